Background: an optimization exercise with open tools, aiming at small area. Do not read the settings as production practice.
The RTL was checked by simulation tests, not by an equivalence proof against the original design.
The runs stand in the order in which they began. Some may have run side by side, so a run need not build on the results above it, and the first need not be the original design.
Some runs may be left out. An edit can pass the tests and still lose a function that they never use.
The clock cells of runs 9 to 15 and 17 to 25 come from the design's own scripts or RTL, not from TritonCTS.
The flow treats the clock pin as an ideal source. Dropping or thinning the clock tree relies on that and would not hold on a real chip.

==> flow/design.v <==
module rom_256x8 (
    input wire [7:0] address,
    input wire clock,
    output wire [7:0] q
);
    reg [7:0] mem [0:255];
    reg [7:0] address_reg;
    initial $readmemh("rom_256x8.hex", mem);
    always @(posedge clock) address_reg <= address;
    assign q = mem[address_reg];
endmodule
module key_filter #(
    parameter CNT_MAX=7'd99
) (
    input wire sys_clk,
    input wire sys_rst_n,
    input wire key_in,
    output reg key_flag
);
    reg[6:0] cnt_20ms;
    always @(posedge sys_clk or negedge sys_rst_n) begin
        if(sys_rst_n==1'b0)
            cnt_20ms<=7'b0;
        else if(key_in==1'b1)
            cnt_20ms<=7'b0;
        else if(cnt_20ms==CNT_MAX&&key_in==1'b0)
            cnt_20ms<=cnt_20ms;
        else
            cnt_20ms<=cnt_20ms+1'b1;
    end
    always @(posedge sys_clk or negedge sys_rst_n) begin
        if(sys_rst_n==1'b0)
            key_flag<=1'b0;
        else if(cnt_20ms==CNT_MAX-1'b1)
            key_flag<=1'b1;
        else
            key_flag<=1'b0;
    end
endmodule
module rom_ctrl (
    input wire sys_clk,
    input wire sys_rst_n,
    input wire key1_flag,    
    input wire key2_flag,    
    output reg [7:0] addr    
);
    parameter CNT_MAX = 1999;     
    reg addr_flag1;
    reg addr_flag2;
    reg [10:0] cnt_200ms;
    always @(posedge sys_clk or negedge sys_rst_n) begin
        if(sys_rst_n == 1'b0) addr_flag1 <= 1'b0;
        else if(key2_flag) addr_flag1 <= 1'b0;
        else if(key1_flag) addr_flag1 <= ~addr_flag1;
    end
    always @(posedge sys_clk or negedge sys_rst_n) begin
        if(sys_rst_n == 1'b0) addr_flag2 <= 1'b0;
        else if(key1_flag) addr_flag2 <= 1'b0;
        else if(key2_flag) addr_flag2 <= ~addr_flag2;
    end
    always @(posedge sys_clk or negedge sys_rst_n) begin
        if(sys_rst_n == 1'b0) cnt_200ms <= 11'd0;
        else if((cnt_200ms == CNT_MAX) || addr_flag1 || addr_flag2) cnt_200ms <= 11'd0;
        else cnt_200ms <= cnt_200ms + 1'b1;
    end
    always @(posedge sys_clk or negedge sys_rst_n) begin
        if(sys_rst_n == 1'b0) addr <= 8'd0;
        else if(addr == 8'd255 && cnt_200ms == CNT_MAX) addr <= 8'd0;
        else if(addr_flag1) addr <= 8'd99;
        else if(addr_flag2) addr <= 8'd199;
        else if(cnt_200ms == CNT_MAX) addr <= addr + 1'b1;
    end
endmodule
module bcd_8421 (
    input wire sys_clk,
    input wire sys_rst_n,
    input wire [19:0] data,
    output reg [3:0] unit,
    output reg [3:0] ten,
    output reg [3:0] hun,
    output reg [3:0] tho,
    output reg [3:0] t_tho,
    output reg [3:0] h_hun
);
    reg [4:0] cnt_shift;
    reg [43:0] data_shift;
    reg shift_flag;
    always @(posedge sys_clk or negedge sys_rst_n) begin
        if(sys_rst_n == 1'b0) cnt_shift <= 5'd0;
        else if((cnt_shift == 5'd21)&&(shift_flag == 1'b1)) cnt_shift <= 5'd0;
        else if(shift_flag == 1'b1) cnt_shift <= cnt_shift + 1'b1;
        else cnt_shift <= cnt_shift;
    end
    always @(posedge sys_clk or negedge sys_rst_n) begin
        if(sys_rst_n == 1'b0) data_shift <= 44'b0;
        else if(cnt_shift == 5'd0) data_shift <= {24'b0, data};
        else if((cnt_shift <= 20)&&(shift_flag == 1'b0)) begin
            data_shift[23:20] <= (data_shift[23:20]>4) ? (data_shift[23:20] + 2'd3) : (data_shift[23:20]);
            data_shift[27:24] <= (data_shift[27:24]>4) ? (data_shift[27:24] + 2'd3) : (data_shift[27:24]);
            data_shift[31:28] <= (data_shift[31:28]>4) ? (data_shift[31:28] + 2'd3) : (data_shift[31:28]);
            data_shift[35:32] <= (data_shift[35:32]>4) ? (data_shift[35:32] + 2'd3) : (data_shift[35:32]);
            data_shift[39:36] <= (data_shift[39:36]>4) ? (data_shift[39:36] + 2'd3) : (data_shift[39:36]);
            data_shift[43:40] <= (data_shift[43:40]>4) ? (data_shift[43:40] + 2'd3) : (data_shift[43:40]);
        end
        else if((cnt_shift <= 20)&&(shift_flag == 1'b1)) data_shift <= data_shift << 1;
        else data_shift <= data_shift;
    end
    always @(posedge sys_clk or negedge sys_rst_n) begin
        if(sys_rst_n == 1'b0) begin
            shift_flag <= 1'b0;
        end
        else begin
            shift_flag <= ~shift_flag;
        end
    end
    always @(posedge sys_clk or negedge sys_rst_n) begin
        if(sys_rst_n == 1'b0) begin
            unit <= 4'b0;
            ten <= 4'b0;
            hun <= 4'b0;
            tho <= 4'b0;
            t_tho <= 4'b0;
            h_hun <= 4'b0;
        end
        else if(cnt_shift == 5'd21) begin
            unit <= data_shift[23:20];
            ten <= data_shift[27:24];
            hun <= data_shift[31:28];
            tho <= data_shift[35:32];
            t_tho <= data_shift[39:36];
            h_hun <= data_shift[43:40];
        end
    end
endmodule
module seg_dynamic (
    input wire sys_clk,          
    input wire sys_rst_n,        
    input wire [19:0] data,      
    input wire [5:0] point,      
    input wire seg_en,           
    input wire sign,             
    output reg [5:0] sel,        
    output reg [7:0] seg         
);
    parameter CNT_MAX = 8'd199;   
    wire [3:0] unit;
    wire [3:0] ten;
    wire [3:0] hun;
    wire [3:0] tho;
    wire [3:0] t_tho;
    wire [3:0] h_hun;
    reg [23:0] data_reg;     
    reg [7:0] cnt_1ms;      
    reg flag_1ms;            
    reg [2:0] cnt_sel;       
    reg [5:0] sel_reg;       
    reg [3:0] data_disp;     
    reg dot_disp;            
    always @(posedge sys_clk or negedge sys_rst_n) begin
        if(sys_rst_n == 1'b0) data_reg <= 24'b0;
        else if(h_hun||point[5]) data_reg <= {h_hun,t_tho,tho,hun,ten,unit};
        else if((t_tho || point[4]) && sign) data_reg <= {4'd10,t_tho,tho,hun,ten,unit};
        else if((t_tho || point[4]) && !sign) data_reg <= {4'd11,t_tho,tho,hun,ten,unit};
        else if((tho || point[3]) && sign) data_reg <= {4'd11,4'd10,tho,hun,ten,unit};
        else if((tho || point[3]) && !sign) data_reg <= {4'd11,4'd11,tho,hun,ten,unit};
        else if((hun || point[2]) && sign) data_reg <= {4'd11,4'd11,4'd10,hun,ten,unit};
        else if((hun || point[2]) && !sign) data_reg <= {4'd11,4'd11,4'd11,hun,ten,unit};
        else if((ten || point[1]) && sign) data_reg <= {4'd11,4'd11,4'd11,4'd10,ten,unit};
        else if((ten || point[1]) && !sign) data_reg <= {4'd11,4'd11,4'd11,4'd11,ten,unit};
        else if((unit || point[0]) && sign) data_reg <= {4'd11,4'd11,4'd11,4'd11,4'd10,unit};
        else data_reg <= {4'd11,4'd11,4'd11,4'd11,4'd11,unit};
    end
    always @(posedge sys_clk or negedge sys_rst_n) begin
        if(sys_rst_n == 1'b0) cnt_1ms <= 8'd0;
        else if(cnt_1ms == CNT_MAX) cnt_1ms <= 8'd0;
        else cnt_1ms <= cnt_1ms + 1'b1;
    end
    always @(posedge sys_clk or negedge sys_rst_n) begin
        if(sys_rst_n == 1'b0) flag_1ms <= 1'b0;
        else if(cnt_1ms == CNT_MAX - 1'b1) flag_1ms <= 1'b1;
        else flag_1ms <= 1'b0;
    end
    always @(posedge sys_clk or negedge sys_rst_n) begin
        if(sys_rst_n == 1'b0) cnt_sel <= 3'd0;
        else if((cnt_sel == 3'd5)&&(flag_1ms)) cnt_sel <= 3'd0;
        else if(flag_1ms) cnt_sel <= cnt_sel + 1'b1;
        else cnt_sel <= cnt_sel;
    end
    always @(posedge sys_clk or negedge sys_rst_n) begin
        if(sys_rst_n == 1'b0) sel_reg <= 6'b0;
        else if((cnt_sel == 3'd0)&&(flag_1ms)) sel_reg <= 6'b000001;
        else if(flag_1ms) sel_reg <= sel_reg << 1;
        else sel_reg <= sel_reg;
    end
    always @(posedge sys_clk or negedge sys_rst_n) begin
        if(sys_rst_n == 1'b0) data_disp <= 4'b0;
        else if((seg_en)&&(flag_1ms)) begin
            case (cnt_sel)
                3'd0: data_disp <= data_reg[3:0];
                3'd1: data_disp <= data_reg[7:4];
                3'd2: data_disp <= data_reg[11:8];
                3'd3: data_disp <= data_reg[15:12];
                3'd4: data_disp <= data_reg[19:16];
                3'd5: data_disp <= data_reg[23:20];
                default: data_disp <= 4'b0;
            endcase
        end
        else data_disp <= data_disp;
    end
    always @(posedge sys_clk or negedge sys_rst_n) begin
        if(sys_rst_n == 1'b0) dot_disp <= 1'b1;
        else if(flag_1ms) dot_disp <= ~point[cnt_sel];
        else dot_disp <= dot_disp;
    end
    always @(posedge sys_clk or negedge sys_rst_n) begin
        if(sys_rst_n == 1'b0) seg <= 8'b11111111;
        else begin
            case (data_disp)
                4'd0: seg <= {dot_disp,7'b1000000};
                4'd1: seg <= {dot_disp,7'b1111001};
                4'd2: seg <= {dot_disp,7'b0100100};
                4'd3: seg <= {dot_disp,7'b0110000};
                4'd4: seg <= {dot_disp,7'b0011001};
                4'd5: seg <= {dot_disp,7'b0010010};
                4'd6: seg <= {dot_disp,7'b0000010};
                4'd7: seg <= {dot_disp,7'b1111000};
                4'd8: seg <= {dot_disp,7'b0000000};
                4'd9: seg <= {dot_disp,7'b0010000};
                4'd10: seg <= {dot_disp,8'b10111111};
                4'd11: seg <= {dot_disp,8'b11111111};
                default: seg <= 8'b11000000;
            endcase
        end
    end
    always @(posedge sys_clk or negedge sys_rst_n) begin
        if(sys_rst_n == 1'b0) sel <= 6'b000000;
        else sel <= sel_reg;
    end
    bcd_8421 bcd_inst(
        .sys_clk(sys_clk),
        .sys_rst_n(sys_rst_n),
        .data(data),
        .unit(unit),
        .ten(ten),
        .hun(hun),
        .tho(tho),
        .t_tho(t_tho),
        .h_hun(h_hun)
    );
endmodule
module hc595_ctrl (
    input wire sys_clk,
    input wire sys_rst_n,
    input wire [5:0] sel,
    input wire [7:0] seg,
    output reg stcp,
    output reg shcp,
    output reg ds,
    output wire oe
);
    reg [1:0] cnt_4;         
    reg [3:0] cnt_bit;       
    wire [13:0] data;
    assign data = {seg[0],seg[1],seg[2],seg[3],seg[4],seg[5],seg[6],seg[7],sel};
    assign oe = ~sys_rst_n;
    always @(posedge sys_clk or negedge sys_rst_n) begin
        if(sys_rst_n == 1'b0) cnt_4 <= 2'd0;
        else if(cnt_4 == 2'd3) cnt_4 <= 2'd0;
        else cnt_4 <= cnt_4 + 1'b1;
    end
    always @(posedge sys_clk or negedge sys_rst_n) begin
        if(sys_rst_n == 1'b0) cnt_bit <= 4'd0;
        else if(cnt_4 == 2'd3 && cnt_bit == 4'd13) cnt_bit <= 4'd0;
        else if(cnt_4 == 2'd3) cnt_bit <= cnt_bit + 1'b1;
        else cnt_bit <= cnt_bit;
    end
    always @(posedge sys_clk or negedge sys_rst_n) begin
        if(sys_rst_n == 1'b0) stcp <= 1'b0;
        else if(cnt_bit == 4'd13 && cnt_4 == 2'd3) stcp <= 1'b1;
        else stcp <= 1'b0;
    end
    always @(posedge sys_clk or negedge sys_rst_n) begin
        if(sys_rst_n == 1'b0) shcp <= 1'b0;
        else if(cnt_4 >= 4'd2) shcp <= 1'b1;
        else shcp <= 1'b0;
    end
    always @(posedge sys_clk or negedge sys_rst_n) begin
        if(sys_rst_n == 1'b0) ds <= 1'b0;
        else if(cnt_4 == 2'd0) ds <= data[cnt_bit];
        else ds <= ds;
    end
endmodule
module seg_595_dynamic (
    input wire sys_clk,
    input wire sys_rst_n,
    input wire [19:0] data,
    input wire [5:0] point,
    input wire seg_en,
    input wire sign,
    output wire stcp,
    output wire shcp,
    output wire ds,
    output wire oe
);
    wire [5:0] sel;
    wire [7:0] seg;
    seg_dynamic seg_dynamic_inst(
        .sys_clk(sys_clk),
        .sys_rst_n(sys_rst_n),
        .data(data),
        .point(point),
        .seg_en(seg_en),
        .sign(sign),
        .sel(sel),
        .seg(seg)
    );
    hc595_ctrl hc595_ctrl_inst(
        .sys_clk(sys_clk),
        .sys_rst_n(sys_rst_n),
        .sel(sel),
        .seg(seg),
        .stcp(stcp),
        .shcp(shcp),
        .ds(ds),
        .oe(oe)
    );
endmodule
module ROM (
    input wire sys_clk,
    input wire sys_rst_n,
    input wire [1:0] key,
    output wire stcp,
    output wire shcp,
    output wire ds,
    output wire oe
);
    wire [7:0] addr;
    wire [7:0] rom_data;     
    wire key1_flag;          
    wire key2_flag;          
    rom_ctrl rom_ctrl_inst(
        .sys_clk(sys_clk),
        .sys_rst_n(sys_rst_n),
        .key1_flag(key1_flag),
        .key2_flag(key2_flag),
        .addr(addr)
    );
    key_filter key1_filter_inst(
        .sys_clk(sys_clk),
        .sys_rst_n(sys_rst_n),
        .key_in(key[0]),         
        .key_flag(key1_flag)     
    );
    key_filter key2_filter_inst(
        .sys_clk(sys_clk),
        .sys_rst_n(sys_rst_n),
        .key_in(key[1]),
        .key_flag(key2_flag)
    );
    seg_595_dynamic seg_595_dynamic_inst(
        .sys_clk(sys_clk),
        .sys_rst_n(sys_rst_n),
        .data({12'd0,rom_data}),
        .point(6'd0),
        .seg_en(1'b1),
        .sign(1'b0),
        .stcp(stcp),
        .shcp(shcp),
        .ds(ds),
        .oe(oe)
    );
    rom_256x8 rom_256x8_inst(
        .address(addr),
        .clock(sys_clk),
        .q(rom_data)
    );
endmodule
==> flow/rom_256x8.hex <==
00
01
02
03
04
05
06
07
08
09
0a
0b
0c
0d
0e
0f
10
11
12
13
14
15
16
17
18
19
1a
1b
1c
1d
1e
1f
20
21
22
23
24
25
26
27
28
29
2a
2b
2c
2d
2e
2f
30
31
32
33
34
35
36
37
38
39
3a
3b
3c
3d
3e
3f
40
41
42
43
44
45
46
47
48
49
4a
4b
4c
4d
4e
4f
50
51
52
53
54
55
56
57
58
59
5a
5b
5c
5d
5e
5f
60
61
62
63
64
65
66
67
68
69
6a
6b
6c
6d
6e
6f
70
71
72
73
74
75
76
77
78
79
7a
7b
7c
7d
7e
7f
80
81
82
83
84
85
86
87
88
89
8a
8b
8c
8d
8e
8f
90
91
92
93
94
95
96
97
98
99
9a
9b
9c
9d
9e
9f
a0
a1
a2
a3
a4
a5
a6
a7
a8
a9
aa
ab
ac
ad
ae
af
b0
b1
b2
b3
b4
b5
b6
b7
b8
b9
ba
bb
bc
bd
be
bf
c0
c1
c2
c3
c4
c5
c6
c7
c8
c9
ca
cb
cc
cd
ce
cf
d0
d1
d2
d3
d4
d5
d6
d7
d8
d9
da
db
dc
dd
de
df
e0
e1
e2
e3
e4
e5
e6
e7
e8
e9
ea
eb
ec
ed
ee
ef
f0
f1
f2
f3
f4
f5
f6
f7
f8
f9
fa
fb
fc
fd
fe
ff
==> flow/run.sh <==
#!/bin/bash
# synth_recipe.tcl (not shown) runs the flow's synth.tcl, then flattens the netlist and writes it again
# the make line also repeats each setting of config.mk as NAME=value (left out here)
make -C /OpenROAD-flow-scripts/flow DESIGN_CONFIG=/design/flow/config.mk WORK_HOME=/design/flow/orfs CLKGATE_MAP_FILE= SYNTH_SCRIPT=/design/flow/synth_recipe.tcl finish
==> flow/config.mk <==
export PLATFORM = sky130hd
export DESIGN_NAME = ROM
export DESIGN_NICKNAME = ROM
export VERILOG_FILES = /design/flow/design.v
export SDC_FILE = /design/flow/constraint.sdc
export NUM_CORES = 4
export LEC_CHECK = 0
export CAP_MARGIN = 20
export CORE_MARGIN = 2
export CORE_UTILIZATION = 40
export SLEW_MARGIN = 20
==> flow/constraint.sdc <==
create_clock -name core_clock -period 5.0 [get_ports {sys_clk}]
set_input_delay 1.0000 -clock core_clock [delete_from_list [all_inputs] [get_ports {sys_clk}]]
set_output_delay 1.0000 -clock core_clock [all_outputs]
set_load 0.01 [all_outputs]
==> impl_metrics.env, run 1 <==
export IMPL_dr_first_iter_drc_count=356
export IMPL_grt_pass1_vias=5547
export IMPL_outcome="timing/DRC/antenna clean"
export IMPL_first_pass_iters=5
export IMPL_synth_area_top_cells="dfrtp_1, ha_1, nand2_1"
export IMPL_syn_area_um2=8620
export IMPL_drv_slew=0
export IMPL_yosys_area_top_type="dfrtp_1"
export IMPL_maxCapViolCount=0
export IMPL_syn_num_nets=881
export IMPL_criticalPathCategory="in2out"
export IMPL_wl_per_cell_um=13.7
export IMPL_htreeDepth=4
export IMPL_cp_slowest_cell="clkdlybuf4s50_1"
export IMPL_synth_top_area_share=0.499
export IMPL_layout_min_cycle_time_ns=2.89
export IMPL_finalCritPeriodShare=0.577
export IMPL_grtUsageTotal=0.146
export IMPL_synth_area_per_cell_um2=10.2
export IMPL_die_area_um2=22700
export IMPL_wl_um=15300
export IMPL_hold_path_class="reg2reg"
export IMPL_die_w_um=151
export IMPL_placed_area_um2=8890
export IMPL_nFillCells=1979
export IMPL_fin_skew_ns=0.0103
export IMPL_globalRouteOverflowTotal=0
export IMPL_cp_end_kind="output port"
export IMPL_io_pins=8
export IMPL_via_per_inst=5.12
export IMPL_rows=53
export IMPL_path_clk_slew_ns=0.07
export IMPL_synth_edf_count=0
export IMPL_timing_fmax_mhz=346
export IMPL_cp_start_kind="primary input"
export IMPL_cts_root_buf="clkbuf_16"
export IMPL_tns_ns=0
export IMPL_core_um2=21100
export IMPL_arrival_ns=1.89
export IMPL_worstPathMaxFanout=43
export IMPL_cts_sinks=188
export IMPL_cp_slowest_stage_delay_ns=0.53
export IMPL_hold_slack_ns=0.374
export IMPL_drc=0
export IMPL_rsz0062_at_grt="false"
export IMPL_gp_congestion=0.811
export IMPL_route_vias_total=5738
export IMPL_ys_ff_latch=188
export IMPL_hpwl_um=10200
export IMPL_yosysSeqAreaShare=0.542
export IMPL_setup_viol=0
export IMPL_die_h_um=151
export IMPL_final_area_um2=9480
export IMPL_clk_latency_ns=0.43
export IMPL_syn2layout_area_growth_pct=9.96
export IMPL_antenna_found_initial=0
export IMPL_initial_utilization=0.409
export IMPL_nets=869
export IMPL_final_instance_count_excl_fill=1120
export IMPL_grt_pass1_wl_um=26800
export IMPL_port_buffers=7
export IMPL_largest_reg_flops=44
export IMPL_layout_drive_gt1_share=0.101
export IMPL_synth_async_reset_ratio=0.957
export IMPL_tightest_slew_ns=0.932
export IMPL_cts_tree="built"
export IMPL_worstPathRequired_ns=4.00
export IMPL_diodes=0
export IMPL_synth_warnings=6
export IMPL_synth_ff_type="dfrtp_1"
export IMPL_path_buf_inv=3
export IMPL_cp_top_family="buffers and inverters"
export IMPL_cts_buffers=17
export IMPL_synthesis_instances=844
export IMPL_place_inst=1088
export IMPL_yosysUniqueCellTypes=62
export IMPL_relSlewSlack=0.376
export IMPL_clockBufferDepth=2
export IMPL_cts_resized_gates=0
export IMPL_hold_violations=0
export IMPL_post_cts_buffers=0
export IMPL_crit_chain="clkbuf_8, inv_1, clkdlybuf4s50_1"
export IMPL_drtAntennaViolNets=0
export IMPL_cts_hold_buffers=0
export IMPL_grt_max_degree=74
==> kinds of logic (layout without fill, tap and decap cells) <==
group           after synthesis  count (layout)  synth area share
simple gates                292             292             0.159
flops                       188             188             0.542
compound gates              196             196             0.152
fa+ha+maj                    33              33            0.0479
buf+inv                      87              88            0.0417
xor+xnor                     28              28            0.0285
mux                          19              19            0.0280
other cells                   1               1          0.000435
==> layer usage <==
| layer | wire [um] | GRT usage | vias up |
|---|---|---|---|
| li1 | - | - | 2905 |
| met1 | 7470 | 0.197 | 2756 |
| met4 | 212 | 0.0430 | 0 |
| met2 | 7240 | 0.240 | 57 |
| met3 | 366 | 0.0301 | 20 |
| met5 | 0 | 0 | - |
==> path summary, 6_finish.rpt <==
path	depth (start not counted)	endpoint	from	slack, ns
max in group asynchronous	2	async pin	sys_rst_n	3.28
min	0	seg_595_dynamic_inst.seg_dynamic_inst.data_reg[2]	flop	0.37
max	3	oe	sys_rst_n	2.11
max reg2reg	7	flop	flop	2.54
min reg2reg	0	seg_595_dynamic_inst.seg_dynamic_inst.data_reg[2]	flop	0.37
min in group asynchronous	1	seg_595_dynamic_inst.seg_dynamic_inst.cnt_1ms[4]	sys_rst_n	0.47
==> cells in the final DEF (no fill, tap or decap), types with 9 or more instances in the layout <==
cell and instances:
nor2_1 76, o21ai_0 59, dfrtp_1 171, mux2_2 11
nand2b_1 13, nand2_1 110, clkbuf_16 17, inv_1 44
a21oi_1 43, a31oi_1 17, xor2_1 11, and3_1 9
xnor2_1 17, nor4_1 12, nor3_1 19, nand3_1 18
ha_1 33, o22ai_1 11
==> final cells by class <==
cell class | instances | area, um2 | area share
multi-input combinational | 569 | 3590 | 0.379
tap | 275 | 344 | 0.0363
clock buffer | 18 | 429 | 0.0453
timing repair buffer | 12 | 111 | 0.0118
inverter | 44 | 165 | 0.0174
sequential | 188 | 4680 | 0.493
clock inverter | 14 | 158 | 0.0166
==> worst register-to-register path, stage by stage, from the launching register on <==
cell and delay [ns]:
dfrtp_1 0.41, inv_1 0.10, ha_1 0.20, nor2b_1 0.09, o21a_1 0.40, nor2_1 0.81, a31oi_1 0.19, o32ai_1 0.15
==> cell usage after synthesis, drive strengths merged (9+ instances only) <==
cell type,count
dfrtp,172
nand2,111
nor2,76
o21ai,67
inv,44
a21oi,43
ha,33
clkbuf,31
nand3,19
nor3,19
a31oi,17
xnor2,17
nand2b,13
buf,12
nor4,12
mux2,11
o22ai,11
xor2,11
and3,9
==> metrics by stage <==
stage / setup slack [ns] / utilization
finish: 2.11 / 0.449
floorplan: 2.93 / -
detailed placement: 2.09 / 0.422
CTS: 2.09 / 0.449
global route: 2.05 / 0.449
global placement: 2.08 / 0.422
Power of run 1 is not shown: the default activity estimate is doubtful for this run.
==> run 2: changes to the inputs <==
==> flow/design.v (replaced) <==
module key_filter (
    input wire sys_clk,
    input wire sys_rst_n,
    input wire key_in,
    output wire key_hit
);
    localparam [6:0] S98 = 7'd101, S99 = 7'd75;
    reg [6:0] cnt;
    always @(posedge sys_clk or negedge sys_rst_n) begin
        if (sys_rst_n == 1'b0) cnt <= 7'd0;
        else if (key_in == 1'b1) cnt <= 7'd0;
        else if (cnt != S99) cnt <= {cnt[5:0], ~(cnt[6] ^ cnt[5])};
    end
    assign key_hit = (cnt == S98);
endmodule
module rom_ctrl (
    input wire sys_clk,
    input wire sys_rst_n,
    input wire key1_hit,
    input wire key2_hit,
    output reg [1:0] hun,
    output reg [3:0] ten,
    output reg [3:0] unit
);
    localparam [10:0] S1 = 11'd1, S1999 = 11'd1491;
    reg addr_flag1, addr_flag2;
    reg [10:0] cnt;
    wire wrap = (cnt == S1999);
    always @(posedge sys_clk or negedge sys_rst_n) begin
        if (sys_rst_n == 1'b0) addr_flag1 <= 1'b0;
        else if (key2_hit) addr_flag1 <= 1'b0;
        else if (key1_hit) addr_flag1 <= ~addr_flag1;
    end
    always @(posedge sys_clk or negedge sys_rst_n) begin
        if (sys_rst_n == 1'b0) addr_flag2 <= 1'b0;
        else if (key1_hit) addr_flag2 <= 1'b0;
        else if (key2_hit) addr_flag2 <= ~addr_flag2;
    end
    always @(posedge sys_clk or negedge sys_rst_n) begin
        if (sys_rst_n == 1'b0) cnt <= S1;
        else if (wrap || addr_flag1 || addr_flag2) cnt <= 11'd0;
        else cnt <= {cnt[9:0], ~(cnt[10] ^ cnt[8])};
    end
    always @(posedge sys_clk or negedge sys_rst_n) begin
        if (sys_rst_n == 1'b0) begin
            hun <= 2'd0; ten <= 4'd0; unit <= 4'd0;
        end else if (wrap && hun == 2'd2 && ten == 4'd5 && unit == 4'd5) begin
            hun <= 2'd0; ten <= 4'd0; unit <= 4'd0;
        end else if (addr_flag1) begin
            hun <= 2'd0; ten <= 4'd9; unit <= 4'd9;
        end else if (addr_flag2) begin
            hun <= 2'd1; ten <= 4'd9; unit <= 4'd9;
        end else if (wrap) begin
            if (unit != 4'd9) unit <= unit + 1'b1;
            else begin
                unit <= 4'd0;
                if (ten != 4'd9) ten <= ten + 1'b1;
                else begin
                    ten <= 4'd0;
                    hun <= hun + 1'b1;
                end
            end
        end
    end
endmodule
module seg_595_dynamic (
    input wire sys_clk,
    input wire sys_rst_n,
    input wire [1:0] hun,
    input wire [3:0] ten,
    input wire [3:0] unit,
    output wire stcp,
    output wire shcp,
    output reg ds,
    output wire oe
);
    reg [1:0] cnt_4;
    reg [3:0] c14;
    reg [3:0] c11;
    reg [5:0] c50;
    reg [2:0] jsel;
    reg [3:0] nxt;
    reg [3:0] cur;
    wire tick = (cnt_4 == 2'd3);
    wire slot = (cnt_4 == 2'd0) && (c50 == 6'd0);
    wire [2:0] jnext = (jsel == 3'd7) ? 3'd6 :
                       ((jsel == 3'd6) || (jsel == 3'd5)) ? 3'd0 : jsel + 1'b1;
    wire first = (jsel == 3'd7);
    assign oe = ~sys_rst_n;
    assign shcp = tick || ((cnt_4 == 2'd0) && !first);
    assign stcp = (cnt_4 == 2'd0) && (c14 == 4'd0) && !first;
    always @(posedge sys_clk or negedge sys_rst_n) begin
        if (sys_rst_n == 1'b0) cnt_4 <= 2'd0;
        else cnt_4 <= cnt_4 + 1'b1;
    end
    always @(posedge sys_clk or negedge sys_rst_n) begin
        if (sys_rst_n == 1'b0) c14 <= 4'd0;
        else if (tick) c14 <= (c14 == 4'd4) ? 4'd0 : {c14[2:0], ~(c14[3] ^ c14[2])};
    end
    always @(posedge sys_clk or negedge sys_rst_n) begin
        if (sys_rst_n == 1'b0) c11 <= 4'd0;
        else if (tick) c11 <= (c11 == 4'd2) ? 4'd0 : {c11[2:0], ~(c11[3] ^ c11[2])};
    end
    always @(posedge sys_clk or negedge sys_rst_n) begin
        if (sys_rst_n == 1'b0) c50 <= 6'd0;
        else if (tick) c50 <= (c50 == 6'd49) ? 6'd0 : c50 + 1'b1;
    end
    always @(posedge sys_clk or negedge sys_rst_n) begin
        if (sys_rst_n == 1'b0) jsel <= 3'd7;
        else if (slot) jsel <= jnext;
    end
    reg [3:0] dig;
    always @(*) begin
        case (jnext)
            3'd0: dig = unit;
            3'd1: dig = (hun != 2'd0 || ten != 4'd0) ? ten : 4'd11;
            3'd2: dig = (hun != 2'd0) ? {2'b00, hun} : 4'd11;
            default: dig = 4'd11;
        endcase
    end
    always @(posedge sys_clk) begin
        if (tick && c11 == 4'd2 && c50 <= 6'd37) nxt <= dig;
    end
    always @(posedge sys_clk) begin
        if (slot) cur <= first ? 4'd0 : nxt;
    end
    reg [6:0] seg;
    always @(*) begin
        case (cur)
            4'd0: seg = 7'b1000000;
            4'd1: seg = 7'b1111001;
            4'd2: seg = 7'b0100100;
            4'd3: seg = 7'b0110000;
            4'd4: seg = 7'b0011001;
            4'd5: seg = 7'b0010010;
            4'd6: seg = 7'b0000010;
            4'd7: seg = 7'b1111000;
            4'd8: seg = 7'b0000000;
            4'd9: seg = 7'b0010000;
            default: seg = 7'b1111111;
        endcase
    end
    wire [5:0] sel = {jsel == 3'd5, jsel == 3'd4, jsel == 3'd3,
                      jsel == 3'd2, jsel == 3'd1, jsel == 3'd0};
    wire [13:0] data = {seg[0], seg[1], seg[2], seg[3], seg[4], seg[5], seg[6],
                        1'b1, sel};
    reg bit_out;
    always @(*) begin
        case (c14)    
            4'd0:  bit_out = data[0];
            4'd1:  bit_out = data[1];
            4'd3:  bit_out = data[2];
            4'd7:  bit_out = data[3];
            4'd14: bit_out = data[4];
            4'd13: bit_out = data[5];
            4'd11: bit_out = data[6];
            4'd6:  bit_out = data[7];
            4'd12: bit_out = data[8];
            4'd9:  bit_out = data[9];
            4'd2:  bit_out = data[10];
            4'd5:  bit_out = data[11];
            4'd10: bit_out = data[12];
            4'd4:  bit_out = data[13];
            default: bit_out = 1'b0;
        endcase
    end
    always @(posedge sys_clk or negedge sys_rst_n) begin
        if (sys_rst_n == 1'b0) ds <= 1'b0;
        else if (cnt_4 == 2'd0) ds <= bit_out;
    end
endmodule
module ROM (
    input wire sys_clk,
    input wire sys_rst_n,
    input wire [1:0] key,
    output wire stcp,
    output wire shcp,
    output wire ds,
    output wire oe
);
    wire key1_hit, key2_hit;    
    wire [1:0] a_hun;
    wire [3:0] a_ten, a_unit;   
    key_filter key1_filter_inst(.sys_clk(sys_clk), .sys_rst_n(sys_rst_n),
        .key_in(key[0]), .key_hit(key1_hit));
    key_filter key2_filter_inst(.sys_clk(sys_clk), .sys_rst_n(sys_rst_n),
        .key_in(key[1]), .key_hit(key2_hit));
    rom_ctrl rom_ctrl_inst(.sys_clk(sys_clk), .sys_rst_n(sys_rst_n),
        .key1_hit(key1_hit), .key2_hit(key2_hit),
        .hun(a_hun), .ten(a_ten), .unit(a_unit));
    seg_595_dynamic seg_595_dynamic_inst(.sys_clk(sys_clk), .sys_rst_n(sys_rst_n),
        .hun(a_hun), .ten(a_ten), .unit(a_unit),
        .stcp(stcp), .shcp(shcp), .ds(ds), .oe(oe));
endmodule
removed: flow/rom_256x8.hex
==> run 2 against run 1 <==
Effect of this change: still clean; global-route usage rose by 0.10 points; critical path depth up 2; synthesized area decreased by 56%.
==> impl_metrics.env, run 2 <==
export IMPL_crit_cells=5
export IMPL_cts_resized_gates=0
export IMPL_dr_first_iter_drc_count=86
export IMPL_r2r_start="seg_595_dynamic_inst.jsel[1]"
export IMPL_cp_end_kind="output port"
export IMPL_largest_reg_flops=11
export IMPL_hold_slack_ns=0.454
export IMPL_htreeDepth=3
export IMPL_worstPathMaxFanout=6
export IMPL_crit_top_cell="ha_1"
export IMPL_cts_root_buf="clkbuf_8"
export IMPL_path_buf_inv=2
export IMPL_crit_chain="ha_1, ha_1, inv_1, and4_1, clkdlybuf4s50_1"
export IMPL_globalRouteOverflowTotal=0
export IMPL_die_area_um2=10200
export IMPL_synth_area_top_cells="dfrtp_1, ha_1, edfxtp_1"
export IMPL_post_cts_buffers=0
export IMPL_wl_per_cell_um=13.6
export IMPL_synth_warnings=3
export IMPL_grtUsageTotal=0.148
export IMPL_r2r_cells=7
export IMPL_yosysUniqueCellTypes=60
export IMPL_relSlewSlack=0.460
export IMPL_drv_slew=0
export IMPL_cp_slowest_stage_delay_ns=0.57
export IMPL_synth_ff_type="dfrtp_1"
export IMPL_tns_ns=0
export IMPL_yosysMostFrequentCell="dfrtp_1"
export IMPL_setup_viol=0
export IMPL_die_w_um=101
export IMPL_ys_ff_latch=72
export IMPL_gp_congestion=0.784
export IMPL_tightest_slew_ns=0.807
export IMPL_rows=35
export IMPL_diodes=0
export IMPL_cp_start_kind="flop"
export IMPL_via_per_inst=5.22
export IMPL_layout_min_cycle_time_ns=3.12
export IMPL_core_um2=9200
export IMPL_reg2reg_setup_slack_ns=2.66
export IMPL_final_common_cell="dfrtp_1"
export IMPL_route_vias_total=2561
export IMPL_cts_sinks=72
export IMPL_reg2reg_to="seg_595_dynamic_inst.nxt[3]"
export IMPL_mostFrequentLayoutCells="dfrtp_1, inv_1, o21ai_0"
export IMPL_finalCritPeriodShare=0.625
export IMPL_grt_max_degree=58
export IMPL_crit_path_end="stcp"
export IMPL_drc=0
export IMPL_drtAntennaViolNets=0
export IMPL_yosys_area_top_type="dfrtp_1"
export IMPL_rsz0062_at_grt="false"
export IMPL_synthesis_instances=363
export IMPL_cts_tree="built"
export IMPL_layout_drive_gt1_share=0.0921
export IMPL_grt_pass1_vias=2565
export IMPL_synth_common_cells="dfrtp_1, inv_1, o21ai_0"
export IMPL_path_clk_slew_ns=0.07
export IMPL_syn_area_um2=3780
export IMPL_synth_async_reset_ratio=0.792
export IMPL_io_pins=8
export IMPL_criticalPathCategory="reg2out"
export IMPL_cts_hold_buffers=0
export IMPL_cts_buffers=9
export IMPL_wl_um=6670
export IMPL_cp_top_family="buffers and inverters"
export IMPL_outcome="timing/DRC/antenna clean"
export IMPL_first_pass_iters=4
export IMPL_port_buffers=7
export IMPL_antenna_found_initial=0
export IMPL_hpwl_um=4760
export IMPL_syn2layout_area_growth_pct=9.26
export IMPL_synth_edf_count=8
export IMPL_top_register="rom_ctrl_inst.cnt"
export IMPL_initial_utilization=0.411
export IMPL_startpoint="seg_595_dynamic_inst.jsel[1]"
export IMPL_worstPathRequired_ns=4.00
export IMPL_synth_top_area_share=0.351
export IMPL_syn_num_nets=396
export IMPL_maxCapViolCount=0
export IMPL_hold_violations=0
export IMPL_timing_fmax_mhz=320
export IMPL_cp_slowest_cell="dfstp_2"
export IMPL_grt_pass1_wl_um=11900
export IMPL_clk_latency_ns=0.34
export IMPL_hold_path_class="reg2reg"
export IMPL_die_h_um=101
export IMPL_nets=408
export IMPL_arrival_ns=2.12
export IMPL_yosysSeqAreaShare=0.479
export IMPL_synth_area_per_cell_um2=10.4
export IMPL_fin_skew_ns=0.00997
export IMPL_clockBufferDepth=2
-- run 2: worst min path at each step --
stage,depth (start not counted),endpoint,slack [ns],startpoint
after floorplan,1,seg_595_dynamic_inst.cnt_4[0],0.42,seg_595_dynamic_inst.cnt_4[0]
after global placement,1,seg_595_dynamic_inst.cnt_4[0],0.43,seg_595_dynamic_inst.cnt_4[0]
after detailed placement,1,seg_595_dynamic_inst.cnt_4[0],0.46,seg_595_dynamic_inst.cnt_4[0]
after CTS,1,seg_595_dynamic_inst.cnt_4[0],0.47,seg_595_dynamic_inst.cnt_4[0]
after global routing,1,seg_595_dynamic_inst.cnt_4[0],0.49,seg_595_dynamic_inst.cnt_4[0]
final,1,seg_595_dynamic_inst.cnt_4[0],0.45,seg_595_dynamic_inst.cnt_4[0]
-- run 2: stage by stage --
step | setup WS (ns) | util | instance area [um2] | instances
CTS | 1.84 | 0.449 | 4130 | 491
global route | 1.72 | 0.449 | 4130 | 491
floorplan | 2.79 | - | 3780 | 363
finish | 1.88 | 0.449 | 4130 | 491
global placement | 2.26 | 0.432 | 3970 | 475
detailed placement | 2.22 | 0.432 | 3970 | 475
-- run 2: cell type report --
cell class	instances	area (um2)
inverters	31	116
clock inverters	1	5.00
well taps	111	139
flip-flops and latches	72	1810
clock buffers	15	156
multi-input cells	251	1820
repair buffers	10	87.6
fillers	863	5060
-- run 2: metal layers --
layer  GRT usage  routed length [um]  up-vias
met5           0                   0        -
met4      0.0374                  42        0
met3      0.0455                 186        4
met2       0.245                3230       28
met1       0.188                3210     1232
li1            -                   -     1297
-- run 2: cell families (layout without fill, tap and decap cells) --
family | Yosys count | after routing | synth area share
XOR/XNOR | 10 | 10 | 0.0232
adder cells (fa/ha/maj) | 29 | 29 | 0.0959
buffers and inverters | 40 | 57 | 0.0407
flip-flops | 72 | 72 | 0.479
AO/OA/AOI/OAI | 82 | 82 | 0.142
multiplexers | 12 | 12 | 0.0413
AND/OR/NAND/NOR | 118 | 118 | 0.178
Power of run 2 is not shown: the default activity estimate is doubtful for this run.
==> run 3: changes to the inputs <==
==> flow/design.v (replaced) <==
module key_filter (
    input wire sys_clk,
    input wire sys_rst_n,
    input wire key_in,
    output wire key_hit
);
    localparam [6:0] POL = 7'b1010101;
    localparam [15:0] FB = 16'd12241;
    reg [6:0] t;
    wire [6:0] s = t ^ POL;
    wire clr = key_in | ~sys_rst_n;
    wire fb = FB[{s[6], s[4], s[2], s[0]}];
    wire [6:0] sn = clr ? 7'd0 : {s[5:0], fb};
    always @(posedge sys_clk) t <= sn ^ POL;
    assign key_hit = ((s[6] & s[5] & s[4] & ~s[3] & s[2] & s[1] & s[0]));
endmodule
module rom_ctrl (
    input wire sys_clk,
    input wire sys_rst_n,
    input wire key1_hit,
    input wire key2_hit,
    output reg [1:0] hun,
    output reg [3:0] ten,
    output reg [3:0] unit
);
    localparam [10:0] POL = 11'b01010101010;
    reg addr_flag1, addr_flag2;
    reg [10:0] t;
    wire [10:0] s = t ^ POL;
    wire rst = ~sys_rst_n;
    wire wrap = ((~s[10] & s[9] & ~s[8] & s[7] & s[6] & s[5] & ~s[4] & s[3] & ~s[2] & ~s[1] & s[0]));
    wire [9:0] a = {hun, ten, unit};
    wire at255 = ((a[9] & a[7] & ~a[5] & a[3] & ~a[1]));
    wire u9 = ((unit[3] & ~unit[2] & ~unit[1]));
    wire t9 = ((ten[3] & ~ten[2] & ~ten[1]));
    wire hold = wrap || addr_flag1 || addr_flag2;
    wire [10:0] sn = rst ? 11'd0 : hold ? 11'h400 : {s[9:0], ~(s[10] ^ s[8])};
    always @(posedge sys_clk) t <= sn ^ POL;
    always @(posedge sys_clk) begin
        if (rst) addr_flag1 <= 1'b0;
        else if (key2_hit) addr_flag1 <= 1'b0;
        else if (key1_hit) addr_flag1 <= ~addr_flag1;
    end
    always @(posedge sys_clk) begin
        if (rst) addr_flag2 <= 1'b0;
        else if (key1_hit) addr_flag2 <= 1'b0;
        else if (key2_hit) addr_flag2 <= ~addr_flag2;
    end
    always @(posedge sys_clk) begin
        if (rst || (wrap && at255)) begin
            hun <= 2'b00; ten <= 4'd0; unit <= 4'd0;
        end else if (addr_flag1) begin
            hun <= 2'b00; ten <= 4'd9; unit <= 4'd9;
        end else if (addr_flag2) begin
            hun <= 2'b01; ten <= 4'd9; unit <= 4'd9;
        end else if (wrap) begin
            unit <= u9 ? 4'd0 : {unit[2:0], ~(unit[3] ^ unit[2])};
            if (u9) begin
                ten <= t9 ? 4'd0 : {ten[2:0], ~(ten[3] ^ ten[2])};
                if (t9) hun <= {hun[0], 1'b1};
            end
        end
    end
endmodule
module seg_595_dynamic (
    input wire sys_clk,
    input wire sys_rst_n,
    input wire [1:0] hun,
    input wire [3:0] ten,
    input wire [3:0] unit,
    output wire stcp,
    output wire shcp,
    output reg ds,
    output wire oe
);
    reg [2:0] cnt_8;
    reg [2:0] c7;
    reg [4:0] c25;
    reg [3:0] c11;
    reg [2:0] jsel;
    reg [3:0] nxt;
    reg [3:0] cur;
    wire rst = ~sys_rst_n;
    wire q0 = (cnt_8[1:0] == 2'd0);
    wire tick4 = (cnt_8[1:0] == 2'd3);
    wire tick8 = (cnt_8 == 3'd7);
    wire c25_0 = ((~c25[3] & ~c25[2] & ~c25[1] & ~c25[0]));
    wire c25_24 = ((c25[4] & ~c25[3] & ~c25[1] & ~c25[0]));
    wire c11_10 = ((~c11[2] & c11[1] & ~c11[0]));
    wire c7_0 = ((~c7[2] & ~c7[1] & ~c7[0]));
    wire slot = (cnt_8 == 3'd0) && c25_0;
    wire first = (jsel == 3'd7);
    wire grab = tick4 && c11_10 && ((~c25[4] & ~c25[2]) | (~c25[3] & c25[0]) | (c25[3] & c25[2] & c25[1]));
    assign oe = rst;
    assign shcp = sys_rst_n && (tick4 || (q0 && !first));
    assign stcp = sys_rst_n && (cnt_8 == 3'd0) && c7_0 && !first;
    always @(posedge sys_clk) begin
        if (rst) cnt_8 <= 3'd0;
        else cnt_8 <= cnt_8 + 1'b1;
    end
    always @(posedge sys_clk) begin
        if (rst) c7 <= 3'd0;
        else if (tick8) c7 <= {c7[1:0], ~(c7[2] ^ c7[1])};
    end
    always @(posedge sys_clk) begin
        if (rst) c25 <= 5'd0;
        else if (tick8) c25 <= c25_24 ? 5'd0 : {c25[3:0], ~(c25[4] ^ c25[2])};
    end
    always @(posedge sys_clk) begin
        if (rst) c11 <= 4'd0;
        else if (tick4) c11 <= c11_10 ? 4'd0 : {c11[2:0], ~(c11[3] ^ c11[2])};
    end
    reg [2:0] jnext;
    always @(*) begin
        case (jsel)
            3'd0: jnext = 3'd1;
            3'd1: jnext = 3'd2;
            3'd2: jnext = 3'd3;
            3'd3: jnext = 3'd4;
            3'd4: jnext = 3'd5;
            3'd5: jnext = 3'd0;
            3'd6: jnext = 3'd0;
            3'd7: jnext = 3'd6;
        endcase
    end
    always @(posedge sys_clk) begin
        if (rst) jsel <= 3'd7;
        else if (slot) jsel <= jnext;
    end
    wire hun_nz = hun[0];
    wire ten_nz = |ten;
    wire [3:0] dig = (jnext == 3'd0) ? unit :
                     (jnext == 3'd1) ? ((hun_nz || ten_nz) ? ten : 4'd15) :
                     (jnext == 3'd2) ? (hun_nz ? {2'b00, hun} : 4'd15) : 4'd15;
    always @(posedge sys_clk) begin
        if (grab) nxt <= dig;
    end
    always @(posedge sys_clk) begin
        if (slot) cur <= first ? 4'd0 : nxt;
    end
    wire [6:0] seg;
    assign seg[0] = ((cur[3] & cur[2] & cur[1]) | (~cur[3] & ~cur[1] & cur[0]));
    assign seg[1] = ((cur[3] & ~cur[2] & cur[1]) | (cur[3] & cur[2] & cur[0]));
    assign seg[2] = ((~cur[3] & ~cur[2] & cur[1]) | (cur[3] & cur[2] & cur[1] & cur[0]));
    assign seg[3] = ((cur[1] & ~cur[0]) | (cur[3] & cur[2] & cur[1]) | (~cur[3] & ~cur[1] & cur[0]));
    assign seg[4] = ((cur[2] & cur[1]) | (~cur[1] & cur[0]));
    assign seg[5] = ((~cur[3] & cur[2]) | (~cur[3] & cur[0]) | (cur[2] & cur[1] & cur[0]));
    assign seg[6] = ((~cur[3] & ~cur[1]) | (~cur[3] & ~cur[0]) | (cur[3] & cur[2] & cur[1] & cur[0]));
    wire [5:0] sel = {jsel == 3'd5, jsel == 3'd4, jsel == 3'd3, jsel == 3'd2, jsel == 3'd1, jsel == 3'd0};
    wire [13:0] data = {seg[0], seg[1], seg[2], seg[3], seg[4], seg[5], seg[6],
                        1'b1, sel};
    reg bit_out;
    always @(*) begin
        case ({c7, cnt_8[2]})
            {3'd0, 1'b0}: bit_out = data[0];
            {3'd0, 1'b1}: bit_out = data[1];
            {3'd1, 1'b0}: bit_out = data[2];
            {3'd1, 1'b1}: bit_out = data[3];
            {3'd3, 1'b0}: bit_out = data[4];
            {3'd3, 1'b1}: bit_out = data[5];
            {3'd6, 1'b0}: bit_out = data[6];
            {3'd6, 1'b1}: bit_out = data[7];
            {3'd5, 1'b0}: bit_out = data[8];
            {3'd5, 1'b1}: bit_out = data[9];
            {3'd2, 1'b0}: bit_out = data[10];
            {3'd2, 1'b1}: bit_out = data[11];
            {3'd4, 1'b0}: bit_out = data[12];
            {3'd4, 1'b1}: bit_out = data[13];
            default: bit_out = 1'b0;
        endcase
    end
    always @(posedge sys_clk or negedge sys_rst_n) begin
        if (sys_rst_n == 1'b0) ds <= 1'b0;
        else if (q0) ds <= bit_out;
    end
endmodule
module ROM (
    input wire sys_clk,
    input wire sys_rst_n,
    input wire [1:0] key,
    output wire stcp,
    output wire shcp,
    output wire ds,
    output wire oe
);
    wire key1_hit, key2_hit;
    wire [1:0] a_hun;
    wire [3:0] a_ten, a_unit;
    key_filter key1_filter_inst(.sys_clk(sys_clk), .sys_rst_n(sys_rst_n),
        .key_in(key[0]), .key_hit(key1_hit));
    key_filter key2_filter_inst(.sys_clk(sys_clk), .sys_rst_n(sys_rst_n),
        .key_in(key[1]), .key_hit(key2_hit));
    rom_ctrl rom_ctrl_inst(.sys_clk(sys_clk), .sys_rst_n(sys_rst_n),
        .key1_hit(key1_hit), .key2_hit(key2_hit),
        .hun(a_hun), .ten(a_ten), .unit(a_unit));
    seg_595_dynamic seg_595_dynamic_inst(.sys_clk(sys_clk), .sys_rst_n(sys_rst_n),
        .hun(a_hun), .ten(a_ten), .unit(a_unit),
        .stcp(stcp), .shcp(shcp), .ds(ds), .oe(oe));
endmodule
==> run 3 against run 2 <==
Effect of this change: wire length is 14% lower; synthesized area shrank 20%; via count fell by 12%; count of clock-buffer cells in the layout fell by 3; core utilization increased by 1.3 points; cell area fell by 18%; largest cell class unchanged; highest routed layer unchanged.
==> impl_metrics.env, run 3 <==
export IMPL_outcome="timing/DRC/antenna clean"
export IMPL_synth_area_per_cell_um2=9.27
export IMPL_worstPathMaxFanout=19
export IMPL_dr_first_iter_drc_count=137
export IMPL_tightest_slew_ns=0.657
export IMPL_cts_root_buf="clkbuf_8"
export IMPL_cts_sinks=67
export IMPL_grtUsageTotal=0.151
export IMPL_wl_per_cell_um=13.0
export IMPL_synth_ff_type="dfxtp_1"
export IMPL_cp_start_kind="primary input"
export IMPL_globalRouteOverflowTotal=0
export IMPL_clockBufferDepth=2
export IMPL_hold_violations=0
export IMPL_die_area_um2=8270
export IMPL_reg2reg_setup_slack_ns=2.93
export IMPL_grt_pass1_vias=2179
export IMPL_rsz0062_at_grt="false"
export IMPL_yosysUniqueCellTypes=50
export IMPL_rows=31
export IMPL_post_cts_buffers=0
export IMPL_tns_ns=0
export IMPL_drc=0
export IMPL_startpoint="sys_rst_n"
export IMPL_r2r_cells=6
export IMPL_synth_edf_count=8
export IMPL_ys_ff_latch=67
export IMPL_synth_async_reset_ratio=0.0149
export IMPL_final_common_cell="dfxtp_1"
export IMPL_port_buffers=7
export IMPL_setup_viol=0
export IMPL_yosysMostFrequentCell="dfxtp_1"
export IMPL_cts_hold_buffers=0
export IMPL_grt_pass1_wl_um=10000
export IMPL_grt_max_degree=20
export IMPL_cts_resized_gates=0
export IMPL_synth_top_area_share=0.384
export IMPL_die_h_um=90.9
export IMPL_mostFrequentLayoutCells="dfxtp_1, nor2_1, nand2_1"
export IMPL_clk_latency_ns=0.35
export IMPL_gp_congestion=0.796
export IMPL_route_vias_total=2252
export IMPL_crit_path_end="shcp"
export IMPL_timing_fmax_mhz=276
export IMPL_worstPathRequired_ns=4.00
export IMPL_path_clk_slew_ns=0.06
export IMPL_layout_drive_gt1_share=0.0762
export IMPL_synth_common_cells="dfxtp_1, nor2_1, nand2_1"
export IMPL_reg2reg_to="seg_595_dynamic_inst.jnext[1]"
export IMPL_io_pins=8
export IMPL_yosysSeqAreaShare=0.472
export IMPL_drtAntennaViolNets=0
export IMPL_fin_skew_ns=0.00631
export IMPL_syn_area_um2=3020
export IMPL_die_w_um=90.9
export IMPL_yosys_area_top_type="dfxtp_1"
export IMPL_htreeDepth=3
export IMPL_cts_tree="built"
export IMPL_core_um2=7290
export IMPL_synth_area_top_cells="dfxtp_1, edfxtp_1, ha_1"
export IMPL_maxCapViolCount=0
export IMPL_nFillCells=752
export IMPL_finalCritPeriodShare=0.726
export IMPL_synthesis_instances=326
export IMPL_via_per_inst=5.12
export IMPL_cts_buffers=9
export IMPL_initial_utilization=0.415
export IMPL_nets=354
export IMPL_hold_path_class="reg2reg"
export IMPL_relSlewSlack=0.562
export IMPL_syn_num_nets=344
export IMPL_layout_min_cycle_time_ns=3.63
export IMPL_diodes=0
export IMPL_arrival_ns=2.63
export IMPL_top_register="rom_ctrl_inst.t"
export IMPL_r2r_start="seg_595_dynamic_inst.cnt_8[2]"
export IMPL_multi_input_area_um2=1470
export IMPL_antenna_found_initial=0
export IMPL_hpwl_um=4030
export IMPL_synth_warnings=3
export IMPL_syn2layout_area_growth_pct=11.5
export IMPL_cp_end_kind="output port"
export IMPL_first_pass_iters=4
export IMPL_criticalPathCategory="in2out"
export IMPL_wl_um=5720
export IMPL_largest_reg_flops=11
export IMPL_ff_latch_area_um2=1430
export IMPL_drv_slew=0
==> run 3: per-layer routing <==
layer  share of wire  up-vias  track usage
met5               0        -            0
met4           0.022        0       0.0871
met3           0.028       10       0.0290
met2            0.47       25        0.243
met1            0.48     1058        0.188
li1                -     1159            -
==> run 3: logic make-up (layout without fill, tap and decap cells) <==
kind of cell               count (synthesis)  count (layout)  share of synthesized area
AOI/OAI and AO/OA                         53              53                      0.110
buffers and inverters                     33              48                     0.0443
adders and majority gates                 14              14                     0.0579
xor gates and xnor gates                   6               6                     0.0174
muxes                                     19              19                     0.0662
DFF                                       67              67                      0.472
and+or+nand+nor                          134             134                      0.232
==> run 3: how the worst min path moves through the flow <==
stage / start / cells past startpoint / end
2_1_floorplan: key1_filter_inst.t[1] / 1 / key1_filter_inst.t[2]
3_3_place_gp: key1_filter_inst.t[5] / 1 / key1_filter_inst.t[6]
3_5_place_dp: key1_filter_inst.t[1] / 1 / key1_filter_inst.t[2]
4_1_cts: rom_ctrl_inst.t[0] / 1 / rom_ctrl_inst.t[1]
5_1_grt: key2_filter_inst.t[5] / 1 / key2_filter_inst.t[6]
6_report: key2_filter_inst.t[1] / 1 / key2_filter_inst.t[2]
==> run 3: worst max-delay path: stages <==
cell and delay, ns:
clkdlybuf4s50_1 0.45, buf_4 0.22, clkinv_1 0.09, buf_4 0.20
nor2_1 0.12, clkdlybuf4s50_1 0.54
==> run 3: layout make-up <==
| cell class | count | area share |
|---|---|---|
| Multi-Input combinational cell | 226 | 0.436 |
| Sequential cell | 67 | 0.423 |
| Clock buffer | 12 | 0.0460 |
| Tap cell | 99 | 0.0367 |
| Inverter | 23 | 0.0256 |
| Timing Repair Buffer | 9 | 0.0252 |
| Clock inverter | 4 | 0.00742 |
==> run 3: through the flow <==
step	std cells	util	cell area, um2	worst slack (ns)	hold slack (ns)
2_1_floorplan	326	-	3020	2.17	0.353
3_3_place_gp	424	0.437	3180	1.37	0.361
3_5_place_dp	424	0.437	3180	1.34	0.365
4_1_cts	440	0.461	3360	1.34	0.382
5_1_grt	440	0.462	3370	1.27	0.392
6_report	440	0.462	3370	1.37	0.381
Power of run 3 is not shown: the default activity estimate is doubtful for this run.
==> run 4: changes to the inputs <==
--- a/flow/config.mk
+++ b/flow/config.mk
@@ -9,3 +9,5 @@
 export CORE_MARGIN = 2
 export CORE_UTILIZATION = 40
+export CTS_BUF_LIST = sky130_fd_sc_hd__clkbuf_4
+export CTS_CLUSTER_SIZE = 30
 export SLEW_MARGIN = 20
==> run 4 against run 3 <==
Effect of this change: still clean on timing, DRC and antenna; worst setup slack improved by 0.0048 ns; synthesized area unchanged; cell count unchanged; sequential share of layout area up 0.93 points; worst hold slack improved by 0.0065 ns; core utilization fell by 1.0 points; synthesized cell count did not move; cell area is 2.2% lower; critical path type unchanged; largest cell class unchanged; highest routed layer unchanged.
==> impl_metrics.env, run 4 <==
export IMPL_synth_warnings=3
export IMPL_antenna_found_initial=0
export IMPL_final_common_cell="dfxtp_1"
export IMPL_cp_end_kind="output port"
export IMPL_grt_pass1_vias=2142
export IMPL_first_pass_iters=4
export IMPL_hold_path_class="reg2reg"
export IMPL_syn2layout_area_growth_pct=9.11
export IMPL_wl_met3_um=152
export IMPL_r2r_start="seg_595_dynamic_inst.cnt_8[2]"
export IMPL_die_area_um2=8270
export IMPL_synthesis_instances=326
export IMPL_r2r_cells=6
export IMPL_cts_sinks=67
export IMPL_setup_viol=0
export IMPL_nets=354
export IMPL_wl_met2_um=2640
export IMPL_core_um2=7290
export IMPL_yosys_area_top_type="dfxtp_1"
export IMPL_final_area_um2=3300
export IMPL_hpwl_um=4030
export IMPL_port_buffers=7
export IMPL_finalCritPeriodShare=0.725
export IMPL_relSlewSlack=0.560
export IMPL_criticalPathCategory="in2out"
export IMPL_synth_edf_count=8
export IMPL_die_w_um=90.9
export IMPL_hold_depth=1
export IMPL_die_h_um=90.9
export IMPL_yosysUniqueCellTypes=50
export IMPL_outcome="timing/DRC/antenna clean"
export IMPL_post_cts_buffers=0
export IMPL_clk_latency_ns=0.40
export IMPL_placed_area_um2=3180
export IMPL_rows=31
export IMPL_mostFrequentLayoutCells="dfxtp_1, nor2_1, nand2_1"
export IMPL_synth_async_reset_ratio=0.0149
export IMPL_route_vias_total=2251
export IMPL_cp_start_kind="primary input"
export IMPL_synth_ff_type="dfxtp_1"
export IMPL_io_pins=8
export IMPL_largest_reg_flops=11
export IMPL_tns_ns=0
export IMPL_cp_slowest_cell="clkdlybuf4s50_1"
export IMPL_postLayoutCoreUtil=0.452
export IMPL_layout_drive_gt1_share=0.0733
export IMPL_syn_area_um2=3020
export IMPL_drc=0
export IMPL_reg2reg_to="seg_595_dynamic_inst.jnext[1]"
export IMPL_whs_endpoint="rom_ctrl_inst.t[1]"
export IMPL_cp_slowest_stage_delay_ns=0.54
export IMPL_grt_pass1_wl_um=9870
export IMPL_syn_num_nets=344
export IMPL_layout_min_cycle_time_ns=3.62
export IMPL_worstPathMaxFanout=19
export IMPL_grt_max_degree=20
export IMPL_reg2reg_setup_slack_ns=2.92
export IMPL_drv_slew=0
export IMPL_path_clk_slew_ns=0.10
export IMPL_via_per_inst=5.12
export IMPL_timing_fmax_mhz=276
export IMPL_synth_top_area_share=0.384
export IMPL_min_delay_start="rom_ctrl_inst.t[0]"
export IMPL_cts_hold_buffers=0
export IMPL_globalRouteOverflowTotal=0
export IMPL_hold_slack_ns=0.387
export IMPL_top_register="rom_ctrl_inst.t"
export IMPL_cts_resized_gates=0
export IMPL_diodes=0
export IMPL_synth_common_cells="dfxtp_1, nor2_1, nand2_1"
export IMPL_yosysMostFrequentCell="dfxtp_1"
export IMPL_maxCapViolCount=0
export IMPL_worstPathRequired_ns=4.00
export IMPL_tightest_slew_ns=0.658
export IMPL_cts_root_buf="clkbuf_4"
export IMPL_ys_ff_latch=67
export IMPL_dr_first_iter_drc_count=109
export IMPL_wl_per_cell_um=12.9
export IMPL_drt_met1_wl_um=2800
export IMPL_rsz0062_at_grt="false"
export IMPL_yosysSeqAreaShare=0.472
export IMPL_synth_area_top_cells="dfxtp_1, edfxtp_1, ha_1"
export IMPL_cts_tree="built"
export IMPL_drtAntennaViolNets=0
export IMPL_htreeDepth=3
export IMPL_crit_chain="clkdlybuf4s50_1, buf_4, clkinv_1, buf_4, nor2_1, clkdlybuf4s50_1"
export IMPL_top_layer="met4"
export IMPL_cts_buffers=9
export IMPL_initial_utilization=0.415
export IMPL_arrival_ns=2.62
export IMPL_clockBufferDepth=2
export IMPL_gp_congestion=0.796
export IMPL_hold_violations=0
export IMPL_synth_area_per_cell_um2=9.27
export IMPL_fin_skew_ns=0.0115
export IMPL_wl_um=5680
export IMPL_grtUsageTotal=0.148
[run 4: cell types whose count changed in the layout (fill, tap and decap cells not counted), sizes merged]
cell | before | now
clkinv | 3 | 5
clkbuf | 12 | 10
[run 4: metrics by stage]
step / setup WS [ns] / cells
2_1_floorplan: 2.17 / 326
3_5_place_dp: 1.34 / 424
4_1_cts: 1.34 / 440
6_report: 1.38 / 440
5_1_grt: 1.27 / 440
3_3_place_gp: 1.37 / 424
[run 4: cell type report]
cell class | count | area (um2)
fill | 758 | 3990
multi-input combinational | 226 | 1470
sequential | 67 | 1430
tap | 99 | 124
inverter | 23 | 86.3
timing repair buffer | 9 | 85.1
clock buffer | 10 | 75.1
clock inverter | 6 | 32.5
[run 4: routing by layer]
metal  track usage  vias to the layer above
li1              -                     1161
met1         0.189                     1059
met2         0.236                       24
met3        0.0290                        7
met4        0.0758                        0
met5             0                        -
[run 4: how the worst max path moves through the flow]
stage / start / endpoint / cells after the start / slack, ns
global route: sys_rst_n / shcp / 6 / 1.27
detailed placement: sys_rst_n / shcp / 6 / 1.34
CTS: sys_rst_n / shcp / 6 / 1.34
finish: sys_rst_n / shcp / 6 / 1.38
global placement: sys_rst_n / shcp / 6 / 1.37
floorplan: sys_rst_n / stcp / 4 / 2.17
[run 4: logic make-up after synthesis]
| family | count (synthesis) | share of synthesized area |
|---|---|---|
| XOR/XNOR | 6 | 0.0174 |
| adder cells (fa/ha/maj) | 14 | 0.0579 |
| AO/OA/AOI/OAI | 53 | 0.110 |
| multiplexers | 19 | 0.0662 |
| flip-flops | 67 | 0.472 |
| buffers and inverters | 33 | 0.0443 |
| AND/OR/NAND/NOR | 134 | 0.232 |
[run 4: critical path: cells and delay by family]
kind / cells / cell delay [ns]
buf+inv: 5 / 1.49
simple gates: 1 / 0.12
Power of run 4 is not shown: the default activity estimate is doubtful for this run.
==> run 5: changes to the inputs <==
--- a/flow/config.mk
+++ b/flow/config.mk
@@ -9,5 +9,5 @@
 export CORE_MARGIN = 2
 export CORE_UTILIZATION = 40
-export CTS_BUF_LIST = sky130_fd_sc_hd__clkbuf_4
-export CTS_CLUSTER_SIZE = 30
+export CTS_CLUSTER_DIAMETER = 500
+export CTS_CLUSTER_SIZE = 70
 export SLEW_MARGIN = 20
==> run 5 against run 4 <==
Effect of this change: flip-flop and latch count stayed put; count of clock-buffer cells in the layout grew 2; cell count is the same; first-iteration DRC count increased by 26%; synthesized area unchanged; register-to-register slack hardly changed; maximum frequency decreased by 0.13%; synthesized cell count stayed put.
==> impl_metrics.env, run 5 <==
export IMPL_outcome="timing/DRC/antenna clean"
export IMPL_worstPathRequired_ns=4.00
export IMPL_path_clk_slew_ns=0.06
export IMPL_core_um2=7290
export IMPL_fin_skew_ns=0.00631
export IMPL_die_h_um=90.9
export IMPL_relSlewSlack=0.562
export IMPL_gp_congestion=0.796
export IMPL_final_instance_count_excl_fill=440
export IMPL_nFillCells=752
export IMPL_cp_start_kind="primary input"
export IMPL_tns_ns=0
export IMPL_synth_warnings=3
export IMPL_setup_viol=0
export IMPL_criticalPathCategory="in2out"
export IMPL_synth_common_cells="dfxtp_1, nor2_1, nand2_1"
export IMPL_clk_latency_ns=0.35
export IMPL_post_cts_buffers=0
export IMPL_die_area_um2=8270
export IMPL_top_register="rom_ctrl_inst.t"
export IMPL_syn_area_um2=3020
export IMPL_cts_buffers=9
export IMPL_synth_top_area_share=0.384
export IMPL_grt_pass1_wl_um=10000
export IMPL_layout_min_cycle_time_ns=3.63
export IMPL_grt_pass1_vias=2179
export IMPL_crit_chain="clkdlybuf4s50_1, buf_4, clkinv_1, buf_4, nor2_1, clkdlybuf4s50_1"
export IMPL_die_w_um=90.9
export IMPL_synth_edf_count=8
export IMPL_io_pins=8
export IMPL_grtUsageTotal=0.151
export IMPL_first_pass_iters=4
export IMPL_rows=31
export IMPL_worstPathMaxFanout=19
export IMPL_dr_first_iter_drc_count=137
export IMPL_route_vias_total=2252
export IMPL_ys_ff_latch=67
export IMPL_synth_ff_type="dfxtp_1"
export IMPL_layout_drive_gt1_share=0.0762
export IMPL_yosys_area_top_type="dfxtp_1"
export IMPL_yosysUniqueCellTypes=50
export IMPL_drv_slew=0
export IMPL_hold_path_class="reg2reg"
export IMPL_cp_end_kind="output port"
export IMPL_drc=0
export IMPL_wl_per_cell_um=13.0
export IMPL_wl_um=5720
export IMPL_yosysSeqAreaShare=0.472
export IMPL_synth_area_per_cell_um2=9.27
export IMPL_antenna_found_initial=0
export IMPL_diodes=0
export IMPL_synth_area_top_cells="dfxtp_1, edfxtp_1, ha_1"
export IMPL_maxCapViolCount=0
export IMPL_yosysMostFrequentCell="dfxtp_1"
export IMPL_syn2layout_area_growth_pct=11.5
export IMPL_cts_root_buf="clkbuf_8"
export IMPL_largest_reg_flops=11
export IMPL_htreeDepth=3
export IMPL_cts_resized_gates=0
export IMPL_cp_slowest_cell="clkdlybuf4s50_1"
export IMPL_finalCritPeriodShare=0.726
export IMPL_cts_sinks=67
export IMPL_synthesis_instances=326
export IMPL_hpwl_um=4030
export IMPL_tightest_slew_ns=0.657
export IMPL_grt_max_degree=20
export IMPL_place_inst=424
export IMPL_arrival_ns=2.63
export IMPL_cts_tree="built"
export IMPL_clockBufferDepth=2
export IMPL_final_common_cell="dfxtp_1"
export IMPL_cts_hold_buffers=0
export IMPL_globalRouteOverflowTotal=0
export IMPL_initial_utilization=0.415
export IMPL_cp_slowest_stage_delay_ns=0.54
export IMPL_hold_violations=0
export IMPL_synth_async_reset_ratio=0.0149
export IMPL_mostFrequentLayoutCells="dfxtp_1, nor2_1, nand2_1"
export IMPL_port_buffers=7
export IMPL_rsz0062_at_grt="false"
export IMPL_drtAntennaViolNets=0
export IMPL_timing_fmax_mhz=276
export IMPL_syn_num_nets=344
export IMPL_nets=354
export IMPL_via_per_inst=5.12
run 5: stage by stage:
stage          cell area, um2  utilization  hold slack [ns]  worst slack [ns]
5_1_grt                  3370        0.462            0.392              1.27
4_1_cts                  3360        0.461            0.382              1.34
3_5_place_dp             3180        0.437            0.365              1.34
2_1_floorplan            3020            -            0.353              2.17
6_report                 3370        0.462            0.381              1.37
3_3_place_gp             3180        0.437            0.361              1.37
run 5: final timing paths:
path	cells after the start	slack, ns	end	startpoint
max in group asynchronous	2	3.86	seg_595_dynamic_inst.ds	sys_rst_n
max reg2reg	6	2.93	seg_595_dynamic_inst.jnext[1]	seg_595_dynamic_inst.cnt_8[2]
min in group asynchronous	2	0.96	seg_595_dynamic_inst.ds	sys_rst_n
min reg2reg	1	0.38	key2_filter_inst.t[2]	key2_filter_inst.t[1]
min	1	0.38	key2_filter_inst.t[2]	key2_filter_inst.t[1]
max	6	1.37	shcp	sys_rst_n
run 5: cells by family after synthesis:
family                   after synthesis  share of synthesized area
adder cells (fa/ha/maj)               14                     0.0579
XOR/XNOR                               6                     0.0174
buffers and inverters                 33                     0.0443
AND/OR/NAND/NOR                      134                      0.232
multiplexers                          19                     0.0662
AO/OA/AOI/OAI                         53                      0.110
flip-flops                            67                      0.472
run 5: metal layers:
| layer | up-vias | part of all wire | track usage |
|---|---|---|---|
| li1 | 1159 | - | - |
| met1 | 1058 | 0.48 | 0.188 |
| met2 | 25 | 0.47 | 0.243 |
| met3 | 10 | 0.028 | 0.0290 |
| met4 | 0 | 0.022 | 0.0871 |
| met5 | - | 0 | 0 |
run 5: worst max-delay path, delay by kind of cell:
family | cells | cell delay [ns]
simple gates | 1 | 0.12
buf+inv | 5 | 1.50
run 5: cell type report:
cell class | count | area [um2] | area share
repair buffers | 9 | 85.1 | 0.0252
well taps | 99 | 124 | 0.0367
clock inverters | 4 | 25.0 | 0.00742
flip-flops and latches | 67 | 1430 | 0.423
inverters | 23 | 86.3 | 0.0256
clock buffers | 12 | 155 | 0.0460
multi-input cells | 226 | 1470 | 0.436
Power of run 5 is not shown: the default activity estimate is doubtful for this run.
==> run 6: changes to the inputs <==
==> flow/flow/run.sh (new file) <==
#!/bin/bash
# Own layout flow: the standard flow (standard.sh) with two changes.
# 1. Synthesis: the standard synthesis script, with only the ABC mapping
#    script swapped for an area-oriented one (flow/abc_area.script). The
#    registers, their names and cells are those of the standard synthesis.
# 2. Clock tree: clkbuf_4 buffers and no dummy loads, so less clock
#    buffer area (every register still gets the clock through buffers).
# Each step's full output goes to a log file in the work folder.
set -euo pipefail
W=$PWD
F=$W/flow
cat > "$W/area_synth.tcl" <<EOT
proc abc {args} {
  set i [lsearch -exact \$args -script]
  if {\$i >= 0} { lset args [expr {\$i + 1}] $F/abc_area.script }
  yosys abc {*}\$args
}
source $W/synth_recipe.tcl
EOT
CTS="-sink_clustering_enable -repair_clock_nets -dont_use_dummy_load -buf_list sky130_fd_sc_hd__clkbuf_4 -root_buf sky130_fd_sc_hd__clkbuf_4"
bash "$W/standard.sh" synth "SYNTH_SCRIPT=$W/area_synth.tcl" > "$W/synth.log" 2>&1
bash "$W/standard.sh" finish "SYNTH_SCRIPT=$W/area_synth.tcl" "CTS_ARGS=$CTS" > "$W/layout.log" 2>&1
==> flow/flow/abc_area.script (new file) <==
strash
dch
map -a
mfs2
strash
dch
map -a
topo
dnsize
==> flow/standard.sh (new file) <==
#!/bin/bash
# synth_recipe.tcl (not shown) runs the flow's synth.tcl, then flattens the netlist and writes it again
# the make line also repeats each setting of config.mk as NAME=value (left out here)
make -C /OpenROAD-flow-scripts/flow DESIGN_CONFIG=/design/flow/config.mk WORK_HOME=/design/flow/orfs CLKGATE_MAP_FILE= SYNTH_SCRIPT=/design/flow/synth_recipe.tcl "${@:-finish}"
--- a/flow/config.mk
+++ b/flow/config.mk
@@ -9,5 +9,3 @@
 export CORE_MARGIN = 2
 export CORE_UTILIZATION = 40
-export CTS_CLUSTER_DIAMETER = 500
-export CTS_CLUSTER_SIZE = 70
 export SLEW_MARGIN = 20
removed: flow/run.sh
==> run 6 against run 5 <==
Effect of this change: first-iteration DRC count shrank 19%; critical endpoint is now stcp; worst hold slack gained 0.012 ns; synthesized cell count grew 4.0%; cell area shrank 10%.
==> impl_metrics.env, run 6 <==
export IMPL_mostFrequentLayoutCells="dfxtp_1, clkinv_1, nor2_1"
export IMPL_cp_start_kind="primary input"
export IMPL_finalCritPeriodShare=0.765
export IMPL_r2r_start="rom_ctrl_inst.t[10]"
export IMPL_tightest_slew_ns=0.691
export IMPL_cts_resized_gates=0
export IMPL_syn_num_nets=357
export IMPL_first_pass_iters=4
export IMPL_r2r_cells=10
export IMPL_setup_viol=0
export IMPL_yosysSeqAreaShare=0.513
export IMPL_timing_fmax_mhz=261
export IMPL_initial_utilization=0.411
export IMPL_synth_top_area_share=0.418
export IMPL_drv_slew=0
export IMPL_fin_skew_ns=0.0442
export IMPL_synthesis_instances=339
export IMPL_die_w_um=87.4
export IMPL_die_area_um2=7630
export IMPL_antenna_found_initial=0
export IMPL_synth_ff_type="dfxtp_1"
export IMPL_via_per_inst=5.06
export IMPL_whs_endpoint="key2_filter_inst.t[6]"
export IMPL_synth_common_cells="dfxtp_1, clkinv_1, nor2_1"
export IMPL_route_vias_total=2194
export IMPL_die_h_um=87.4
export IMPL_cp_end_kind="output port"
export IMPL_hold_path_class="reg2reg"
export IMPL_grt_pass1_wl_um=8850
export IMPL_arrival_ns=2.83
export IMPL_relSlewSlack=0.534
export IMPL_synth_top_family_by_area="simple AND/OR/NAND/NOR gates"
export IMPL_tns_ns=0
export IMPL_htreeDepth=3
export IMPL_cts_hold_buffers=0
export IMPL_largest_reg_flops=11
export IMPL_drtAntennaViolNets=0
export IMPL_nFillCells=670
export IMPL_synth_area_per_cell_um2=8.20
export IMPL_synth_area_top_cells="dfxtp_1, edfxtp_1, clkinv_1"
export IMPL_io_pins=8
export IMPL_nets=374
export IMPL_syn_area_um2=2780
export IMPL_synth_edf_count=8
export IMPL_grt_max_degree=19
export IMPL_path_clk_slew_ns=0.09
export IMPL_final_instance_count_excl_fill=434
export IMPL_synth_simple_area_share=0.189
export IMPL_syn2layout_area_growth_pct=8.55
export IMPL_clockBufferDepth=2
export IMPL_clk_latency_ns=0.40
export IMPL_port_buffers=7
export IMPL_grt_pass1_vias=2044
export IMPL_diodes=0
export IMPL_dr_first_iter_drc_count=111
export IMPL_cts_sinks=67
export IMPL_rows=30
export IMPL_min_delay_start="key2_filter_inst.t[5]"
export IMPL_wl_um=4980
export IMPL_cts_root_buf="clkbuf_4"
export IMPL_synth_compound_area_frac=0.146
export IMPL_final_common_cell="dfxtp_1"
export IMPL_cts_buffers=9
export IMPL_post_cts_buffers=0
export IMPL_hold_violations=0
export IMPL_criticalPathCategory="in2out"
export IMPL_reg2reg_to="rom_ctrl_inst.ten[1]"
export IMPL_place_inst=425
export IMPL_grtUsageTotal=0.149
export IMPL_synthAdderAreaFrac=0.0630
export IMPL_gp_congestion=0.837
export IMPL_yosysMostFrequentCell="dfxtp_1"
export IMPL_reg2reg_setup_slack_ns=2.87
export IMPL_core_um2=6760
export IMPL_synth_async_reset_ratio=0.0149
export IMPL_yosysUniqueCellTypes=29
export IMPL_rsz0062_at_grt="false"
export IMPL_worstPathMaxFanout=11
export IMPL_synth_warnings=3
export IMPL_synthXorXnorAreaFrac=0.00945
export IMPL_ys_ff_latch=67
export IMPL_layout_min_cycle_time_ns=3.83
export IMPL_synth_area_mux_share=0.00405
export IMPL_wl_per_cell_um=11.5
export IMPL_yosys_area_top_type="dfxtp_1"
export IMPL_hold_depth=1
export IMPL_hpwl_um=3800
export IMPL_globalRouteOverflowTotal=0
export IMPL_maxCapViolCount=0
export IMPL_drc=0
export IMPL_worstPathRequired_ns=4.00
export IMPL_top_register="rom_ctrl_inst.t"
export IMPL_outcome="timing/DRC/antenna clean"
export IMPL_layout_drive_gt1_share=0.0367
export IMPL_cts_tree="built"
## run 6: metrics by stage
| step | util | setup WS (ns) | hold slack (ns) | instance area [um2] |
|---|---|---|---|---|
| after CTS | 0.447 | 1.13 | 0.393 | 3020 |
| after global routing | 0.447 | 0.987 | 0.398 | 3020 |
| after global placement | 0.437 | 1.20 | 0.375 | 2950 |
| final | 0.447 | 1.17 | 0.393 | 3020 |
| after floorplan | - | 2.13 | 0.365 | 2780 |
| after detailed placement | 0.437 | 1.16 | 0.376 | 2950 |
## run 6: cells by family after synthesis
group | count (synthesis)
xor gates and xnor gates | 3
buffers and inverters | 56
adders and majority gates | 14
and+or+nand+nor | 127
DFF | 67
muxes | 1
AOI/OAI and AO/OA | 71
## run 6: routing by layer
layer | global-route usage | up-vias | part of all wire
li1 | - | 1169 | -
met1 | 0.200 | 984 | 0.52
met2 | 0.220 | 33 | 0.44
met3 | 0.0341 | 8 | 0.022
met4 | 0.0825 | 0 | 0.016
met5 | 0 | - | 0
## run 6: final cells by class
class | count | area, um2 | share of cell area
Inverter | 54 | 203 | 0.0672
Multi-Input combinational cell | 216 | 1140 | 0.379
Sequential cell | 67 | 1430 | 0.473
Clock buffer | 9 | 67.6 | 0.0224
Tap cell | 80 | 100 | 0.0332
Timing Repair Buffer | 8 | 77.6 | 0.0257
## run 6: worst max-delay path by stage
| stage | from | endpoint | cells past startpoint |
|---|---|---|---|
| 3_5_place_dp | sys_rst_n | stcp | 4 |
| 3_3_place_gp | sys_rst_n | stcp | 4 |
| 4_1_cts | sys_rst_n | stcp | 4 |
| 5_1_grt | sys_rst_n | stcp | 4 |
| 6_report | sys_rst_n | stcp | 4 |
| 2_1_floorplan | sys_rst_n | stcp | 2 |
## run 6: worst max-delay path: stages
cell and delay (ns):
clkdlybuf4s50_1 0.70, clkinv_1 0.16, nor4_1 0.36, clkdlybuf4s50_1 0.60
Power of run 6 is not shown: the default activity estimate is doubtful for this run.
==> run 7: changes to the inputs <==
--- a/flow/design.v
+++ b/flow/design.v
@@ -90,23 +90,23 @@
     wire c7_0 = ((~c7[2] & ~c7[1] & ~c7[0]));
     wire slot = (cnt_8 == 3'd0) && c25_0;
-    wire first = (jsel == 3'd7);
+    wire first = (jsel == 3'd0);
     wire grab = tick4 && c11_10 && ((~c25[4] & ~c25[2]) | (~c25[3] & c25[0]) | (c25[3] & c25[2] & c25[1]));
     assign oe = rst;
-    assign shcp = sys_rst_n && (tick4 || (q0 && !first));
-    assign stcp = sys_rst_n && (cnt_8 == 3'd0) && c7_0 && !first;
-    always @(posedge sys_clk) begin
-        if (rst) cnt_8 <= 3'd0;
+    assign shcp = (tick4 || (q0 && !first));
+    assign stcp = (cnt_8 == 3'd0) && c7_0 && !first;
+    always @(posedge sys_clk or negedge sys_rst_n) begin
+        if (!sys_rst_n) cnt_8 <= 3'd0;
         else cnt_8 <= cnt_8 + 1'b1;
     end
-    always @(posedge sys_clk) begin
-        if (rst) c7 <= 3'd0;
+    always @(posedge sys_clk or negedge sys_rst_n) begin
+        if (!sys_rst_n) c7 <= 3'd0;
         else if (tick8) c7 <= {c7[1:0], ~(c7[2] ^ c7[1])};
     end
-    always @(posedge sys_clk) begin
-        if (rst) c25 <= 5'd0;
+    always @(posedge sys_clk or negedge sys_rst_n) begin
+        if (!sys_rst_n) c25 <= 5'd0;
         else if (tick8) c25 <= c25_24 ? 5'd0 : {c25[3:0], ~(c25[4] ^ c25[2])};
     end
-    always @(posedge sys_clk) begin
-        if (rst) c11 <= 4'd0;
+    always @(posedge sys_clk or negedge sys_rst_n) begin
+        if (!sys_rst_n) c11 <= 4'd0;
         else if (tick4) c11 <= c11_10 ? 4'd0 : {c11[2:0], ~(c11[3] ^ c11[2])};
     end
@@ -114,23 +114,23 @@
     always @(*) begin
         case (jsel)
-            3'd0: jnext = 3'd1;
-            3'd1: jnext = 3'd2;
+            3'd3: jnext = 3'd7;
+            3'd7: jnext = 3'd5;
+            3'd5: jnext = 3'd4;
+            3'd4: jnext = 3'd1;
+            3'd1: jnext = 3'd6;
+            3'd6: jnext = 3'd3;
             3'd2: jnext = 3'd3;
-            3'd3: jnext = 3'd4;
-            3'd4: jnext = 3'd5;
-            3'd5: jnext = 3'd0;
-            3'd6: jnext = 3'd0;
-            3'd7: jnext = 3'd6;
+            3'd0: jnext = 3'd2;
         endcase
     end
-    always @(posedge sys_clk) begin
-        if (rst) jsel <= 3'd7;
+    always @(posedge sys_clk or negedge sys_rst_n) begin
+        if (!sys_rst_n) jsel <= 3'd0;
         else if (slot) jsel <= jnext;
     end
     wire hun_nz = hun[0];
     wire ten_nz = |ten;
-    wire [3:0] dig = (jnext == 3'd0) ? unit :
-                     (jnext == 3'd1) ? ((hun_nz || ten_nz) ? ten : 4'd15) :
-                     (jnext == 3'd2) ? (hun_nz ? {2'b00, hun} : 4'd15) : 4'd15;
+    wire [3:0] dig = (jnext == 3'd3) ? unit :
+                     (jnext == 3'd7) ? ((hun_nz || ten_nz) ? ten : 4'd5) :
+                     (jnext == 3'd5) ? (hun_nz ? (hun[1] ? 4'd3 : 4'd1) : 4'd5) : 4'd5;
     always @(posedge sys_clk) begin
         if (grab) nxt <= dig;
@@ -141,11 +141,11 @@
     wire [6:0] seg;
     assign seg[0] = ((cur[3] & cur[2] & cur[1]) | (~cur[3] & ~cur[1] & cur[0]));
-    assign seg[1] = ((cur[3] & ~cur[2] & cur[1]) | (cur[3] & cur[2] & cur[0]));
-    assign seg[2] = ((~cur[3] & ~cur[2] & cur[1]) | (cur[3] & cur[2] & cur[1] & cur[0]));
-    assign seg[3] = ((cur[1] & ~cur[0]) | (cur[3] & cur[2] & cur[1]) | (~cur[3] & ~cur[1] & cur[0]));
+    assign seg[1] = ((cur[3] & ~cur[2] & cur[1]) | (cur[2] & ~cur[1] & cur[0]));
+    assign seg[2] = ((~cur[3] & cur[2] & ~cur[1]) | (~cur[3] & ~cur[2] & cur[1]));
+    assign seg[3] = ((cur[1] & ~cur[0]) | (~cur[3] & ~cur[1] & cur[0]));
     assign seg[4] = ((cur[2] & cur[1]) | (~cur[1] & cur[0]));
-    assign seg[5] = ((~cur[3] & cur[2]) | (~cur[3] & cur[0]) | (cur[2] & cur[1] & cur[0]));
-    assign seg[6] = ((~cur[3] & ~cur[1]) | (~cur[3] & ~cur[0]) | (cur[3] & cur[2] & cur[1] & cur[0]));
-    wire [5:0] sel = {jsel == 3'd5, jsel == 3'd4, jsel == 3'd3, jsel == 3'd2, jsel == 3'd1, jsel == 3'd0};
+    assign seg[5] = ((~cur[3] & cur[2]) | (~cur[3] & cur[0]));
+    assign seg[6] = ((~cur[3] & ~cur[1]) | (~cur[3] & ~cur[0]));
+    wire [5:0] sel = {jsel == 3'd6, jsel == 3'd1, jsel == 3'd4, jsel == 3'd5, jsel == 3'd7, jsel == 3'd3};
     wire [13:0] data = {seg[0], seg[1], seg[2], seg[3], seg[4], seg[5], seg[6],
                         1'b1, sel};
--- a/flow/flow/run.sh
+++ b/flow/flow/run.sh
@@ -6,4 +6,6 @@
 # 2. Clock tree: clkbuf_4 buffers and no dummy loads, so less clock
 #    buffer area (every register still gets the clock through buffers).
+# 3. Port buffers: every input and output port still gets a buffer, of the
+#    smallest buffer cell (buf_1) instead of the default choice.
 # Each step's full output goes to a log file in the work folder.
 set -euo pipefail
@@ -20,3 +22,3 @@
 CTS="-sink_clustering_enable -repair_clock_nets -dont_use_dummy_load -buf_list sky130_fd_sc_hd__clkbuf_4 -root_buf sky130_fd_sc_hd__clkbuf_4"
 bash "$W/standard.sh" synth "SYNTH_SCRIPT=$W/area_synth.tcl" > "$W/synth.log" 2>&1
-bash "$W/standard.sh" finish "SYNTH_SCRIPT=$W/area_synth.tcl" "CTS_ARGS=$CTS" > "$W/layout.log" 2>&1
+bash "$W/standard.sh" finish "SYNTH_SCRIPT=$W/area_synth.tcl" "CTS_ARGS=$CTS" "BUFFER_PORTS_ARGS=-buffer_cell sky130_fd_sc_hd__buf_1" > "$W/layout.log" 2>&1
==> run 7 against run 6 <==
Effect of this change: maximum frequency up 37%; global-route usage down 0.57 points; sequential share of layout area up 3.0 points; critical path depth rose by 2; synthesized cell count is 9.4% lower; critical endpoint unchanged; critical path type is now reg2out; still clean on timing, DRC and antenna.
==> impl_metrics.env, run 7 <==
export IMPL_outcome="timing/DRC/antenna clean"
export IMPL_grt_pass1_wl_um=8230
export IMPL_synth_area_per_cell_um2=8.77
export IMPL_tightest_slew_ns=0.487
export IMPL_hold_depth=1
export IMPL_die_area_um2=7410
export IMPL_clockBufferDepth=2
export IMPL_criticalPathCategory="reg2out"
export IMPL_grt_max_degree=22
export IMPL_cp_slowest_cell="dfrtp_1"
export IMPL_setup_viol=0
export IMPL_gp_congestion=0.813
export IMPL_antenna_found_initial=0
export IMPL_mostFrequentLayoutCells="clkinv_1, nand2_1, dfxtp_1"
export IMPL_crit_chain="clkinv_1, ha_1, clkinv_1, or2_2, nor3_1, buf_1"
export IMPL_htreeDepth=3
export IMPL_drc=0
export IMPL_rows=29
export IMPL_synth_area_top_cells="dfxtp_1, dfrtp_1, edfxtp_1"
export IMPL_wl_per_cell_um=11.7
export IMPL_nets=343
export IMPL_cts_root_buf="clkbuf_4"
export IMPL_top_register="rom_ctrl_inst.t"
export IMPL_cts_tree="built"
export IMPL_r2r_cells=8
export IMPL_cp_end_kind="output port"
export IMPL_initial_utilization=0.419
export IMPL_final_common_cell="clkinv_1"
export IMPL_hold_violations=0
export IMPL_worstPathMaxFanout=3
export IMPL_die_w_um=86.1
export IMPL_via_per_inst=5.09
export IMPL_synth_common_cells="clkinv_1, nand2_1, dfxtp_1"
export IMPL_path_clk_slew_ns=0.11
export IMPL_synth_async_reset_ratio=0.297
export IMPL_reg2reg_setup_slack_ns=2.97
export IMPL_hold_path_class="reg2reg"
export IMPL_cp_start_kind="flop"
export IMPL_largest_reg_flops=11
export IMPL_drv_slew=0
export IMPL_yosysUniqueCellTypes=30
export IMPL_maxCapViolCount=0
export IMPL_port_buffers=7
export IMPL_cp_top_family="simple AND/OR/NAND/NOR gates"
export IMPL_synth_top_area_share=0.275
export IMPL_first_pass_iters=4
export IMPL_fin_skew_ns=0.0292
export IMPL_io_pins=8
export IMPL_layout_min_cycle_time_ns=2.79
export IMPL_cts_buffers=9
export IMPL_yosys_area_top_type="dfxtp_1"
export IMPL_syn2layout_area_growth_pct=7.62
export IMPL_cp_slowest_stage_delay_ns=0.40
export IMPL_arrival_ns=1.79
export IMPL_cts_sinks=64
export IMPL_hpwl_um=3560
export IMPL_syn_num_nets=323
export IMPL_post_cts_buffers=0
export IMPL_layout_drive_gt1_share=0.0431
export IMPL_die_h_um=86.1
export IMPL_cts_resized_gates=0
export IMPL_synthesis_instances=307
export IMPL_grt_pass1_vias=1891
export IMPL_globalRouteOverflowTotal=0
export IMPL_syn_area_um2=2690
export IMPL_diodes=0
export IMPL_dr_first_iter_drc_count=40
export IMPL_yosysMostFrequentCell="clkinv_1"
export IMPL_synth_ff_type="dfxtp_1"
export IMPL_cts_hold_buffers=0
export IMPL_crit_top_cell="clkinv_1"
export IMPL_min_delay_start="key1_filter_inst.t[1]"
export IMPL_synth_edf_count=8
export IMPL_grtUsageTotal=0.143
export IMPL_relSlewSlack=0.673
export IMPL_wl_um=4690
export IMPL_route_vias_total=2047
export IMPL_ys_ff_latch=64
export IMPL_clk_latency_ns=0.40
export IMPL_timing_fmax_mhz=358
export IMPL_worstPathRequired_ns=4.00
export IMPL_yosysSeqAreaShare=0.541
export IMPL_core_um2=6420
export IMPL_whs_endpoint="key1_filter_inst.t[2]"
export IMPL_r2r_start="rom_ctrl_inst.t[10]"
export IMPL_rsz0062_at_grt="false"
export IMPL_reg2reg_to="rom_ctrl_inst.hun[0]"
export IMPL_drtAntennaViolNets=0
export IMPL_crit_cells=6
export IMPL_finalCritPeriodShare=0.559
export IMPL_path_buf_inv=3
export IMPL_tns_ns=0
export IMPL_synth_warnings=3
[run 7: area by class of cell]
class | count | area, um2
Clock buffer | 9 | 67.6
Fill cell | 622 | 3520
Inverter | 53 | 199
Multi-Input combinational cell | 190 | 1040
Sequential cell | 64 | 1460
Tap cell | 77 | 96.3
Timing Repair Buffer | 9 | 41.3
[run 7: cell families after synthesis]
logic type,count (synthesis),share of synthesized area
simple gates,108,0.171
fa+ha+maj,12,0.0557
xor+xnor,3,0.00976
compound gates,67,0.149
flops,64,0.541
buf+inv,53,0.0739
[run 7: routing by layer]
layer	part of all wire	track usage
met3	0.031	0.0558
met5	0	0
met4	0.025	0.0678
met2	0.45	0.218
met1	0.49	0.178
[run 7: worst max path at each step]
stage | startpoint | endpoint
after global placement | sys_rst_n | oe
after detailed placement | sys_rst_n | oe
final | seg_595_dynamic_inst.cnt_8[0] | stcp
after floorplan | seg_595_dynamic_inst.cnt_8[0] | stcp
after CTS | sys_rst_n | oe
after global routing | seg_595_dynamic_inst.cnt_8[0] | stcp
[run 7: metrics by stage]
stage	std cells	worst slack, ns	area (um2)	util	hold WS [ns]
2_1_floorplan	307	2.78	2690	-	0.361
3_3_place_gp	393	2.17	2830	0.441	0.374
3_5_place_dp	393	2.15	2830	0.441	0.376
4_1_cts	402	2.15	2900	0.451	0.381
5_1_grt	402	2.03	2900	0.451	0.389
6_report	402	2.21	2900	0.451	0.379
[run 7: worst reg2reg max path: stages (launching register included)]
cell	delay, ns
dfxtp_1	0.33
or2_2	0.30
nor3_1	0.17
nand3_1	0.22
nor2_1	0.36
clkinv_1	0.23
nor2_1	0.16
nor3_1	0.06
nor3_1	0.11
Power of run 7 is not shown: the default activity estimate is doubtful for this run.
==> run 8: changes to the inputs <==
--- a/flow/design.v
+++ b/flow/design.v
@@ -31,7 +31,7 @@
     wire wrap = ((~s[10] & s[9] & ~s[8] & s[7] & s[6] & s[5] & ~s[4] & s[3] & ~s[2] & ~s[1] & s[0]));
     wire [9:0] a = {hun, ten, unit};
-    wire at255 = ((a[9] & a[7] & ~a[5] & a[3] & ~a[1]));
-    wire u9 = ((unit[3] & ~unit[2] & ~unit[1]));
-    wire t9 = ((ten[3] & ~ten[2] & ~ten[1]));
+    wire at255 = ((a[9] & a[6] & ~a[4] & a[2] & ~a[0]));
+    wire u9 = ((unit[3] & unit[2]));
+    wire t9 = ((ten[3] & ten[2]));
     wire hold = wrap || addr_flag1 || addr_flag2;
     wire [10:0] sn = rst ? 11'd0 : hold ? 11'h400 : {s[9:0], ~(s[10] ^ s[8])};
@@ -51,11 +51,11 @@
             hun <= 2'b00; ten <= 4'd0; unit <= 4'd0;
         end else if (addr_flag1) begin
-            hun <= 2'b00; ten <= 4'd9; unit <= 4'd9;
+            hun <= 2'b00; ten <= 4'd13; unit <= 4'd13;
         end else if (addr_flag2) begin
-            hun <= 2'b01; ten <= 4'd9; unit <= 4'd9;
+            hun <= 2'b01; ten <= 4'd13; unit <= 4'd13;
         end else if (wrap) begin
-            unit <= u9 ? 4'd0 : {unit[2:0], ~(unit[3] ^ unit[2])};
+            unit <= u9 ? 4'd0 : {unit[2:0], ~(unit[3] ^ unit[0])};
             if (u9) begin
-                ten <= t9 ? 4'd0 : {ten[2:0], ~(ten[3] ^ ten[2])};
+                ten <= t9 ? 4'd0 : {ten[2:0], ~(ten[3] ^ ten[0])};
                 if (t9) hun <= {hun[0], 1'b1};
             end
@@ -90,5 +90,5 @@
     wire c7_0 = ((~c7[2] & ~c7[1] & ~c7[0]));
     wire slot = (cnt_8 == 3'd0) && c25_0;
-    wire first = (jsel == 3'd0);
+    wire first = (jsel == 3'd6);
     wire grab = tick4 && c11_10 && ((~c25[4] & ~c25[2]) | (~c25[3] & c25[0]) | (c25[3] & c25[2] & c25[1]));
     assign oe = rst;
@@ -103,9 +103,9 @@
         else if (tick8) c7 <= {c7[1:0], ~(c7[2] ^ c7[1])};
     end
-    always @(posedge sys_clk or negedge sys_rst_n) begin
+    always @(posedge sys_clk) begin
         if (!sys_rst_n) c25 <= 5'd0;
         else if (tick8) c25 <= c25_24 ? 5'd0 : {c25[3:0], ~(c25[4] ^ c25[2])};
     end
-    always @(posedge sys_clk or negedge sys_rst_n) begin
+    always @(posedge sys_clk) begin
         if (!sys_rst_n) c11 <= 4'd0;
         else if (tick4) c11 <= c11_10 ? 4'd0 : {c11[2:0], ~(c11[3] ^ c11[2])};
@@ -114,23 +114,23 @@
     always @(*) begin
         case (jsel)
-            3'd3: jnext = 3'd7;
-            3'd7: jnext = 3'd5;
-            3'd5: jnext = 3'd4;
-            3'd4: jnext = 3'd1;
-            3'd1: jnext = 3'd6;
-            3'd6: jnext = 3'd3;
-            3'd2: jnext = 3'd3;
-            3'd0: jnext = 3'd2;
+            3'd4: jnext = 3'd0;
+            3'd0: jnext = 3'd5;
+            3'd5: jnext = 3'd1;
+            3'd1: jnext = 3'd7;
+            3'd7: jnext = 3'd3;
+            3'd3: jnext = 3'd4;
+            3'd2: jnext = 3'd4;
+            3'd6: jnext = 3'd2;
         endcase
     end
     always @(posedge sys_clk or negedge sys_rst_n) begin
-        if (!sys_rst_n) jsel <= 3'd0;
+        if (!sys_rst_n) jsel <= 3'd6;
         else if (slot) jsel <= jnext;
     end
     wire hun_nz = hun[0];
-    wire ten_nz = |ten;
-    wire [3:0] dig = (jnext == 3'd3) ? unit :
-                     (jnext == 3'd7) ? ((hun_nz || ten_nz) ? ten : 4'd5) :
-                     (jnext == 3'd5) ? (hun_nz ? (hun[1] ? 4'd3 : 4'd1) : 4'd5) : 4'd5;
+    wire ten_nz = ~((~ten[2] & ~ten[1] & ~ten[0]));
+    wire [3:0] dig = (jnext == 3'd4) ? unit :
+                     (jnext == 3'd0) ? ((hun_nz || ten_nz) ? ten : 4'd15) :
+                     (jnext == 3'd5) ? (hun_nz ? (hun[1] ? 4'd2 : 4'd1) : 4'd15) : 4'd15;
     always @(posedge sys_clk) begin
         if (grab) nxt <= dig;
@@ -140,12 +140,12 @@
     end
     wire [6:0] seg;
-    assign seg[0] = ((cur[3] & cur[2] & cur[1]) | (~cur[3] & ~cur[1] & cur[0]));
-    assign seg[1] = ((cur[3] & ~cur[2] & cur[1]) | (cur[2] & ~cur[1] & cur[0]));
-    assign seg[2] = ((~cur[3] & cur[2] & ~cur[1]) | (~cur[3] & ~cur[2] & cur[1]));
-    assign seg[3] = ((cur[1] & ~cur[0]) | (~cur[3] & ~cur[1] & cur[0]));
-    assign seg[4] = ((cur[2] & cur[1]) | (~cur[1] & cur[0]));
-    assign seg[5] = ((~cur[3] & cur[2]) | (~cur[3] & cur[0]));
-    assign seg[6] = ((~cur[3] & ~cur[1]) | (~cur[3] & ~cur[0]));
-    wire [5:0] sel = {jsel == 3'd6, jsel == 3'd1, jsel == 3'd4, jsel == 3'd5, jsel == 3'd7, jsel == 3'd3};
+    assign seg[0] = ((cur[3] & cur[1]) | (~cur[3] & ~cur[2] & ~cur[1] & cur[0]));
+    assign seg[1] = ((cur[3] & ~cur[2] & ~cur[1]) | (cur[3] & cur[2] & cur[1]) | (cur[2] & ~cur[1] & ~cur[0]));
+    assign seg[2] = ((cur[3] & cur[2] & cur[1]) | (~cur[3] & ~cur[2] & cur[1] & ~cur[0]));
+    assign seg[3] = ((cur[3] & cur[1]) | (~cur[3] & ~cur[2] & cur[0]));
+    assign seg[4] = ((cur[2] & ~cur[1]) | (cur[3] & cur[1]) | (~cur[3] & cur[0]));
+    assign seg[5] = ((~cur[3] & cur[0]) | (cur[1] & cur[0]) | (~cur[3] & ~cur[2] & cur[1]));
+    assign seg[6] = ((cur[1] & cur[0]) | (~cur[3] & ~cur[2] & ~cur[1]));
+    wire [5:0] sel = {jsel == 3'd3, jsel == 3'd7, jsel == 3'd1, jsel == 3'd5, jsel == 3'd0, jsel == 3'd4};
     wire [13:0] data = {seg[0], seg[1], seg[2], seg[3], seg[4], seg[5], seg[6],
                         1'b1, sel};
==> flow/flow/abc_area.script (replaced) <==
strash
dch
map -a
mfs2 -W 4 -M 5000
strash
dch
map -a
mfs2 -W 4
strash
dch -f
map -a
topo
dnsize
==> run 8 against run 7 <==
Effect of this change: non-clock buffer count is the same; register-to-register slack lost 0.05 ns; wire length grew 2.5%; worst hold slack lost 0.017 ns; clock skew grew 0.00080 ns; flip-flop and latch count is the same; critical path depth shrank 1; cell count grew 2.0%; core utilization shrank 0.45 points; critical endpoint unchanged.
==> impl_metrics.env, run 8 <==
export IMPL_synth_area_per_cell_um2=8.34
export IMPL_cp_top_family="simple AND/OR/NAND/NOR gates"
export IMPL_cts_resized_gates=0
export IMPL_syn_area_um2=2630
export IMPL_cp_end_kind="output port"
export IMPL_yosysUniqueCellTypes=26
export IMPL_grt_pass1_vias=1972
export IMPL_relSlewSlack=0.548
export IMPL_first_pass_iters=4
export IMPL_synth_common_cells="clkinv_1, dfxtp_1, nand2_1"
export IMPL_fin_skew_ns=0.0300
export IMPL_grtUsageTotal=0.152
export IMPL_yosys_area_top_type="dfxtp_1"
export IMPL_dr_first_iter_drc_count=113
export IMPL_ys_ff_latch=64
export IMPL_drc=0
export IMPL_startpoint="seg_595_dynamic_inst.jsel[1]"
export IMPL_crit_path_end="stcp"
export IMPL_synth_area_top_cells="dfxtp_1, edfxtp_1, dfrtp_1"
export IMPL_globalRouteMet3Util=0.0584
export IMPL_synth_top_area_share=0.351
export IMPL_gp_congestion=0.837
export IMPL_die_h_um=85.0
export IMPL_yosysMostFrequentCell="clkinv_1"
export IMPL_largest_reg_flops=11
export IMPL_globalRouteOverflowTotal=0
export IMPL_yosysSeqAreaShare=0.538
export IMPL_htreeDepth=3
export IMPL_synth_warnings=3
export IMPL_maxCapViolCount=0
export IMPL_arrival_ns=1.96
export IMPL_post_cts_buffers=0
export IMPL_crit_chain="clkinv_1, nor3_1, or2_2, nor4_1, buf_1"
export IMPL_reg2reg_setup_slack_ns=2.92
export IMPL_diodes=0
export IMPL_grt_util_met2=0.250
export IMPL_hold_path_class="reg2reg"
export IMPL_drtAntennaViolNets=0
export IMPL_cts_buffers=9
export IMPL_nets=347
export IMPL_finalCritPeriodShare=0.591
export IMPL_synthesis_instances=315
export IMPL_top_register="rom_ctrl_inst.t"
export IMPL_port_buffers=7
export IMPL_r2r_cells=9
export IMPL_outcome="timing/DRC/antenna clean"
export IMPL_hpwl_um=3590
export IMPL_cp_slowest_stage_delay_ns=0.60
export IMPL_timing_fmax_mhz=338
export IMPL_cts_root_buf="clkbuf_4"
export IMPL_layout_min_cycle_time_ns=2.96
export IMPL_setup_viol=0
export IMPL_syn_num_nets=327
export IMPL_cts_tree="built"
export IMPL_cp_start_kind="flop"
export IMPL_grt_pass1_wl_um=8740
export IMPL_mostFrequentLayoutCells="clkinv_1, dfxtp_1, nand2_1"
export IMPL_path_buf_inv=2
export IMPL_drv_slew=0
export IMPL_criticalPathCategory="reg2out"
export IMPL_rsz0062_at_grt="false"
export IMPL_antenna_found_initial=0
export IMPL_grt_max_degree=18
export IMPL_wl_um=4810
export IMPL_layout_drive_gt1_share=0.0480
export IMPL_synth_async_reset_ratio=0.156
export IMPL_r2r_start="seg_595_dynamic_inst.cnt_8[0]"
export IMPL_clockBufferDepth=2
export IMPL_wl_per_cell_um=11.7
export IMPL_rows=29
export IMPL_cts_sinks=64
export IMPL_reg2reg_to="seg_595_dynamic_inst.jsel[1]"
export IMPL_via_per_inst=4.99
export IMPL_synth_ff_type="dfxtp_1"
export IMPL_syn2layout_area_growth_pct=8.05
export IMPL_io_pins=8
export IMPL_synth_edf_count=8
export IMPL_route_vias_total=2047
export IMPL_die_area_um2=7230
export IMPL_initial_utilization=0.414
export IMPL_crit_cells=5
export IMPL_tns_ns=0
export IMPL_cp_slowest_cell="dfstp_2"
export IMPL_clk_latency_ns=0.40
export IMPL_worstPathRequired_ns=4.00
export IMPL_worstPathMaxFanout=8
export IMPL_cts_hold_buffers=0
export IMPL_path_clk_slew_ns=0.11
export IMPL_hold_violations=0
export IMPL_grtUsageMet1=0.181
export IMPL_die_w_um=85.0
export IMPL_grt_busiest_layer="met2"
export IMPL_tightest_slew_ns=0.670
export IMPL_final_common_cell="clkinv_1"
export IMPL_core_um2=6350
run 8: changes by cell type in the layout (fill, tap and decap cells not counted), moves of 6 or more:
cell,change
o21ai_0,+10
a21oi_1,+10
dfrtp_1,-11
dfxtp_1,+9
o22ai_1,-6
nor2_1,+11
run 8: kinds of logic after synthesis:
| family | synth area share |
|---|---|
| adder cells (fa/ha/maj) | 0.0381 |
| AND/OR/NAND/NOR | 0.178 |
| XOR/XNOR | 0.00667 |
| buffers and inverters | 0.0715 |
| AO/OA/AOI/OAI | 0.167 |
| flip-flops | 0.538 |
run 8: cell type report:
| class | instances | area [um2] |
|---|---|---|
| Fill cell | 650 | 3510 |
| Sequential cell | 64 | 1410 |
| Multi-Input combinational cell | 201 | 1030 |
| Inverter | 50 | 188 |
| Tap cell | 77 | 96.3 |
| Clock buffer | 9 | 67.6 |
| Timing Repair Buffer | 9 | 41.3 |
run 8: worst register-to-register path, cell delays in order, from the launching register on:
cell	delay (ns)
dfrtp_1	0.39
clkinv_1	0.07
ha_1	0.17
clkinv_1	0.12
nor4_2	0.59
clkinv_1	0.19
nor2_1	0.21
clkinv_1	0.12
nand2_1	0.08
o21ai_0	0.07
run 8: worst min path at each step:
| stage | to | depth (start not counted) | from | slack [ns] |
|---|---|---|---|---|
| 2_1_floorplan | key1_filter_inst.t[2] | 1 | key1_filter_inst.t[1] | 0.36 |
| 3_3_place_gp | key1_filter_inst.t[2] | 1 | key1_filter_inst.t[1] | 0.37 |
| 3_5_place_dp | rom_ctrl_inst.t[1] | 1 | rom_ctrl_inst.t[0] | 0.38 |
| 4_1_cts | key1_filter_inst.t[2] | 1 | key1_filter_inst.t[1] | 0.37 |
| 5_1_grt | rom_ctrl_inst.t[1] | 1 | rom_ctrl_inst.t[0] | 0.39 |
| 6_report | rom_ctrl_inst.t[1] | 1 | rom_ctrl_inst.t[0] | 0.36 |
run 8: through the flow:
stage | utilization | setup slack [ns] | hold WS (ns) | cells | area [um2]
after detailed placement | 0.435 | 2.09 | 0.378 | 401 | 2760
after global placement | 0.435 | 2.12 | 0.371 | 401 | 2760
after floorplan | - | 2.69 | 0.361 | 315 | 2630
after CTS | 0.446 | 1.97 | 0.371 | 410 | 2830
after global routing | 0.447 | 1.81 | 0.388 | 410 | 2840
final | 0.447 | 2.04 | 0.362 | 410 | 2840
run 8: metal layers:
layer	part of all wire	vias up
li1	-	1101
met2	0.47	25
met4	0.014	0
met1	0.48	915
met3	0.037	6
met5	0	-
Power of run 8 is not shown: the default activity estimate is doubtful for this run.
==> run 9: changes to the inputs <==
==> flow/flow/run.sh (replaced) <==
#!/bin/bash
# Own layout flow: the standard flow (standard.sh) with two changes.
# 1. Synthesis: the standard synthesis script, with only the ABC mapping
#    script swapped for an area-oriented one (flow/abc_area.script). The
#    registers, their names and cells are those of the standard synthesis.
# 2. Clock tree: made by flow/manual_cts.tcl (run as cts.tcl's PRE_CTS_TCL
#    hook) instead of TritonCTS: the registers are split by position into
#    4 groups, each driven by one clock buffer at its centre; the clock port
#    drives only those 4 buffers. Every register gets the clock through one
#    buffer of the same kind.
# 3. Port buffers: every input and output port still gets a buffer, of the
#    smallest buffer cell (buf_1) instead of the default choice.
# Each step's full output goes to a log file in the work folder.
set -euo pipefail
W=$PWD
F=$W/flow
cat > "$W/area_synth.tcl" <<EOT
proc abc {args} {
  set i [lsearch -exact \$args -script]
  if {\$i >= 0} { lset args [expr {\$i + 1}] $F/abc_area.script }
  yosys abc {*}\$args
}
source $W/synth_recipe.tcl
EOT
export MANUAL_CTS_NET=sys_clk MANUAL_CTS_N=4 MANUAL_CTS_BUF=sky130_fd_sc_hd__clkbuf_8
bash "$W/standard.sh" synth "SYNTH_SCRIPT=$W/area_synth.tcl" > "$W/synth.log" 2>&1
bash "$W/standard.sh" finish "SYNTH_SCRIPT=$W/area_synth.tcl" "PRE_CTS_TCL=$F/manual_cts.tcl" "BUFFER_PORTS_ARGS=-buffer_cell sky130_fd_sc_hd__buf_1" > "$W/layout.log" 2>&1
==> flow/flow/manual_cts.tcl (new file) <==
# Clock tree made here instead of by TritonCTS (run as cts.tcl's PRE_CTS_TCL
# hook): the clock pins are split into MANUAL_CTS_N groups by position
# (k-means), and one clock buffer (MANUAL_CTS_BUF) at the centre of each group
# drives that group's clock pins. The clock port drives only these buffers,
# so every register gets the clock through exactly one buffer.
set block [ord::get_db_block]
set db [ord::get_db]
set clk [$block findNet $::env(MANUAL_CTS_NET)]
set master [$db findMaster $::env(MANUAL_CTS_BUF)]
set k $::env(MANUAL_CTS_N)
set sinks [$clk getITerms]
set xs {}
set ys {}
foreach it $sinks {
  set b [[$it getInst] getBBox]
  lappend xs [expr {([$b xMin] + [$b xMax]) / 2.0}]
  lappend ys [expr {([$b yMin] + [$b yMax]) / 2.0}]
}
set n [llength $sinks]
# initial centres: sinks spread along the sorted x order
set order [lsort -real -indices $xs]
set cx {}
set cy {}
for {set c 0} {$c < $k} {incr c} {
  set i [lindex $order [expr {int(($c + 0.5) * $n / $k)}]]
  lappend cx [lindex $xs $i]
  lappend cy [lindex $ys $i]
}
for {set iter 0} {$iter < 50} {incr iter} {
  set asg {}
  for {set i 0} {$i < $n} {incr i} {
    set best 0
    set bd 1e30
    for {set c 0} {$c < $k} {incr c} {
      set d [expr {abs([lindex $xs $i] - [lindex $cx $c]) + abs([lindex $ys $i] - [lindex $cy $c])}]
      if {$d < $bd} { set bd $d; set best $c }
    }
    lappend asg $best
  }
  for {set c 0} {$c < $k} {incr c} {
    set sx 0.0; set sy 0.0; set m 0
    for {set i 0} {$i < $n} {incr i} {
      if {[lindex $asg $i] == $c} {
        set sx [expr {$sx + [lindex $xs $i]}]; set sy [expr {$sy + [lindex $ys $i]}]; incr m
      }
    }
    if {$m > 0} { lset cx $c [expr {$sx / $m}]; lset cy $c [expr {$sy / $m}] }
  }
}
for {set c 0} {$c < $k} {incr c} {
  set buf [odb::dbInst_create $block $master clkbuf_manual_$c]
  set net [odb::dbNet_create $block clknet_manual_$c]
  $net setSigType CLOCK
  [$buf findITerm A] connect $clk
  [$buf findITerm X] connect $net
  set m 0
  for {set i 0} {$i < $n} {incr i} {
    if {[lindex $asg $i] == $c} {
      set it [lindex $sinks $i]
      $it disconnect
      $it connect $net
      incr m
    }
  }
  $buf setLocation [expr {int([lindex $cx $c])}] [expr {int([lindex $cy $c])}]
  $buf setPlacementStatus PLACED
  puts "manual clock tree: buffer $c ([$master getName]) drives $m clock pins"
}
proc clock_tree_synthesis {args} { puts "clock_tree_synthesis skipped: clock tree made by manual_cts.tcl" }
set_propagated_clock [all_clocks]
==> run 9 against run 8 <==
Effect of this change: still clean on timing, DRC and antenna; synthesized area unchanged; critical path depth down 1; clock skew down 0.013 ns; first-iteration DRC count down 6.2%; sequential share of layout area up 0.22 points; cell count down 1.2%; global-route usage down 1.7 points; critical path type is now in2out.
==> impl_metrics.env, run 9 <==
export IMPL_dr_first_iter_drc_count=106
export IMPL_yosysSeqAreaShare=0.538
export IMPL_synth_area_top_cells="dfxtp_1, edfxtp_1, dfrtp_1"
export IMPL_path_clk_slew_ns=0.10
export IMPL_globalRouteMet3Util=0.0126
export IMPL_syn_num_nets=327
export IMPL_cts_hold_buffers=0
export IMPL_outcome="timing/DRC/antenna clean"
export IMPL_cp_start_kind="primary input"
export IMPL_criticalPathCategory="in2out"
export IMPL_wl_per_cell_um=11.5
export IMPL_grt_util_met2=0.243
export IMPL_nFillCells=643
export IMPL_wl_um=4660
export IMPL_synth_area_per_cell_um2=8.34
export IMPL_hold_path_class="reg2reg"
export IMPL_hpwl_um=3590
export IMPL_setup_viol=0
export IMPL_grt_max_degree=19
export IMPL_io_pins=8
export IMPL_cp_end_kind="output port"
export IMPL_syn2layout_area_growth_pct=7.58
export IMPL_clk_latency_ns=0.16
export IMPL_synthesis_instances=315
export IMPL_relSlewSlack=0.545
export IMPL_worstPathMaxFanout=17
export IMPL_die_h_um=85.0
export IMPL_synth_top_area_share=0.351
export IMPL_diodes=0
export IMPL_first_pass_iters=4
export IMPL_rsz0062_at_grt="false"
export IMPL_final_common_cell="clkinv_1"
export IMPL_yosysMostFrequentCell="clkinv_1"
export IMPL_arrival_ns=1.83
export IMPL_rows=29
export IMPL_layout_drive_gt1_share=0.0335
export IMPL_port_buffers=7
export IMPL_synth_warnings=3
export IMPL_yosys_area_top_type="dfxtp_1"
export IMPL_grt_pass1_vias=1915
export IMPL_globalRouteOverflowTotal=0
export IMPL_die_area_um2=7230
export IMPL_gp_congestion=0.837
export IMPL_initial_utilization=0.414
export IMPL_tightest_slew_ns=0.674
export IMPL_syn_area_um2=2630
export IMPL_tns_ns=0
export IMPL_post_cts_buffers=0
export IMPL_drtAntennaViolNets=0
export IMPL_drc=0
export IMPL_grt_busiest_layer="met2"
export IMPL_nets=342
export IMPL_core_um2=6350
export IMPL_grtUsageMet1=0.183
export IMPL_timing_fmax_mhz=353
export IMPL_via_per_inst=4.95
export IMPL_drv_slew=0
export IMPL_grtUsageTotal=0.135
export IMPL_synth_async_reset_ratio=0.156
export IMPL_hold_violations=0
export IMPL_grt_pass1_wl_um=8540
export IMPL_cts_resized_gates=0
export IMPL_synth_common_cells="clkinv_1, dfxtp_1, nand2_1"
export IMPL_synth_ff_type="dfxtp_1"
export IMPL_fin_skew_ns=0.0165
export IMPL_largest_reg_flops=11
export IMPL_die_w_um=85.0
export IMPL_mostFrequentLayoutCells="clkinv_1, dfxtp_1, nand2_1"
export IMPL_yosysUniqueCellTypes=26
export IMPL_maxCapViolCount=0
export IMPL_antenna_found_initial=0
export IMPL_worstPathRequired_ns=4.00
export IMPL_ys_ff_latch=64
export IMPL_route_vias_total=2005
export IMPL_layout_min_cycle_time_ns=2.83
export IMPL_finalCritPeriodShare=0.567
export IMPL_synth_edf_count=8
export IMPL_top_register="rom_ctrl_inst.t"
-- run 9: cell counts after synthesis --
Identical to the previous run, type by type.
-- run 9: area by class of cell --
type / instances / area [um2] / area share
repair buffers: 9 / 41.3 / 0.0146
flip-flops and latches: 64 / 1410 / 0.500
multi-input cells: 201 / 1030 / 0.365
inverters: 50 / 188 / 0.0664
plain buffers: 4 / 55.1 / 0.0195
well taps: 77 / 96.3 / 0.0341
-- run 9: cells by family (layout without fill, tap and decap cells) --
kind of cell / Yosys count / after routing / synth area share
DFF: 64 / 64 / 0.538
adders and majority gates: 8 / 8 / 0.0381
AOI/OAI and AO/OA: 78 / 78 / 0.167
xor gates and xnor gates: 2 / 2 / 0.00667
and+or+nand+nor: 113 / 113 / 0.178
buffers and inverters: 50 / 63 / 0.0715
-- run 9: worst paths after layout --
kind | from | endpoint | slack [ns] | depth (start not counted)
worst min register to register | rom_ctrl_inst.t[2] | rom_ctrl_inst.t[3] | 0.40 | 1
worst max-delay path | sys_rst_n | oe | 2.17 | 4
max in group asynchronous | sys_rst_n | seg_595_dynamic_inst.jsel[1] | 3.99 | 2
worst max register to register | seg_595_dynamic_inst.cnt_8[0] | seg_595_dynamic_inst.jsel[1] | 2.92 | 9
min in group asynchronous | sys_rst_n | seg_595_dynamic_inst.c7[2] | 0.76 | 2
worst min-delay path | rom_ctrl_inst.t[2] | rom_ctrl_inst.t[3] | 0.40 | 1
-- run 9: metrics by stage --
| stage | std cells | instance area [um2] | hold slack (ns) | util | setup WS (ns) |
|---|---|---|---|---|---|
| 3_3_place_gp | 401 | 2760 | 0.371 | 0.435 | 2.12 |
| 6_report | 405 | 2830 | 0.395 | 0.445 | 2.17 |
| 5_1_grt | 405 | 2830 | 0.418 | 0.445 | 2.03 |
| 4_1_cts | 405 | 2820 | 0.401 | 0.444 | 2.09 |
| 2_1_floorplan | 315 | 2630 | 0.361 | - | 2.69 |
| 3_5_place_dp | 401 | 2760 | 0.378 | 0.435 | 2.09 |
-- run 9: worst max-delay path, cell delays in order --
cell      delay, ns
buf_1          0.06
buf_4          0.22
clkinv_1       0.32
buf_1          0.22
-- run 9: per-layer routing --
metal	wire length (um)	part of all wire
met4	31	0.0067
met3	152	0.033
met1	2290	0.49
met5	0	0
met2	2180	0.47
Power of run 9 is not shown: the default activity estimate is doubtful for this run.
==> run 10: changes to the inputs <==
--- a/flow/config.mk
+++ b/flow/config.mk
@@ -8,4 +8,5 @@
 export CAP_MARGIN = 20
 export CORE_MARGIN = 2
-export CORE_UTILIZATION = 40
+export CORE_UTILIZATION = 70
+export GPL_TIMING_DRIVEN = 0
 export SLEW_MARGIN = 20
==> run 10 against run 9 <==
Effect of this change: still clean; core utilization increased by 32 points; cell count decreased by 7.7%; via count increased by 3.3%; critical path depth decreased by 1; global-route usage increased by 9.8 points; flip-flop and latch count unchanged; sequential share of layout area increased by 1.0 points; die area decreased by 41%; worst setup slack got worse by 0.74 ns; first-iteration DRC count decreased by 36%; wire length decreased by 0.56%; largest cell class unchanged; highest routed layer unchanged.
==> impl_metrics.env, run 10 <==
export IMPL_outcome="timing/DRC/antenna clean"
export IMPL_mostFrequentLayoutCells="clkinv_1, dfxtp_1, nand2_1"
export IMPL_maxCapViolCount=0
export IMPL_postLayoutCoreUtil=0.762
export IMPL_synth_top_area_share=0.351
export IMPL_arrival_ns=2.57
export IMPL_synthesis_instances=315
export IMPL_synth_edf_count=8
export IMPL_crit_chain="buf_1, clkinv_1, buf_1"
export IMPL_grt_pass1_vias=2056
export IMPL_min_delay_start="rom_ctrl_inst.t[2]"
export IMPL_ys_ff_latch=64
export IMPL_cp_end_kind="output port"
export IMPL_yosysMostFrequentCell="clkinv_1"
export IMPL_cp_start_kind="primary input"
export IMPL_layout_drive_gt1_share=0.0245
export IMPL_worstPathMaxFanout=17
export IMPL_synth_area_top_cells="dfxtp_1, edfxtp_1, dfrtp_1"
export IMPL_startpoint="sys_rst_n"
export IMPL_dr_first_iter_drc_count=68
export IMPL_fin_skew_ns=0.0280
export IMPL_finalCritPeriodShare=0.715
export IMPL_synth_common_cells="clkinv_1, dfxtp_1, nand2_1"
export IMPL_gp_congestion=0.820
export IMPL_grt_pass1_wl_um=8160
export IMPL_top_register="rom_ctrl_inst.t"
export IMPL_hold_depth=1
export IMPL_largest_reg_flops=11
export IMPL_route_vias_total=2071
export IMPL_reg2reg_setup_slack_ns=2.65
export IMPL_whs_endpoint="rom_ctrl_inst.t[3]"
export IMPL_wl_um=4630
export IMPL_wl_per_cell_um=12.4
export IMPL_clk_latency_ns=0.16
export IMPL_globalRouteOverflowTotal=0
export IMPL_rsz0062_at_grt="false"
export IMPL_yosysUniqueCellTypes=26
export IMPL_io_pins=8
export IMPL_reg2reg_to="seg_595_dynamic_inst.jsel[1]"
export IMPL_cts_hold_buffers=0
export IMPL_r2r_cells=8
export IMPL_drtAntennaViolNets=0
export IMPL_hpwl_um=3490
export IMPL_initial_utilization=0.723
export IMPL_cts_resized_gates=0
export IMPL_layout_min_cycle_time_ns=3.57
export IMPL_via_per_inst=5.54
export IMPL_post_cts_buffers=0
export IMPL_rows=22
export IMPL_antenna_found_initial=0
export IMPL_synth_area_per_cell_um2=8.34
export IMPL_relSlewSlack=0.260
export IMPL_die_area_um2=4260
export IMPL_criticalPathCategory="in2out"
export IMPL_core_um2=3630
export IMPL_die_h_um=65.3
export IMPL_synth_warnings=3
export IMPL_tns_ns=0
export IMPL_cp_slowest_stage_delay_ns=0.66
export IMPL_path_clk_slew_ns=0.10
export IMPL_drv_slew=0
export IMPL_yosysSeqAreaShare=0.538
export IMPL_grtUsageTotal=0.233
export IMPL_yosys_area_top_type="dfxtp_1"
export IMPL_hold_violations=0
export IMPL_r2r_start="seg_595_dynamic_inst.cnt_8[0]"
export IMPL_synth_async_reset_ratio=0.156
export IMPL_syn_area_um2=2630
export IMPL_worstPathRequired_ns=4.00
export IMPL_grt_max_degree=21
export IMPL_timing_fmax_mhz=280
export IMPL_nets=340
export IMPL_syn_num_nets=327
export IMPL_cp_slowest_cell="buf_1"
export IMPL_hold_slack_ns=0.393
export IMPL_synth_ff_type="dfxtp_1"
export IMPL_final_common_cell="clkinv_1"
export IMPL_drc=0
export IMPL_crit_top_cell="buf_1"
export IMPL_port_buffers=7
export IMPL_tightest_slew_ns=1.11
export IMPL_syn2layout_area_growth_pct=5.43
export IMPL_diodes=0
export IMPL_setup_viol=0
export IMPL_hold_path_class="reg2reg"
export IMPL_first_pass_iters=4
export IMPL_die_w_um=65.3
==> run 10: cell counts after synthesis <==
Identical to the previous run, type by type.
==> run 10: worst max-delay path by stage <==
stage                end  slack [ns]
floorplan           stcp        2.69
global placement      oe        1.46
detailed placement    oe        1.48
CTS                   oe        1.47
global route          oe        1.28
finish                oe        1.43
==> run 10: worst max-delay path: cells and delay by family <==
family / cells / cell delay [ns]
buffers and inverters: 3 / 1.56
==> run 10: kinds of logic after synthesis <==
kind of cell,share of synthesized area
buf+inv,0.0715
fa+ha+maj,0.0381
flops,0.538
simple gates,0.178
xor+xnor,0.00667
compound gates,0.167
==> run 10: stage by stage <==
step	cell area (um2)	cells	setup WS, ns
2_1_floorplan	2630	315	2.69
3_3_place_gp	2710	370	1.46
3_5_place_dp	2710	370	1.48
4_1_cts	2770	374	1.47
5_1_grt	2770	374	1.28
6_report	2770	374	1.43
==> run 10: cell type report <==
class | count | area, um2
Inverter | 50 | 188
Timing Repair Buffer | 7 | 26.3
Fill cell | 275 | 865
Multi-Input combinational cell | 201 | 1030
Tap cell | 48 | 60.1
Buffer | 4 | 55.1
Sequential cell | 64 | 1410
==> run 10: layer usage <==
metal | vias up | routed length (um) | global-route usage
met5 | - | 0 | 0
met4 | 0 | 75 | 0.0365
met3 | 7 | 130 | 0.0171
met2 | 30 | 2370 | 0.471
met1 | 953 | 2050 | 0.269
li1 | 1081 | - | -
Power of run 10 is not shown: the default activity estimate is doubtful for this run.
==> run 11: changes to the inputs <==
--- a/flow/config.mk
+++ b/flow/config.mk
@@ -8,5 +8,5 @@
 export CAP_MARGIN = 20
 export CORE_MARGIN = 2
-export CORE_UTILIZATION = 70
+export CORE_UTILIZATION = 40
 export GPL_TIMING_DRIVEN = 0
 export SLEW_MARGIN = 20
==> run 11 against run 10 <==
Effect of this change: via count fell by 1.8%; maximum frequency rose by 0.86%; die area rose by 70%; clock skew rose by 0.0013 ns.
==> impl_metrics.env, run 11 <==
export IMPL_outcome="timing/DRC/antenna clean"
export IMPL_ff_latch_area_um2=1410
export IMPL_globalRouteOverflowTotal=0
export IMPL_timing_fmax_mhz=282
export IMPL_worstPathMaxFanout=17
export IMPL_fin_skew_ns=0.0293
export IMPL_layout_drive_gt1_share=0.0245
export IMPL_maxCapViolCount=0
export IMPL_wl_per_cell_um=11.4
export IMPL_antenna_found_initial=0
export IMPL_path_clk_slew_ns=0.09
export IMPL_ys_ff_latch=64
export IMPL_yosysMostFrequentCell="clkinv_1"
export IMPL_criticalPathCategory="in2out"
export IMPL_cp_start_kind="primary input"
export IMPL_cts_hold_buffers=0
export IMPL_die_h_um=85.0
export IMPL_yosysSeqAreaShare=0.538
export IMPL_cp_end_kind="output port"
export IMPL_port_buffers=7
export IMPL_synth_common_cells="clkinv_1, dfxtp_1, nand2_1"
export IMPL_drtAntennaViolNets=0
export IMPL_synth_async_reset_ratio=0.156
export IMPL_syn_area_um2=2630
export IMPL_crit_top_cell="buf_1"
export IMPL_hold_violations=0
export IMPL_io_pins=8
export IMPL_finalCritPeriodShare=0.709
export IMPL_nFillCells=632
export IMPL_synth_warnings=3
export IMPL_rsz0062_at_grt="false"
export IMPL_grt_max_degree=23
export IMPL_drv_slew=0
export IMPL_relSlewSlack=0.333
export IMPL_yosys_area_top_type="dfxtp_1"
export IMPL_hold_slack_ns=0.396
export IMPL_postLayoutCoreUtil=0.442
export IMPL_top_register="rom_ctrl_inst.t"
export IMPL_hpwl_um=3470
export IMPL_syn2layout_area_growth_pct=6.81
export IMPL_worstPathRequired_ns=4.00
export IMPL_setup_viol=0
export IMPL_yosysUniqueCellTypes=26
export IMPL_via_per_inst=5.04
export IMPL_hold_path_class="reg2reg"
export IMPL_timing_final_ws_setup_ns=1.46
export IMPL_grtUsageTotal=0.130
export IMPL_die_w_um=85.0
export IMPL_crit_chain="buf_1, clkinv_1, buf_1"
export IMPL_cp_slowest_cell="buf_1"
export IMPL_synth_area_per_cell_um2=8.34
export IMPL_tightest_slew_ns=0.992
export IMPL_synth_ff_type="dfxtp_1"
export IMPL_route_vias_total=2033
export IMPL_dr_first_iter_drc_count=69
export IMPL_initial_utilization=0.414
export IMPL_cp_slowest_stage_delay_ns=0.65
export IMPL_path_buf_inv=3
export IMPL_nets=340
export IMPL_die_area_um2=7230
export IMPL_core_um2=6350
export IMPL_first_pass_iters=4
export IMPL_syn_num_nets=327
export IMPL_synth_top_area_share=0.351
export IMPL_grt_pass1_wl_um=8140
export IMPL_layout_min_cycle_time_ns=3.54
export IMPL_synth_area_top_cells="dfxtp_1, edfxtp_1, dfrtp_1"
export IMPL_cp_top_family="buffers and inverters"
export IMPL_mostFrequentLayoutCells="clkinv_1, dfxtp_1, nand2_1"
export IMPL_largest_reg_flops=11
export IMPL_clk_latency_ns=0.17
export IMPL_drc=0
export IMPL_grt_pass1_vias=1864
export IMPL_gp_congestion=0.826
export IMPL_post_cts_buffers=0
export IMPL_synthesis_instances=315
export IMPL_synth_edf_count=8
export IMPL_diodes=0
export IMPL_final_common_cell="clkinv_1"
export IMPL_tns_ns=0
export IMPL_wl_um=4580
export IMPL_rows=29
export IMPL_multi_input_area_um2=1030
export IMPL_place_ws_ns=1.40
export IMPL_arrival_ns=2.54
export IMPL_cts_resized_gates=0
## run 11: cell counts after synthesis
No cell type changed its count.
## run 11: per-layer routing
| layer | vias up | wire, um | GRT usage |
|---|---|---|---|
| met5 | - | 0 | 0 |
| met4 | 0 | 68 | 0.0173 |
| met3 | 4 | 117 | 0.00875 |
| met2 | 22 | 2190 | 0.240 |
| met1 | 916 | 2210 | 0.171 |
| li1 | 1091 | - | - |
## run 11: through the flow
step | instances | instance area [um2]
finish | 403 | 2810
detailed placement | 399 | 2750
floorplan | 315 | 2630
CTS | 403 | 2810
global route | 403 | 2810
global placement | 399 | 2750
## run 11: final timing paths
path,endpoint,depth (start not counted),slack (ns),start
max in group asynchronous,seg_595_dynamic_inst.cnt_8[2],1,3.51,sys_rst_n
worst min register to register,key2_filter_inst.t[6],1,0.40,key2_filter_inst.t[5]
worst min-delay path,key2_filter_inst.t[6],1,0.40,key2_filter_inst.t[5]
worst max register to register,seg_595_dynamic_inst.jsel[1],9,2.70,seg_595_dynamic_inst.cnt_8[0]
worst max-delay path,oe,3,1.46,sys_rst_n
min in group asynchronous,seg_595_dynamic_inst.ds,1,0.94,sys_rst_n
## run 11: layout make-up
| class | instances | share of cell area |
|---|---|---|
| multi-input cells | 201 | 0.366 |
| well taps | 77 | 0.0343 |
| inverters | 50 | 0.0669 |
| repair buffers | 7 | 0.00937 |
| plain buffers | 4 | 0.0196 |
| flip-flops and latches | 64 | 0.504 |
## run 11: cell families after synthesis
family,Yosys count,synth area share
AO/OA/AOI/OAI,78,0.167
XOR/XNOR,2,0.00667
adder cells (fa/ha/maj),8,0.0381
flip-flops,64,0.538
buffers and inverters,50,0.0715
AND/OR/NAND/NOR,113,0.178
Power of run 11 is not shown: the default activity estimate is doubtful for this run.
==> run 12: changes to the inputs <==
--- a/flow/design.v
+++ b/flow/design.v
@@ -25,5 +25,6 @@
 );
     localparam [10:0] POL = 11'b01010101010;
-    reg addr_flag1, addr_flag2;
+    reg addr_flag1;
+    reg addr_flag2;
     reg [10:0] t;
     wire [10:0] s = t ^ POL;
@@ -89,7 +90,7 @@
     wire c11_10 = ((~c11[2] & c11[1] & ~c11[0]));
     wire c7_0 = ((~c7[2] & ~c7[1] & ~c7[0]));
-    wire slot = (cnt_8 == 3'd0) && c25_0;
+    wire slot = (cnt_8 == 3'd3) && c25_0;
     wire first = (jsel == 3'd6);
-    wire grab = tick4 && c11_10 && ((~c25[4] & ~c25[2]) | (~c25[3] & c25[0]) | (c25[3] & c25[2] & c25[1]));
+    wire grab = tick4 && c11_10 && ((~c25[4] & c25[1]) | (~c25[3] & c25[0]) | (c25[3] & c25[2] & c25[1]));
     assign oe = rst;
     assign shcp = (tick4 || (q0 && !first));
@@ -172,5 +173,5 @@
     always @(posedge sys_clk or negedge sys_rst_n) begin
         if (sys_rst_n == 1'b0) ds <= 1'b0;
-        else if (q0) ds <= bit_out;
+        else ds <= bit_out;
     end
 endmodule
--- a/flow/config.mk
+++ b/flow/config.mk
@@ -8,5 +8,5 @@
 export CAP_MARGIN = 20
 export CORE_MARGIN = 2
-export CORE_UTILIZATION = 40
+export CORE_UTILIZATION = 70
 export GPL_TIMING_DRIVEN = 0
 export SLEW_MARGIN = 20
==> run 12 against run 11 <==
Effect of this change: critical path type unchanged; flip-flop and latch count stayed put; sequential share of layout area is 1.1 points higher; synthesized area down 0.95%; critical endpoint unchanged; cell area is 2.2% lower; still clean on timing, DRC and antenna; global-route usage up 9.5 points; register-to-register slack improved by 0.31 ns.
==> impl_metrics.env, run 12 <==
export IMPL_outcome="timing/DRC/antenna clean"
export IMPL_syn_area_um2=2600
export IMPL_core_um2=3610
export IMPL_nets=338
export IMPL_placed_area_um2=2690
export IMPL_crit_chain="buf_1, clkinv_1, buf_1"
export IMPL_via_per_inst=5.55
export IMPL_rows=22
export IMPL_drc=0
export IMPL_crit_top_cell="buf_1"
export IMPL_tightest_slew_ns=0.858
export IMPL_wl_um=4540
export IMPL_synth_edf_count=8
export IMPL_post_cts_buffers=0
export IMPL_synth_top_area_share=0.354
export IMPL_worstPathRequired_ns=4.00
export IMPL_die_h_um=65.0
export IMPL_timing_fmax_mhz=289
export IMPL_final_area_um2=2740
export IMPL_cp_end_kind="output port"
export IMPL_yosysSeqAreaShare=0.544
export IMPL_antenna_found_initial=0
export IMPL_die_area_um2=4220
export IMPL_yosys_area_top_type="dfxtp_1"
export IMPL_die_w_um=65.0
export IMPL_worstPathMaxFanout=17
export IMPL_cts_resized_gates=0
export IMPL_synth_async_reset_ratio=0.156
export IMPL_globalRouteOverflowTotal=0
export IMPL_relSlewSlack=0.428
export IMPL_mostFrequentLayoutCells="nor2_1, clkinv_1, dfxtp_1"
export IMPL_synth_area_top_cells="dfxtp_1, edfxtp_1, dfrtp_1"
export IMPL_arrival_ns=2.46
export IMPL_ys_ff_latch=64
export IMPL_synth_ff_type="dfxtp_1"
export IMPL_hold_slack_ns=0.390
export IMPL_place_ws_ns=1.50
export IMPL_synth_common_cells="nor2_1, clkinv_1, dfxtp_1"
export IMPL_rsz0062_at_grt="false"
export IMPL_hold_violations=0
export IMPL_grt_pass1_wl_um=7900
export IMPL_timing_final_ws_setup_ns=1.54
export IMPL_yosysMostFrequentCell="nor2_1"
export IMPL_criticalPathCategory="in2out"
export IMPL_cp_start_kind="primary input"
export IMPL_grt_pass1_vias=1880
export IMPL_drt_met1_wl_um=2230
export IMPL_first_pass_iters=4
export IMPL_top_layer="met3"
export IMPL_gp_congestion=0.853
export IMPL_io_pins=8
export IMPL_path_clk_slew_ns=0.08
export IMPL_tns_ns=0
export IMPL_nFillCells=276
export IMPL_yosysUniqueCellTypes=26
export IMPL_cp_slowest_stage_delay_ns=0.63
export IMPL_cts_hold_buffers=0
export IMPL_top_register="rom_ctrl_inst.t"
export IMPL_synth_area_per_cell_um2=8.31
export IMPL_grtUsageTotal=0.225
export IMPL_syn_num_nets=325
export IMPL_synthesis_instances=313
export IMPL_wl_met2_um=2210
export IMPL_wl_per_cell_um=12.2
export IMPL_syn2layout_area_growth_pct=5.44
export IMPL_largest_reg_flops=11
export IMPL_fin_skew_ns=0.0291
export IMPL_maxCapViolCount=0
export IMPL_layout_min_cycle_time_ns=3.46
export IMPL_route_vias_total=2066
export IMPL_port_buffers=7
export IMPL_final_common_cell="nor2_1"
export IMPL_hpwl_um=3450
export IMPL_hold_path_class="reg2reg"
export IMPL_dr_first_iter_drc_count=112
export IMPL_finalCritPeriodShare=0.692
export IMPL_setup_viol=0
export IMPL_synth_warnings=3
export IMPL_drv_slew=0
export IMPL_layout_drive_gt1_share=0.0247
export IMPL_clk_latency_ns=0.17
export IMPL_diodes=0
export IMPL_drtAntennaViolNets=0
export IMPL_grt_max_degree=23
export IMPL_wl_met3_um=101
export IMPL_initial_utilization=0.721
export IMPL_cp_slowest_cell="buf_1"
run 12: cell families (layout without fill, tap and decap cells):
kind of cell | Yosys count | after routing | share of synthesized area
adder cells (fa/ha/maj) | 8 | 8 | 0.0385
XOR/XNOR | 1 | 1 | 0.00337
AO/OA/AOI/OAI | 71 | 71 | 0.155
buffers and inverters | 47 | 58 | 0.0678
flip-flops | 64 | 64 | 0.544
AND/OR/NAND/NOR | 122 | 122 | 0.192
run 12: final timing paths:
check / startpoint / to / slack, ns / cells after the start
max in group asynchronous: sys_rst_n / seg_595_dynamic_inst.jsel[0] / 3.54 / 1
min reg2reg: key2_filter_inst.t[1] / key2_filter_inst.t[2] / 0.39 / 1
min: key2_filter_inst.t[1] / key2_filter_inst.t[2] / 0.39 / 1
max reg2reg: rom_ctrl_inst.t[8] / rom_ctrl_inst.ten[0] / 3.01 / 9
max: sys_rst_n / oe / 1.54 / 3
min in group asynchronous: sys_rst_n / seg_595_dynamic_inst.c7[2] / 0.90 / 1
run 12: routing by layer:
layer,global-route usage,vias up
li1,-,1072
met1,0.313,964
met2,0.403,30
met3,0.0174,0
met4,0.0160,0
met5,0,-
run 12: stage by stage:
| step | util | std cells |
|---|---|---|
| floorplan | - | 313 |
| CTS | 0.761 | 372 |
| global placement | 0.745 | 368 |
| finish | 0.761 | 372 |
| global route | 0.761 | 372 |
| detailed placement | 0.745 | 368 |
run 12: layout make-up:
type | count | area, um2 | share of cell area
sequential | 64 | 1410 | 0.516
multi-input combinational | 202 | 1010 | 0.369
inverter | 47 | 176 | 0.0643
tap | 48 | 60.1 | 0.0219
buffer | 4 | 55.1 | 0.0201
timing repair buffer | 7 | 26.3 | 0.00958
run 12: critical path: cells and delay by family:
family	cells	cell delay [ns]
buf+inv	3	1.46
Power of run 12 is not shown: the default activity estimate is doubtful for this run.
==> run 13: changes to the inputs <==
--- a/flow/flow/run.sh
+++ b/flow/flow/run.sh
@@ -23,5 +23,5 @@
 source $W/synth_recipe.tcl
 EOT
-export MANUAL_CTS_NET=sys_clk MANUAL_CTS_N=4 MANUAL_CTS_BUF=sky130_fd_sc_hd__clkbuf_8
+export MANUAL_CTS_NET=sys_clk MANUAL_CTS_N=2 MANUAL_CTS_BUF=sky130_fd_sc_hd__clkbuf_16
 bash "$W/standard.sh" synth "SYNTH_SCRIPT=$W/area_synth.tcl" > "$W/synth.log" 2>&1
 bash "$W/standard.sh" finish "SYNTH_SCRIPT=$W/area_synth.tcl" "PRE_CTS_TCL=$F/manual_cts.tcl" "BUFFER_PORTS_ARGS=-buffer_cell sky130_fd_sc_hd__buf_1" > "$W/layout.log" 2>&1
==> run 13 against run 12 <==
Effect of this change: register-to-register slack better by 0.06 ns; flip-flop and latch count unchanged; critical path depth unchanged; global-route usage is 0.30 points lower.
==> impl_metrics.env, run 13 <==
export IMPL_path_buf_inv=3
export IMPL_drtAntennaViolNets=0
export IMPL_fin_skew_ns=0.00740
export IMPL_first_pass_iters=4
export IMPL_synthAdderAreaFrac=0.0385
export IMPL_crit_top_cell="buf_1"
export IMPL_tns_ns=0
export IMPL_syn2layout_area_growth_pct=5.24
export IMPL_initial_utilization=0.721
export IMPL_synthesis_instances=313
export IMPL_criticalPathCategory="in2out"
export IMPL_grt_max_degree=34
export IMPL_synth_area_top_cells="dfxtp_1, edfxtp_1, dfrtp_1"
export IMPL_hold_depth=1
export IMPL_synth_async_reset_ratio=0.156
export IMPL_via_per_inst=5.57
export IMPL_maxCapViolCount=0
export IMPL_antenna_found_initial=0
export IMPL_final_instance_count_excl_fill=370
export IMPL_grtUsageTotal=0.222
export IMPL_cp_start_kind="primary input"
export IMPL_drv_slew=0
export IMPL_grt_pass1_vias=1861
export IMPL_rows=22
export IMPL_timing_fmax_mhz=289
export IMPL_cp_slowest_cell="buf_1"
export IMPL_port_buffers=7
export IMPL_top_register="rom_ctrl_inst.t"
export IMPL_rsz0062_at_grt="false"
export IMPL_postLayoutCoreUtil=0.759
export IMPL_post_cts_buffers=0
export IMPL_nets=336
export IMPL_mostFrequentLayoutCells="nor2_1, clkinv_1, dfxtp_1"
export IMPL_synth_area_per_cell_um2=8.31
export IMPL_synth_ff_type="dfxtp_1"
export IMPL_worstPathRequired_ns=4.00
export IMPL_io_pins=8
export IMPL_synth_common_cells="nor2_1, clkinv_1, dfxtp_1"
export IMPL_worstPathMaxFanout=17
export IMPL_reg2reg_setup_slack_ns=3.07
export IMPL_largest_reg_flops=11
export IMPL_synth_simple_area_share=0.192
export IMPL_grt_pass1_wl_um=7810
export IMPL_layout_min_cycle_time_ns=3.46
export IMPL_r2r_cells=9
export IMPL_ys_ff_latch=64
export IMPL_die_h_um=65.0
export IMPL_die_area_um2=4220
export IMPL_synth_warnings=3
export IMPL_whs_endpoint="key2_filter_inst.t[2]"
export IMPL_relSlewSlack=0.424
export IMPL_wl_per_cell_um=12.0
export IMPL_outcome="timing/DRC/antenna clean"
export IMPL_setup_viol=0
export IMPL_min_delay_start="key2_filter_inst.t[1]"
export IMPL_final_common_cell="nor2_1"
export IMPL_clk_latency_ns=0.17
export IMPL_r2r_start="rom_ctrl_inst.t[8]"
export IMPL_die_w_um=65.0
export IMPL_layout_drive_gt1_share=0.0186
export IMPL_hold_path_class="reg2reg"
export IMPL_crit_chain="buf_1, clkinv_1, buf_1"
export IMPL_cts_resized_gates=0
export IMPL_wl_um=4450
export IMPL_synth_compound_area_frac=0.155
export IMPL_cp_top_family="buffers and inverters"
export IMPL_cp_slowest_stage_delay_ns=0.63
export IMPL_tightest_slew_ns=0.864
export IMPL_place_inst=368
export IMPL_path_clk_slew_ns=0.10
export IMPL_cp_end_kind="output port"
export IMPL_hpwl_um=3450
export IMPL_syn_num_nets=325
export IMPL_yosysUniqueCellTypes=26
export IMPL_globalRouteOverflowTotal=0
export IMPL_drc=0
export IMPL_synth_top_family_by_area="simple AND/OR/NAND/NOR gates"
export IMPL_reg2reg_to="rom_ctrl_inst.unit[3]"
export IMPL_synthXorXnorAreaFrac=0.00337
export IMPL_yosysMostFrequentCell="nor2_1"
export IMPL_arrival_ns=2.46
export IMPL_route_vias_total=2061
export IMPL_yosysSeqAreaShare=0.544
export IMPL_yosys_area_top_type="dfxtp_1"
export IMPL_synth_area_mux_share=0
export IMPL_synth_top_area_share=0.354
export IMPL_diodes=0
export IMPL_hold_violations=0
export IMPL_gp_congestion=0.853
export IMPL_cts_hold_buffers=0
export IMPL_syn_area_um2=2600
export IMPL_dr_first_iter_drc_count=135
export IMPL_synth_edf_count=8
export IMPL_core_um2=3610
export IMPL_finalCritPeriodShare=0.693
-- run 13: how the worst max path moves through the flow --
stage	start	to	slack [ns]	cells after the start
after floorplan	seg_595_dynamic_inst.jsel[1]	shcp	2.70	5
after global placement	sys_rst_n	oe	1.52	3
after detailed placement	sys_rst_n	oe	1.50	3
after CTS	sys_rst_n	oe	1.50	3
after global routing	sys_rst_n	oe	1.36	3
final	sys_rst_n	oe	1.54	3
-- run 13: logic make-up after synthesis --
group                      count (synthesis)
and+or+nand+nor                          122
AOI/OAI and AO/OA                         71
DFF                                       64
buffers and inverters                     47
adders and majority gates                  8
xor gates and xnor gates                   1
-- run 13: routing by layer --
layer  vias up  track usage  routed length [um]
met2        31        0.402                2170
met3         4       0.0104                 111
met1       958        0.310                2130
li1       1068            -                   -
met4         0       0.0133                  34
met5         -            0                   0
-- run 13: metrics by stage --
stage | setup slack [ns] | instance area [um2] | hold WS, ns
floorplan | 2.70 | 2600 | 0.366
global placement | 1.52 | 2690 | 0.371
detailed placement | 1.50 | 2690 | 0.373
CTS | 1.50 | 2740 | 0.399
global route | 1.36 | 2740 | 0.408
finish | 1.54 | 2740 | 0.396
-- run 13: cell type report --
class	count	area (um2)
buffer	2	50.0
multi-input combinational	202	1010
sequential	64	1410
inverter	47	176
timing repair buffer	7	26.3
fill	276	868
tap	48	60.1
Power of run 13 is not shown: the default activity estimate is doubtful for this run.
==> run 14: changes to the inputs <==
==> flow/flow/run.sh (replaced) <==
#!/bin/bash
set -euo pipefail
W=$PWD
F=$W/flow
cat > "$W/area_synth.tcl" <<EOT
proc abc {args} {
  set i [lsearch -exact \$args -script]
  if {\$i >= 0} { lset args [expr {\$i + 1}] $F/abc_area.script }
  yosys abc {*}\$args
}
source $W/synth_recipe.tcl
EOT
export MANUAL_CTS_NET=sys_clk MANUAL_CTS_N=2 MANUAL_CTS_BUF=sky130_fd_sc_hd__clkbuf_16
bash "$W/standard.sh" synth "SYNTH_SCRIPT=$W/area_synth.tcl" > "$W/synth.log" 2>&1
bash "$W/standard.sh" finish "SYNTH_SCRIPT=$W/area_synth.tcl" "PRE_CTS_TCL=$F/manual_cts.tcl" "BUFFER_PORTS_ARGS=-buffer_cell sky130_fd_sc_hd__buf_1" > "$W/layout.log" 2>&1
==> run 14 against run 13 <==
Effect of this change: clock skew unchanged; still clean on timing, DRC and antenna; critical path type unchanged; register-to-register slack about the same; core utilization unchanged; cell area unchanged; sequential share of layout area unchanged.
==> impl_metrics.env, run 14 <==
export IMPL_cp_start_kind="primary input"
export IMPL_grt_pass1_wl_um=7810
export IMPL_drtAntennaViolNets=0
export IMPL_ys_ff_latch=64
export IMPL_diodes=0
export IMPL_nets=336
export IMPL_die_area_um2=4220
export IMPL_post_cts_buffers=0
export IMPL_layout_min_cycle_time_ns=3.46
export IMPL_initial_utilization=0.721
export IMPL_clk_latency_ns=0.17
export IMPL_first_pass_iters=4
export IMPL_synthAdderAreaFrac=0.0385
export IMPL_synth_async_reset_ratio=0.156
export IMPL_syn_num_nets=325
export IMPL_finalCritPeriodShare=0.693
export IMPL_startpoint="sys_rst_n"
export IMPL_synth_edf_count=8
export IMPL_criticalPathCategory="in2out"
export IMPL_multi_input_area_um2=1010
export IMPL_drv_slew=0
export IMPL_maxCapViolCount=0
export IMPL_r2r_start="rom_ctrl_inst.t[8]"
export IMPL_die_h_um=65.0
export IMPL_tightest_slew_ns=0.864
export IMPL_synth_area_mux_share=0
export IMPL_route_vias_total=2061
export IMPL_syn2layout_area_growth_pct=5.24
export IMPL_cts_hold_buffers=0
export IMPL_cp_end_kind="output port"
export IMPL_port_buffers=7
export IMPL_antenna_found_initial=0
export IMPL_nFillCells=276
export IMPL_final_common_cell="nor2_1"
export IMPL_yosysSeqAreaShare=0.544
export IMPL_r2r_cells=9
export IMPL_via_per_inst=5.57
export IMPL_synth_common_cells="nor2_1, clkinv_1, dfxtp_1"
export IMPL_timing_fmax_mhz=289
export IMPL_arrival_ns=2.46
export IMPL_wl_per_cell_um=12.0
export IMPL_synth_top_area_share=0.354
export IMPL_yosys_area_top_type="dfxtp_1"
export IMPL_mostFrequentLayoutCells="nor2_1, clkinv_1, dfxtp_1"
export IMPL_hpwl_um=3450
export IMPL_yosysUniqueCellTypes=26
export IMPL_final_area_um2=2740
export IMPL_grt_max_degree=34
export IMPL_dr_first_iter_drc_count=135
export IMPL_synth_top_family_by_area="simple AND/OR/NAND/NOR gates"
export IMPL_worstPathMaxFanout=17
export IMPL_setup_viol=0
export IMPL_layout_drive_gt1_share=0.0186
export IMPL_placed_area_um2=2690
export IMPL_tns_ns=0
export IMPL_synth_warnings=3
export IMPL_crit_path_end="oe"
export IMPL_hold_path_class="reg2reg"
export IMPL_postLayoutCoreUtil=0.759
export IMPL_cts_resized_gates=0
export IMPL_hold_violations=0
export IMPL_rows=22
export IMPL_worstPathRequired_ns=4.00
export IMPL_gp_congestion=0.853
export IMPL_reg2reg_to="rom_ctrl_inst.unit[3]"
export IMPL_cp_slowest_stage_delay_ns=0.63
export IMPL_outcome="timing/DRC/antenna clean"
export IMPL_hold_slack_ns=0.396
export IMPL_relSlewSlack=0.424
export IMPL_crit_chain="buf_1, clkinv_1, buf_1"
export IMPL_largest_reg_flops=11
export IMPL_drc=0
export IMPL_grtUsageTotal=0.222
export IMPL_wl_um=4450
export IMPL_yosysMostFrequentCell="nor2_1"
export IMPL_syn_area_um2=2600
export IMPL_globalRouteOverflowTotal=0
export IMPL_synth_compound_area_frac=0.155
export IMPL_synthesis_instances=313
export IMPL_fin_skew_ns=0.00740
export IMPL_crit_top_cell="buf_1"
export IMPL_ff_latch_area_um2=1410
export IMPL_io_pins=8
export IMPL_rsz0062_at_grt="false"
export IMPL_cp_top_family="buffers and inverters"
export IMPL_synth_area_top_cells="dfxtp_1, edfxtp_1, dfrtp_1"
export IMPL_crit_cells=3
export IMPL_core_um2=3610
export IMPL_synth_ff_type="dfxtp_1"
export IMPL_synth_area_per_cell_um2=8.31
export IMPL_synthXorXnorAreaFrac=0.00337
export IMPL_synth_simple_area_share=0.192
export IMPL_top_register="rom_ctrl_inst.t"
export IMPL_cp_slowest_cell="buf_1"
export IMPL_path_clk_slew_ns=0.10
export IMPL_path_buf_inv=3
export IMPL_die_w_um=65.0
export IMPL_reg2reg_setup_slack_ns=3.07
export IMPL_grt_pass1_vias=1861
==> run 14: cell counts after synthesis <==
Identical to the previous run, type by type.
==> run 14: layer usage <==
metal,up-vias,global-route usage,share of wire
li1,1068,-,-
met1,958,0.310,0.48
met2,31,0.402,0.49
met3,4,0.0104,0.025
met4,0,0.0133,0.0076
met5,-,0,0
==> run 14: through the flow <==
step	cells	worst slack [ns]
after global placement	368	1.52
after CTS	370	1.50
after global routing	370	1.36
after detailed placement	368	1.50
after floorplan	313	2.70
final	370	1.54
==> run 14: worst min-delay path by stage <==
stage | start | to | depth (start not counted)
after CTS | key2_filter_inst.t[1] | key2_filter_inst.t[2] | 1
after detailed placement | key2_filter_inst.t[1] | key2_filter_inst.t[2] | 1
after global routing | key1_filter_inst.t[3] | key1_filter_inst.t[4] | 1
after global placement | rom_ctrl_inst.t[2] | rom_ctrl_inst.t[3] | 1
after floorplan | key1_filter_inst.t[3] | key1_filter_inst.t[4] | 1
final | key2_filter_inst.t[1] | key2_filter_inst.t[2] | 1
==> run 14: kinds of logic after synthesis <==
family	after synthesis
AO/OA/AOI/OAI	71
XOR/XNOR	1
adder cells (fa/ha/maj)	8
buffers and inverters	47
flip-flops	64
AND/OR/NAND/NOR	122
==> run 14: area by class of cell <==
cell class                 count  share of cell area
sequential                    64               0.516
multi-input combinational    202               0.369
inverter                      47              0.0644
tap                           48              0.0219
buffer                         2              0.0183
timing repair buffer           7             0.00960
Power of run 14 is not shown: the default activity estimate is doubtful for this run.
==> run 15: changes to the inputs <==
==> flow/flow/abc_area.script (replaced) <==
strash
dch
map -a
mfs2 -W 4 -M 5000
strash
dch
map -a
mfs2 -W 4
strash
dch -f
map -a
mfs2 -W 4
strash
dch -f
map -a
topo
dnsize
==> run 15 against run 14 <==
Effect of this change: still clean on timing, DRC and antenna; synthesized cell count decreased by 0.32%; cell count decreased by 0.27%; worst setup slack improved by 0.028 ns; maximum frequency increased by 0.80%; critical endpoint unchanged.
==> impl_metrics.env, run 15 <==
export IMPL_final_instance_count_excl_fill=369
export IMPL_final_common_cell="nor2_1"
export IMPL_globalRouteOverflowTotal=0
export IMPL_dr_first_iter_drc_count=103
export IMPL_port_buffers=7
export IMPL_globalRouteMet3Util=0.0104
export IMPL_cts_hold_buffers=0
export IMPL_relSlewSlack=0.433
export IMPL_synth_async_reset_ratio=0.156
export IMPL_grtUsageMet1=0.298
export IMPL_synthesis_instances=312
export IMPL_reg2reg_to="rom_ctrl_inst.ten[0]"
export IMPL_syn_area_um2=2590
export IMPL_synth_top_area_share=0.356
export IMPL_hold_path_class="reg2reg"
export IMPL_drv_slew=0
export IMPL_synth_ff_type="dfxtp_1"
export IMPL_grt_pass1_wl_um=8040
export IMPL_maxCapViolCount=0
export IMPL_hold_violations=0
export IMPL_worstPathRequired_ns=4.00
export IMPL_rows=22
export IMPL_yosysMostFrequentCell="nor2_1"
export IMPL_yosysUniqueCellTypes=25
export IMPL_synth_area_per_cell_um2=8.30
export IMPL_synth_edf_count=8
export IMPL_hold_depth=1
export IMPL_die_h_um=64.8
export IMPL_criticalPathCategory="in2out"
export IMPL_wl_per_cell_um=12.4
export IMPL_reg2reg_setup_slack_ns=2.98
export IMPL_initial_utilization=0.718
export IMPL_layout_min_cycle_time_ns=3.44
export IMPL_grt_util_met2=0.452
export IMPL_whs_endpoint="key2_filter_inst.t[2]"
export IMPL_synth_warnings=3
export IMPL_nets=335
export IMPL_yosys_area_top_type="dfxtp_1"
export IMPL_placed_area_um2=2680
export IMPL_die_w_um=64.8
export IMPL_cts_resized_gates=0
export IMPL_postLayoutCoreUtil=0.756
export IMPL_mostFrequentLayoutCells="nor2_1, dfxtp_1, clkinv_1, nand2_1, a21oi_1"
export IMPL_place_inst=367
export IMPL_path_clk_slew_ns=0.11
export IMPL_drtAntennaViolNets=0
export IMPL_outcome="timing/DRC/antenna clean"
export IMPL_syn2layout_area_growth_pct=5.27
export IMPL_core_um2=3610
export IMPL_syn_num_nets=324
export IMPL_timing_fmax_mhz=291
export IMPL_layout_drive_gt1_share=0.0156
export IMPL_io_pins=8
export IMPL_diodes=0
export IMPL_final_area_um2=2730
export IMPL_min_delay_start="key2_filter_inst.t[1]"
export IMPL_yosysSeqAreaShare=0.546
export IMPL_fin_skew_ns=0.00962
export IMPL_hpwl_um=3420
export IMPL_grt_busiest_layer="met2"
export IMPL_route_vias_total=2075
export IMPL_first_pass_iters=4
export IMPL_tns_ns=0
export IMPL_r2r_cells=9
export IMPL_setup_viol=0
export IMPL_tightest_slew_ns=0.851
export IMPL_wl_um=4560
export IMPL_clk_latency_ns=0.17
export IMPL_rsz0062_at_grt="false"
export IMPL_finalCritPeriodShare=0.687
export IMPL_drc=0
export IMPL_antenna_found_initial=0
export IMPL_die_area_um2=4200
export IMPL_cp_end_kind="output port"
export IMPL_ys_ff_latch=64
export IMPL_synth_area_top_cells="dfxtp_1, edfxtp_1, dfrtp_1"
export IMPL_post_cts_buffers=0
export IMPL_largest_reg_flops=11
export IMPL_worstPathMaxFanout=17
export IMPL_grt_pass1_vias=1902
export IMPL_synth_common_cells="nor2_1, dfxtp_1, clkinv_1, nand2_1, a21oi_1"
export IMPL_top_register="rom_ctrl_inst.t"
export IMPL_grt_max_degree=35
export IMPL_arrival_ns=2.44
export IMPL_r2r_start="rom_ctrl_inst.t[8]"
export IMPL_gp_congestion=0.818
export IMPL_cp_start_kind="primary input"
export IMPL_via_per_inst=5.62
export IMPL_grtUsageTotal=0.234
## run 15: cell count changes after synthesis, sizes merged, moves of 2 or more
| cell | before | now |
|---|---|---|
| nor3 | 9 | 12 |
| nand3 | 14 | 10 |
| nand2 | 43 | 45 |
| clkinv | 47 | 45 |
| nand4 | 1 | 3 |
| a31oi | 3 | 5 |
## run 15: kinds of logic after synthesis
group / synth area share
buffers and inverters: 0.0652
flip-flops: 0.546
AND/OR/NAND/NOR: 0.198
AO/OA/AOI/OAI: 0.153
adder cells (fa/ha/maj): 0.0386
## run 15: worst max-delay path by stage
stage,start,slack (ns),cells after the start,endpoint
global placement,sys_rst_n,1.52,3,oe
global route,sys_rst_n,1.35,3,oe
finish,sys_rst_n,1.56,3,oe
CTS,sys_rst_n,1.48,3,oe
detailed placement,sys_rst_n,1.48,3,oe
floorplan,seg_595_dynamic_inst.jsel[1],2.69,5,shcp
## run 15: layout make-up
class	count	area, um2
sequential	64	1410
multi-input combinational	203	1010
fill	266	880
inverter	45	169
tap	48	60.1
buffer	2	50.0
timing repair buffer	7	26.3
## run 15: metal layers
layer / wire length [um] / part of all wire
met5: 0 / 0
met4: 39 / 0.0086
met3: 148 / 0.032
met2: 2270 / 0.50
met1: 2100 / 0.46
## run 15: stage by stage
step	setup WS [ns]	hold WS, ns
2_1_floorplan	2.69	0.365
3_3_place_gp	1.52	0.372
3_5_place_dp	1.48	0.375
4_1_cts	1.48	0.402
5_1_grt	1.35	0.413
6_report	1.56	0.400
## run 15: critical path, cell delays in order
cell and delay [ns]:
buf_1 0.62, clkinv_1 0.56, buf_1 0.25
Power of run 15 is not shown: the default activity estimate is doubtful for this run.
==> run 16: changes to the inputs <==
--- a/flow/flow/run.sh
+++ b/flow/flow/run.sh
@@ -11,5 +11,5 @@
 source $W/synth_recipe.tcl
 EOT
-export MANUAL_CTS_NET=sys_clk MANUAL_CTS_N=2 MANUAL_CTS_BUF=sky130_fd_sc_hd__clkbuf_16
+export MANUAL_CTS_NET=sys_clk MANUAL_CTS_N=1 MANUAL_CTS_BUF=sky130_fd_sc_hd__clkbuf_16
 bash "$W/standard.sh" synth "SYNTH_SCRIPT=$W/area_synth.tcl" > "$W/synth.log" 2>&1
 bash "$W/standard.sh" finish "SYNTH_SCRIPT=$W/area_synth.tcl" "PRE_CTS_TCL=$F/manual_cts.tcl" "BUFFER_PORTS_ARGS=-buffer_cell sky130_fd_sc_hd__buf_1" > "$W/layout.log" 2>&1
--- a/flow/config.mk
+++ b/flow/config.mk
@@ -8,5 +8,5 @@
 export CAP_MARGIN = 20
 export CORE_MARGIN = 2
-export CORE_UTILIZATION = 70
+export CORE_UTILIZATION = 90
 export GPL_TIMING_DRIVEN = 0
 export SLEW_MARGIN = 20
==> run 16 against run 15 <==
Effect of this change: the flow now stops in global placement without I/O; synthesized cell count unchanged; synthesized area stayed put.
==> impl_metrics.env, run 16 <==
export IMPL_synth_common_cells="nor2_1, dfxtp_1, clkinv_1, nand2_1, a21oi_1"
export IMPL_synth_edf_count=8
export IMPL_synth_area_top_cells="dfxtp_1, edfxtp_1, dfrtp_1"
export IMPL_stop_error="[ERROR GPL-0301] Utilization 105.310 % exceeds 100%."
export IMPL_synth_top_area_share=0.356
export IMPL_rows=19
export IMPL_yosysUniqueCellTypes=25
export IMPL_syn_num_nets=324
export IMPL_synth_warnings=3
export IMPL_outcome="did not finish"
export IMPL_synth_area_per_cell_um2=8.30
export IMPL_yosys_area_top_type="dfxtp_1"
export IMPL_synthesis_instances=312
export IMPL_die_h_um=57.6
export IMPL_haltStage="global placement without I/O"
export IMPL_initial_utilization=0.947
export IMPL_ys_ff_latch=64
export IMPL_yosysMostFrequentCell="nor2_1"
export IMPL_die_w_um=57.6
export IMPL_synth_ff_type="dfxtp_1"
export IMPL_syn_area_um2=2590
export IMPL_synth_async_reset_ratio=0.156
export IMPL_yosysSeqAreaShare=0.546
[run 16: cell counts after synthesis]
No cell type changed its count.
[run 16: cell families after synthesis]
kind of cell,count (synthesis),synth area share
and+or+nand+nor,124,0.198
AOI/OAI and AO/OA,71,0.153
DFF,64,0.546
buffers and inverters,45,0.0652
adders and majority gates,8,0.0386
==> run 17: changes to the inputs <==
--- a/flow/design.v
+++ b/flow/design.v
@@ -72,5 +72,5 @@
     output wire stcp,
     output wire shcp,
-    output reg ds,
+    output wire ds,
     output wire oe
 );
@@ -90,24 +90,25 @@
     wire c11_10 = ((~c11[2] & c11[1] & ~c11[0]));
     wire c7_0 = ((~c7[2] & ~c7[1] & ~c7[0]));
+    wire c7_6 = ((c7[2] & ~c7[1] & ~c7[0]));
     wire slot = (cnt_8 == 3'd3) && c25_0;
     wire first = (jsel == 3'd6);
-    wire grab = tick4 && c11_10 && ((~c25[4] & c25[1]) | (~c25[3] & c25[0]) | (c25[3] & c25[2] & c25[1]));
+    wire grab = (cnt_8[1:0] == 2'd2) && c11_10 && ((~c25[4] & c25[1]) | (~c25[3] & c25[0]) | (c25[3] & c25[2] & c25[1]));
     assign oe = rst;
-    assign shcp = (tick4 || (q0 && !first));
-    assign stcp = (cnt_8 == 3'd0) && c7_0 && !first;
+    assign shcp = cnt_8[1] && !(first && cnt_8[2]);
+    assign stcp = (cnt_8 == 3'd7) && c7_6 && !first;
     always @(posedge sys_clk or negedge sys_rst_n) begin
-        if (!sys_rst_n) cnt_8 <= 3'd0;
+        if (!sys_rst_n) cnt_8 <= 3'd7;
         else cnt_8 <= cnt_8 + 1'b1;
     end
     always @(posedge sys_clk or negedge sys_rst_n) begin
-        if (!sys_rst_n) c7 <= 3'd0;
+        if (!sys_rst_n) c7 <= 3'd4;
         else if (tick8) c7 <= {c7[1:0], ~(c7[2] ^ c7[1])};
     end
     always @(posedge sys_clk) begin
-        if (!sys_rst_n) c25 <= 5'd0;
+        if (!sys_rst_n) c25 <= 5'd20;
         else if (tick8) c25 <= c25_24 ? 5'd0 : {c25[3:0], ~(c25[4] ^ c25[2])};
     end
     always @(posedge sys_clk) begin
-        if (!sys_rst_n) c11 <= 4'd0;
+        if (!sys_rst_n) c11 <= 4'd2;
         else if (tick4) c11 <= c11_10 ? 4'd0 : {c11[2:0], ~(c11[3] ^ c11[2])};
     end
@@ -171,8 +172,5 @@
         endcase
     end
-    always @(posedge sys_clk or negedge sys_rst_n) begin
-        if (sys_rst_n == 1'b0) ds <= 1'b0;
-        else ds <= bit_out;
-    end
+    assign ds = bit_out && !first;
 endmodule
 module ROM (
--- a/flow/flow/run.sh
+++ b/flow/flow/run.sh
@@ -11,5 +11,5 @@
 source $W/synth_recipe.tcl
 EOT
-export MANUAL_CTS_NET=sys_clk MANUAL_CTS_N=1 MANUAL_CTS_BUF=sky130_fd_sc_hd__clkbuf_16
+export MANUAL_CTS_NET=sys_clk MANUAL_CTS_N=2 MANUAL_CTS_BUF=sky130_fd_sc_hd__clkbuf_16
 bash "$W/standard.sh" synth "SYNTH_SCRIPT=$W/area_synth.tcl" > "$W/synth.log" 2>&1
 bash "$W/standard.sh" finish "SYNTH_SCRIPT=$W/area_synth.tcl" "PRE_CTS_TCL=$F/manual_cts.tcl" "BUFFER_PORTS_ARGS=-buffer_cell sky130_fd_sc_hd__buf_1" > "$W/layout.log" 2>&1
--- a/flow/flow/abc_area.script
+++ b/flow/flow/abc_area.script
@@ -14,4 +14,8 @@
 dch -f
 map -a
+mfs2 -W 4
+strash
+dch -f
+map -a
 topo
 dnsize
--- a/flow/config.mk
+++ b/flow/config.mk
@@ -8,5 +8,5 @@
 export CAP_MARGIN = 20
 export CORE_MARGIN = 2
-export CORE_UTILIZATION = 90
+export CORE_UTILIZATION = 70
 export GPL_TIMING_DRIVEN = 0
 export SLEW_MARGIN = 20
==> run 17 against run 16 <==
Effect of this change: the run now finishes clean; synthesized cell count down 1.9%; synthesized area down 0.14%.
==> impl_metrics.env, run 17 <==
export IMPL_outcome="timing/DRC/antenna clean"
export IMPL_r2r_cells=4
export IMPL_io_pins=8
export IMPL_wl_um=4810
export IMPL_grt_util_met2=0.472
export IMPL_synth_async_reset_ratio=0.143
export IMPL_rsz0062_at_grt="false"
export IMPL_cp_start_kind="primary input"
export IMPL_rows=22
export IMPL_yosysMostFrequentCell="nor2_1"
export IMPL_nets=329
export IMPL_grt_pass1_vias=1967
export IMPL_arrival_ns=2.46
export IMPL_largest_reg_flops=11
export IMPL_syn2layout_area_growth_pct=5.27
export IMPL_grtUsageTotal=0.240
export IMPL_clk_latency_ns=0.17
export IMPL_yosysUniqueCellTypes=27
export IMPL_core_um2=3610
export IMPL_die_area_um2=4200
export IMPL_first_pass_iters=4
export IMPL_timing_fmax_mhz=289
export IMPL_globalRouteOverflowTotal=0
export IMPL_cp_slowest_cell="buf_1"
export IMPL_route_vias_total=2065
export IMPL_nFillCells=280
export IMPL_relSlewSlack=0.406
export IMPL_synth_area_per_cell_um2=8.45
export IMPL_crit_chain="buf_1, clkinv_1, buf_1"
export IMPL_drc=0
export IMPL_reg2reg_setup_slack_ns=2.98
export IMPL_grt_busiest_layer="met2"
export IMPL_ys_ff_latch=63
export IMPL_ff_latch_area_um2=1390
export IMPL_via_per_inst=5.69
export IMPL_drv_slew=0
export IMPL_worstPathRequired_ns=4.00
export IMPL_multi_input_area_um2=1030
export IMPL_dr_first_iter_drc_count=147
export IMPL_synthesis_instances=306
export IMPL_die_h_um=64.8
export IMPL_startpoint="sys_rst_n"
export IMPL_min_delay_start="key2_filter_inst.t[5]"
export IMPL_synth_area_top_cells="dfxtp_1, edfxtp_1, nor2_1"
export IMPL_maxCapViolCount=0
export IMPL_gp_congestion=0.858
export IMPL_grt_pass1_wl_um=8230
export IMPL_top_register="rom_ctrl_inst.t"
export IMPL_cts_resized_gates=0
export IMPL_tns_ns=0
export IMPL_cp_slowest_stage_delay_ns=0.65
export IMPL_r2r_start="seg_595_dynamic_inst.cnt_8[1]"
export IMPL_setup_viol=0
export IMPL_wl_per_cell_um=13.3
export IMPL_crit_path_end="oe"
export IMPL_synth_edf_count=8
export IMPL_fin_skew_ns=0.00520
export IMPL_hold_path_class="reg2reg"
export IMPL_cp_end_kind="output port"
export IMPL_synth_ff_type="dfxtp_1"
export IMPL_grt_max_degree=33
export IMPL_die_w_um=64.8
export IMPL_port_buffers=7
export IMPL_final_common_cell="nor2_1"
export IMPL_crit_top_cell="buf_1"
export IMPL_globalRouteMet3Util=0.00868
export IMPL_tightest_slew_ns=0.892
export IMPL_antenna_found_initial=0
export IMPL_yosysSeqAreaShare=0.539
export IMPL_synth_top_area_share=0.356
export IMPL_initial_utilization=0.717
export IMPL_diodes=0
export IMPL_hold_violations=0
export IMPL_criticalPathCategory="in2out"
export IMPL_drtAntennaViolNets=0
export IMPL_grtUsageMet1=0.296
export IMPL_finalCritPeriodShare=0.691
export IMPL_syn_area_um2=2590
export IMPL_yosys_area_top_type="dfxtp_1"
export IMPL_reg2reg_to="seg_595_dynamic_inst.c25[3]"
export IMPL_worstPathMaxFanout=17
export IMPL_path_clk_slew_ns=0.11
export IMPL_cts_hold_buffers=0
export IMPL_layout_drive_gt1_share=0.0286
export IMPL_mostFrequentLayoutCells="nor2_1, dfxtp_1, clkinv_1"
export IMPL_hpwl_um=3610
export IMPL_layout_min_cycle_time_ns=3.46
export IMPL_post_cts_buffers=0
export IMPL_synth_common_cells="nor2_1, dfxtp_1, clkinv_1"
export IMPL_synth_warnings=3
export IMPL_syn_num_nets=318
## run 17: changes by cell type after synthesis, sizes merged, moves of 3 or more
cell | previous run | this run
a22oi | 2 | 6
a31oi | 5 | 2
clkinv | 45 | 42
dfrtp | 8 | 3
dfstp | 2 | 6
nand2 | 45 | 35
nand4 | 3 | 0
nor4 | 2 | 7
## run 17: layout make-up
cell class	instances	area share
Multi-Input combinational cell	201	0.380
Timing Repair Buffer	7	0.00965
Buffer	2	0.0184
Inverter	42	0.0579
Tap cell	48	0.0221
Sequential cell	63	0.512
## run 17: how the worst min path moves through the flow
stage          cells past startpoint                    end
2_1_floorplan                      1  key1_filter_inst.t[4]
3_3_place_gp                       1  key1_filter_inst.t[6]
3_5_place_dp                       1  key2_filter_inst.t[6]
4_1_cts                            1  key2_filter_inst.t[6]
5_1_grt                            1  key2_filter_inst.t[6]
6_report                           1  key2_filter_inst.t[6]
## run 17: logic make-up after synthesis
family                   synth area share
AO/OA/AOI/OAI                       0.164
flip-flops                          0.539
buffers and inverters              0.0610
AND/OR/NAND/NOR                     0.191
XOR/XNOR                          0.00677
adder cells (fa/ha/maj)            0.0387
## run 17: through the flow
step                      utilization  area [um2]  hold slack, ns  instances  worst slack, ns
after global routing            0.755        2720           0.419        363             1.38
final                           0.755        2720           0.402        363             1.54
after CTS                       0.755        2720           0.404        363             1.57
after floorplan                     -        2590           0.365        306             2.21
after global placement          0.741        2670           0.372        361             1.60
after detailed placement        0.741        2670           0.374        361             1.57
## run 17: routing by layer
layer  up-vias  routed length [um]
li1       1073                   -
met1       952                2140
met2        35                2490
met3         5                 124
met4         0                  58
met5         -                   0
## run 17: critical path, delay by kind of cell
family,cells,cell delay [ns]
buf+inv,3,1.44
Power of run 17 is not shown: the default activity estimate is doubtful for this run.
==> run 18: changes to the inputs <==
--- a/flow/design.v
+++ b/flow/design.v
@@ -72,5 +72,5 @@
     output wire stcp,
     output wire shcp,
-    output wire ds,
+    output reg ds,
     output wire oe
 );
@@ -90,25 +90,24 @@
     wire c11_10 = ((~c11[2] & c11[1] & ~c11[0]));
     wire c7_0 = ((~c7[2] & ~c7[1] & ~c7[0]));
-    wire c7_6 = ((c7[2] & ~c7[1] & ~c7[0]));
     wire slot = (cnt_8 == 3'd3) && c25_0;
     wire first = (jsel == 3'd6);
-    wire grab = (cnt_8[1:0] == 2'd2) && c11_10 && ((~c25[4] & c25[1]) | (~c25[3] & c25[0]) | (c25[3] & c25[2] & c25[1]));
+    wire grab = tick4 && c11_10 && ((~c25[4] & c25[1]) | (~c25[3] & c25[0]) | (c25[3] & c25[2] & c25[1]));
     assign oe = rst;
-    assign shcp = cnt_8[1] && !(first && cnt_8[2]);
-    assign stcp = (cnt_8 == 3'd7) && c7_6 && !first;
-    always @(posedge sys_clk or negedge sys_rst_n) begin
-        if (!sys_rst_n) cnt_8 <= 3'd7;
+    assign shcp = (tick4 || (q0 && !first));
+    assign stcp = (cnt_8 == 3'd0) && c7_0 && !first;
+    always @(posedge sys_clk or negedge sys_rst_n) begin
+        if (!sys_rst_n) cnt_8 <= 3'd0;
         else cnt_8 <= cnt_8 + 1'b1;
     end
     always @(posedge sys_clk or negedge sys_rst_n) begin
-        if (!sys_rst_n) c7 <= 3'd4;
+        if (!sys_rst_n) c7 <= 3'd0;
         else if (tick8) c7 <= {c7[1:0], ~(c7[2] ^ c7[1])};
     end
     always @(posedge sys_clk) begin
-        if (!sys_rst_n) c25 <= 5'd20;
+        if (!sys_rst_n) c25 <= 5'd0;
         else if (tick8) c25 <= c25_24 ? 5'd0 : {c25[3:0], ~(c25[4] ^ c25[2])};
     end
     always @(posedge sys_clk) begin
-        if (!sys_rst_n) c11 <= 4'd2;
+        if (!sys_rst_n) c11 <= 4'd0;
         else if (tick4) c11 <= c11_10 ? 4'd0 : {c11[2:0], ~(c11[3] ^ c11[2])};
     end
@@ -172,5 +171,8 @@
         endcase
     end
-    assign ds = bit_out && !first;
+    always @(posedge sys_clk or negedge sys_rst_n) begin
+        if (sys_rst_n == 1'b0) ds <= 1'b0;
+        else ds <= bit_out;
+    end
 endmodule
 module ROM (
--- a/flow/flow/abc_area.script
+++ b/flow/flow/abc_area.script
@@ -14,4 +14,8 @@
 dch -f
 map -a
+mfs2 -W 4 -a
+strash
+dch -f
+map -a
 mfs2 -W 4
 strash
==> run 18 against run 17 <==
Effect of this change: worst setup slack worse by 0.0089 ns; critical path depth stayed put; sequential share of layout area is 0.81 points higher; cell count is 0.55% higher; maximum frequency is 0.26% lower; via count is 1.0% lower.
==> impl_metrics.env, run 18 <==
export IMPL_worstPathMaxFanout=18
export IMPL_outcome="timing/DRC/antenna clean"
export IMPL_relSlewSlack=0.406
export IMPL_cts_hold_buffers=0
export IMPL_io_pins=8
export IMPL_yosys_area_top_type="dfxtp_1"
export IMPL_hpwl_um=3450
export IMPL_drv_slew=0
export IMPL_place_inst=363
export IMPL_worstPathRequired_ns=4.00
export IMPL_cts_resized_gates=0
export IMPL_diodes=0
export IMPL_tns_ns=0
export IMPL_synth_area_per_cell_um2=8.38
export IMPL_layout_drive_gt1_share=0.0158
export IMPL_postLayoutCoreUtil=0.754
export IMPL_maxCapViolCount=0
export IMPL_synth_compound_area_frac=0.159
export IMPL_first_pass_iters=4
export IMPL_grt_pass1_vias=1886
export IMPL_drtAntennaViolNets=0
export IMPL_synth_edf_count=8
export IMPL_synth_top_family_by_area="simple AND/OR/NAND/NOR gates"
export IMPL_top_register="rom_ctrl_inst.t"
export IMPL_ys_ff_latch=64
export IMPL_synth_common_cells="nor2_1, dfxtp_1, clkinv_1"
export IMPL_nFillCells=259
export IMPL_timing_fmax_mhz=289
export IMPL_die_area_um2=4190
export IMPL_globalRouteOverflowTotal=0
export IMPL_core_um2=3610
export IMPL_setup_viol=0
export IMPL_final_common_cell="nor2_1"
export IMPL_nets=331
export IMPL_syn2layout_area_growth_pct=5.28
export IMPL_mostFrequentLayoutCells="nor2_1, dfxtp_1, clkinv_1"
export IMPL_hold_violations=0
export IMPL_antenna_found_initial=0
export IMPL_die_h_um=64.7
export IMPL_grt_max_degree=34
export IMPL_tightest_slew_ns=0.891
export IMPL_post_cts_buffers=0
export IMPL_cp_start_kind="primary input"
export IMPL_rows=22
export IMPL_initial_utilization=0.716
export IMPL_layout_min_cycle_time_ns=3.46
export IMPL_port_buffers=7
export IMPL_grt_pass1_wl_um=7970
export IMPL_synthAdderAreaFrac=0.0388
export IMPL_syn_area_um2=2580
export IMPL_die_w_um=64.7
export IMPL_route_vias_total=2044
export IMPL_synth_warnings=3
export IMPL_hold_path_class="reg2reg"
export IMPL_clk_latency_ns=0.17
export IMPL_synth_async_reset_ratio=0.156
export IMPL_grtUsageTotal=0.233
export IMPL_synth_area_top_cells="dfxtp_1, edfxtp_1, dfrtp_1"
export IMPL_largest_reg_flops=11
export IMPL_syn_num_nets=320
export IMPL_yosysSeqAreaShare=0.547
export IMPL_synthXorXnorAreaFrac=0.00339
export IMPL_hold_slack_ns=0.398
export IMPL_drc=0
export IMPL_dr_first_iter_drc_count=132
export IMPL_reg2reg_setup_slack_ns=2.99
export IMPL_path_clk_slew_ns=0.10
export IMPL_synth_simple_area_share=0.187
export IMPL_wl_um=4640
export IMPL_rsz0062_at_grt="false"
export IMPL_synth_ff_type="dfxtp_1"
export IMPL_cp_end_kind="output port"
export IMPL_via_per_inst=5.60
export IMPL_wl_per_cell_um=12.7
export IMPL_synthesis_instances=308
export IMPL_yosysUniqueCellTypes=26
export IMPL_fin_skew_ns=0.0115
export IMPL_synth_top_area_share=0.357
export IMPL_finalCritPeriodShare=0.693
export IMPL_criticalPathCategory="in2out"
export IMPL_yosysMostFrequentCell="nor2_1"
export IMPL_arrival_ns=2.46
export IMPL_gp_congestion=0.834
export IMPL_synth_area_mux_share=0
export IMPL_final_instance_count_excl_fill=365
run 18: final timing paths:
check,start,to,cells past startpoint
hold reg to reg,key2_filter_inst.t[5],key2_filter_inst.t[6],1
max in group asynchronous,sys_rst_n,seg_595_dynamic_inst.ds,1
hold / removal,key2_filter_inst.t[5],key2_filter_inst.t[6],1
setup reg to reg,rom_ctrl_inst.t[10],rom_ctrl_inst.hun[1],9
min in group asynchronous,sys_rst_n,seg_595_dynamic_inst.cnt_8[1],1
setup / recovery,sys_rst_n,oe,3
run 18: cell type report:
type	instances	area [um2]	area share
Multi-Input combinational cell	200	1000	0.369
Inverter	44	165	0.0607
Timing Repair Buffer	7	26.3	0.00966
Tap cell	48	60.1	0.0221
Sequential cell	64	1410	0.520
Buffer	2	50.0	0.0184
run 18: per-stage QoR:
step           cell area, um2  worst slack (ns)
2_1_floorplan            2580              2.69
3_3_place_gp             2670              1.48
3_5_place_dp             2670              1.49
4_1_cts                  2720              1.49
5_1_grt                  2720              1.31
6_report                 2720              1.54
run 18: logic make-up after synthesis:
logic type | count (synthesis)
and+or+nand+nor | 118
buffers and inverters | 44
adders and majority gates | 8
xor gates and xnor gates | 1
DFF | 64
AOI/OAI and AO/OA | 73
run 18: worst max-delay path: stages:
cell	delay, ns
buf_1	0.65
clkinv_1	0.56
buf_1	0.24
run 18: metal layers:
metal,global-route usage,part of all wire
met5,0,0
met3,0.0139,0.031
met1,0.301,0.45
met4,0.0319,0.0082
met2,0.439,0.51
Power of run 18 is not shown: the default activity estimate is doubtful for this run.
==> run 19: changes to the inputs <==
--- a/flow/design.v
+++ b/flow/design.v
@@ -72,5 +72,5 @@
     output wire stcp,
     output wire shcp,
-    output reg ds,
+    output wire ds,
     output wire oe
 );
@@ -90,24 +90,25 @@
     wire c11_10 = ((~c11[2] & c11[1] & ~c11[0]));
     wire c7_0 = ((~c7[2] & ~c7[1] & ~c7[0]));
+    wire c7_6 = ((c7[2] & ~c7[1] & ~c7[0]));
     wire slot = (cnt_8 == 3'd3) && c25_0;
     wire first = (jsel == 3'd6);
-    wire grab = tick4 && c11_10 && ((~c25[4] & c25[1]) | (~c25[3] & c25[0]) | (c25[3] & c25[2] & c25[1]));
+    wire grab = (cnt_8[1:0] == 2'd2) && c11_10 && ((~c25[4] & c25[1]) | (~c25[3] & c25[0]) | (c25[3] & c25[2] & c25[1]));
     assign oe = rst;
-    assign shcp = (tick4 || (q0 && !first));
-    assign stcp = (cnt_8 == 3'd0) && c7_0 && !first;
+    assign shcp = cnt_8[1] && !(first && cnt_8[2]);
+    assign stcp = (cnt_8 == 3'd7) && c7_6 && !first;
     always @(posedge sys_clk or negedge sys_rst_n) begin
-        if (!sys_rst_n) cnt_8 <= 3'd0;
+        if (!sys_rst_n) cnt_8 <= 3'd7;
         else cnt_8 <= cnt_8 + 1'b1;
     end
     always @(posedge sys_clk or negedge sys_rst_n) begin
-        if (!sys_rst_n) c7 <= 3'd0;
+        if (!sys_rst_n) c7 <= 3'd4;
         else if (tick8) c7 <= {c7[1:0], ~(c7[2] ^ c7[1])};
     end
     always @(posedge sys_clk) begin
-        if (!sys_rst_n) c25 <= 5'd0;
+        if (!sys_rst_n) c25 <= 5'd20;
         else if (tick8) c25 <= c25_24 ? 5'd0 : {c25[3:0], ~(c25[4] ^ c25[2])};
     end
     always @(posedge sys_clk) begin
-        if (!sys_rst_n) c11 <= 4'd0;
+        if (!sys_rst_n) c11 <= 4'd2;
         else if (tick4) c11 <= c11_10 ? 4'd0 : {c11[2:0], ~(c11[3] ^ c11[2])};
     end
@@ -171,8 +172,5 @@
         endcase
     end
-    always @(posedge sys_clk or negedge sys_rst_n) begin
-        if (sys_rst_n == 1'b0) ds <= 1'b0;
-        else ds <= bit_out;
-    end
+    assign ds = bit_out && !first;
 endmodule
 module ROM (
==> flow/flow/abc_area.script (replaced) <==
strash
dch
map -a
mfs2 -W 5
strash
dch -f
map -a
mfs2 -W 4
strash
dch
map -a
mfs2 -W 4
strash
balance
rewrite
refactor
balance
rewrite
rewrite -z
balance
refactor -z
rewrite -z
balance
dch
map -a
mfs2 -W 6 -M 5000
strash
balance
rewrite
refactor
balance
rewrite
rewrite -z
balance
refactor -z
rewrite -z
balance
dch
map -a
mfs2 -W 4 -M 5000
strash
balance
rewrite
refactor
balance
rewrite
rewrite -z
balance
refactor -z
rewrite -z
balance
dch
map -a
topo
dnsize
==> run 19 against run 18 <==
Effect of this change: worst setup slack gained 0.026 ns; via count decreased by 2.2%; synthesized cell count shrank 3.9%; core utilization grew 3.1 points; wire length shrank 0.28%; sequential share of layout area about the same; cell count decreased by 3.8%.
==> impl_metrics.env, run 19 <==
export IMPL_synth_ff_type="dfxtp_1"
export IMPL_gp_congestion=0.750
export IMPL_worstPathRequired_ns=4.00
export IMPL_core_um2=3420
export IMPL_syn2layout_area_growth_pct=5.25
export IMPL_r2r_start="rom_ctrl_inst.addr_flag2"
export IMPL_worstPathMaxFanout=20
export IMPL_hold_violations=0
export IMPL_cts_hold_buffers=0
export IMPL_cp_top_family="buffers and inverters"
export IMPL_grt_max_degree=35
export IMPL_ys_ff_latch=63
export IMPL_outcome="timing/DRC/antenna clean"
export IMPL_largest_reg_flops=11
export IMPL_via_per_inst=5.70
export IMPL_synth_top_area_share=0.361
export IMPL_io_pins=8
export IMPL_yosysMostFrequentCell="nor2_1"
export IMPL_syn_num_nets=308
export IMPL_cp_end_kind="output port"
export IMPL_grtUsageTotal=0.233
export IMPL_cp_slowest_stage_delay_ns=0.68
export IMPL_mostFrequentLayoutCells="nor2_1, dfxtp_1, nand2_1"
export IMPL_initial_utilization=0.746
export IMPL_layout_min_cycle_time_ns=3.44
export IMPL_reg2reg_setup_slack_ns=2.99
export IMPL_clk_latency_ns=0.17
export IMPL_synthesis_instances=296
export IMPL_layout_drive_gt1_share=0.0361
export IMPL_diodes=0
export IMPL_hold_path_class="reg2reg"
export IMPL_wl_um=4620
export IMPL_first_pass_iters=7
export IMPL_hpwl_um=3470
export IMPL_r2r_cells=5
export IMPL_synth_warnings=3
export IMPL_relSlewSlack=0.376
export IMPL_drc=0
export IMPL_route_vias_total=1999
export IMPL_post_cts_buffers=0
export IMPL_synth_common_cells="nor2_1, dfxtp_1, nand2_1"
export IMPL_startpoint="sys_rst_n"
export IMPL_grt_pass1_vias=1959
export IMPL_yosysUniqueCellTypes=28
export IMPL_port_buffers=7
export IMPL_synth_edf_count=8
export IMPL_synth_area_top_cells="dfxtp_1, edfxtp_1, nor2_1"
export IMPL_synth_area_per_cell_um2=8.61
export IMPL_crit_top_cell="buf_1"
export IMPL_path_clk_slew_ns=0.11
export IMPL_final_common_cell="nor2_1"
export IMPL_drv_slew=0
export IMPL_wl_per_cell_um=13.2
export IMPL_min_delay_start="rom_ctrl_inst.t[2]"
export IMPL_synth_async_reset_ratio=0.143
export IMPL_reg2reg_to="rom_ctrl_inst.t[0]"
export IMPL_yosys_area_top_type="dfxtp_1"
export IMPL_path_buf_inv=3
export IMPL_tightest_slew_ns=0.935
export IMPL_fin_skew_ns=0.0114
export IMPL_criticalPathCategory="in2out"
export IMPL_crit_chain="buf_1, clkinv_1, buf_1"
export IMPL_finalCritPeriodShare=0.688
export IMPL_timing_fmax_mhz=291
export IMPL_cts_resized_gates=0
export IMPL_maxCapViolCount=0
export IMPL_die_h_um=64.3
export IMPL_cp_slowest_cell="buf_1"
export IMPL_dr_first_iter_drc_count=114
export IMPL_syn_area_um2=2550
export IMPL_antenna_found_initial=0
export IMPL_tns_ns=0
export IMPL_die_w_um=64.3
export IMPL_rows=21
export IMPL_yosysSeqAreaShare=0.547
export IMPL_cp_start_kind="primary input"
export IMPL_arrival_ns=2.44
export IMPL_grt_pass1_wl_um=7980
export IMPL_die_area_um2=4140
export IMPL_rsz0062_at_grt="false"
export IMPL_top_register="rom_ctrl_inst.t"
export IMPL_nets=319
export IMPL_whs_endpoint="rom_ctrl_inst.t[3]"
export IMPL_setup_viol=0
export IMPL_hold_depth=1
export IMPL_drtAntennaViolNets=0
export IMPL_globalRouteOverflowTotal=0
export IMPL_nFillCells=233
==> run 19: cell count changes in the layout (fill, tap and decap cells not counted), moves of 3 or more <==
cell / before / now
dfrtp_1: 8 / 3
dfstp_2: 2 / 6
nor3_1: 15 / 10
clkinv_1: 44 / 38
a211oi_1: 2 / 5
a21oi_1: 33 / 21
nand4_1: 1 / 4
==> run 19: worst max-delay path by stage <==
stage / end / slack (ns) / cells after the start
2_1_floorplan: stcp / 2.19 / 4
3_3_place_gp: rom_ctrl_inst.t[0] / 1.53 / 5
3_5_place_dp: oe / 1.54 / 3
4_1_cts: oe / 1.55 / 3
5_1_grt: oe / 1.38 / 3
6_report: oe / 1.56 / 3
==> run 19: metal layers <==
metal / vias to the layer above / routed length [um] / GRT usage
li1: 1024 / - / -
met1: 940 / 2080 / 0.277
met2: 29 / 2360 / 0.454
met3: 6 / 119 / 0.0158
met4: 0 / 65 / 0.0532
met5: - / 0 / 0
==> run 19: logic make-up (layout without fill, tap and decap cells) <==
family / Yosys count / in the layout / synth area share
fa+ha+maj: 8 / 8 / 0.0393
buf+inv: 38 / 47 / 0.0560
compound gates: 70 / 70 / 0.165
flops: 63 / 63 / 0.547
simple gates: 115 / 115 / 0.186
xor+xnor: 2 / 2 / 0.00687
==> run 19: layout make-up <==
cell class / count / area (um2) / share of cell area
Buffer: 2 / 50.0 / 0.0187
Inverter: 38 / 143 / 0.0532
Multi-Input combinational cell: 195 / 1010 / 0.377
Sequential cell: 63 / 1390 / 0.520
Tap cell: 46 / 57.6 / 0.0215
Timing Repair Buffer: 7 / 26.3 / 0.00979
==> run 19: through the flow <==
stage          instance area (um2)  std cells  utilization  worst slack, ns  hold WS (ns)
2_1_floorplan                 2550        296            -             2.19         0.365
3_3_place_gp                  2630        349        0.771             1.53         0.369
4_1_cts                       2680        351        0.785             1.55         0.400
6_report                      2680        351        0.785             1.56         0.397
3_5_place_dp                  2630        349        0.771             1.54         0.372
5_1_grt                       2680        351        0.785             1.38         0.414
Power of run 19 is not shown: the default activity estimate is doubtful for this run.
==> run 20: changes to the inputs <==
--- a/flow/flow/abc_area.script
+++ b/flow/flow/abc_area.script
@@ -6,6 +6,34 @@
 dch -f
 map -a
-mfs2 -W 4
+mfs2 -W 6
 strash
+balance
+rewrite
+refactor
+balance
+rewrite
+rewrite -z
+balance
+refactor -z
+rewrite -z
+balance
+dch
+map -a
+mfs2 -W 5
+strash
+dch -f
+map -a
+mfs2 -W 5
+strash
+balance
+rewrite
+refactor
+balance
+rewrite
+rewrite -z
+balance
+refactor -z
+rewrite -z
+balance
 dch
 map -a
@@ -24,17 +52,12 @@
 dch
 map -a
-mfs2 -W 6 -M 5000
+mfs2 -W 4
 strash
 balance
-rewrite
-refactor
-balance
-rewrite
 rewrite -z
-balance
 refactor -z
 rewrite -z
 balance
-dch
+dch -f
 map -a
 mfs2 -W 4 -M 5000
==> run 20 against run 19 <==
Effect of this change: highest routed layer unchanged; critical path type unchanged; clock skew grew 0.013 ns; sequential share of layout area is the same; worst hold slack gained 0.0026 ns; largest cell class unchanged.
==> impl_metrics.env, run 20 <==
export IMPL_crit_chain="buf_1, clkinv_1, buf_1"
export IMPL_setup_viol=0
export IMPL_synth_common_cells="dfxtp_1, nand2_1, clkinv_1"
export IMPL_hold_violations=0
export IMPL_outcome="timing/DRC/antenna clean"
export IMPL_hpwl_um=3260
export IMPL_rows=21
export IMPL_cp_end_kind="output port"
export IMPL_synthesis_instances=291
export IMPL_synth_async_reset_ratio=0.143
export IMPL_tns_ns=0
export IMPL_worstPathMaxFanout=19
export IMPL_top_register="rom_ctrl_inst.t"
export IMPL_rsz0062_at_grt="false"
export IMPL_fin_skew_ns=0.0244
export IMPL_synth_area_top_cells="dfxtp_1, edfxtp_1, dfstp_2"
export IMPL_nets=314
export IMPL_ys_ff_latch=63
export IMPL_r2r_cells=8
export IMPL_antenna_found_initial=0
export IMPL_yosysMostFrequentCell="dfxtp_1"
export IMPL_grt_max_degree=39
export IMPL_wl_per_cell_um=12.6
export IMPL_syn_area_um2=2540
export IMPL_largest_reg_flops=11
export IMPL_syn2layout_area_growth_pct=5.56
export IMPL_first_pass_iters=4
export IMPL_cp_slowest_cell="buf_1"
export IMPL_relSlewSlack=0.401
export IMPL_globalRouteOverflowTotal=0
export IMPL_layout_drive_gt1_share=0.0433
export IMPL_syn_num_nets=303
export IMPL_die_h_um=64.3
export IMPL_synth_warnings=3
export IMPL_synth_ff_type="dfxtp_1"
export IMPL_synth_edf_count=8
export IMPL_die_area_um2=4130
export IMPL_drtAntennaViolNets=0
export IMPL_synth_top_area_share=0.362
export IMPL_finalCritPeriodShare=0.677
export IMPL_reg2reg_to="rom_ctrl_inst.hun[1]"
export IMPL_grt_pass1_wl_um=7850
export IMPL_tightest_slew_ns=0.899
export IMPL_dr_first_iter_drc_count=67
export IMPL_io_pins=8
export IMPL_r2r_start="rom_ctrl_inst.t[10]"
export IMPL_maxCapViolCount=0
export IMPL_criticalPathCategory="in2out"
export IMPL_path_clk_slew_ns=0.12
export IMPL_layout_min_cycle_time_ns=3.39
export IMPL_yosysSeqAreaShare=0.548
export IMPL_gp_congestion=0.809
export IMPL_cts_resized_gates=0
export IMPL_grt_pass1_vias=1905
export IMPL_worstPathRequired_ns=4.00
export IMPL_die_w_um=64.3
export IMPL_via_per_inst=5.68
export IMPL_synth_area_per_cell_um2=8.73
export IMPL_final_common_cell="dfxtp_1"
export IMPL_diodes=0
export IMPL_yosysUniqueCellTypes=26
export IMPL_core_um2=3420
export IMPL_drc=0
export IMPL_timing_fmax_mhz=295
export IMPL_clk_latency_ns=0.18
export IMPL_whs_endpoint="key1_filter_inst.t[6]"
export IMPL_grtUsageTotal=0.227
export IMPL_cp_start_kind="primary input"
export IMPL_cts_hold_buffers=0
export IMPL_drv_slew=0
export IMPL_hold_path_class="reg2reg"
export IMPL_min_delay_start="key1_filter_inst.t[5]"
export IMPL_arrival_ns=2.39
export IMPL_crit_top_cell="buf_1"
export IMPL_port_buffers=7
export IMPL_cp_slowest_stage_delay_ns=0.65
export IMPL_yosys_area_top_type="dfxtp_1"
export IMPL_post_cts_buffers=0
export IMPL_hold_depth=1
export IMPL_initial_utilization=0.744
export IMPL_reg2reg_setup_slack_ns=2.61
export IMPL_wl_um=4350
export IMPL_mostFrequentLayoutCells="dfxtp_1, nand2_1, clkinv_1"
export IMPL_route_vias_total=1965
[run 20: cell types whose count changed in the layout (fill, tap and decap cells not counted), sizes merged, moves of 2 or more]
cell,before,now
nor3,10,12
nor2,47,38
nand4,4,0
a21oi,21,26
o211ai,3,5
nand2,43,40
[run 20: worst max-delay path, delay by kind of cell]
| family | cells | cell delay, ns |
|---|---|---|
| buffers and inverters | 3 | 1.38 |
[run 20: layer usage]
layer / vias to the layer above / track usage / wire [um]
li1: 1016 / - / -
met1: 913 / 0.293 / 1930
met2: 33 / 0.441 / 2270
met3: 3 / 0.0106 / 116
met4: 0 / 0.0106 / 21
met5: - / 0 / 0
[run 20: worst max-delay path by stage]
stage	start	endpoint	cells after the start
2_1_floorplan	seg_595_dynamic_inst.cnt_8[1]	stcp	4
3_3_place_gp	sys_rst_n	oe	3
3_5_place_dp	sys_rst_n	rom_ctrl_inst.t[0]	5
4_1_cts	sys_rst_n	oe	3
5_1_grt	sys_rst_n	oe	3
6_report	sys_rst_n	oe	3
[run 20: logic make-up after synthesis]
group           count (synthesis)  synth area share
compound gates                 76             0.180
fa+ha+maj                       8            0.0394
xor+xnor                        2           0.00689
flops                          63             0.548
simple gates                  103             0.167
buf+inv                        39            0.0576
[run 20: through the flow]
step | setup slack (ns) | hold slack, ns | utilization | std cells | cell area [um2]
floorplan | 2.19 | 0.365 | - | 291 | 2540
global placement | 1.60 | 0.370 | 0.768 | 344 | 2630
detailed placement | 1.54 | 0.372 | 0.771 | 344 | 2630
CTS | 1.59 | 0.402 | 0.785 | 346 | 2680
global route | 1.42 | 0.410 | 0.785 | 346 | 2680
finish | 1.61 | 0.400 | 0.785 | 346 | 2680
[run 20: layout make-up]
class	count	area, um2
Buffer	2	50.0
Fill cell	247	733
Inverter	39	146
Multi-Input combinational cell	189	1010
Sequential cell	63	1390
Tap cell	46	57.6
Timing Repair Buffer	7	26.3
Power of run 20 is not shown: the default activity estimate is doubtful for this run.
==> run 21: changes to the inputs <==
--- a/flow/config.mk
+++ b/flow/config.mk
@@ -6,7 +6,7 @@
 export NUM_CORES = 4
 export LEC_CHECK = 0
-export CAP_MARGIN = 20
+export CAP_MARGIN = 0
 export CORE_MARGIN = 2
 export CORE_UTILIZATION = 70
 export GPL_TIMING_DRIVEN = 0
-export SLEW_MARGIN = 20
+export SLEW_MARGIN = 0
==> run 21 against run 20 <==
Effect of this change: clock skew is 0.0031 ns lower; highest routed layer unchanged; critical path depth is the same; worst hold slack improved by 0.0020 ns; register-to-register slack got worse by 0.39 ns; worst setup slack improved by 0.0014 ns; flip-flop and latch count stayed put; still clean on timing, DRC and antenna; cell area down 0.28%.
==> impl_metrics.env, run 21 <==
export IMPL_outcome="timing/DRC/antenna clean"
export IMPL_maxCapViolCount=0
export IMPL_wl_um=4430
export IMPL_synth_edf_count=8
export IMPL_synth_area_per_cell_um2=8.73
export IMPL_grtUsageTotal=0.235
export IMPL_port_buffers=7
export IMPL_largest_reg_flops=11
export IMPL_yosysMostFrequentCell="dfxtp_1"
export IMPL_yosysUniqueCellTypes=26
export IMPL_antenna_found_initial=0
export IMPL_grt_pass1_wl_um=8030
export IMPL_top_register="rom_ctrl_inst.t"
export IMPL_cp_end_kind="output port"
export IMPL_arrival_ns=2.39
export IMPL_drc=0
export IMPL_drv_slew=0
export IMPL_io_pins=8
export IMPL_yosys_area_top_type="dfxtp_1"
export IMPL_tns_ns=0
export IMPL_via_per_inst=5.73
export IMPL_hold_path_class="reg2reg"
export IMPL_ys_ff_latch=63
export IMPL_synth_top_area_share=0.362
export IMPL_criticalPathCategory="in2out"
export IMPL_die_w_um=64.3
export IMPL_die_h_um=64.3
export IMPL_gp_congestion=0.809
export IMPL_synth_ff_type="dfxtp_1"
export IMPL_finalCritPeriodShare=0.677
export IMPL_initial_utilization=0.744
export IMPL_synth_warnings=3
export IMPL_worstPathMaxFanout=19
export IMPL_cts_resized_gates=0
export IMPL_nets=314
export IMPL_syn_area_um2=2540
export IMPL_synth_async_reset_ratio=0.143
export IMPL_synth_common_cells="dfxtp_1, nand2_1, clkinv_1"
export IMPL_cts_hold_buffers=0
export IMPL_mostFrequentLayoutCells="dfxtp_1, nand2_1, clkinv_1"
export IMPL_synth_area_top_cells="dfxtp_1, edfxtp_1, dfstp_2"
export IMPL_hpwl_um=3230
export IMPL_worstPathRequired_ns=4.00
export IMPL_grt_max_degree=39
export IMPL_path_clk_slew_ns=0.12
export IMPL_dr_first_iter_drc_count=77
export IMPL_layout_drive_gt1_share=0.0400
export IMPL_rsz0062_at_grt="false"
export IMPL_globalRouteOverflowTotal=0
export IMPL_tightest_slew_ns=1.23
export IMPL_die_area_um2=4130
export IMPL_core_um2=3420
export IMPL_diodes=0
export IMPL_setup_viol=0
export IMPL_fin_skew_ns=0.0213
export IMPL_route_vias_total=1982
export IMPL_timing_fmax_mhz=295
export IMPL_post_cts_buffers=0
export IMPL_rows=21
export IMPL_relSlewSlack=0.168
export IMPL_clk_latency_ns=0.18
export IMPL_layout_min_cycle_time_ns=3.39
export IMPL_syn_num_nets=303
export IMPL_final_common_cell="dfxtp_1"
export IMPL_wl_per_cell_um=12.8
export IMPL_synthesis_instances=291
export IMPL_yosysSeqAreaShare=0.548
export IMPL_syn2layout_area_growth_pct=5.27
export IMPL_cp_start_kind="primary input"
export IMPL_first_pass_iters=4
export IMPL_drtAntennaViolNets=0
export IMPL_hold_violations=0
export IMPL_grt_pass1_vias=1928
run 21: cell counts after synthesis:
Identical to the previous run, type by type.
run 21: worst max-delay path, cell delays in order:
cell and delay, ns:
buf_1 0.65, clkinv_1 0.50, buf_1 0.23
run 21: kinds of logic (layout without fill, tap and decap cells):
logic type,Yosys count,count (layout),synth area share
AO/OA/AOI/OAI,76,76,0.180
flip-flops,63,63,0.548
buffers and inverters,39,48,0.0576
XOR/XNOR,2,2,0.00689
adder cells (fa/ha/maj),8,8,0.0394
AND/OR/NAND/NOR,103,103,0.167
run 21: metrics by stage:
step,area (um2),setup slack [ns],instances,utilization,hold WS [ns]
floorplan,2540,2.19,291,-,0.365
global placement,2630,1.60,344,0.768,0.370
detailed placement,2630,1.57,344,0.768,0.372
CTS,2680,1.59,346,0.783,0.401
global route,2680,1.40,346,0.783,0.412
finish,2680,1.61,346,0.783,0.402
run 21: path summary, 6_finish.rpt:
path / slack (ns) / start / depth (start not counted) / to
setup / recovery: 1.61 / sys_rst_n / 3 / oe
hold / removal: 0.40 / key2_filter_inst.t[3] / 1 / key2_filter_inst.t[4]
setup reg to reg: 2.22 / rom_ctrl_inst.t[10] / 8 / rom_ctrl_inst.hun[1]
hold reg to reg: 0.40 / key2_filter_inst.t[3] / 1 / key2_filter_inst.t[4]
max in group asynchronous: 3.52 / sys_rst_n / 1 / seg_595_dynamic_inst.c7[0]
min in group asynchronous: 0.93 / sys_rst_n / 1 / seg_595_dynamic_inst.c7[1]
run 21: routing by layer:
layer / global-route usage / share of wire / vias to the layer above
met5: 0 / 0 / -
met4: 0.0160 / 0.0099 / 0
met3: 0.0106 / 0.025 / 5
met2: 0.458 / 0.52 / 32
met1: 0.298 / 0.45 / 919
li1: - / - / 1026
run 21: final cells by class:
cell class                 count  area, um2
fill                         238        741
timing repair buffer           7       26.3
inverter                      39        146
multi-input combinational    189       1000
sequential                    63       1390
tap                           46       57.6
buffer                         2       50.0
Power of run 21 is not shown: the default activity estimate is doubtful for this run.
==> run 22: changes to the inputs <==
--- a/flow/config.mk
+++ b/flow/config.mk
@@ -6,7 +6,7 @@
 export NUM_CORES = 4
 export LEC_CHECK = 0
-export CAP_MARGIN = 0
+export CAP_MARGIN = 5
 export CORE_MARGIN = 2
 export CORE_UTILIZATION = 70
 export GPL_TIMING_DRIVEN = 0
-export SLEW_MARGIN = 0
+export SLEW_MARGIN = 5
==> run 22 against run 21 <==
Effect of this change: flip-flop and latch count did not move; worst setup slack worse by 0.0030 ns; die area unchanged; first-iteration DRC count fell by 9.1%; synthesized area unchanged; wire length up 0.77%; cell count unchanged; sequential share of layout area down 0.15 points; cell area grew 0.28%; critical path depth unchanged; worst hold slack is essentially flat.
==> impl_metrics.env, run 22 <==
export IMPL_core_um2=3420
export IMPL_tightest_slew_ns=0.900
export IMPL_syn_num_nets=303
export IMPL_grt_pass1_wl_um=8030
export IMPL_finalCritPeriodShare=0.678
export IMPL_synth_common_cells="dfxtp_1, nand2_1, clkinv_1"
export IMPL_via_per_inst=5.73
export IMPL_wl_um=4460
export IMPL_crit_top_cell="buf_1"
export IMPL_die_w_um=64.3
export IMPL_path_buf_inv=3
export IMPL_cp_top_family="buffers and inverters"
export IMPL_path_clk_slew_ns=0.12
export IMPL_hold_path_class="reg2reg"
export IMPL_synth_area_top_cells="dfxtp_1, edfxtp_1, dfstp_2"
export IMPL_grt_max_degree=39
export IMPL_yosysUniqueCellTypes=26
export IMPL_hold_depth=1
export IMPL_hold_violations=0
export IMPL_grt_pass1_vias=1928
export IMPL_cp_slowest_stage_delay_ns=0.66
export IMPL_cts_resized_gates=0
export IMPL_synth_warnings=3
export IMPL_top_register="rom_ctrl_inst.t"
export IMPL_cp_slowest_cell="buf_1"
export IMPL_yosys_area_top_type="dfxtp_1"
export IMPL_drc=0
export IMPL_synth_top_family_by_area="compound AO/OA/AOI/OAI gates"
export IMPL_synth_top_area_share=0.362
export IMPL_synthXorXnorAreaFrac=0.00689
export IMPL_dr_first_iter_drc_count=70
export IMPL_synth_async_reset_ratio=0.143
export IMPL_setup_viol=0
export IMPL_route_vias_total=1981
export IMPL_diodes=0
export IMPL_worstPathMaxFanout=19
export IMPL_synth_area_per_cell_um2=8.73
export IMPL_synth_area_mux_share=0
export IMPL_relSlewSlack=0.400
export IMPL_nFillCells=234
export IMPL_layout_min_cycle_time_ns=3.39
export IMPL_io_pins=8
export IMPL_rsz0062_at_grt="false"
export IMPL_hpwl_um=3230
export IMPL_wl_per_cell_um=12.9
export IMPL_r2r_cells=8
export IMPL_die_h_um=64.3
export IMPL_port_buffers=7
export IMPL_yosysMostFrequentCell="dfxtp_1"
export IMPL_synth_ff_type="dfxtp_1"
export IMPL_crit_cells=3
export IMPL_timing_final_ws_setup_ns=1.61
export IMPL_syn2layout_area_growth_pct=5.56
export IMPL_outcome="timing/DRC/antenna clean"
export IMPL_fin_skew_ns=0.0212
export IMPL_grtUsageTotal=0.235
export IMPL_cp_start_kind="primary input"
export IMPL_gp_congestion=0.809
export IMPL_post_cts_buffers=0
export IMPL_die_area_um2=4130
export IMPL_layout_drive_gt1_share=0.0433
export IMPL_synth_compound_area_frac=0.180
export IMPL_ys_ff_latch=63
export IMPL_nets=314
export IMPL_synth_edf_count=8
export IMPL_synthesis_instances=291
export IMPL_place_ws_ns=1.57
export IMPL_cts_hold_buffers=0
export IMPL_synthAdderAreaFrac=0.0394
export IMPL_rows=21
export IMPL_drtAntennaViolNets=0
export IMPL_final_common_cell="dfxtp_1"
export IMPL_crit_chain="buf_1, clkinv_1, buf_1"
export IMPL_largest_reg_flops=11
export IMPL_yosysSeqAreaShare=0.548
export IMPL_criticalPathCategory="in2out"
export IMPL_drv_slew=0
export IMPL_timing_fmax_mhz=295
export IMPL_first_pass_iters=4
export IMPL_initial_utilization=0.744
export IMPL_tns_ns=0
export IMPL_synth_simple_area_share=0.167
export IMPL_mostFrequentLayoutCells="dfxtp_1, nand2_1, clkinv_1"
export IMPL_arrival_ns=2.39
export IMPL_maxCapViolCount=0
export IMPL_clk_latency_ns=0.18
export IMPL_worstPathRequired_ns=4.00
export IMPL_antenna_found_initial=0
export IMPL_syn_area_um2=2540
export IMPL_cp_end_kind="output port"
export IMPL_globalRouteOverflowTotal=0
## run 22: cell types whose count changed in the layout (fill, tap and decap cells not counted)
cell / before / now
o41ai_2: 0 / 1
o41ai_1: 1 / 0
## run 22: logic make-up (layout without fill, tap and decap cells)
| kind of cell | count (synthesis) | after routing |
|---|---|---|
| adder cells (fa/ha/maj) | 8 | 8 |
| AO/OA/AOI/OAI | 76 | 76 |
| AND/OR/NAND/NOR | 103 | 103 |
| flip-flops | 63 | 63 |
| buffers and inverters | 39 | 48 |
| XOR/XNOR | 2 | 2 |
## run 22: layer usage
layer  part of all wire  track usage  up-vias
li1                   -            -     1031
met2               0.52        0.458       28
met5                  0            0        -
met4             0.0054       0.0160        0
met3              0.028       0.0106        2
met1               0.45        0.298      920
## run 22: final cells by class
cell class / count / area [um2] / share of cell area
Tap cell: 46 / 57.6 / 0.0215
Sequential cell: 63 / 1390 / 0.520
Multi-Input combinational cell: 189 / 1010 / 0.376
Buffer: 2 / 50.0 / 0.0187
Inverter: 39 / 146 / 0.0546
Timing Repair Buffer: 7 / 26.3 / 0.00979
## run 22: stage by stage
step | cell area (um2) | util | cells | hold WS, ns
2_1_floorplan | 2540 | - | 291 | 0.365
3_3_place_gp | 2630 | 0.768 | 344 | 0.370
3_5_place_dp | 2630 | 0.768 | 344 | 0.372
4_1_cts | 2680 | 0.783 | 346 | 0.401
5_1_grt | 2680 | 0.785 | 346 | 0.412
6_report | 2680 | 0.785 | 346 | 0.401
## run 22: worst paths after layout
path / startpoint / endpoint / slack [ns]
worst max-delay path: sys_rst_n / oe / 1.61
worst min-delay path: key2_filter_inst.t[3] / key2_filter_inst.t[4] / 0.40
worst max register to register: rom_ctrl_inst.t[10] / rom_ctrl_inst.hun[1] / 2.64
worst min register to register: key2_filter_inst.t[3] / key2_filter_inst.t[4] / 0.40
max in group asynchronous: sys_rst_n / seg_595_dynamic_inst.c7[0] / 3.52
min in group asynchronous: sys_rst_n / seg_595_dynamic_inst.c7[1] / 0.94
Power of run 22 is not shown: the default activity estimate is doubtful for this run.
==> run 23: changes to the inputs <==
--- a/flow/config.mk
+++ b/flow/config.mk
@@ -6,7 +6,7 @@
 export NUM_CORES = 4
 export LEC_CHECK = 0
-export CAP_MARGIN = 5
+export CAP_MARGIN = 0
 export CORE_MARGIN = 2
 export CORE_UTILIZATION = 70
 export GPL_TIMING_DRIVEN = 0
-export SLEW_MARGIN = 5
+export SLEW_MARGIN = 0
==> run 23 against run 22 <==
Effect of this change: synthesized area stayed put; critical path type unchanged; highest routed layer unchanged; still clean; synthesized cell count did not move; global-route usage stayed put; worst setup slack better by 0.0030 ns; cell count is the same; die area is the same; first-iteration DRC count grew 10%; wire length fell by 0.76%; clock skew about the same; cell area shrank 0.28%; critical path depth unchanged; maximum frequency hardly changed.
==> impl_metrics.env, run 23 <==
export IMPL_syn_num_nets=303
export IMPL_nets=314
export IMPL_cts_hold_buffers=0
export IMPL_rows=21
export IMPL_grt_max_degree=39
export IMPL_final_instance_count_excl_fill=346
export IMPL_grt_pass1_vias=1928
export IMPL_synth_simple_area_share=0.167
export IMPL_wl_um=4430
export IMPL_syn_area_um2=2540
export IMPL_yosysUniqueCellTypes=26
export IMPL_fin_skew_ns=0.0213
export IMPL_drc=0
export IMPL_grtUsageTotal=0.235
export IMPL_via_per_inst=5.73
export IMPL_arrival_ns=2.39
export IMPL_wl_per_cell_um=12.8
export IMPL_hold_slack_ns=0.402
export IMPL_first_pass_iters=4
export IMPL_top_register="rom_ctrl_inst.t"
export IMPL_final_common_cell="dfxtp_1"
export IMPL_globalRouteOverflowTotal=0
export IMPL_io_pins=8
export IMPL_synth_area_mux_share=0
export IMPL_die_area_um2=4130
export IMPL_synth_top_area_share=0.362
export IMPL_largest_reg_flops=11
export IMPL_clk_latency_ns=0.18
export IMPL_cts_resized_gates=0
export IMPL_synth_compound_area_frac=0.180
export IMPL_port_buffers=7
export IMPL_synth_async_reset_ratio=0.143
export IMPL_tns_ns=0
export IMPL_place_inst=344
export IMPL_relSlewSlack=0.168
export IMPL_drv_slew=0
export IMPL_yosys_area_top_type="dfxtp_1"
export IMPL_worstPathRequired_ns=4.00
export IMPL_outcome="timing/DRC/antenna clean"
export IMPL_worstPathMaxFanout=19
export IMPL_synth_common_cells="dfxtp_1, nand2_1, clkinv_1"
export IMPL_synth_top_family_by_area="compound AO/OA/AOI/OAI gates"
export IMPL_hpwl_um=3230
export IMPL_finalCritPeriodShare=0.677
export IMPL_cp_start_kind="primary input"
export IMPL_rsz0062_at_grt="false"
export IMPL_maxCapViolCount=0
export IMPL_crit_top_cell="buf_1"
export IMPL_diodes=0
export IMPL_cp_slowest_cell="buf_1"
export IMPL_antenna_found_initial=0
export IMPL_hold_violations=0
export IMPL_synth_area_top_cells="dfxtp_1, edfxtp_1, dfstp_2"
export IMPL_tightest_slew_ns=1.23
export IMPL_synth_area_per_cell_um2=8.73
export IMPL_route_vias_total=1982
export IMPL_die_w_um=64.3
export IMPL_synthXorXnorAreaFrac=0.00689
export IMPL_die_h_um=64.3
export IMPL_gp_congestion=0.809
export IMPL_synth_ff_type="dfxtp_1"
export IMPL_post_cts_buffers=0
export IMPL_ys_ff_latch=63
export IMPL_synthesis_instances=291
export IMPL_yosysMostFrequentCell="dfxtp_1"
export IMPL_mostFrequentLayoutCells="dfxtp_1, nand2_1, clkinv_1"
export IMPL_yosysSeqAreaShare=0.548
export IMPL_initial_utilization=0.744
export IMPL_synth_warnings=3
export IMPL_setup_viol=0
export IMPL_layout_min_cycle_time_ns=3.39
export IMPL_core_um2=3420
export IMPL_synthAdderAreaFrac=0.0394
export IMPL_cp_slowest_stage_delay_ns=0.65
export IMPL_layout_drive_gt1_share=0.0400
export IMPL_dr_first_iter_drc_count=77
export IMPL_hold_path_class="reg2reg"
export IMPL_timing_fmax_mhz=295
export IMPL_criticalPathCategory="in2out"
export IMPL_syn2layout_area_growth_pct=5.27
export IMPL_path_clk_slew_ns=0.12
export IMPL_crit_chain="buf_1, clkinv_1, buf_1"
export IMPL_synth_edf_count=8
export IMPL_grt_pass1_wl_um=8030
export IMPL_cp_end_kind="output port"
export IMPL_drtAntennaViolNets=0
-- run 23: cell counts after synthesis --
Identical to the previous run, type by type.
-- run 23: cell type report --
class,instances,area [um2]
Tap cell,46,57.6
Buffer,2,50.0
Multi-Input combinational cell,189,1000
Timing Repair Buffer,7,26.3
Sequential cell,63,1390
Fill cell,238,741
Inverter,39,146
-- run 23: per-layer routing --
| metal | up-vias | track usage | part of all wire |
|---|---|---|---|
| li1 | 1026 | - | - |
| met1 | 919 | 0.298 | 0.45 |
| met4 | 0 | 0.0160 | 0.0099 |
| met3 | 5 | 0.0106 | 0.025 |
| met2 | 32 | 0.458 | 0.52 |
| met5 | - | 0 | 0 |
-- run 23: path summary, 6_finish.rpt --
path / end / cells after the start / start / slack (ns)
max reg2reg: rom_ctrl_inst.hun[1] / 8 / rom_ctrl_inst.t[10] / 2.22
min in group asynchronous: seg_595_dynamic_inst.c7[1] / 1 / sys_rst_n / 0.93
min reg2reg: key2_filter_inst.t[4] / 1 / key2_filter_inst.t[3] / 0.40
max in group asynchronous: seg_595_dynamic_inst.c7[0] / 1 / sys_rst_n / 3.52
max: oe / 3 / sys_rst_n / 1.61
min: key2_filter_inst.t[4] / 1 / key2_filter_inst.t[3] / 0.40
-- run 23: cell families (layout without fill, tap and decap cells) --
family,Yosys count,after routing
AOI/OAI and AO/OA,76,76
xor gates and xnor gates,2,2
adders and majority gates,8,8
buffers and inverters,39,48
DFF,63,63
and+or+nand+nor,103,103
-- run 23: per-stage QoR --
| step | util | setup WS (ns) | instance area [um2] |
|---|---|---|---|
| after global placement | 0.768 | 1.60 | 2630 |
| after detailed placement | 0.768 | 1.57 | 2630 |
| after CTS | 0.783 | 1.59 | 2680 |
| after floorplan | - | 2.19 | 2540 |
| final | 0.783 | 1.61 | 2680 |
| after global routing | 0.783 | 1.40 | 2680 |
-- run 23: worst max-delay path, delay by kind of cell --
kind | cells | cell delay, ns
buffers and inverters | 3 | 1.38
Power of run 23 is not shown: the default activity estimate is doubtful for this run.
==> run 24: changes to the inputs <==
--- a/flow/flow/run.sh
+++ b/flow/flow/run.sh
@@ -11,5 +11,5 @@
 source $W/synth_recipe.tcl
 EOT
-export MANUAL_CTS_NET=sys_clk MANUAL_CTS_N=2 MANUAL_CTS_BUF=sky130_fd_sc_hd__clkbuf_16
+export MANUAL_CTS_NET=sys_clk MANUAL_CTS_N=2 MANUAL_CTS_BUF=sky130_fd_sc_hd__buf_12
 bash "$W/standard.sh" synth "SYNTH_SCRIPT=$W/area_synth.tcl" > "$W/synth.log" 2>&1
 bash "$W/standard.sh" finish "SYNTH_SCRIPT=$W/area_synth.tcl" "PRE_CTS_TCL=$F/manual_cts.tcl" "BUFFER_PORTS_ARGS=-buffer_cell sky130_fd_sc_hd__buf_1" > "$W/layout.log" 2>&1
==> run 24 against run 23 <==
Effect of this change: still clean; worst setup slack lost 0.0026 ns; first-iteration DRC count is 3.9% lower; maximum frequency is essentially flat; via count is 1.9% lower; sequential share of layout area up 0.20 points; largest cell class unchanged; highest routed layer unchanged.
==> impl_metrics.env, run 24 <==
export IMPL_drtAntennaViolNets=0
export IMPL_outcome="timing/DRC/antenna clean"
export IMPL_placed_area_um2=2630
export IMPL_top_register="rom_ctrl_inst.t"
export IMPL_wl_um=4300
export IMPL_nets=314
export IMPL_yosysUniqueCellTypes=26
export IMPL_first_pass_iters=4
export IMPL_synth_ff_type="dfxtp_1"
export IMPL_globalRouteMet3Util=0.0106
export IMPL_synth_warnings=3
export IMPL_rsz0062_at_grt="false"
export IMPL_final_common_cell="dfxtp_1"
export IMPL_synth_edf_count=8
export IMPL_grt_max_degree=39
export IMPL_syn_area_um2=2540
export IMPL_timing_fmax_mhz=295
export IMPL_rows=21
export IMPL_cp_slowest_cell="buf_1"
export IMPL_setup_viol=0
export IMPL_tns_ns=0
export IMPL_grt_pass1_vias=1899
export IMPL_globalRouteOverflowTotal=0
export IMPL_drv_slew=0
export IMPL_grtUsageTotal=0.229
export IMPL_synth_top_area_share=0.362
export IMPL_criticalPathCategory="in2out"
export IMPL_ys_ff_latch=63
export IMPL_die_area_um2=4130
export IMPL_tightest_slew_ns=1.23
export IMPL_grt_util_met2=0.449
export IMPL_clk_latency_ns=0.15
export IMPL_diodes=0
export IMPL_synth_common_cells="dfxtp_1, nand2_1, clkinv_1"
export IMPL_worstPathRequired_ns=4.00
export IMPL_synth_async_reset_ratio=0.143
export IMPL_layout_drive_gt1_share=0.0400
export IMPL_die_h_um=64.3
export IMPL_grt_pass1_wl_um=7870
export IMPL_crit_top_cell="buf_1"
export IMPL_hpwl_um=3230
export IMPL_worstPathMaxFanout=19
export IMPL_arrival_ns=2.39
export IMPL_initial_utilization=0.744
export IMPL_gp_congestion=0.809
export IMPL_die_w_um=64.3
export IMPL_cp_start_kind="primary input"
export IMPL_hold_violations=0
export IMPL_final_area_um2=2670
export IMPL_cts_hold_buffers=0
export IMPL_port_buffers=7
export IMPL_cp_slowest_stage_delay_ns=0.66
export IMPL_yosysSeqAreaShare=0.548
export IMPL_dr_first_iter_drc_count=74
export IMPL_largest_reg_flops=11
export IMPL_finalCritPeriodShare=0.678
export IMPL_antenna_found_initial=0
export IMPL_via_per_inst=5.62
export IMPL_wl_per_cell_um=12.4
export IMPL_fin_skew_ns=0.0211
export IMPL_synthesis_instances=291
export IMPL_synth_area_per_cell_um2=8.73
export IMPL_grtUsageMet1=0.291
export IMPL_synth_area_top_cells="dfxtp_1, edfxtp_1, dfstp_2"
export IMPL_io_pins=8
export IMPL_mostFrequentLayoutCells="dfxtp_1, nand2_1, clkinv_1"
export IMPL_path_clk_slew_ns=0.12
export IMPL_core_um2=3420
export IMPL_maxCapViolCount=0
export IMPL_hold_path_class="reg2reg"
export IMPL_yosys_area_top_type="dfxtp_1"
export IMPL_hold_slack_ns=0.401
export IMPL_drc=0
export IMPL_syn2layout_area_growth_pct=4.87
export IMPL_crit_chain="buf_1, clkinv_1, buf_1"
export IMPL_layout_min_cycle_time_ns=3.39
export IMPL_grt_busiest_layer="met2"
export IMPL_cp_end_kind="output port"
export IMPL_route_vias_total=1944
export IMPL_cts_resized_gates=0
export IMPL_syn_num_nets=303
export IMPL_yosysMostFrequentCell="dfxtp_1"
export IMPL_post_cts_buffers=0
export IMPL_relSlewSlack=0.170
-- run 24: cell families after synthesis --
group                      count (synthesis)  synth area share
buffers and inverters                     39            0.0576
xor gates and xnor gates                   2           0.00689
adders and majority gates                  8            0.0394
DFF                                       63             0.548
AOI/OAI and AO/OA                         76             0.180
and+or+nand+nor                          103             0.167
-- run 24: critical path, delay by kind of cell --
family                 cells  cell delay (ns)
buffers and inverters      3             1.39
-- run 24: final cells by class --
type / instances / area (um2)
plain buffers: 2 / 40.0
inverters: 39 / 146
multi-input cells: 189 / 1000
repair buffers: 7 / 26.3
fillers: 241 / 751
well taps: 46 / 57.6
flip-flops and latches: 63 / 1390
-- run 24: final timing paths --
kind | from | endpoint | slack (ns) | depth (start not counted)
worst max-delay path | sys_rst_n | oe | 1.61 | 3
worst min-delay path | key1_filter_inst.t[5] | key1_filter_inst.t[6] | 0.40 | 1
worst min register to register | key1_filter_inst.t[5] | key1_filter_inst.t[6] | 0.40 | 1
min in group asynchronous | sys_rst_n | seg_595_dynamic_inst.c7[1] | 0.96 | 1
max in group asynchronous | sys_rst_n | seg_595_dynamic_inst.c7[0] | 3.49 | 1
worst max register to register | rom_ctrl_inst.t[10] | rom_ctrl_inst.hun[1] | 2.23 | 8
-- run 24: through the flow --
step | setup WS (ns) | utilization | cells
final | 1.61 | 0.780 | 346
after global routing | 1.37 | 0.780 | 346
after CTS | 1.59 | 0.780 | 346
after detailed placement | 1.57 | 0.768 | 344
after global placement | 1.60 | 0.768 | 344
after floorplan | 2.19 | - | 291
-- run 24: layer usage --
layer  share of wire  vias to the layer above
met3           0.017                        2
li1                -                     1029
met5               0                        -
met1            0.47                      894
met4          0.0056                        0
met2            0.50                       19
Power of run 24 is not shown: the default activity estimate is doubtful for this run.
==> run 25: changes to the inputs <==
--- a/flow/flow/run.sh
+++ b/flow/flow/run.sh
@@ -11,5 +11,5 @@
 source $W/synth_recipe.tcl
 EOT
-export MANUAL_CTS_NET=sys_clk MANUAL_CTS_N=2 MANUAL_CTS_BUF=sky130_fd_sc_hd__buf_12
+export MANUAL_CTS_NET=sys_clk MANUAL_CTS_N=3 MANUAL_CTS_BUF=sky130_fd_sc_hd__buf_8
 bash "$W/standard.sh" synth "SYNTH_SCRIPT=$W/area_synth.tcl" > "$W/synth.log" 2>&1
 bash "$W/standard.sh" finish "SYNTH_SCRIPT=$W/area_synth.tcl" "PRE_CTS_TCL=$F/manual_cts.tcl" "BUFFER_PORTS_ARGS=-buffer_cell sky130_fd_sc_hd__buf_1" > "$W/layout.log" 2>&1
==> run 25 against run 24 <==
Effect of this change: still clean; core utilization is 0.29 points higher; clock skew is 0.0059 ns higher; register-to-register slack better by 0.26 ns; critical path depth stayed put; worst hold slack worse by 0.024 ns; critical path type unchanged.
==> impl_metrics.env, run 25 <==
export IMPL_post_cts_buffers=0
export IMPL_grtUsageMet1=0.295
export IMPL_cp_slowest_stage_delay_ns=0.66
export IMPL_layout_drive_gt1_share=0.0464
export IMPL_globalRouteMet3Util=0.0141
export IMPL_fin_skew_ns=0.0270
export IMPL_drtAntennaViolNets=0
export IMPL_arrival_ns=2.39
export IMPL_grt_pass1_vias=1905
export IMPL_syn2layout_area_growth_pct=5.27
export IMPL_maxCapViolCount=0
export IMPL_wl_per_cell_um=12.4
export IMPL_cp_end_kind="output port"
export IMPL_synth_area_top_cells="dfxtp_1, edfxtp_1, dfstp_2"
export IMPL_cp_slowest_cell="buf_1"
export IMPL_synth_area_per_cell_um2=8.73
export IMPL_gp_congestion=0.809
export IMPL_path_clk_slew_ns=0.12
export IMPL_syn_num_nets=303
export IMPL_antenna_found_initial=0
export IMPL_via_per_inst=5.66
export IMPL_final_instance_count_excl_fill=348
export IMPL_diodes=0
export IMPL_first_pass_iters=4
export IMPL_cp_top_family="buffers and inverters"
export IMPL_yosys_area_top_type="dfxtp_1"
export IMPL_synth_top_area_share=0.362
export IMPL_layout_min_cycle_time_ns=3.39
export IMPL_worstPathMaxFanout=19
export IMPL_die_h_um=64.3
export IMPL_yosysUniqueCellTypes=26
export IMPL_synth_common_cells="dfxtp_1, nand2_1, clkinv_1"
export IMPL_synthesis_instances=291
export IMPL_cts_hold_buffers=0
export IMPL_grt_busiest_layer="met2"
export IMPL_tns_ns=0
export IMPL_relSlewSlack=0.398
export IMPL_initial_utilization=0.744
export IMPL_synth_warnings=3
export IMPL_wl_um=4330
export IMPL_syn_area_um2=2540
export IMPL_hold_path_class="reg2reg"
export IMPL_yosysMostFrequentCell="dfxtp_1"
export IMPL_tightest_slew_ns=0.903
export IMPL_grt_max_degree=28
export IMPL_route_vias_total=1970
export IMPL_top_register="rom_ctrl_inst.t"
export IMPL_port_buffers=7
export IMPL_rsz0062_at_grt="false"
export IMPL_crit_chain="buf_1, clkinv_1, buf_1"
export IMPL_rows=21
export IMPL_nets=316
export IMPL_grtUsageTotal=0.232
export IMPL_io_pins=8
export IMPL_synth_edf_count=8
export IMPL_largest_reg_flops=11
export IMPL_mostFrequentLayoutCells="dfxtp_1, nand2_1, clkinv_1"
export IMPL_finalCritPeriodShare=0.678
export IMPL_final_common_cell="dfxtp_1"
export IMPL_outcome="timing/DRC/antenna clean"
export IMPL_path_buf_inv=3
export IMPL_worstPathRequired_ns=4.00
export IMPL_place_inst=344
export IMPL_drc=0
export IMPL_cts_resized_gates=0
export IMPL_core_um2=3420
export IMPL_cp_start_kind="primary input"
export IMPL_setup_viol=0
export IMPL_dr_first_iter_drc_count=52
export IMPL_grt_pass1_wl_um=7950
export IMPL_clk_latency_ns=0.15
export IMPL_hpwl_um=3230
export IMPL_nFillCells=247
export IMPL_hold_violations=0
export IMPL_die_w_um=64.3
export IMPL_die_area_um2=4130
export IMPL_synth_async_reset_ratio=0.143
export IMPL_crit_top_cell="buf_1"
export IMPL_globalRouteOverflowTotal=0
export IMPL_synth_ff_type="dfxtp_1"
export IMPL_criticalPathCategory="in2out"
export IMPL_ys_ff_latch=63
export IMPL_grt_util_met2=0.449
export IMPL_drv_slew=0
export IMPL_timing_fmax_mhz=295
export IMPL_yosysSeqAreaShare=0.548
==> run 25: cell counts after synthesis <==
No cell type changed its count.
==> run 25: worst paths after layout <==
| path | startpoint | to | slack [ns] | cells after the start |
|---|---|---|---|---|
| setup / recovery | sys_rst_n | oe | 1.61 | 3 |
| hold / removal | rom_ctrl_inst.t[6] | rom_ctrl_inst.t[7] | 0.38 | 1 |
| setup reg to reg | rom_ctrl_inst.t[10] | rom_ctrl_inst.hun[1] | 2.49 | 9 |
| hold reg to reg | rom_ctrl_inst.t[6] | rom_ctrl_inst.t[7] | 0.38 | 1 |
| max in group asynchronous | sys_rst_n | seg_595_dynamic_inst.c7[0] | 3.48 | 1 |
| min in group asynchronous | sys_rst_n | seg_595_dynamic_inst.c7[1] | 0.97 | 1 |
==> run 25: logic make-up after synthesis <==
| logic type | share of synthesized area |
|---|---|
| xor+xnor | 0.00689 |
| simple gates | 0.167 |
| compound gates | 0.180 |
| fa+ha+maj | 0.0394 |
| buf+inv | 0.0576 |
| flops | 0.548 |
==> run 25: worst reg2reg max path, delay by kind of cell (launching register included) <==
| kind | cells | cell delay, ns |
|---|---|---|
| flip-flops | 1 | 0.34 |
| AO/OA/AOI/OAI | 2 | 0.66 |
| buffers and inverters | 2 | 0.37 |
| AND/OR/NAND/NOR | 5 | 1.02 |
==> run 25: metrics by stage <==
step | utilization | setup slack (ns) | hold WS (ns) | area (um2)
3_5_place_dp | 0.768 | 1.57 | 0.372 | 2630
5_1_grt | 0.783 | 1.37 | 0.400 | 2680
4_1_cts | 0.782 | 1.59 | 0.383 | 2670
6_report | 0.783 | 1.61 | 0.378 | 2680
2_1_floorplan | - | 2.19 | 0.365 | 2540
3_3_place_gp | 0.768 | 1.60 | 0.370 | 2630
==> run 25: layer usage <==
layer  vias up  wire length [um]
li1       1033                 -
met1       906              2000
met2        29              2190
met3         2               106
met4         0                34
met5         -                 0
==> run 25: final cells by class <==
class / count / area, um2 / area share
Tap cell: 46 / 57.6 / 0.0215
Timing Repair Buffer: 8 / 31.3 / 0.0117
Multi-Input combinational cell: 189 / 1000 / 0.374
Inverter: 39 / 146 / 0.0547
Buffer: 3 / 45.0 / 0.0168
Sequential cell: 63 / 1390 / 0.521
Power of run 25 is not shown: the default activity estimate is doubtful for this run.

==> what the ideal ports hide <==
Ports are ideal in the flow. The routed layouts listed here were re-timed in OpenROAD. Step 1 sets driving cells, clkbuf_16 on the clock port and buf_2 on the other inputs (assumed; they add their load-dependent delay and slew). Step 2 moves the port delays by t, midway between the first and last clock arrival at a register: inputs arrive t later, outputs are due t later. That takes back most of the time a late clock gives input paths. Slacks: ideal ports / drivers / drivers and shift; pairs: ideal ports / drivers.
run | shift t [ns] | slack for setup (ns) | worst setup path after step 2
run 1 | 0.466 | 2.113 / 2.075 / 2.075 | input to output
run 2 | 0.367 | 1.877 / 1.847 / 2.214 | register to output
run 3 | 0.371 | 1.372 / 1.342 / 1.342 | input to output
run 4 | 0.421 | 1.377 / 1.347 / 1.347 | input to output
run 5 | 0.371 | 1.372 / 1.342 / 1.342 | input to output
run 6 | 0.403 | 1.174 / 1.151 / 1.151 | input to output
run 7 | 0.409 | 2.207 / 2.179 / 2.180 | input to output
run 8 | 0.408 | 2.043 / 2.016 / 2.121 | input to output
run 9 | 0.206 | 2.167 / 2.143 / 2.143 | input to output
run 10 | 0.200 | 1.426 / 1.399 / 1.399 | input to output
run 11 | 0.213 | 1.457 / 1.427 / 1.427 | input to output
run 12 | 0.210 | 1.541 / 1.514 / 1.514 | input to output
run 13 | 0.212 | 1.536 / 1.508 / 1.508 | input to output
run 14 | 0.212 | 1.536 / 1.508 / 1.508 | input to output
run 15 | 0.211 | 1.563 / 1.537 / 1.537 | input to output
run 17 | 0.213 | 1.544 / 1.517 / 1.517 | input to output
run 18 | 0.214 | 1.535 / 1.509 / 1.509 | input to output
run 19 | 0.208 | 1.561 / 1.535 / 1.535 | input to output
run 20 | 0.209 | 1.613 / 1.585 / 1.585 | input to output
run 21 | 0.210 | 1.614 / 1.588 / 1.588 | input to output
run 22 | 0.210 | 1.611 / 1.585 / 1.585 | input to output
run 23 | 0.210 | 1.614 / 1.588 / 1.588 | input to output
run 24 | 0.189 | 1.612 / 1.585 / 1.585 | input to output
run 25 | 0.191 | 1.612 / 1.585 / 1.585 | input to output
After both steps every run listed still meets setup and hold. The setup slack of run 1, which loses most, moves by -0.038 ns with the drivers and by -0.038 ns with both steps.
